This is an optimization exercise on Yosys and OpenROAD, whose aim is small area, not a production implementation. Function was checked by simulation only, so behaviour that the tests miss may differ from the original. Order is by start time. A run may have started before the one above it ended, and the first run may already hold edits. Not every run is shown, and edits may drop behaviour that the tests do not exercise.

<file path="config.mk">
export PLATFORM = sky130hd
export DESIGN_NAME = BPC_TOP
export DESIGN_NICKNAME = BPC_TOP
export VERILOG_FILES = /design/flow/design.v
export SDC_FILE = /design/flow/constraint.sdc
export NUM_CORES = 4
export LEC_CHECK = 0
export CAP_MARGIN = 20
export CELL_PAD_IN_SITES_DETAIL_PLACEMENT = 1
export CELL_PAD_IN_SITES_GLOBAL_PLACEMENT = 2
export CORE_MARGIN = 2
export CORE_UTILIZATION = 22
export SLEW_MARGIN = 20
</file>
<file path="constraint.sdc">
create_clock -name core_clock -period 14.0 [get_ports {clk}]
set_input_delay 2.8000 -clock core_clock [delete_from_list [all_inputs] [get_ports {clk}]]
set_output_delay 2.8000 -clock core_clock [all_outputs]
set_load 0.01 [all_outputs]
</file>
<file path="design.v">
module BPC_DBX_ENC
(
    input wire	[62:0]		dbx_i,
    input wire			dbp_flag_i,
    output wire  		zeroflag_o,
    output wire [63:0]		codeword_o,
    output wire [6:0]		size_o
);
    reg				zeroflag_out;
    reg		[63:0]		codeword_out;
    reg		[6:0]		size_out;
    assign zeroflag_o = zeroflag_out;
    assign codeword_o = codeword_out;
    assign size_o = size_out;
    always @(*) begin
	    if ((| dbx_i) == 0) begin
		zeroflag_out = 1;
		codeword_out = 0;
		size_out = 0;
	    end else if ((& dbx_i) == 1) begin
		zeroflag_out = 0;
		codeword_out = {64'b0};
		size_out = 5;
	    end else if (dbp_flag_i) begin
		zeroflag_out = 0;
		codeword_out = {5'b00001, 59'b0};
		size_out = 5;
	    end else begin
		zeroflag_out = 0;
		size_out = 11;
		case (dbx_i)
		    {61'b0, 2'b11} : codeword_out = {5'b00010, 6'b000000, 53'b0};  
                    {60'b0, 2'b11, 1'b0} : codeword_out = {5'b00010, 6'b000001, 53'b0};
		    {59'b0, 2'b11, 2'b0} : codeword_out = {5'b00010, 6'b000010, 53'b0};
		    {58'b0, 2'b11, 3'b0} : codeword_out = {5'b00010, 6'b000011, 53'b0};
		    {57'b0, 2'b11, 4'b0} : codeword_out = {5'b00010, 6'b000100, 53'b0};
		    {56'b0, 2'b11, 5'b0} : codeword_out = {5'b00010, 6'b000101, 53'b0};
		    {55'b0, 2'b11, 6'b0} : codeword_out = {5'b00010, 6'b000110, 53'b0};
		    {54'b0, 2'b11, 7'b0} : codeword_out = {5'b00010, 6'b000111, 53'b0};
		    {53'b0, 2'b11, 8'b0} : codeword_out = {5'b00010, 6'b001000, 53'b0};
		    {52'b0, 2'b11, 9'b0} : codeword_out = {5'b00010, 6'b001001, 53'b0};
		    {51'b0, 2'b11, 10'b0} : codeword_out = {5'b00010, 6'b001010, 53'b0};
		    {50'b0, 2'b11, 11'b0} : codeword_out = {5'b00010, 6'b001011, 53'b0};
		    {49'b0, 2'b11, 12'b0} : codeword_out = {5'b00010, 6'b001100, 53'b0};
		    {48'b0, 2'b11, 13'b0} : codeword_out = {5'b00010, 6'b001101, 53'b0};
		    {47'b0, 2'b11, 14'b0} : codeword_out = {5'b00010, 6'b001110, 53'b0};
		    {46'b0, 2'b11, 15'b0} : codeword_out = {5'b00010, 6'b001111, 53'b0};
		    {45'b0, 2'b11, 16'b0} : codeword_out = {5'b00010, 6'b010000, 53'b0};
		    {44'b0, 2'b11, 17'b0} : codeword_out = {5'b00010, 6'b010001, 53'b0};
		    {43'b0, 2'b11, 18'b0} : codeword_out = {5'b00010, 6'b010010, 53'b0};
		    {42'b0, 2'b11, 19'b0} : codeword_out = {5'b00010, 6'b010011, 53'b0};
		    {41'b0, 2'b11, 20'b0} : codeword_out = {5'b00010, 6'b010100, 53'b0};
		    {40'b0, 2'b11, 21'b0} : codeword_out = {5'b00010, 6'b010101, 53'b0};
		    {39'b0, 2'b11, 22'b0} : codeword_out = {5'b00010, 6'b010110, 53'b0};
		    {38'b0, 2'b11, 23'b0} : codeword_out = {5'b00010, 6'b010111, 53'b0};
		    {37'b0, 2'b11, 24'b0} : codeword_out = {5'b00010, 6'b011000, 53'b0};
		    {36'b0, 2'b11, 25'b0} : codeword_out = {5'b00010, 6'b011001, 53'b0};
		    {35'b0, 2'b11, 26'b0} : codeword_out = {5'b00010, 6'b011010, 53'b0};
		    {34'b0, 2'b11, 27'b0} : codeword_out = {5'b00010, 6'b011011, 53'b0};
		    {33'b0, 2'b11, 28'b0} : codeword_out = {5'b00010, 6'b011100, 53'b0};
		    {32'b0, 2'b11, 29'b0} : codeword_out = {5'b00010, 6'b011101, 53'b0};
		    {31'b0, 2'b11, 30'b0} : codeword_out = {5'b00010, 6'b011110, 53'b0};
		    {30'b0, 2'b11, 31'b0} : codeword_out = {5'b00010, 6'b011111, 53'b0};
		    {29'b0, 2'b11, 32'b0} : codeword_out = {5'b00010, 6'b100000, 53'b0};
		    {28'b0, 2'b11, 33'b0} : codeword_out = {5'b00010, 6'b100001, 53'b0};
		    {27'b0, 2'b11, 34'b0} : codeword_out = {5'b00010, 6'b100010, 53'b0};
		    {26'b0, 2'b11, 35'b0} : codeword_out = {5'b00010, 6'b100011, 53'b0};
		    {25'b0, 2'b11, 36'b0} : codeword_out = {5'b00010, 6'b100100, 53'b0};
		    {24'b0, 2'b11, 37'b0} : codeword_out = {5'b00010, 6'b100101, 53'b0};
		    {23'b0, 2'b11, 38'b0} : codeword_out = {5'b00010, 6'b100110, 53'b0};
		    {22'b0, 2'b11, 39'b0} : codeword_out = {5'b00010, 6'b100111, 53'b0};
		    {21'b0, 2'b11, 40'b0} : codeword_out = {5'b00010, 6'b101000, 53'b0};
		    {20'b0, 2'b11, 41'b0} : codeword_out = {5'b00010, 6'b101001, 53'b0};
		    {19'b0, 2'b11, 42'b0} : codeword_out = {5'b00010, 6'b101010, 53'b0};
		    {18'b0, 2'b11, 43'b0} : codeword_out = {5'b00010, 6'b101011, 53'b0};
		    {17'b0, 2'b11, 44'b0} : codeword_out = {5'b00010, 6'b101100, 53'b0};
		    {16'b0, 2'b11, 45'b0} : codeword_out = {5'b00010, 6'b101101, 53'b0};
		    {15'b0, 2'b11, 46'b0} : codeword_out = {5'b00010, 6'b101110, 53'b0};
		    {14'b0, 2'b11, 47'b0} : codeword_out = {5'b00010, 6'b101111, 53'b0};
		    {13'b0, 2'b11, 48'b0} : codeword_out = {5'b00010, 6'b110000, 53'b0};
		    {12'b0, 2'b11, 49'b0} : codeword_out = {5'b00010, 6'b110001, 53'b0};
		    {11'b0, 2'b11, 50'b0} : codeword_out = {5'b00010, 6'b110010, 53'b0};
		    {10'b0, 2'b11, 51'b0} : codeword_out = {5'b00010, 6'b110011, 53'b0};
		    {9'b0, 2'b11, 52'b0} : codeword_out = {5'b00010, 6'b110100, 53'b0};
		    {8'b0, 2'b11, 53'b0} : codeword_out = {5'b00010, 6'b110101, 53'b0};
		    {7'b0, 2'b11, 54'b0} : codeword_out = {5'b00010, 6'b110110, 53'b0};
		    {6'b0, 2'b11, 55'b0} : codeword_out = {5'b00010, 6'b110111, 53'b0};
		    {5'b0, 2'b11, 56'b0} : codeword_out = {5'b00010, 6'b111000, 53'b0};
		    {4'b0, 2'b11, 57'b0} : codeword_out = {5'b00010, 6'b111001, 53'b0};
		    {3'b0, 2'b11, 58'b0} : codeword_out = {5'b00010, 6'b111010, 53'b0};
		    {2'b0, 2'b11, 59'b0} : codeword_out = {5'b00010, 6'b111011, 53'b0};
		    {1'b0, 2'b11, 60'b0} : codeword_out = {5'b00010, 6'b111100, 53'b0};
		    {2'b11, 61'b0} : codeword_out = {5'b00010, 6'b111101, 53'b0};  
		    {62'b0, 1'b1} : codeword_out = {5'b00011, 6'b000000, 53'b0};  
		    {61'b0, 1'b1, 1'b0} : codeword_out = {5'b00011, 6'b000001, 53'b0};
		    {60'b0, 1'b1, 2'b0} : codeword_out = {5'b00011, 6'b000010, 53'b0};
		    {59'b0, 1'b1, 3'b0} : codeword_out = {5'b00011, 6'b000011, 53'b0};
		    {58'b0, 1'b1, 4'b0} : codeword_out = {5'b00011, 6'b000100, 53'b0};
		    {57'b0, 1'b1, 5'b0} : codeword_out = {5'b00011, 6'b000101, 53'b0};
		    {56'b0, 1'b1, 6'b0} : codeword_out = {5'b00011, 6'b000110, 53'b0};
		    {55'b0, 1'b1, 7'b0} : codeword_out = {5'b00011, 6'b000111, 53'b0};
		    {54'b0, 1'b1, 8'b0} : codeword_out = {5'b00011, 6'b001000, 53'b0};
		    {53'b0, 1'b1, 9'b0} : codeword_out = {5'b00011, 6'b001001, 53'b0};
		    {52'b0, 1'b1, 10'b0} : codeword_out = {5'b00011, 6'b001010, 53'b0};
		    {51'b0, 1'b1, 11'b0} : codeword_out = {5'b00011, 6'b001011, 53'b0};
		    {50'b0, 1'b1, 12'b0} : codeword_out = {5'b00011, 6'b001100, 53'b0};
		    {49'b0, 1'b1, 13'b0} : codeword_out = {5'b00011, 6'b001101, 53'b0};
		    {48'b0, 1'b1, 14'b0} : codeword_out = {5'b00011, 6'b001110, 53'b0};
		    {47'b0, 1'b1, 15'b0} : codeword_out = {5'b00011, 6'b001111, 53'b0};
		    {46'b0, 1'b1, 16'b0} : codeword_out = {5'b00011, 6'b010000, 53'b0};
		    {45'b0, 1'b1, 17'b0} : codeword_out = {5'b00011, 6'b010001, 53'b0};
		    {44'b0, 1'b1, 18'b0} : codeword_out = {5'b00011, 6'b010010, 53'b0};
		    {43'b0, 1'b1, 19'b0} : codeword_out = {5'b00011, 6'b010011, 53'b0};
		    {42'b0, 1'b1, 20'b0} : codeword_out = {5'b00011, 6'b010100, 53'b0};
		    {41'b0, 1'b1, 21'b0} : codeword_out = {5'b00011, 6'b010101, 53'b0};
		    {40'b0, 1'b1, 22'b0} : codeword_out = {5'b00011, 6'b010110, 53'b0};
		    {39'b0, 1'b1, 23'b0} : codeword_out = {5'b00011, 6'b010111, 53'b0};
		    {38'b0, 1'b1, 24'b0} : codeword_out = {5'b00011, 6'b011000, 53'b0};
		    {37'b0, 1'b1, 25'b0} : codeword_out = {5'b00011, 6'b011001, 53'b0};
		    {36'b0, 1'b1, 26'b0} : codeword_out = {5'b00011, 6'b011010, 53'b0};
		    {35'b0, 1'b1, 27'b0} : codeword_out = {5'b00011, 6'b011011, 53'b0};
		    {34'b0, 1'b1, 28'b0} : codeword_out = {5'b00011, 6'b011100, 53'b0};
		    {33'b0, 1'b1, 29'b0} : codeword_out = {5'b00011, 6'b011101, 53'b0};
		    {32'b0, 1'b1, 30'b0} : codeword_out = {5'b00011, 6'b011110, 53'b0};
		    {31'b0, 1'b1, 31'b0} : codeword_out = {5'b00011, 6'b011111, 53'b0};
		    {30'b0, 1'b1, 32'b0} : codeword_out = {5'b00011, 6'b100000, 53'b0};
		    {29'b0, 1'b1, 33'b0} : codeword_out = {5'b00011, 6'b100001, 53'b0};
		    {28'b0, 1'b1, 34'b0} : codeword_out = {5'b00011, 6'b100010, 53'b0};
		    {27'b0, 1'b1, 35'b0} : codeword_out = {5'b00011, 6'b100011, 53'b0};
		    {26'b0, 1'b1, 36'b0} : codeword_out = {5'b00011, 6'b100100, 53'b0};
		    {25'b0, 1'b1, 37'b0} : codeword_out = {5'b00011, 6'b100101, 53'b0};
		    {24'b0, 1'b1, 38'b0} : codeword_out = {5'b00011, 6'b100110, 53'b0};
		    {23'b0, 1'b1, 39'b0} : codeword_out = {5'b00011, 6'b100111, 53'b0};
		    {22'b0, 1'b1, 40'b0} : codeword_out = {5'b00011, 6'b101000, 53'b0};
		    {21'b0, 1'b1, 41'b0} : codeword_out = {5'b00011, 6'b101001, 53'b0};
		    {20'b0, 1'b1, 42'b0} : codeword_out = {5'b00011, 6'b101010, 53'b0};
		    {19'b0, 1'b1, 43'b0} : codeword_out = {5'b00011, 6'b101011, 53'b0};
		    {18'b0, 1'b1, 44'b0} : codeword_out = {5'b00011, 6'b101100, 53'b0};
		    {17'b0, 1'b1, 45'b0} : codeword_out = {5'b00011, 6'b101101, 53'b0};
		    {16'b0, 1'b1, 46'b0} : codeword_out = {5'b00011, 6'b101110, 53'b0};
		    {15'b0, 1'b1, 47'b0} : codeword_out = {5'b00011, 6'b101111, 53'b0};
		    {14'b0, 1'b1, 48'b0} : codeword_out = {5'b00011, 6'b110000, 53'b0};
		    {13'b0, 1'b1, 49'b0} : codeword_out = {5'b00011, 6'b110001, 53'b0};
		    {12'b0, 1'b1, 50'b0} : codeword_out = {5'b00011, 6'b110010, 53'b0};
		    {11'b0, 1'b1, 51'b0} : codeword_out = {5'b00011, 6'b110011, 53'b0};
		    {10'b0, 1'b1, 52'b0} : codeword_out = {5'b00011, 6'b110100, 53'b0};
		    {9'b0, 1'b1, 53'b0} : codeword_out = {5'b00011, 6'b110101, 53'b0};
		    {8'b0, 1'b1, 54'b0} : codeword_out = {5'b00011, 6'b110110, 53'b0};
		    {7'b0, 1'b1, 55'b0} : codeword_out = {5'b00011, 6'b110111, 53'b0};
		    {6'b0, 1'b1, 56'b0} : codeword_out = {5'b00011, 6'b111000, 53'b0};
		    {5'b0, 1'b1, 57'b0} : codeword_out = {5'b00011, 6'b111001, 53'b0};
		    {4'b0, 1'b1, 58'b0} : codeword_out = {5'b00011, 6'b111010, 53'b0};
		    {3'b0, 1'b1, 59'b0} : codeword_out = {5'b00011, 6'b111011, 53'b0};
		    {2'b0, 1'b1, 60'b0} : codeword_out = {5'b00011, 6'b111100, 53'b0};
		    {1'b0, 1'b1, 61'b0} : codeword_out = {5'b00011, 6'b111101, 53'b0};
		    {1'b1, 62'b0} : codeword_out = {5'b00011, 6'b111110, 53'b0};  
		    default : begin
			codeword_out = {1'b1, dbx_i};
			size_out = 64;
		    end
	        endcase
	    end
    end
endmodule
module BPC_COMP
(
    input   wire  [63:0] 	data_i,
    input   wire              valid_i,
    input   wire  			sop_i,
    input   wire			eop_i,
    input   wire              rst_n,
    input   wire              clk,
    output  wire   [151:0] 	data_o,
    output  wire   [7:0]		size_o,
    output  wire			sop_o,
    output  wire 			eop_o,
    output  wire			valid_o
);
    reg		[15:0]		delta [0:62];
    reg		[15:0]		baseword_1;
    reg		[3:0]		bcnt_1, bcnt_1_n;
    reg 					valid_mid, valid_mid_n;
    reg 		[62:0]         mid_buf [0:15];
    reg        [62:0]         mid_buf_n [0:15];
    reg		[15:0]		baseword_buf, baseword_buf_n;
    reg					stage_2, stage_2_n;
    reg		[62:0]		dbp [0:15];
    reg		[62:0]		dbx [0:15];
    reg		[15:0]		baseword_2;
    reg		[3:0]		bcnt_2, bcnt_2_n;
    reg		[62:0]		de_input_1, de_input_2;
    reg					de_flag_1, de_flag_2;
    wire					de_zero_1, de_zero_2;
    wire		[63:0]		de_output_1, de_output_2;
    wire		[6:0]		de_size_1, de_size_2;
    reg		[4:0]		len_cnt, len_cnt_n;
    reg		[3:0]		send_cnt, send_cnt_n;
    reg		[151:0]		data_out, data_out_n;
    reg		[7:0]		size_out, size_out_n;
    reg					sop_out, sop_out_n;
    reg					eop_out, eop_out_n;
    reg					valid_out, valid_out_n;
    integer i;
    integer j;
    BPC_DBX_ENC DE0
    (
        .dbx_i		(de_input_1),
	.dbp_flag_i	(de_flag_1),
	.zeroflag_o	(de_zero_1),
	.codeword_o	(de_output_1),
	.size_o		(de_size_1)
    );
    BPC_DBX_ENC DE1
    (
	.dbx_i		(de_input_2),
	.dbp_flag_i	(de_flag_2),
	.zeroflag_o	(de_zero_2),
	.codeword_o	(de_output_2),
	.size_o		(de_size_2)
    );
    reg		[3:0]		idx_1;
    reg		[15:0]		base_1;
    reg		[15:0]		delta_cur [0:62];
    always @(*) begin
	idx_1 = sop_i ? 4'd0 : bcnt_1;
	base_1 = sop_i ? data_i[63:48] : baseword_1;
	for (i = 0; i < 63; i = i + 1) begin
	    delta_cur[i] = delta[i];
	end
	if (!sop_i && idx_1 != 0) begin
	    delta_cur[(idx_1*4)-1] = data_i[63:48] - base_1;
	end
	delta_cur[idx_1*4] = data_i[47:32] - base_1;
	delta_cur[(idx_1*4)+1] = data_i[31:16] - base_1;
	delta_cur[(idx_1*4)+2] = data_i[15:0] - base_1;
    end
    always @(*) begin
	bcnt_1_n = bcnt_1;
	valid_mid_n = 0;
	for (i = 0; i < 16; i = i + 1) begin
	    mid_buf_n[i] = mid_buf[i];
	end
	baseword_buf_n = baseword_buf;
	if (valid_i) begin
		bcnt_1_n = idx_1 + 1;
		if (eop_i) begin
			for (i = 0; i < 63; i = i + 1) begin
				for (j = 0; j < 16; j = j + 1) begin
					mid_buf_n[15-j][62-i] = delta_cur[i][j];
				end
			end
			baseword_buf_n = base_1;
			valid_mid_n = 1;
		end
	end
    end
    always @(posedge clk) begin
	if (valid_i) begin
	    for (i = 0; i < 63; i = i + 1) begin
		delta[i] <= delta_cur[i];
	    end
	    baseword_1 <= base_1;
	end
	if (valid_mid) begin
	    for (i = 0; i < 16; i = i + 1) begin
		dbp[i] <= mid_buf[i];
	    end
	    baseword_2 <= baseword_buf;
	end
    end
    always @(*) begin
	dbx[0] = dbp[0];
	for (i = 1; i < 16; i = i + 1) begin
	    dbx[i] = dbp[i-1] ^ dbp[i];
	end
    end
    always @(*) begin
	bcnt_2_n = bcnt_2;
	len_cnt_n = len_cnt;
	send_cnt_n = send_cnt;
	stage_2_n = stage_2;
	sop_out_n = 0;
	eop_out_n = 0;
	valid_out_n = 0;
	data_out_n = 'b0;
	size_out_n = 0;
	de_input_1 = dbx[bcnt_2*2];
	de_input_2 = dbx[(bcnt_2*2)+1];
	de_flag_1 = ~(| dbp[bcnt_2*2]);
	de_flag_2 = ~(| dbp[(bcnt_2*2)+1]);
	if (valid_mid) begin
	    len_cnt_n = 0;
	    bcnt_2_n = 0;
	    stage_2_n = 1;
        end
	if (stage_2) begin														 
	        size_out_n = de_size_1 + de_size_2;
            	case ({de_zero_1, de_zero_2})
		    2'b11 : begin
		        if (bcnt_2 == 7) begin
		            data_out_n = {2'b01, len_cnt_n[3:0], 146'b0};
			        size_out_n = 6;
			        valid_out_n = 1;
		        end 
                else begin
		 	        len_cnt_n = len_cnt_n + 2;
			        valid_out_n = 0;
	            end
	        end
		    2'b10 : begin
	                if (len_cnt_n == 0) begin
			    data_out_n = {3'b001, de_output_2, 85'b0};
			    size_out_n = size_out_n + 3;
		        end else begin
			    len_cnt_n = len_cnt_n - 1;
			    data_out_n = {2'b01, len_cnt_n[3:0], de_output_2, 82'b0};
			    size_out_n = size_out_n + 6;
		        end
		        len_cnt_n = 0;
		        valid_out_n = 1;
	            end
		    2'b01 : begin
		        if (len_cnt_n == 0) begin
			    data_out_n = {de_output_1, 88'b0};
		        end else if (len_cnt_n == 1) begin
			    data_out_n = {3'b001, de_output_1, 85'b0};
			    size_out_n = size_out_n + 3;
		        end else begin
			    len_cnt_n = len_cnt_n - 2;
			    data_out_n = {2'b01, len_cnt_n[3:0], de_output_1, 82'b0};
			    size_out_n = size_out_n + 6;
	                end
		        len_cnt_n = 1;
		        valid_out_n = 1;
		        if (bcnt_2 == 7) begin
			    data_out_n = data_out_n | ({3'b001} << (149 - size_out_n));
			    size_out_n = size_out_n + 3;
		        end
	            end
		    2'b00 : begin
		        if (len_cnt_n == 0) begin
			    data_out_n = {de_output_1, 88'b0};
			    data_out_n = data_out_n | (de_output_2 << (88 - de_size_1));
		        end else if (len_cnt_n == 1) begin
			    data_out_n = {3'b001, de_output_1, 85'b0};
			    data_out_n = data_out_n | (de_output_2 << (85 - de_size_1));
			    size_out_n = size_out_n + 3;
		        end else begin
			    len_cnt_n = len_cnt_n - 2;
			    data_out_n = {2'b01, len_cnt_n[3:0], de_output_1, 82'b0};
			    data_out_n = data_out_n | (de_output_2 << (82 - de_size_1));
		            size_out_n = size_out_n + 6;
		        end
		        len_cnt_n = 0;
		        valid_out_n = 1;
		    end
                endcase
	        if (valid_out_n) begin
		    send_cnt_n = send_cnt + 1;
		    if (send_cnt == 0) begin
	                sop_out_n = 1;
		        data_out_n = {2'b00, baseword_2, data_out_n[151:18]};
			size_out_n = size_out_n + 18;
	            end
		    if (bcnt_2 == 7) begin
	                eop_out_n = 1;
		        len_cnt_n = 0;
		        send_cnt_n = 0;
		        stage_2_n = 0;
	            end
	        end
	    bcnt_2_n = bcnt_2 + 1;
	    if (bcnt_2 == 7) begin
		bcnt_2_n = 0;
		send_cnt_n = 0;
	    end
	end
    end
    always @(posedge clk or negedge rst_n) begin
        if (!rst_n) begin
	    for (i = 0; i < 16; i = i + 1) begin
	        mid_buf[i] <= 'b0;
	    end
	    baseword_buf <= 'b0;
	    bcnt_1 <= 'b0;
	    valid_mid <= 'b0;
	    bcnt_2 <= 'b0;
	    len_cnt <= 'b0;
	    send_cnt <= 'b0;
	    data_out <= 'b0;
	    size_out <= 'b0;
	    sop_out <= 'b0;
	    eop_out <= 'b0;
	    valid_out <= 'b0;
	    stage_2 <= 'b0;
        end else begin
	    for (i = 0; i < 16; i = i + 1) begin
	        mid_buf[i] <= mid_buf_n[i];
	    end
	    baseword_buf <= baseword_buf_n;
	    bcnt_1 <= bcnt_1_n;
	    valid_mid <= valid_mid_n;
	    bcnt_2 <= bcnt_2_n;
	    len_cnt <= len_cnt_n;
	    send_cnt <= send_cnt_n;
	    data_out <= data_out_n;
	    size_out <= size_out_n;
	    sop_out <= sop_out_n;
	    eop_out <= eop_out_n;
	    valid_out <= valid_out_n;
	    stage_2 <= stage_2_n;
        end
    end
    assign data_o = data_out;
    assign size_o = size_out;
    assign sop_o = sop_out;
    assign eop_o = eop_out;
    assign valid_o = valid_out;
endmodule
module BPC_CODEBUF
(
    input wire [151:0]       data_i,             
    input wire [7:0]         size_i,             
    input wire             valid_i,
    input wire            sop_i,    
    input wire             eop_i,
    input wire               rst_n,
    input wire            clk,
    output wire [63:0]         data_o,             
    output wire [10:0]        size_o,             
    output wire             d_valid,
    output wire            s_valid
);
    reg [63:0]             data_out, data_out_n;         
    reg [10:0]             size_out, size_out_n;         
    reg [447:0]             code_buf, code_buf_n;         
    reg [8:0]             buf_size, buf_size_n;         
    reg [10:0]            total_size, total_size_n;
    reg                data_valid, data_valid_n;
    reg                 size_valid, size_valid_n;
    reg                flush, flush_n;
    reg [3:0]            output_cnt, output_cnt_n;
    reg [3:0]           send_cnt_n, send_cnt;
    always @(posedge clk or negedge rst_n) begin
        if (!rst_n) begin
            data_out <= 'b0;
            size_out <= 'b0;
            code_buf <= 'b0;
            buf_size <= 'b0;
            total_size <= 'b0;
            data_valid <= 'b0;
            size_valid <= 'b0;
            flush <= 'b0;
            send_cnt <= 'b0;
            output_cnt <= 'b0;
        end
        else begin
            data_out <= data_out_n;
            size_out <= size_out_n;
            code_buf <= code_buf_n;
            buf_size <= buf_size_n;
            total_size <= total_size_n;
            data_valid <= data_valid_n;
            size_valid <= size_valid_n;
            flush <= flush_n;
            send_cnt <= send_cnt_n;
            output_cnt <= output_cnt_n;
        end
    end
always @(*) begin
		buf_size_n = buf_size;
		total_size_n = total_size;
		code_buf_n = code_buf;
		flush_n = flush;
		send_cnt_n = send_cnt;
		data_valid_n = 1'b0;
		size_valid_n = 1'b0;
		data_out_n = 'b0;
		size_out_n = 'b0;
		if (valid_i) begin
			if (total_size < 512) begin
				code_buf_n = code_buf | (data_i << (296 - buf_size));
				buf_size_n = buf_size + size_i;
				total_size_n = total_size + size_i;
			end
			if (buf_size_n >= 64) begin
				data_valid_n = 1'b1;
				data_out_n = code_buf_n[447:384];
				code_buf_n = code_buf_n << 64;
				buf_size_n = buf_size_n - 64;
				send_cnt_n = send_cnt + 1;
			end
			if (eop_i) begin
				if (send_cnt_n == 8) begin
					flush_n = 0;
					size_valid_n = 1'b1;
					size_out_n = total_size_n;
					total_size_n = 0;
					code_buf_n = 'b0;
					buf_size_n = 0;
					send_cnt_n = 0;
				end else begin
					flush_n = 1;
					if (buf_size_n == 0) begin
						flush_n = 0;
						size_valid_n = 1'b1;
						size_out_n = total_size_n;
						total_size_n = 0;
						send_cnt_n = 0;
					end else if (buf_size_n <= 64) begin
						buf_size_n = 64;
					end else if (buf_size_n <= 128) begin
						buf_size_n = 128;
					end else if (buf_size_n <= 192) begin
						buf_size_n = 192;
					end else if (buf_size_n <= 256) begin
						buf_size_n = 256;
					end else if (buf_size_n <= 320) begin
						buf_size_n = 320;
					end else if (buf_size_n <= 384) begin
						buf_size_n = 384;
					end else begin
						buf_size_n = 448;
					end
				end
			end
		end
		if (flush) begin
			data_valid_n = 1'b1;
			data_out_n = code_buf_n[447:384];
			code_buf_n = code_buf_n << 64;
			buf_size_n = buf_size_n - 64;
			send_cnt_n = send_cnt + 1;
			if ((send_cnt_n == 8) | (buf_size_n == 0)) begin
				flush_n = 0;
				size_valid_n = 1'b1;
				size_out_n = total_size_n;
				total_size_n = 0;
				code_buf_n = 'b0;
				buf_size_n = 0;
				send_cnt_n = 0;
			end
		end
	end
    assign data_o = data_out;
    assign size_o = size_out;
    assign d_valid = data_valid;
    assign s_valid = size_valid;
endmodule
module BPC_TOP
(
    input   wire            clk,
    input   wire            rst_n,
    input   wire  [63:0]    data_i,
    input   wire            valid_i,
    input   wire            sop_i,
    input   wire            eop_i,
    output  wire  [63:0]    data_o,
    output  wire  [10:0]    size_o,
    output  wire            d_valid,
    output  wire            s_valid
);
    wire  [151:0] bpc_data_mid;
    wire  [7:0]   bpc_size_mid;
    wire          bpc_sop_mid;
    wire          bpc_eop_mid;
    wire          bpc_valid_mid;
    BPC_COMP BE0
    (
    .data_i           (data_i),
    .valid_i          (valid_i),
    .sop_i            (sop_i),
    .eop_i            (eop_i),
    .rst_n            (rst_n),
    .clk              (clk),
    .data_o           (bpc_data_mid),
    .size_o           (bpc_size_mid),
    .sop_o            (bpc_sop_mid),
    .eop_o            (bpc_eop_mid),
    .valid_o          (bpc_valid_mid)
    );
    BPC_CODEBUF BEBUF
    (
    .data_i           (bpc_data_mid),
    .size_i           (bpc_size_mid),
    .valid_i          (bpc_valid_mid),
    .sop_i            (bpc_sop_mid),
    .eop_i            (bpc_eop_mid),
    .rst_n            (rst_n),
    .clk              (clk),
    .data_o           (data_o),
    .size_o           (size_o),
    .d_valid          (d_valid),
    .s_valid          (s_valid)
    );
endmodule
</file>
<file path="run.sh">
#!/bin/bash
# synth_recipe.tcl (not shown) runs the flow's synth.tcl, then flattens the netlist and writes it again
# the make line also repeats each setting of config.mk as NAME=value (left out here)
make -C /OpenROAD-flow-scripts/flow DESIGN_CONFIG=/design/flow/config.mk WORK_HOME=/design/flow/orfs CLKGATE_MAP_FILE= SYNTH_SCRIPT=/design/flow/synth_recipe.tcl finish
</file>
==> impl_metrics.env, run 1 <==
export IMPL_clk_path_buf_depth=5
export IMPL_h_tree_depth=5
export IMPL_place_inst=37500
export IMPL_startpoint="BE0.bcnt_2[2]"
export IMPL_hold_path_class="flip-flop to flip-flop"
export IMPL_slowest_stage="dfrtp_4"
export IMPL_clkSlewWorstSetupHoldPaths_ns=0.07
export IMPL_ctsResizeCount=0
export IMPL_netlist_area_um2=222000
export IMPL_drive_above_1_share=0.127
export IMPL_clkLatencyLatePin_ns=1.20
export IMPL_worst_pin_slew_ns=1.38
export IMPL_vias_per_cell=5.74
export IMPL_yosysTopAreaCellShare=0.277
export IMPL_ys_warn_count=9
export IMPL_ys_ff_latch=3803
export IMPL_setup_tns_ns=0
export IMPL_finalCriticalPeriod_ns=13.58
export IMPL_gp_congestion=1.02
export IMPL_num_io_pins=146
export IMPL_instances_no_fill=38700
export IMPL_hold_viol=0
export IMPL_wl_per_cell_um=44.2
export IMPL_arrival_ns=14.48
export IMPL_setup_viol=0
export IMPL_synth_nets=24900
export IMPL_cts_setup_buffers=0
export IMPL_die_h_um=1010
export IMPL_skew_ns=0.239
export IMPL_syn_inst=24700
export IMPL_fmax_mhz=73.6
export IMPL_route_detailed_drc=0
export IMPL_finalMaxSlewViolations=0
export IMPL_yosysSeqAreaShare=0.475
export IMPL_async_flop_share=0.461
export IMPL_grt_usage=0.323
export IMPL_ant_nets=0
export IMPL_fp_dieW_um=1010
export IMPL_start_util=0.220
export IMPL_clockRootBuffer="clkbuf_16"
export IMPL_cts_buffers=464
export IMPL_dieArea_um2=1020000
export IMPL_synth_edf_count=2048
export IMPL_dp_hpwl_um=1280000
export IMPL_drv_cap=0
export IMPL_crit_path_end_kind="flip-flop"
export IMPL_period_share=0.970
export IMPL_crit_type="flip-flop to flip-flop"
export IMPL_synth_area_leader_cell="edfxtp_1"
export IMPL_worstPathRequired_ns=14.90
export IMPL_reg2reg_slack_ns=0.42
export IMPL_whs_ns=0.336
export IMPL_crit_top_cell="buf_4"
export IMPL_dr_pass1_iters=9
export IMPL_cp_max_fo=38
export IMPL_cts_tree="built"
export IMPL_row_count=369
export IMPL_rsz0062_at_grt="no"
export IMPL_max_stage_delay_ns=0.87
export IMPL_port_buffers=145
export IMPL_startpoint_type="flip-flop"
export IMPL_drt_iter0_drc=29500
export IMPL_final_nets=24800
export IMPL_yosys_most_used_dff="edfxtp_1"
export IMPL_grt_max_degree=190
export IMPL_grt_pass1_wl_um=2210000
export IMPL_first_global_vias=214000
export IMPL_regToRegStartpoint="BE0.bcnt_2[2]"
export IMPL_core_area_um2=1010000
export IMPL_synth_top_cells_by_area="edfxtp_1 (28%), dfrtp_1 (20%), nand2_1 (9.1%)"
export IMPL_hold_buffers=0
export IMPL_grt_ovfl_total=0
export IMPL_wl_um=1710000
export IMPL_syn_avg_cell_area_um2=9.00
export IMPL_antenna_found_initial=305
export IMPL_status="finished clean"
export IMPL_relSlewSlack=0.0761
export IMPL_cts_sinks=3803
export IMPL_vias=222000
export IMPL_area_growth_pct=18.0
export IMPL_synth_cell_types=135
export IMPL_worstHoldStart="BE0.mid_buf[9][28]"
[registers in the layout, summed over array words and instances (netlist names), 8 cells and up]
register and cells:
BE0.baseword_1 16, BE0.baseword_2 16, BE0.baseword_buf 16, BE0.data_out 152, BE0.dbp 1008, BE0.delta 1008, BE0.mid_buf 1008, BE0.size_out 8
BEBUF.buf_size 9, BEBUF.code_buf 448, BEBUF.data_out 64, BEBUF.size_out 11, BEBUF.total_size 11
[stage by stage]
| step | worst slack, ns | instance area (um2) | utilization |
|---|---|---|---|
| 6_report | 0.416 | 262000 | 0.260 |
| 5_1_grt | 0.215 | 261000 | 0.259 |
| 4_1_cts | 0.578 | 261000 | 0.259 |
| 3_5_place_dp | 0.694 | 245000 | 0.244 |
| 3_3_place_gp | 0.501 | 245000 | 0.243 |
| 2_1_floorplan | 2.30 | 222000 | - |
[layer usage]
metal	part of all wire	track usage	routed length, um
met5	0.00037	0	637
met4	0.058	0.161	98300
met3	0.078	0.0642	133000
met2	0.42	0.476	722000
met1	0.44	0.448	754000
[worst max-delay path: cells and delay by family (launching register included)]
family | cells | cell delay, ns
adders and majority gates | 4 | 1.71
AOI/OAI and AO/OA | 9 | 2.93
DFF | 1 | 0.87
and+or+nand+nor | 16 | 5.14
xor gates and xnor gates | 2 | 0.35
buffers and inverters | 8 | 2.30
[logic make-up (layout without fill, tap and decap cells)]
| family | Yosys count | in the layout | synth area share |
|---|---|---|---|
| xor gates and xnor gates | 1150 | 1150 | 0.0454 |
| other | 0 | 292 | 0 |
| muxes | 892 | 892 | 0.0469 |
| adders and majority gates | 130 | 130 | 0.00755 |
| DFF | 3803 | 3803 | 0.475 |
| and+or+nand+nor | 9357 | 9357 | 0.182 |
| AOI/OAI and AO/OA | 7196 | 7196 | 0.204 |
| buffers and inverters | 2141 | 2497 | 0.0397 |
[Yosys cell counts (62+ instances only)]
master    instances
a211oi_1        263
a21o_1          146
a21oi_1        1694
a221oi_1        117
a22o_1          115
a22oi_1         315
a31oi_1         170
and2_1           78
and3_1          165
buf_1           323
buf_2           170
clkbuf_1       1414
dfrtp_1        1755
edfxtp_1       2048
ha_1            122
inv_1           120
mux2_2          429
mux2i_1         385
mux4_2           72
nand2_1        5380
nand2b_1         62
nand3_1         628
nand4_1         160
nor2_1         1688
nor2b_1          86
nor3_1          385
nor4_1          286
o211ai_1        214
o21a_1           79
o21ai_0        2032
o221ai_1        104
o22ai_1         934
o31ai_1          65
or3_1            97
or4_1           110
xnor2_1         536
xor2_1          613
[layout make-up]
| class | count | area (um2) |
|---|---|---|
| sequential | 3803 | 105000 |
| multi-input combinational | 18700 | 110000 |
| inverter | 134 | 528 |
| timing repair buffer | 1516 | 12700 |
| antenna | 292 | 731 |
| tap | 13400 | 16700 |
| clock inverter | 195 | 2450 |
| clock buffer | 652 | 13100 |
| fill | 116000 | 746000 |
[path summary, 6_finish.rpt]
kind / depth (start not counted) / end
max in group asynchronous: 4 / BE0.mid_buf[4][26]
min reg2reg: 0 / BE0.dbp[9][28]
min in group asynchronous: 1 / BEBUF.data_out[18]
max reg2reg: 39 / BE0.data_out[123]
max: 39 / BE0.data_out[123]
min: 0 / BE0.dbp[9][28]
[layout by cell type, fill, tap and decap left out, types with 83 or more instances in the layout]
cell / instances
nor4_1: 273
or3_1: 96
mux2_2: 429
clkbuf_16: 466
nand3_1: 618
buf_4: 1287
a211oi_1: 250
a221oi_1: 114
o21ai_1: 86
nand4_1: 160
nor2_1: 1636
clkdlybuf4s50_1: 142
a21o_1: 145
clkinv_2: 83
xor2_1: 593
edfxtp_1: 2048
o21ai_0: 1988
a22oi_1: 313
mux2i_1: 362
xnor2_1: 488
inv_1: 117
dfrtp_1: 1748
nor3_1: 375
clkbuf_1: 112
o22ai_1: 926
or4_1: 110
nand2_1: 5342
diode_2: 292
a31oi_1: 163
nor2b_1: 83
o211ai_1: 214
a21oi_1: 1675
and3_1: 164
o221ai_1: 100
a22o_1: 115
ha_1: 110
Power of run 1 is not shown: the default activity estimate is doubtful for this run.
==> run 2, diff against run 1 <==
==> design.v (replaced) <==
module BPC_DBX_ENC
(
    input  wire [62:0]  dbx_i,
    input  wire         dbp_flag_i,
    output wire         zeroflag_o,
    output wire [63:0]  codeword_o,
    output wire [6:0]   size_o
);
    wire [62:0] adj = dbx_i & {1'b0, dbx_i[62:1]};    
    wire        zero = ~(|dbx_i);
    wire        ones = &dbx_i;
    function automatic onehot63(input [62:0] v);
        integer k;
        reg any, many;
        begin
            any = 1'b0; many = 1'b0;
            for (k = 0; k < 63; k = k + 1) begin
                many = many | (any & v[k]);
                any = any | v[k];
            end
            onehot63 = any & ~many;
        end
    endfunction
    function automatic [5:0] enc63(input [62:0] v);
        integer k;
        reg [5:0] r;
        begin
            r = 6'd0;
            for (k = 0; k < 63; k = k + 1)
                if (v[k]) r = r | k[5:0];
            enc63 = r;
        end
    endfunction
    wire single = onehot63(dbx_i);
    wire consec = onehot63(adj) & ~(|(dbx_i & ~(adj | {adj[61:0], 1'b0})));
    wire [5:0] pos = enc63(dbx_i & ~{dbx_i[61:0], 1'b0});    
    reg [63:0] cw;
    reg [6:0]  sz;
    always @(*) begin
        if (zero) begin
            cw = 64'd0;              sz = 7'd0;
        end else if (ones) begin
            cw = 64'd0;              sz = 7'd5;
        end else if (dbp_flag_i) begin
            cw = {5'b00001, 59'd0};  sz = 7'd5;
        end else if (single | consec) begin
            cw = {4'b0001, single, pos, 53'd0}; sz = 7'd11;
        end else begin
            cw = {1'b1, dbx_i};      sz = 7'd64;
        end
    end
    assign zeroflag_o = zero;
    assign codeword_o = cw;
    assign size_o = sz;
endmodule
module BPC_COMP
(
    input   wire            clk,
    input   wire            rst_n,
    input   wire  [63:0]    data_i,
    input   wire            valid_i,
    input   wire            sop_i,
    input   wire            eop_i,
    output  reg   [151:0]   data_o,
    output  reg   [7:0]     size_o,
    output  wire            valid_o,
    output  wire            eop_o
);
    integer i;
    reg  [3:0]  bcnt;
    reg  [15:0] base;
    wire [3:0]  idx    = sop_i ? 4'd0 : bcnt;
    wire [15:0] base_c = sop_i ? data_i[63:48] : base;
    wire [15:0] dw [0:3];
    assign dw[0] = data_i[63:48] - base;
    assign dw[1] = data_i[47:32] - base_c;
    assign dw[2] = data_i[31:16] - base_c;
    assign dw[3] = data_i[15:0]  - base_c;
    reg  [15:0] delta [0:38];
    always @(posedge clk) begin
        if (valid_i & sop_i)
            base <= data_i[63:48];
        for (i = 0; i < 39; i = i + 1)
            if (valid_i && idx == (i + 1) / 4)
                delta[i] <= dw[(i + 1) % 4];
    end
    always @(posedge clk or negedge rst_n) begin
        if (!rst_n)
            bcnt <= 4'd0;
        else if (valid_i)
            bcnt <= idx + 4'd1;
    end
    reg       vm1, vm2, act;
    reg [2:0] b;
    reg [4:0] len;
    reg       first;
    wire      last = (b == 3'd7);
    function automatic [15:0] ld(input [15:0] d);
        integer r;
        begin
            for (r = 0; r < 16; r = r + 1)
                ld[r] = d[(17 - r) % 16];
        end
    endfunction
    function automatic [15:0] rot(input [15:0] c);
        integer r;
        begin
            for (r = 0; r < 16; r = r + 1)
                rot[r] = c[(r + 2) % 16];
        end
    endfunction
    reg  [15:0] col [0:62];
    reg  [15:0] base2;
    wire        rot_en = vm2 | (act & ~last);
    always @(posedge clk) begin
        for (i = 0; i < 39; i = i + 1)
            col[i] <= vm1 ? ld(delta[i]) : rot(col[i]);
        for (i = 39; i < 63; i = i + 1) begin
            if (valid_i && idx == (i + 1) / 4)
                col[i] <= ld(dw[(i + 1) % 4]);
            else if (rot_en)
                col[i] <= rot(col[i]);
        end
        if (vm1)
            base2 <= base;
    end
    reg  [62:0] p0, p1, pp;
    always @(*) begin
        for (i = 0; i < 63; i = i + 1) begin
            p0[62 - i] = col[i][0];
            p1[62 - i] = col[i][1];
            pp[62 - i] = col[i][15];
        end
    end
    wire        z1, z2;
    wire [63:0] c1, c2;
    wire [6:0]  s1, s2;
    BPC_DBX_ENC DE0 (.dbx_i(p0 ^ (pp & {63{b != 3'd0}})), .dbp_flag_i(~(|p0)),
                     .zeroflag_o(z1), .codeword_o(c1), .size_o(s1));
    BPC_DBX_ENC DE1 (.dbx_i(p0 ^ p1), .dbp_flag_i(~(|p1)),
                     .zeroflag_o(z2), .codeword_o(c2), .size_o(s2));
    wire [4:0]  nrun = len + {4'd0, z1} + {4'd0, z1 & z2};
    wire        tail = ~z1 & z2 & last;            
    wire        cval = act & (~(z1 & z2) | last);
    wire [3:0]  nm2  = nrun[3:0] - 4'd2;
    wire [63:0]  c2t = c2 | {tail, 63'd0} >> 2;     
    reg  [127:0] x;
    reg  [133:0] y;
    reg  [7:0]   rs;
    always @(*) begin
        case (s1)
            7'd5:    x = {c1, 64'd0} | ({c2t, 64'd0} >> 5);
            7'd11:   x = {c1, 64'd0} | ({c2t, 64'd0} >> 11);
            7'd64:   x = {c1, c2t};
            default: x = {c2t, 64'd0};
        endcase
        if (nrun == 5'd0) begin
            y = {x, 6'd0};          rs = 8'd0;
        end else if (nrun == 5'd1) begin
            y = {3'b001, x, 3'd0};  rs = 8'd3;
        end else begin
            y = {2'b01, nm2, x};    rs = 8'd6;
        end
        if (first) begin
            data_o = {2'b00, base2, y};
            size_o = rs + s1 + s2 + (tail ? 8'd3 : 8'd0) + 8'd18;
        end else begin
            data_o = {y, 18'd0};
            size_o = rs + s1 + s2 + (tail ? 8'd3 : 8'd0);
        end
    end
    always @(posedge clk or negedge rst_n) begin
        if (!rst_n) begin
            vm1 <= 1'b0; vm2 <= 1'b0; act <= 1'b0;
            b <= 3'd0; len <= 5'd0; first <= 1'b0;
        end else begin
            vm1 <= valid_i & eop_i;
            vm2 <= vm1;
            if (vm2) begin
                act <= 1'b1; b <= 3'd0; len <= 5'd0; first <= 1'b1;
            end else if (act) begin
                b <= b + 3'd1;
                if (last) begin
                    act <= 1'b0; len <= 5'd0;
                end else if (cval) begin
                    first <= 1'b0;
                    len <= {4'd0, ~z1 & z2};
                end else begin
                    len <= len + 5'd2;
                end
            end
        end
    end
    assign valid_o = cval;
    assign eop_o = act & last;
endmodule
module BPC_CODEBUF
(
    input  wire [151:0] data_i,
    input  wire [7:0]   size_i,
    input  wire         valid_i,
    input  wire         eop_i,
    input  wire         rst_n,
    input  wire         clk,
    output wire [63:0]  data_o,
    output wire [10:0]  size_o,
    output wire         d_valid,
    output wire         s_valid
);
    reg [447:0] sbuf, sbuf_n;
    reg [8:0]   buf_size, buf_size_n;
    reg [10:0]  total_r, total_n;
    reg         dv, dv_n, sv, sv_n;
    reg         flush, flush_n;
    reg [3:0]   send_cnt, send_cnt_n;
    reg         clr;
    wire [447:0] cb    = dv ? {sbuf[383:0], 64'd0} : sbuf;
    wire [10:0]  total = sv ? 11'd0 : total_r;
    always @(*) begin
        sbuf_n     = cb;
        buf_size_n = buf_size;
        total_n    = total;
        flush_n    = flush;
        send_cnt_n = send_cnt;
        dv_n       = 1'b0;
        sv_n       = 1'b0;
        clr        = 1'b0;
        if (valid_i) begin
            if (total < 11'd512) begin
                sbuf_n     = cb | ({296'd0, data_i} << (9'd296 - buf_size));
                buf_size_n = buf_size + {1'b0, size_i};
                total_n    = total + {3'd0, size_i};
            end
            if (buf_size_n >= 9'd64) begin
                dv_n       = 1'b1;
                buf_size_n = buf_size_n - 9'd64;
                send_cnt_n = send_cnt + 4'd1;
            end
            if (eop_i) begin
                if (send_cnt_n == 4'd8) begin
                    flush_n = 1'b0;
                    sv_n    = 1'b1;
                    clr     = 1'b1;
                end else begin
                    flush_n = 1'b1;
                    if (buf_size_n == 9'd0) begin
                        flush_n = 1'b0;
                        sv_n    = 1'b1;
                    end else if (buf_size_n <= 9'd64)  buf_size_n = 9'd64;
                    else if (buf_size_n <= 9'd128) buf_size_n = 9'd128;
                    else if (buf_size_n <= 9'd192) buf_size_n = 9'd192;
                    else if (buf_size_n <= 9'd256) buf_size_n = 9'd256;
                    else if (buf_size_n <= 9'd320) buf_size_n = 9'd320;
                    else if (buf_size_n <= 9'd384) buf_size_n = 9'd384;
                    else                            buf_size_n = 9'd448;
                end
            end
        end else if (flush) begin
            dv_n       = 1'b1;
            buf_size_n = buf_size - 9'd64;
            send_cnt_n = send_cnt + 4'd1;
            if ((send_cnt_n == 4'd8) | (buf_size_n == 9'd0)) begin
                flush_n = 1'b0;
                sv_n    = 1'b1;
                clr     = 1'b1;
            end
        end
        if (sv_n) begin
            send_cnt_n = 4'd0;
            if (clr)
                buf_size_n = 9'd0;
        end
        if (clr)
            sbuf_n = {sbuf_n[447:384] & {64{dv_n}}, 384'd0};
    end
    always @(posedge clk or negedge rst_n) begin
        if (!rst_n) begin
            sbuf     <= 448'd0;
            buf_size <= 9'd0;
            total_r  <= 11'd0;
            dv       <= 1'b0;
            sv       <= 1'b0;
            flush    <= 1'b0;
            send_cnt <= 4'd0;
        end else begin
            sbuf     <= sbuf_n;
            buf_size <= buf_size_n;
            total_r  <= total_n;
            dv       <= dv_n;
            sv       <= sv_n;
            flush    <= flush_n;
            send_cnt <= send_cnt_n;
        end
    end
    assign data_o  = sbuf[447:384];
    assign size_o  = total_r;
    assign d_valid = dv;
    assign s_valid = sv;
endmodule
module BPC_TOP
(
    input   wire            clk,
    input   wire            rst_n,
    input   wire  [63:0]    data_i,
    input   wire            valid_i,
    input   wire            sop_i,
    input   wire            eop_i,
    output  wire  [63:0]    data_o,
    output  wire  [10:0]    size_o,
    output  wire            d_valid,
    output  wire            s_valid
);
    wire  [151:0] chunk;
    wire  [7:0]   chunk_size;
    wire          chunk_valid;
    wire          chunk_eop;
    BPC_COMP BE0
    (
    .clk              (clk),
    .rst_n            (rst_n),
    .data_i           (data_i),
    .valid_i          (valid_i),
    .sop_i            (sop_i),
    .eop_i            (eop_i),
    .data_o           (chunk),
    .size_o           (chunk_size),
    .valid_o          (chunk_valid),
    .eop_o            (chunk_eop)
    );
    BPC_CODEBUF BEBUF
    (
    .data_i           (chunk),
    .size_i           (chunk_size),
    .valid_i          (chunk_valid),
    .eop_i            (chunk_eop),
    .rst_n            (rst_n),
    .clk              (clk),
    .data_o           (data_o),
    .size_o           (size_o),
    .d_valid          (d_valid),
    .s_valid          (s_valid)
    );
endmodule
==> run 2 against run 1 <==
Net effect: sequential share of layout area decreased by 2.0 points; critical endpoint is now BEBUF.sbuf[314]; wire length decreased by 55%; synthesized cell count decreased by 49%; synthesized area decreased by 43%; largest cell class unchanged; clock skew decreased by 0.086 ns; final area decreased by 44%; hold slack improved by 0.050 ns.
==> impl_metrics.env, run 2 <==
export IMPL_clkSlewWorstSetupHoldPaths_ns=0.06
export IMPL_worstPathRequired_ns=14.84
export IMPL_cts_tree="built"
export IMPL_clockRootBuffer="clkbuf_16"
export IMPL_dp_hpwl_um=582000
export IMPL_drive_above_1_share=0.190
export IMPL_cp_max_fo=52
export IMPL_fp_dieW_um=759
export IMPL_ctsResizeCount=0
export IMPL_cts_setup_buffers=0
export IMPL_fin_util=0.258
export IMPL_crit_path_end_kind="flip-flop"
export IMPL_h_tree_depth=4
export IMPL_final_nets=12900
export IMPL_clkLatencyLatePin_ns=1.07
export IMPL_synth_edf_count=1040
export IMPL_yosysTopAreaCellShare=0.249
export IMPL_row_count=277
export IMPL_clk_path_buf_depth=4
export IMPL_area_growth_pct=16.7
export IMPL_crit_top_cell="a21oi_1"
export IMPL_max_stage_delay_ns=1.03
export IMPL_dr_pass1_iters=7
export IMPL_vias=117000
export IMPL_finalCriticalPeriod_ns=13.05
export IMPL_synth_nets=12900
export IMPL_route_detailed_drc=0
export IMPL_synth_most_common_cell="nand2_1"
export IMPL_ant_nets=0
export IMPL_wl_um=773000
export IMPL_wl_per_cell_um=37.8
export IMPL_ys_warn_count=5
export IMPL_drv_cap=0
export IMPL_setup_viol=0
export IMPL_regArea_um2=56000
export IMPL_yosysSeqAreaShare=0.446
export IMPL_reg2reg_slack_ns=0.95
export IMPL_synth_cell_types=127
export IMPL_period_share=0.932
export IMPL_drt_iter0_drc=14700
export IMPL_synth_area_leader_cell="edfxtp_1"
export IMPL_rsz0062_at_grt="no"
export IMPL_num_io_pins=146
export IMPL_hold_buffers=0
export IMPL_crit_type="flip-flop to flip-flop"
export IMPL_port_buffers=145
export IMPL_top_regs="BE0.col (1008), BE0.delta (624), BEBUF.sbuf (448)"
export IMPL_syn_inst=12700
export IMPL_grt_max_degree=138
export IMPL_slowest_stage="xnor2_2"
export IMPL_mostFrequentLayoutCell="nand2_1"
export IMPL_finalMaxSlewViolations=0
export IMPL_async_flop_share=0.228
export IMPL_worst_pin_slew_ns=1.39
export IMPL_hold_viol=0
export IMPL_netlist_area_um2=126000
export IMPL_hold_path_class="flip-flop to flip-flop"
export IMPL_grt_ovfl_total=0
export IMPL_multiInputGateArea_um2=65500
export IMPL_syn_avg_cell_area_um2=9.90
export IMPL_start_util=0.221
export IMPL_startpoint_type="flip-flop"
export IMPL_synth_common_cells="nand2_1 (1074), edfxtp_1 (1040), nor2_1 (1028), mux2_2 (960), o21ai_0 (808)"
export IMPL_regMostFlops="BE0.col"
export IMPL_core_area_um2=569000
export IMPL_skew_ns=0.153
export IMPL_yosys_most_used_dff="edfxtp_1"
export IMPL_final_cell_mix="nand2_1 (1056), edfxtp_1 (1040), nor2_1 (998), mux2_2 (960), o21ai_0 (791)"
export IMPL_nFillCells=64500
export IMPL_synth_top_cells_by_area="edfxtp_1 (25%), dfxtp_1 (9.9%), dfrtp_1 (9.8%)"
export IMPL_largest_register_ffs=1008
export IMPL_gp_congestion=1.03
export IMPL_first_global_vias=115000
export IMPL_antenna_found_initial=78
export IMPL_setup_tns_ns=0
export IMPL_cts_sinks=2155
export IMPL_relSlewSlack=0.0736
export IMPL_arrival_ns=13.89
export IMPL_ys_ff_latch=2155
export IMPL_cts_buffers=237
export IMPL_grt_usage=0.257
export IMPL_fmax_mhz=76.6
export IMPL_dieArea_um2=577000
export IMPL_status="finished clean"
export IMPL_die_h_um=759
export IMPL_grt_pass1_wl_um=1040000
export IMPL_vias_per_cell=5.75
-- run 2: cell types whose count changed in the layout (fill, tap and decap cells not counted), sizes merged, moves of 655 or more --
cell and change:
dfrtp -1264, nand2 -4309, nor2 -664, o22ai -750, a21oi -1063, edfxtp -1008
buf -655, o21ai -1223
-- run 2: worst max-delay path: cells and delay by family, from the launching register on --
kind	cells	cell delay (ns)
buffers and inverters	6	1.38
DFF	1	0.78
adders and majority gates	7	2.74
and+or+nand+nor	8	2.63
AOI/OAI and AO/OA	12	3.40
muxes	2	0.69
xor gates and xnor gates	2	1.19
-- run 2: layout make-up --
type | instances | area share
Multi-Input combinational cell | 9262 | 0.447
Sequential cell | 2155 | 0.382
Tap cell | 7533 | 0.0643
Timing Repair Buffer | 863 | 0.0492
Clock buffer | 344 | 0.0456
Clock inverter | 88 | 0.00688
Inverter | 170 | 0.00442
Antenna cell | 27 | 0.000461
-- run 2: path summary, 6_finish.rpt --
check / to / cells after the start / from
min in group asynchronous: BEBUF.sbuf[38] / 1 / rst_n
max in group asynchronous: BE0.first / 3 / rst_n
worst min-delay path: BE0.col[13][13] / 2 / BE0.delta[13][4]
worst min register to register: BE0.col[13][13] / 2 / BE0.delta[13][4]
worst max-delay path: BEBUF.sbuf[314] / 37 / BE0.col[58][0]
worst max register to register: BEBUF.sbuf[314] / 37 / BE0.col[58][0]
-- run 2: logic make-up after synthesis --
| kind of cell | after synthesis | share of synthesized area |
|---|---|---|
| buffers and inverters | 1272 | 0.0425 |
| AOI/OAI and AO/OA | 3733 | 0.206 |
| adders and majority gates | 122 | 0.0129 |
| and+or+nand+nor | 3601 | 0.137 |
| xor gates and xnor gates | 358 | 0.0254 |
| DFF | 2155 | 0.446 |
| muxes | 1448 | 0.130 |
-- run 2: metal layers --
metal,track usage,vias to the layer above,share of wire
met5,0,-,0.00014
met4,0.131,16,0.062
met3,0.0602,1550,0.087
met2,0.395,6075,0.43
met1,0.335,61600,0.42
li1,-,48200,-
-- run 2: per-stage QoR --
step	hold WS, ns	cell area, um2	worst slack, ns	cells
6_report	0.386	147000	0.952	20400
5_1_grt	0.390	146000	0.204	20400
4_1_cts	0.367	146000	1.06	20400
3_5_place_dp	0.438	139000	1.05	20000
3_3_place_gp	0.427	139000	1.02	20000
2_1_floorplan	0.418	126000	1.69	12700
Power of run 2 is not shown: the default activity estimate is doubtful for this run.
==> run 3, diff against run 2 <==
--- a/design.v
+++ b/design.v
@@ -61,7 +61,10 @@
     input   wire            valid_i,
     input   wire            sop_i,
     input   wire            eop_i,
-    output  reg   [151:0]   data_o,
+    output  reg   [133:0]   data_o,      
+    output  reg   [2:0]     rlen_o,      
+    output  wire  [15:0]    base_o,
+    output  wire            first_o,     
     output  reg   [7:0]     size_o,
     output  wire            valid_o,
     output  wire            eop_o
@@ -145,8 +148,6 @@
     wire [3:0]  nm2  = nrun[3:0] - 4'd2;
     wire [63:0]  c2t = c2 | {tail, 63'd0} >> 2;     
     reg  [127:0] x;
-    reg  [133:0] y;
-    reg  [7:0]   rs;
     always @(*) begin
         case (s1)
             7'd5:    x = {c1, 64'd0} | ({c2t, 64'd0} >> 5);
@@ -155,19 +156,13 @@
             default: x = {c2t, 64'd0};
         endcase
         if (nrun == 5'd0) begin
-            y = {x, 6'd0};          rs = 8'd0;
+            data_o = {6'd0, x};            rlen_o = 3'd0;
         end else if (nrun == 5'd1) begin
-            y = {3'b001, x, 3'd0};  rs = 8'd3;
+            data_o = {3'd0, 3'b001, x};    rlen_o = 3'd3;
         end else begin
-            y = {2'b01, nm2, x};    rs = 8'd6;
-        end
-        if (first) begin
-            data_o = {2'b00, base2, y};
-            size_o = rs + s1 + s2 + (tail ? 8'd3 : 8'd0) + 8'd18;
-        end else begin
-            data_o = {y, 18'd0};
-            size_o = rs + s1 + s2 + (tail ? 8'd3 : 8'd0);
+            data_o = {2'b01, nm2, x};      rlen_o = 3'd6;
         end
+        size_o = {5'd0, rlen_o} + {1'b0, s1} + {1'b0, s2} + (tail ? 8'd3 : 8'd0) + (first ? 8'd18 : 8'd0);
     end
     always @(posedge clk or negedge rst_n) begin
         if (!rst_n) begin
@@ -192,11 +187,16 @@
         end
     end
     assign valid_o = cval;
+    assign first_o = first;
+    assign base_o = base2;
     assign eop_o = act & last;
 endmodule
 module BPC_CODEBUF
 (
-    input  wire [151:0] data_i,
+    input  wire [133:0] data_i,         
+    input  wire [2:0]   rlen_i,
+    input  wire [15:0]  base_i,
+    input  wire         first_i,        
     input  wire [7:0]   size_i,
     input  wire         valid_i,
     input  wire         eop_i,
@@ -207,14 +207,16 @@
     output wire         d_valid,
     output wire         s_valid
 );
-    reg [447:0] sbuf, sbuf_n;
+    reg [447:40] sbuf, sbuf_n;
     reg [8:0]   buf_size, buf_size_n;
     reg [10:0]  total_r, total_n;
     reg         dv, dv_n, sv, sv_n;
     reg         flush, flush_n;
     reg [3:0]   send_cnt, send_cnt_n;
     reg         clr;
-    wire [447:0] cb    = dv ? {sbuf[383:0], 64'd0} : sbuf;
+    wire [447:40] cb   = dv ? {sbuf[383:40], 64'd0} : sbuf;
+    wire [8:0]   amt   = buf_size + (first_i ? 9'd18 : 9'd0) + {6'd0, rlen_i};
+    wire [453:0] field = {data_i, 320'd0} >> amt;
     wire [10:0]  total = sv ? 11'd0 : total_r;
     always @(*) begin
         sbuf_n     = cb;
@@ -227,7 +229,7 @@
         clr        = 1'b0;
         if (valid_i) begin
             if (total < 11'd512) begin
-                sbuf_n     = cb | ({296'd0, data_i} << (9'd296 - buf_size));
+                sbuf_n     = (first_i ? {2'b00, base_i, 390'd0} : cb) | field[447:40];
                 buf_size_n = buf_size + {1'b0, size_i};
                 total_n    = total + {3'd0, size_i};
             end
@@ -270,12 +272,11 @@
             if (clr)
                 buf_size_n = 9'd0;
         end
-        if (clr)
-            sbuf_n = {sbuf_n[447:384] & {64{dv_n}}, 384'd0};
     end
+    always @(posedge clk)
+        sbuf <= sbuf_n;
     always @(posedge clk or negedge rst_n) begin
         if (!rst_n) begin
-            sbuf     <= 448'd0;
             buf_size <= 9'd0;
             total_r  <= 11'd0;
             dv       <= 1'b0;
@@ -283,7 +284,6 @@
             flush    <= 1'b0;
             send_cnt <= 4'd0;
         end else begin
-            sbuf     <= sbuf_n;
             buf_size <= buf_size_n;
             total_r  <= total_n;
             dv       <= dv_n;
@@ -310,7 +310,10 @@
     output  wire            d_valid,
     output  wire            s_valid
 );
-    wire  [151:0] chunk;
+    wire  [133:0] chunk;
+    wire  [2:0]   chunk_rlen;
+    wire  [15:0]  chunk_base;
+    wire          chunk_first;
     wire  [7:0]   chunk_size;
     wire          chunk_valid;
     wire          chunk_eop;
@@ -323,6 +326,9 @@
     .sop_i            (sop_i),
     .eop_i            (eop_i),
     .data_o           (chunk),
+    .rlen_o           (chunk_rlen),
+    .base_o           (chunk_base),
+    .first_o          (chunk_first),
     .size_o           (chunk_size),
     .valid_o          (chunk_valid),
     .eop_o            (chunk_eop)
@@ -330,6 +336,9 @@
     BPC_CODEBUF BEBUF
     (
     .data_i           (chunk),
+    .rlen_i           (chunk_rlen),
+    .base_i           (chunk_base),
+    .first_i          (chunk_first),
     .size_i           (chunk_size),
     .valid_i          (chunk_valid),
     .eop_i            (chunk_eop),
--- a/config.mk
+++ b/config.mk
@@ -5,9 +5,10 @@
 export SDC_FILE = /design/flow/constraint.sdc
 export NUM_CORES = 4
 export LEC_CHECK = 0
+export ABC_AREA = 1
 export CAP_MARGIN = 20
 export CELL_PAD_IN_SITES_DETAIL_PLACEMENT = 1
 export CELL_PAD_IN_SITES_GLOBAL_PLACEMENT = 2
 export CORE_MARGIN = 2
-export CORE_UTILIZATION = 22
+export CORE_UTILIZATION = 50
 export SLEW_MARGIN = 20
==> run 3 against run 2 <==
Net effect: the flow now stops in 5_1_grt; synthesized cell count fell by 4.0%; synthesized area is 12% lower.
==> impl_metrics.env, run 3 <==
export IMPL_ys_ff_latch=2115
export IMPL_async_flop_share=0.0203
export IMPL_synthXorXnorAreaFrac=0.0168
export IMPL_clockRootBuffer="clkbuf_16"
export IMPL_synth_area_leader_cell="edfxtp_1"
export IMPL_cts_setup_buffers=0
export IMPL_ctsResizeCount=0
export IMPL_post_synth_mux_area_share=0.0682
export IMPL_clk_path_buf_depth=3
export IMPL_cts_buffers=211
export IMPL_status="stopped before the end"
export IMPL_start_util=0.504
export IMPL_synth_top_family_by_area="simple AND/OR/NAND/NOR gates"
export IMPL_synth_nets=12400
export IMPL_tool_error="[ERROR GRT-0228] Horizontal edge usage exceeds the maximum allowed. (7, 28) usage=65535 limit=3200"
export IMPL_synth_edf_count=1040
export IMPL_num_io_pins=146
export IMPL_synth_most_common_cell="nand2_1"
export IMPL_die_h_um=475
export IMPL_h_tree_depth=4
export IMPL_synth_common_cells="nand2_1 (2600), nand3_1 (1741), edfxtp_1 (1040), dfxtp_1 (1032), nor2_1 (788)"
export IMPL_yosys_most_used_dff="edfxtp_1"
export IMPL_gp_congestion=1.06
export IMPL_synthAdderAreaFrac=0.0154
export IMPL_synth_top_cells_by_area="edfxtp_1 (28%), dfxtp_1 (19%), nand2_1 (8.8%)"
export IMPL_yosysSeqAreaShare=0.478
export IMPL_hold_buffers=0
export IMPL_syn_inst=12200
export IMPL_synthSimpleGateAreaFrac=0.267
export IMPL_row_count=172
export IMPL_synth_compound_area_share=0.0738
export IMPL_fp_dieW_um=475
export IMPL_cts_sinks=2115
export IMPL_synth_cell_types=88
export IMPL_netlist_area_um2=111000
export IMPL_yosysTopAreaCellShare=0.282
export IMPL_ys_warn_count=5
export IMPL_lastStage="5_1_grt"
export IMPL_syn_avg_cell_area_um2=9.10
export IMPL_port_buffers=145
export IMPL_dp_hpwl_um=392000
export IMPL_grt_max_degree=187
==> run 3: cell count changes after synthesis, moves of 261 or more <==
cell	before	now
inv_1	163	653
nand2_1	1074	2600
dfrtp_1	491	43
mux2i_1	429	57
a21oi_1	645	148
mux2_2	960	620
clkbuf_1	800	317
nand3_2	3	264
nand3_1	256	1741
dfxtp_1	624	1032
==> run 3: through the flow <==
stage	util	setup WS (ns)	instance area, um2	hold slack, ns	std cells
after floorplan	-	3.83	111000	0.422	12200
after global placement	0.511	1.17	112000	0.433	14700
after detailed placement	0.512	1.21	113000	0.439	14700
after CTS	0.545	0.537	120000	0.411	15100
==> run 3: worst max-delay path by stage <==
stage	slack [ns]	cells after the start	from	to
after floorplan	3.83	86	BE0.b[0]	BEBUF.buf_size[6]
after global placement	1.17	57	BE0.b[0]	BEBUF.buf_size[8]
after detailed placement	1.21	82	BE0.b[0]	BEBUF.buf_size[8]
after CTS	0.54	82	BE0.b[0]	BEBUF.buf_size[8]
==> run 3: cell families after synthesis <==
group	Yosys count
xor gates and xnor gates	203
buffers and inverters	1521
and+or+nand+nor	6191
adders and majority gates	127
DFF	2115
muxes	677
AOI/OAI and AO/OA	1349
==> run 4, diff against run 3 <==
--- a/design.v
+++ b/design.v
@@ -31,9 +31,11 @@
             enc63 = r;
         end
     endfunction
-    wire single = onehot63(dbx_i);
-    wire consec = onehot63(adj) & ~(|(dbx_i & ~(adj | {adj[61:0], 1'b0})));
-    wire [5:0] pos = enc63(dbx_i & ~{dbx_i[61:0], 1'b0});    
+    wire [62:0] st = dbx_i & ~{dbx_i[61:0], 1'b0};    
+    wire one_run = onehot63(st);
+    wire single = one_run & ~(|adj);
+    wire consec = one_run & (|adj) & ~(|(adj & {1'b0, adj[62:1]}));
+    wire [5:0] pos = enc63(st);
     reg [63:0] cw;
     reg [6:0]  sz;
     always @(*) begin
@@ -79,11 +81,11 @@
     assign dw[1] = data_i[47:32] - base_c;
     assign dw[2] = data_i[31:16] - base_c;
     assign dw[3] = data_i[15:0]  - base_c;
-    reg  [15:0] delta [0:38];
+    reg  [15:0] delta [0:34];
     always @(posedge clk) begin
         if (valid_i & sop_i)
             base <= data_i[63:48];
-        for (i = 0; i < 39; i = i + 1)
+        for (i = 0; i < 35; i = i + 1)
             if (valid_i && idx == (i + 1) / 4)
                 delta[i] <= dw[(i + 1) % 4];
     end
@@ -116,9 +118,9 @@
     reg  [15:0] base2;
     wire        rot_en = vm2 | (act & ~last);
     always @(posedge clk) begin
-        for (i = 0; i < 39; i = i + 1)
+        for (i = 0; i < 35; i = i + 1)
             col[i] <= vm1 ? ld(delta[i]) : rot(col[i]);
-        for (i = 39; i < 63; i = i + 1) begin
+        for (i = 35; i < 63; i = i + 1) begin
             if (valid_i && idx == (i + 1) / 4)
                 col[i] <= ld(dw[(i + 1) % 4]);
             else if (rot_en)
@@ -214,9 +216,25 @@
     reg         flush, flush_n;
     reg [3:0]   send_cnt, send_cnt_n;
     reg         clr;
-    wire [447:40] cb   = dv ? {sbuf[383:40], 64'd0} : sbuf;
+    wire [447:40] cb   = (dv | (buf_size == 9'd0)) ? {sbuf[383:40], 64'd0} : sbuf;
     wire [8:0]   amt   = buf_size + (first_i ? 9'd18 : 9'd0) + {6'd0, rlen_i};
-    wire [453:0] field = {data_i, 320'd0} >> amt;
+    reg  [138:0] fa;
+    reg  [149:0] fb;
+    reg  [196:0] fr;
+    reg  [453:0] field;
+    integer k;
+    always @(*) begin
+        fa = 139'd0;
+        for (k = 0; k < 4; k = k + 1)
+            fa = fa | (({data_i, 5'd0} >> k) & {139{amt[1:0] == k}});
+        fb = 150'd0;
+        for (k = 0; k < 4; k = k + 1)
+            fb = fb | (({fa, 11'd0} >> (4 * k)) & {150{amt[3:2] == k}});
+        fr = {fb, 47'd0} >> {amt[5:4], 4'd0};
+        field = 454'd0;
+        for (k = 0; k < 5; k = k + 1)
+            field = field | (({fr, 257'd0} >> (64 * k)) & {454{amt[8:6] == k}});
+    end
     wire [10:0]  total = sv ? 11'd0 : total_r;
     always @(*) begin
         sbuf_n     = cb;
@@ -229,7 +247,7 @@
         clr        = 1'b0;
         if (valid_i) begin
             if (total < 11'd512) begin
-                sbuf_n     = (first_i ? {2'b00, base_i, 390'd0} : cb) | field[447:40];
+                sbuf_n     = cb | field[447:40] | {2'b00, base_i & {16{first_i}}, 390'd0};
                 buf_size_n = buf_size + {1'b0, size_i};
                 total_n    = total + {3'd0, size_i};
             end
--- a/config.mk
+++ b/config.mk
@@ -10,5 +10,5 @@
 export CELL_PAD_IN_SITES_DETAIL_PLACEMENT = 1
 export CELL_PAD_IN_SITES_GLOBAL_PLACEMENT = 2
 export CORE_MARGIN = 2
-export CORE_UTILIZATION = 50
+export CORE_UTILIZATION = 40
 export SLEW_MARGIN = 20
==> run 4 against run 3 <==
Net effect: the run now finishes clean; synthesized area shrank 8.6%; synthesized cell count decreased by 3.4%.
==> impl_metrics.env, run 4 <==
export IMPL_worst_slack_ns=2.80
export IMPL_worstPathRequired_ns=14.78
export IMPL_netlist_area_um2=101000
export IMPL_synth_nets=12000
export IMPL_clk_path_buf_depth=3
export IMPL_yosysSeqAreaShare=0.510
export IMPL_synth_cell_types=77
export IMPL_ys_warn_count=5
export IMPL_rsz0062_at_grt="no"
export IMPL_hold_path_class="flip-flop to flip-flop"
export IMPL_grt_usage=0.341
export IMPL_status="finished clean"
export IMPL_mostFrequentLayoutCell="nand2_1"
export IMPL_cts_setup_buffers=0
export IMPL_dr_pass1_iters=5
export IMPL_drive_above_1_share=0.114
export IMPL_regMostFlops="BE0.col"
export IMPL_largest_register_ffs=1008
export IMPL_clkSlewWorstSetupHoldPaths_ns=0.08
export IMPL_yosys_most_used_dff="edfxtp_1"
export IMPL_crit_type="flip-flop to flip-flop"
export IMPL_vias_per_cell=5.66
export IMPL_fmax_mhz=89.3
export IMPL_hold_viol=0
export IMPL_dp_hpwl_um=331000
export IMPL_dieArea_um2=257000
export IMPL_synth_area_leader_cell="edfxtp_1"
export IMPL_holdPathStages=1
export IMPL_ant_nets=0
export IMPL_instances_no_fill=15200
export IMPL_final_nets=11800
export IMPL_synth_edf_count=1040
export IMPL_finalCriticalPeriod_ns=11.20
export IMPL_busiest_layer="met2"
export IMPL_reg2reg_slack_ns=2.80
export IMPL_async_flop_share=0.0210
export IMPL_fp_dieW_um=507
export IMPL_drv_cap=0
export IMPL_grt_max_degree=166
export IMPL_port_buffers=145
export IMPL_clockRootBuffer="clkbuf_16"
export IMPL_hold_buffers=0
export IMPL_area_growth_pct=11.7
export IMPL_syn_avg_cell_area_um2=8.60
export IMPL_grt_met1_usage=0.428
export IMPL_skew_ns=0.119
export IMPL_grt_ovfl_total=0
export IMPL_met3_usage=0.0335
export IMPL_rr_endpoint="BEBUF.send_cnt[1]"
export IMPL_antenna_found_initial=16
export IMPL_max_stage_delay_ns=0.55
export IMPL_setup_viol=0
export IMPL_startpoint="BE0.b[0]"
export IMPL_cp_max_fo=56
export IMPL_worst_pin_slew_ns=1.21
export IMPL_route_detailed_drc=0
export IMPL_gp_congestion=0.974
export IMPL_clkLatencyLatePin_ns=0.94
export IMPL_wl_per_cell_um=29.3
export IMPL_regToRegStartpoint="BE0.b[0]"
export IMPL_startpoint_type="flip-flop"
export IMPL_h_tree_depth=4
export IMPL_vias=85900
export IMPL_synth_common_cells="nand2_1 (3001), nand3_1 (1105), nor2_1 (1083), edfxtp_1 (1040), dfxtp_1 (968)"
export IMPL_worstHoldStart="BE0.col[7][7]"
export IMPL_finalMaxSlewViolations=0
export IMPL_syn_inst=11800
export IMPL_place_inst=14800
export IMPL_first_global_vias=87400
export IMPL_holdPathEnd="BE0.col[7][5]"
export IMPL_core_area_um2=252000
export IMPL_yosysTopAreaCellShare=0.308
export IMPL_cts_tree="built"
export IMPL_period_share=0.800
export IMPL_ys_ff_latch=2051
export IMPL_reg2reg_depth=48
export IMPL_die_h_um=507
export IMPL_num_io_pins=146
export IMPL_ctsResizeCount=0
export IMPL_cts_buffers=215
export IMPL_top_regs="BE0.col (1008), BE0.delta (560), BEBUF.sbuf (408)"
export IMPL_drt_iter0_drc=7102
export IMPL_dp_slack_ns=2.57
export IMPL_whs_ns=0.399
export IMPL_start_util=0.402
export IMPL_cts_sinks=2051
export IMPL_relSlewSlack=0.188
export IMPL_grt_pass1_wl_um=638000
export IMPL_synth_most_common_cell="nand2_1"
export IMPL_arrival_ns=11.99
export IMPL_final_cell_mix="nand2_1 (2993), nand3_1 (1105), nor2_1 (1063), edfxtp_1 (1040), dfxtp_1 (968)"
export IMPL_synth_top_cells_by_area="edfxtp_1 (31%), dfxtp_1 (19%), nand2_1 (11%)"
export IMPL_slowest_stage="buf_4"
export IMPL_crit_path_end_kind="flip-flop"
export IMPL_row_count=184
export IMPL_wl_um=446000
export IMPL_setup_tns_ns=0
export IMPL_met2_usage=0.571
-- run 4: critical path, delay by kind of cell (launching register included) --
| kind | cells | cell delay [ns] |
|---|---|---|
| AND/OR/NAND/NOR | 23 | 4.94 |
| buffers and inverters | 10 | 1.62 |
| flip-flops | 1 | 0.38 |
| XOR/XNOR | 4 | 1.01 |
| AO/OA/AOI/OAI | 4 | 0.78 |
| adder cells (fa/ha/maj) | 7 | 2.23 |
-- run 4: per-stage QoR --
| step | cell area, um2 | util |
|---|---|---|
| 2_1_floorplan | 101000 | - |
| 3_3_place_gp | 106000 | 0.420 |
| 3_5_place_dp | 106000 | 0.421 |
| 4_1_cts | 113000 | 0.449 |
| 5_1_grt | 113000 | 0.450 |
| 6_report | 113000 | 0.450 |
-- run 4: worst max path at each step --
| stage | slack (ns) | cells past startpoint | end |
|---|---|---|---|
| global route | 1.85 | 48 | BEBUF.send_cnt[1] |
| finish | 2.80 | 48 | BEBUF.send_cnt[1] |
| CTS | 2.48 | 48 | BEBUF.send_cnt[1] |
| detailed placement | 2.57 | 48 | BEBUF.send_cnt[1] |
| global placement | 2.84 | 48 | BEBUF.send_cnt[1] |
| floorplan | 5.65 | 54 | BEBUF.buf_size[0] |
-- run 4: kinds of logic after synthesis --
group	after synthesis	synth area share
AOI/OAI and AO/OA	1610	0.0880
xor gates and xnor gates	192	0.0183
adders and majority gates	128	0.0169
buffers and inverters	1486	0.0602
DFF	2051	0.510
muxes	578	0.0641
and+or+nand+nor	5728	0.242
-- run 4: per-layer routing --
metal	wire, um	vias to the layer above
li1	-	39500
met1	185000	43400
met2	213000	2294
met3	17700	679
met4	30400	2
met5	11	-
-- run 4: cell type report --
cell class	instances	area, um2
Antenna cell	3	7.51
Clock buffer	296	6020
Clock inverter	111	1250
Fill cell	29100	139000
Inverter	815	3100
Multi-Input combinational cell	8236	43900
Sequential cell	2051	51700
Tap cell	3348	4190
Timing Repair Buffer	332	2960
Power of run 4 is not shown: the default activity estimate is doubtful for this run.
==> run 5, diff against run 4 <==
--- a/config.mk
+++ b/config.mk
@@ -11,4 +11,6 @@
 export CELL_PAD_IN_SITES_GLOBAL_PLACEMENT = 2
 export CORE_MARGIN = 2
 export CORE_UTILIZATION = 40
+export CTS_CLUSTER_DIAMETER = 60
+export CTS_CLUSTER_SIZE = 20
 export SLEW_MARGIN = 20
==> run 5 against run 4 <==
Net effect: highest routed layer unchanged; maximum frequency is 0.66% higher; final cell count is 0.68% lower; first-iteration DRC count is 0.72% higher; setup slack better by 0.074 ns.
==> impl_metrics.env, run 5 <==
export IMPL_clkSlewWorstSetupHoldPaths_ns=0.09
export IMPL_synth_common_cells="nand2_1 (3001), nand3_1 (1105), nor2_1 (1083), edfxtp_1 (1040), dfxtp_1 (968)"
export IMPL_max_stage_delay_ns=0.55
export IMPL_grt_ovfl_total=0
export IMPL_wl_per_cell_um=29.2
export IMPL_cts_tree="built"
export IMPL_clk_path_buf_depth=3
export IMPL_placed_cell_area_um2=106000
export IMPL_grt_met1_usage=0.425
export IMPL_setup_viol=0
export IMPL_ant_nets=0
export IMPL_fmax_mhz=89.8
export IMPL_row_count=184
export IMPL_async_flop_share=0.0210
export IMPL_drv_cap=0
export IMPL_rsz0062_at_grt="no"
export IMPL_drive_above_1_share=0.108
export IMPL_regArea_um2=51700
export IMPL_crit_top_cell="inv_1"
export IMPL_clockRootBuffer="clkbuf_16"
export IMPL_final_cell_mix="nand2_1 (2993), nand3_1 (1105), nor2_1 (1063), edfxtp_1 (1040), dfxtp_1 (968)"
export IMPL_met3_usage=0.0310
export IMPL_drt_iter0_drc=7153
export IMPL_synth_cell_types=77
export IMPL_worst_pin_slew_ns=1.27
export IMPL_core_area_um2=252000
export IMPL_grt_usage=0.337
export IMPL_arrival_ns=11.87
export IMPL_syn_avg_cell_area_um2=8.60
export IMPL_antenna_found_initial=15
export IMPL_crit_path_end_kind="flip-flop"
export IMPL_synth_nets=12000
export IMPL_yosysSeqAreaShare=0.510
export IMPL_busiest_layer="met2"
export IMPL_yosysTopAreaCellShare=0.308
export IMPL_dr_pass1_iters=5
export IMPL_period_share=0.795
export IMPL_ctsResizeCount=0
export IMPL_wl_um=441000
export IMPL_met2_usage=0.565
export IMPL_nFillCells=29100
export IMPL_syn_inst=11800
export IMPL_clkLatencyLatePin_ns=0.95
export IMPL_cts_buffers=162
export IMPL_worst_slack_ns=2.87
export IMPL_hold_viol=0
export IMPL_setup_tns_ns=0
export IMPL_crit_type="flip-flop to flip-flop"
export IMPL_skew_ns=0.131
export IMPL_hold_buffers=0
export IMPL_first_global_vias=86600
export IMPL_fp_dieW_um=507
export IMPL_start_util=0.402
export IMPL_num_io_pins=146
export IMPL_multiInputGateArea_um2=43900
export IMPL_h_tree_depth=4
export IMPL_relSlewSlack=0.151
export IMPL_ys_ff_latch=2051
export IMPL_netlist_area_um2=101000
export IMPL_slowest_stage="buf_4"
export IMPL_regMostFlops="BE0.col"
export IMPL_grt_pass1_wl_um=631000
export IMPL_yosys_most_used_dff="edfxtp_1"
export IMPL_hold_path_class="flip-flop to flip-flop"
export IMPL_finalCriticalPeriod_ns=11.13
export IMPL_die_h_um=507
export IMPL_vias_per_cell=5.68
export IMPL_worstPathRequired_ns=14.74
export IMPL_fin_area_um2=111000
export IMPL_largest_register_ffs=1008
export IMPL_synth_top_cells_by_area="edfxtp_1 (31%), dfxtp_1 (19%), nand2_1 (11%)"
export IMPL_port_buffers=145
export IMPL_status="finished clean"
export IMPL_route_detailed_drc=0
export IMPL_grt_max_degree=166
export IMPL_ys_warn_count=5
export IMPL_mostFrequentLayoutCell="nand2_1"
export IMPL_vias=85700
export IMPL_final_nets=11800
export IMPL_cp_max_fo=56
export IMPL_instances_no_fill=15100
export IMPL_dp_hpwl_um=331000
export IMPL_top_regs="BE0.col (1008), BE0.delta (560), BEBUF.sbuf (408)"
export IMPL_synth_edf_count=1040
export IMPL_finalMaxSlewViolations=0
export IMPL_cts_sinks=2051
export IMPL_dieArea_um2=257000
export IMPL_synth_most_common_cell="nand2_1"
export IMPL_area_growth_pct=10.1
export IMPL_synth_area_leader_cell="edfxtp_1"
export IMPL_cts_setup_buffers=0
export IMPL_place_inst=14800
export IMPL_dp_slack_ns=2.57
export IMPL_gp_congestion=0.974
export IMPL_startpoint_type="flip-flop"
## run 5: cell counts after synthesis
No cell type changed its count.
## run 5: cell families after synthesis
group	after synthesis	share of synthesized area
adder cells (fa/ha/maj)	128	0.0169
buffers and inverters	1486	0.0602
AO/OA/AOI/OAI	1610	0.0880
flip-flops	2051	0.510
multiplexers	578	0.0641
AND/OR/NAND/NOR	5728	0.242
XOR/XNOR	192	0.0183
## run 5: through the flow
step / hold slack (ns) / utilization
final: 0.410 / 0.443
after detailed placement: 0.439 / 0.421
after floorplan: 0.426 / -
after CTS: 0.412 / 0.443
after global routing: 0.432 / 0.443
after global placement: 0.434 / 0.420
## run 5: cell type report
cell class / instances / area share
clock buffers: 226 / 0.0403
repair buffers: 332 / 0.0266
well taps: 3348 / 0.0376
clock inverters: 78 / 0.0100
inverters: 815 / 0.0278
flip-flops and latches: 2051 / 0.464
multi-input cells: 8236 / 0.394
diodes: 3 / 0.0000673
## run 5: final timing paths
check,endpoint,depth (start not counted),slack [ns],startpoint
max in group asynchronous,BE0.vm1,2,11.38,rst_n
min in group asynchronous,BEBUF.total_r[8],2,2.01,rst_n
worst max-delay path,BEBUF.buf_size[6],49,2.87,BE0.b[0]
worst min-delay path,BE0.col[12][2],1,0.41,BE0.col[12][4]
worst max register to register,BEBUF.buf_size[6],49,2.87,BE0.b[0]
worst min register to register,BE0.col[12][2],1,0.41,BE0.col[12][4]
## run 5: layer usage
layer,vias to the layer above,part of all wire
li1,39400,-
met1,43200,0.41
met2,2374,0.48
met3,660,0.040
met4,2,0.068
met5,-,0.000029
## run 5: worst max-delay path: cells and delay by family (launching register included)
kind / cells / cell delay, ns
and+or+nand+nor: 23 / 4.92
AOI/OAI and AO/OA: 5 / 0.78
DFF: 1 / 0.37
buffers and inverters: 10 / 1.58
xor gates and xnor gates: 4 / 1.02
adders and majority gates: 7 / 2.22
Power of run 5 is not shown: the default activity estimate is doubtful for this run.
==> run 6, diff against run 5 <==
--- a/config.mk
+++ b/config.mk
@@ -11,6 +11,6 @@
 export CELL_PAD_IN_SITES_GLOBAL_PLACEMENT = 2
 export CORE_MARGIN = 2
 export CORE_UTILIZATION = 40
-export CTS_CLUSTER_DIAMETER = 60
+export CTS_CLUSTER_DIAMETER = 120
 export CTS_CLUSTER_SIZE = 20
 export SLEW_MARGIN = 20
==> run 6 against run 5 <==
Net effect: hold slack better by 0.011 ns; global-route usage is 0.26 points lower; final area decreased by 1.9%; utilization decreased by 0.86 points; critical path depth shrank 1; sequential share of layout area is 0.92 points higher; register-to-register slack improved by 0.13 ns; setup slack improved by 0.13 ns; first-iteration DRC count shrank 3.0%.
==> impl_metrics.env, run 6 <==
export IMPL_gp_congestion=0.974
export IMPL_async_flop_share=0.0210
export IMPL_slowest_stage="buf_4"
export IMPL_vias=84800
export IMPL_hold_path_class="flip-flop to flip-flop"
export IMPL_core_area_um2=252000
export IMPL_die_h_um=507
export IMPL_holdPathStages=1
export IMPL_clk_path_buf_depth=3
export IMPL_largest_register_ffs=1008
export IMPL_ys_ff_latch=2051
export IMPL_port_buffers=145
export IMPL_synth_common_cells="nand2_1 (3001), nand3_1 (1105), nor2_1 (1083), edfxtp_1 (1040), dfxtp_1 (968)"
export IMPL_worstPathRequired_ns=14.76
export IMPL_vias_per_cell=5.66
export IMPL_dr_pass1_iters=5
export IMPL_cts_tree="built"
export IMPL_skew_ns=0.153
export IMPL_period_share=0.786
export IMPL_clkLatencyLatePin_ns=0.88
export IMPL_cp_max_fo=56
export IMPL_ys_warn_count=5
export IMPL_first_global_vias=85700
export IMPL_grt_ovfl_total=0
export IMPL_worst_pin_slew_ns=1.27
export IMPL_dieArea_um2=257000
export IMPL_ant_nets=0
export IMPL_antenna_found_initial=11
export IMPL_dp_hpwl_um=331000
export IMPL_finalCriticalPeriod_ns=11.00
export IMPL_reg2reg_depth=48
export IMPL_crit_path_end_kind="flip-flop"
export IMPL_setup_tns_ns=0
export IMPL_synth_most_common_cell="nand2_1"
export IMPL_num_io_pins=146
export IMPL_max_stage_delay_ns=0.55
export IMPL_cts_buffers=115
export IMPL_regToRegStartpoint="BE0.b[0]"
export IMPL_startpoint_type="flip-flop"
export IMPL_row_count=184
export IMPL_relSlewSlack=0.151
export IMPL_rr_endpoint="BEBUF.send_cnt[1]"
export IMPL_top_regs="BE0.col (1008), BE0.delta (560), BEBUF.sbuf (408)"
export IMPL_route_detailed_drc=0
export IMPL_syn_avg_cell_area_um2=8.60
export IMPL_h_tree_depth=3
export IMPL_fmax_mhz=90.9
export IMPL_start_util=0.402
export IMPL_grt_usage=0.335
export IMPL_wl_um=439000
export IMPL_regMostFlops="BE0.col"
export IMPL_netlist_area_um2=101000
export IMPL_cts_setup_buffers=0
export IMPL_nFillCells=29200
export IMPL_synth_cell_types=77
export IMPL_synth_edf_count=1040
export IMPL_final_cell_mix="nand2_1 (2993), nand3_1 (1105), nor2_1 (1063), edfxtp_1 (1040), dfxtp_1 (968)"
export IMPL_grt_pass1_wl_um=627000
export IMPL_drv_cap=0
export IMPL_clockRootBuffer="clkbuf_16"
export IMPL_hold_viol=0
export IMPL_drt_iter0_drc=6938
export IMPL_final_nets=11700
export IMPL_crit_end="BEBUF.send_cnt[1]"
export IMPL_wl_per_cell_um=29.3
export IMPL_status="finished clean"
export IMPL_synth_top_cells_by_area="edfxtp_1 (31%), dfxtp_1 (19%), nand2_1 (11%)"
export IMPL_grt_max_degree=166
export IMPL_clkSlewWorstSetupHoldPaths_ns=0.10
export IMPL_hold_buffers=0
export IMPL_area_growth_pct=7.95
export IMPL_setup_viol=0
export IMPL_mostFrequentLayoutCell="nand2_1"
export IMPL_yosysTopAreaCellShare=0.308
export IMPL_ctsResizeCount=0
export IMPL_startpoint="BE0.b[0]"
export IMPL_drive_above_1_share=0.0986
export IMPL_finalMaxSlewViolations=0
export IMPL_yosysSeqAreaShare=0.510
export IMPL_arrival_ns=11.76
export IMPL_syn_inst=11800
export IMPL_synth_area_leader_cell="edfxtp_1"
export IMPL_rsz0062_at_grt="no"
export IMPL_fp_dieW_um=507
export IMPL_cts_sinks=2051
export IMPL_yosys_most_used_dff="edfxtp_1"
export IMPL_crit_type="flip-flop to flip-flop"
export IMPL_synth_nets=12000
export IMPL_reg2reg_slack_ns=3.00
-- run 6: changes by cell type in the layout (fill, tap and decap cells not counted), moves of 5 or more --
cell	delta
clkbuf_16	-53
clkbuf_1	+17
clkinv_2	-12
clkinvlp_4	-9
clkinv_16	-8
clkinv_4	-8
clkbuf_8	-7
inv_6	-6
bufinv_16	-5
-- run 6: worst min-delay path by stage --
stage / startpoint / to / slack [ns]
finish: BE0.col[12][4] / BE0.col[12][2] / 0.42
global route: BE0.col[20][4] / BE0.col[20][2] / 0.43
CTS: BE0.col[7][9] / BE0.col[7][7] / 0.41
detailed placement: BE0.base[11] / BE0.base2[11] / 0.44
global placement: BE0.base[9] / BE0.base2[9] / 0.43
floorplan: BEBUF.sbuf[50] / BEBUF.sbuf[50] / 0.43
-- run 6: per-stage QoR --
stage | util | cells | hold slack [ns] | area (um2) | setup slack (ns)
6_report | 0.434 | 15000 | 0.422 | 109000 | 3.00
5_1_grt | 0.434 | 15000 | 0.433 | 109000 | 1.99
4_1_cts | 0.434 | 15000 | 0.413 | 109000 | 2.66
3_5_place_dp | 0.421 | 14800 | 0.439 | 106000 | 2.57
3_3_place_gp | 0.420 | 14800 | 0.434 | 106000 | 2.84
2_1_floorplan | - | 11800 | 0.426 | 101000 | 5.65
-- run 6: routing by layer --
| layer | up-vias | track usage | wire length (um) |
|---|---|---|---|
| met5 | - | 0 | 0 |
| met2 | 2081 | 0.562 | 209000 |
| li1 | 39200 | - | - |
| met4 | 0 | 0.189 | 29400 |
| met3 | 600 | 0.0279 | 15800 |
| met1 | 42900 | 0.425 | 184000 |
-- run 6: kinds of logic after synthesis --
| kind of cell | share of synthesized area |
|---|---|
| simple gates | 0.242 |
| xor+xnor | 0.0183 |
| buf+inv | 0.0602 |
| compound gates | 0.0880 |
| flops | 0.510 |
| fa+ha+maj | 0.0169 |
| mux | 0.0641 |
-- run 6: final cells by class --
class | count | area (um2) | area share
Clock inverter | 14 | 290 | 0.00266
Clock buffer | 182 | 3130 | 0.0286
Antenna cell | 3 | 7.51 | 0.0000687
Timing Repair Buffer | 333 | 2990 | 0.0274
Multi-Input combinational cell | 8236 | 43900 | 0.402
Tap cell | 3348 | 4190 | 0.0383
Inverter | 815 | 3100 | 0.0283
Sequential cell | 2051 | 51700 | 0.473
-- run 6: worst max-delay path: cells and delay by family (launching register included) --
family	cells	cell delay [ns]
simple gates	23	4.96
fa+ha+maj	7	2.21
buf+inv	10	1.59
xor+xnor	4	0.98
compound gates	4	0.78
flops	1	0.36
Power of run 6 is not shown: the default activity estimate is doubtful for this run.
==> run 7, diff against run 6 <==
==> flow/run.sh (new file) <==
#!/bin/bash
# The standard layout, with clock tree synthesis clustering up to 24 sinks within
# 90 um per leaf buffer and without dummy loads (the tree is not padded to balance
# load; hold and setup are still repaired by the standard flow).
set -euo pipefail
export CTS_ARGS="-sink_clustering_enable -repair_clock_nets -sink_clustering_size 24 -sink_clustering_max_diameter 90 -dont_use_dummy_load"
bash standard.sh > standard.log 2>&1
==> standard.sh (new file) <==
#!/bin/bash
# synth_recipe.tcl (not shown) runs the flow's synth.tcl, then flattens the netlist and writes it again
# the make line also repeats each setting of config.mk as NAME=value (left out here)
make -C /OpenROAD-flow-scripts/flow DESIGN_CONFIG=/design/flow/config.mk WORK_HOME=/design/flow/orfs CLKGATE_MAP_FILE= SYNTH_SCRIPT=/design/flow/synth_recipe.tcl "${@:-finish}"
--- a/config.mk
+++ b/config.mk
@@ -11,6 +11,4 @@
 export CELL_PAD_IN_SITES_GLOBAL_PLACEMENT = 2
 export CORE_MARGIN = 2
 export CORE_UTILIZATION = 40
-export CTS_CLUSTER_DIAMETER = 120
-export CTS_CLUSTER_SIZE = 20
 export SLEW_MARGIN = 20
removed: run.sh
==> run 7 against run 6 <==
Net effect: still clean on timing, DRC and antenna; maximum frequency fell by 1.1%; synthesized area did not move; critical path depth rose by 3; first-iteration DRC count rose by 3.9%; utilization fell by 0.26 points; register-to-register slack got worse by 0.12 ns; largest cell class unchanged.
==> impl_metrics.env, run 7 <==
export IMPL_yosys_most_used_dff="edfxtp_1"
export IMPL_ys_warn_count=5
export IMPL_dp_hpwl_um=331000
export IMPL_drt_iter0_drc=7211
export IMPL_place_inst=14800
export IMPL_reg2reg_depth=51
export IMPL_arrival_ns=11.74
export IMPL_cp_max_fo=56
export IMPL_crit_type="flip-flop to flip-flop"
export IMPL_dp_slack_ns=2.57
export IMPL_synth_cell_types=77
export IMPL_grt_max_degree=166
export IMPL_syn_inst=11800
export IMPL_worstPathRequired_ns=14.62
export IMPL_final_nets=11700
export IMPL_max_stage_delay_ns=0.55
export IMPL_whs_ns=0.364
export IMPL_clkLatencyLatePin_ns=0.88
export IMPL_row_count=184
export IMPL_vias=84800
export IMPL_holdPathStages=1
export IMPL_met3_usage=0.0302
export IMPL_worst_pin_slew_ns=1.22
export IMPL_mostFrequentLayoutCell="nand2_1"
export IMPL_wl_um=438000
export IMPL_fp_dieW_um=507
export IMPL_holdPathEnd="BE0.col[16][0]"
export IMPL_regToRegStartpoint="BE0.b[0]"
export IMPL_worstHoldStart="BE0.col[16][2]"
export IMPL_drv_cap=0
export IMPL_grt_met1_usage=0.423
export IMPL_worst_slack_ns=2.88
export IMPL_hold_buffers=0
export IMPL_regMostFlops="BE0.col"
export IMPL_drive_above_1_share=0.0977
export IMPL_port_buffers=145
export IMPL_cts_setup_buffers=0
export IMPL_skew_ns=0.154
export IMPL_synth_top_cells_by_area="edfxtp_1 (31%), dfxtp_1 (19%), nand2_1 (11%)"
export IMPL_start_util=0.402
export IMPL_finalCriticalPeriod_ns=11.12
export IMPL_synth_most_common_cell="nand2_1"
export IMPL_synth_area_leader_cell="edfxtp_1"
export IMPL_ctsResizeCount=0
export IMPL_async_flop_share=0.0210
export IMPL_relSlewSlack=0.179
export IMPL_first_global_vias=85500
export IMPL_hold_viol=0
export IMPL_synth_edf_count=1040
export IMPL_yosysTopAreaCellShare=0.308
export IMPL_h_tree_depth=3
export IMPL_rr_endpoint="BEBUF.buf_size[6]"
export IMPL_clockRootBuffer="clkbuf_16"
export IMPL_startpoint_type="flip-flop"
export IMPL_ys_ff_latch=2051
export IMPL_status="finished clean"
export IMPL_setup_viol=0
export IMPL_setup_tns_ns=0
export IMPL_ant_nets=0
export IMPL_fmax_mhz=90.0
export IMPL_netlist_area_um2=101000
export IMPL_area_growth_pct=7.30
export IMPL_reg2reg_slack_ns=2.88
export IMPL_busiest_layer="met2"
export IMPL_dr_pass1_iters=5
export IMPL_yosysSeqAreaShare=0.510
export IMPL_clk_path_buf_depth=3
export IMPL_met2_usage=0.558
export IMPL_clkSlewWorstSetupHoldPaths_ns=0.09
export IMPL_instances_no_fill=14900
export IMPL_final_cell_mix="nand2_1 (2993), nand3_1 (1105), nor2_1 (1063), edfxtp_1 (1040), dfxtp_1 (968)"
export IMPL_period_share=0.794
export IMPL_cts_tree="built"
export IMPL_largest_register_ffs=1008
export IMPL_grt_pass1_wl_um=626000
export IMPL_synth_common_cells="nand2_1 (3001), nand3_1 (1105), nor2_1 (1083), edfxtp_1 (1040), dfxtp_1 (968)"
export IMPL_gp_congestion=0.974
export IMPL_hold_path_class="flip-flop to flip-flop"
export IMPL_vias_per_cell=5.69
export IMPL_dieArea_um2=257000
export IMPL_core_area_um2=252000
export IMPL_grt_ovfl_total=0
export IMPL_route_detailed_drc=0
export IMPL_finalMaxSlewViolations=0
export IMPL_grt_usage=0.334
export IMPL_crit_path_end_kind="flip-flop"
export IMPL_num_io_pins=146
export IMPL_cts_buffers=111
export IMPL_cts_sinks=2051
export IMPL_wl_per_cell_um=29.4
export IMPL_syn_avg_cell_area_um2=8.60
export IMPL_slowest_stage="buf_4"
export IMPL_top_regs="BE0.col (1008), BE0.delta (560), BEBUF.sbuf (408)"
export IMPL_synth_nets=12000
export IMPL_die_h_um=507
export IMPL_antenna_found_initial=13
export IMPL_rsz0062_at_grt="no"
-- run 7: cell counts after synthesis --
No cell type changed its count.
-- run 7: worst max path at each step --
stage	endpoint	slack (ns)	start	depth (start not counted)
finish	BEBUF.buf_size[6]	2.88	BE0.b[0]	51
CTS	BEBUF.send_cnt[1]	2.56	BE0.b[0]	48
global placement	BEBUF.send_cnt[1]	2.84	BE0.b[0]	48
global route	BEBUF.send_cnt[1]	1.90	BE0.b[0]	48
floorplan	BEBUF.buf_size[0]	5.65	BE0.b[0]	54
detailed placement	BEBUF.send_cnt[1]	2.57	BE0.b[0]	48
-- run 7: area by class of cell --
| type | count | area [um2] |
|---|---|---|
| fill | 29200 | 143000 |
| sequential | 2051 | 51700 |
| tap | 3348 | 4190 |
| multi-input combinational | 8236 | 43900 |
| clock buffer | 111 | 2780 |
| antenna | 7 | 17.5 |
| timing repair buffer | 332 | 2960 |
| inverter | 815 | 3100 |
-- run 7: cell families after synthesis --
logic type / Yosys count / synth area share
AND/OR/NAND/NOR: 5728 / 0.242
flip-flops: 2051 / 0.510
AO/OA/AOI/OAI: 1610 / 0.0880
buffers and inverters: 1486 / 0.0602
multiplexers: 578 / 0.0641
XOR/XNOR: 192 / 0.0183
adder cells (fa/ha/maj): 128 / 0.0169
-- run 7: metal layers --
layer	share of wire	vias up	wire length (um)
met1	0.42	42900	182000
met4	0.072	2	31500
met3	0.038	639	16600
met5	0.000030	-	13
met2	0.47	2099	207000
li1	-	39200	-
-- run 7: critical path, delay by kind of cell, from the launching register on --
kind                     cells  cell delay, ns
AO/OA/AOI/OAI                5            0.78
XOR/XNOR                     3            0.61
adder cells (fa/ha/maj)      7            2.22
buffers and inverters       10            1.60
flip-flops                   1            0.37
AND/OR/NAND/NOR             26            5.22
-- run 7: metrics by stage --
step	util	instance area [um2]
after floorplan	-	101000
after detailed placement	0.421	106000
final	0.432	109000
after global routing	0.432	109000
after CTS	0.432	109000
after global placement	0.420	106000
Power of run 7 is not shown: the default activity estimate is doubtful for this run.
==> run 8, diff against run 7 <==
--- a/design.v
+++ b/design.v
@@ -4,21 +4,29 @@
     input  wire         dbp_flag_i,
     output wire         zeroflag_o,
     output wire [63:0]  codeword_o,
-    output wire [6:0]   size_o
+    output wire         len5_o,      
+    output wire         len11_o,     
+    output wire         len64_o      
 );
     wire [62:0] adj = dbx_i & {1'b0, dbx_i[62:1]};    
     wire        zero = ~(|dbx_i);
     wire        ones = &dbx_i;
     function automatic onehot63(input [62:0] v);
-        integer k;
-        reg any, many;
+        integer k, l, w;
+        reg [63:0] a, m;
         begin
-            any = 1'b0; many = 1'b0;
-            for (k = 0; k < 63; k = k + 1) begin
-                many = many | (any & v[k]);
-                any = any | v[k];
+            a = {1'b0, v};
+            m = 64'd0;
+            w = 64;
+            for (l = 0; l < 6; l = l + 1) begin
+                w = w / 2;
+                for (k = 0; k < 32; k = k + 1)
+                    if (k < w) begin
+                        m[k] = m[2*k] | m[2*k+1] | (a[2*k] & a[2*k+1]);
+                        a[k] = a[2*k] | a[2*k+1];
+                    end
             end
-            onehot63 = any & ~many;
+            onehot63 = a[0] & ~m[0];
         end
     endfunction
     function automatic [5:0] enc63(input [62:0] v);
@@ -36,24 +44,13 @@
     wire single = one_run & ~(|adj);
     wire consec = one_run & (|adj) & ~(|(adj & {1'b0, adj[62:1]}));
     wire [5:0] pos = enc63(st);
-    reg [63:0] cw;
-    reg [6:0]  sz;
-    always @(*) begin
-        if (zero) begin
-            cw = 64'd0;              sz = 7'd0;
-        end else if (ones) begin
-            cw = 64'd0;              sz = 7'd5;
-        end else if (dbp_flag_i) begin
-            cw = {5'b00001, 59'd0};  sz = 7'd5;
-        end else if (single | consec) begin
-            cw = {4'b0001, single, pos, 53'd0}; sz = 7'd11;
-        end else begin
-            cw = {1'b1, dbx_i};      sz = 7'd64;
-        end
-    end
+    wire raw = ~zero & ~ones & ~dbp_flag_i & ~single & ~consec;
     assign zeroflag_o = zero;
-    assign codeword_o = cw;
-    assign size_o = sz;
+    assign len5_o  = ~zero & (ones | dbp_flag_i);
+    assign len11_o = ~zero & ~ones & ~dbp_flag_i & (single | consec);
+    assign len64_o = raw;
+    assign codeword_o = raw ? {1'b1, dbx_i}
+                      : {3'b000, len11_o, len11_o & single | len5_o & ~ones, len11_o ? pos : 6'd0, 53'd0};
 endmodule
 module BPC_COMP
 (
@@ -114,36 +111,58 @@
                 rot[r] = c[(r + 2) % 16];
         end
     endfunction
-    reg  [15:0] col [0:62];
+    reg  [15:0] col [0:34];
+    reg  [15:0] dcol [35:62];
+    reg  [62:35] dprev;
     reg  [15:0] base2;
-    wire        rot_en = vm2 | (act & ~last);
     always @(posedge clk) begin
         for (i = 0; i < 35; i = i + 1)
             col[i] <= vm1 ? ld(delta[i]) : rot(col[i]);
-        for (i = 35; i < 63; i = i + 1) begin
+        for (i = 35; i < 63; i = i + 1)
             if (valid_i && idx == (i + 1) / 4)
-                col[i] <= ld(dw[(i + 1) % 4]);
-            else if (rot_en)
-                col[i] <= rot(col[i]);
-        end
+                dcol[i] <= dw[(i + 1) % 4];
         if (vm1)
             base2 <= base;
     end
+    wire [7:0]  bsel = 8'd1 << b;
+    reg  [62:35] dp0, dp1;
+    integer j;
+    always @(*) begin
+        for (i = 35; i < 63; i = i + 1) begin
+            dp0[i] = 1'b0;
+            dp1[i] = 1'b0;
+            for (j = 0; j < 8; j = j + 1) begin
+                dp0[i] = dp0[i] | (bsel[j] & dcol[i][15 - 2 * j]);
+                dp1[i] = dp1[i] | (bsel[j] & dcol[i][14 - 2 * j]);
+            end
+        end
+    end
+    always @(posedge clk)
+        dprev <= dp1;
     reg  [62:0] p0, p1, pp;
     always @(*) begin
-        for (i = 0; i < 63; i = i + 1) begin
+        for (i = 0; i < 35; i = i + 1) begin
             p0[62 - i] = col[i][0];
             p1[62 - i] = col[i][1];
             pp[62 - i] = col[i][15];
         end
+        for (i = 35; i < 63; i = i + 1) begin
+            p0[62 - i] = dp0[i];
+            p1[62 - i] = dp1[i];
+            pp[62 - i] = dprev[i];
+        end
     end
     wire        z1, z2;
     wire [63:0] c1, c2;
-    wire [6:0]  s1, s2;
+    wire        k5a, k11a, k64a, k5b, k11b, k64b;
     BPC_DBX_ENC DE0 (.dbx_i(p0 ^ (pp & {63{b != 3'd0}})), .dbp_flag_i(~(|p0)),
-                     .zeroflag_o(z1), .codeword_o(c1), .size_o(s1));
+                     .zeroflag_o(z1), .codeword_o(c1),
+                     .len5_o(k5a), .len11_o(k11a), .len64_o(k64a));
     BPC_DBX_ENC DE1 (.dbx_i(p0 ^ p1), .dbp_flag_i(~(|p1)),
-                     .zeroflag_o(z2), .codeword_o(c2), .size_o(s2));
+                     .zeroflag_o(z2), .codeword_o(c2),
+                     .len5_o(k5b), .len11_o(k11b), .len64_o(k64b));
+    wire [6:0]  s1 = {k64a, 2'b00, k11a, k5a, k11a, k5a | k11a};
+    wire [6:0]  s2 = {k64b, 2'b00, k11b, k5b, k11b, k5b | k11b};
     wire [4:0]  nrun = len + {4'd0, z1} + {4'd0, z1 & z2};
     wire        tail = ~z1 & z2 & last;            
     wire        cval = act & (~(z1 & z2) | last);
@@ -151,12 +170,14 @@
     wire [63:0]  c2t = c2 | {tail, 63'd0} >> 2;     
     reg  [127:0] x;
     always @(*) begin
-        case (s1)
-            7'd5:    x = {c1, 64'd0} | ({c2t, 64'd0} >> 5);
-            7'd11:   x = {c1, 64'd0} | ({c2t, 64'd0} >> 11);
-            7'd64:   x = {c1, c2t};
-            default: x = {c2t, 64'd0};
-        endcase
+        if (k64a)
+            x = {c1, c2t};
+        else if (k11a)
+            x = {c1, 64'd0} | ({c2t, 64'd0} >> 11);
+        else if (k5a)
+            x = {c1, 64'd0} | ({c2t, 64'd0} >> 5);
+        else
+            x = {c2t, 64'd0};
         if (nrun == 5'd0) begin
             data_o = {6'd0, x};            rlen_o = 3'd0;
         end else if (nrun == 5'd1) begin
@@ -218,19 +239,10 @@
     reg         clr;
     wire [447:40] cb   = (dv | (buf_size == 9'd0)) ? {sbuf[383:40], 64'd0} : sbuf;
     wire [8:0]   amt   = buf_size + (first_i ? 9'd18 : 9'd0) + {6'd0, rlen_i};
-    reg  [138:0] fa;
-    reg  [149:0] fb;
-    reg  [196:0] fr;
+    wire [196:0] fr = {data_i, 63'd0} >> amt[5:0];
     reg  [453:0] field;
     integer k;
     always @(*) begin
-        fa = 139'd0;
-        for (k = 0; k < 4; k = k + 1)
-            fa = fa | (({data_i, 5'd0} >> k) & {139{amt[1:0] == k}});
-        fb = 150'd0;
-        for (k = 0; k < 4; k = k + 1)
-            fb = fb | (({fa, 11'd0} >> (4 * k)) & {150{amt[3:2] == k}});
-        fr = {fb, 47'd0} >> {amt[5:4], 4'd0};
         field = 454'd0;
         for (k = 0; k < 5; k = k + 1)
             field = field | (({fr, 257'd0} >> (64 * k)) & {454{amt[8:6] == k}});
--- a/config.mk
+++ b/config.mk
@@ -12,3 +12,4 @@
 export CORE_MARGIN = 2
 export CORE_UTILIZATION = 40
 export SLEW_MARGIN = 20
+export SYNTH_HIERARCHICAL = 1
==> run 8 against run 7 <==
Net effect: critical path type unchanged; critical endpoint is now BEBUF.buf_size[0]; highest routed layer unchanged; still clean; wire length fell by 2.8%; global-route usage down 0.11 points; synthesized cell count fell by 7.5%; maximum frequency is 6.5% lower.
==> impl_metrics.env, run 8 <==
export IMPL_drt_iter0_drc=6362
export IMPL_slowest_stage="dfrtp_2"
export IMPL_synth_nets=11100
export IMPL_grt_pass1_wl_um=599000
export IMPL_synth_top_cells_by_area="edfxtp_1 (32%), dfxtp_1 (20%), nand2_1 (11%)"
export IMPL_syn_avg_cell_area_um2=9.04
export IMPL_drv_cap=0
export IMPL_startpoint_type="flip-flop"
export IMPL_crit_top_cell="nand2_1"
export IMPL_hold_path_class="flip-flop to flip-flop"
export IMPL_wl_per_cell_um=30.3
export IMPL_netlist_area_um2=98400
export IMPL_cts_sinks=2079
export IMPL_worst_pin_slew_ns=1.29
export IMPL_dieArea_um2=250000
export IMPL_die_h_um=500
export IMPL_vias_per_cell=5.62
export IMPL_relSlewSlack=0.131
export IMPL_dr_pass1_iters=6
export IMPL_top_regs="BE0.col (560), BE0.delta (560), BE0.dcol (448)"
export IMPL_cts_tree="built"
export IMPL_synth_top_family_by_area="simple AND/OR/NAND/NOR gates"
export IMPL_yosys_most_used_dff="edfxtp_1"
export IMPL_crit_path_end_kind="flip-flop"
export IMPL_skew_ns=0.200
export IMPL_async_flop_share=0.0207
export IMPL_synth_common_cells="nand2_1 (2810), edfxtp_1 (1040), nor2_1 (1005), dfxtp_1 (996), inv_1 (844)"
export IMPL_setup_tns_ns=0
export IMPL_critPathTopFamily="simple AND/OR/NAND/NOR gates"
export IMPL_syn_inst=10900
export IMPL_ys_warn_count=12
export IMPL_area_growth_pct=8.21
export IMPL_finalMaxSlewViolations=0
export IMPL_clkSlewWorstSetupHoldPaths_ns=0.09
export IMPL_arrival_ns=12.52
export IMPL_nFillCells=28000
export IMPL_yosysTopAreaCellShare=0.317
export IMPL_vias=78700
export IMPL_port_buffers=145
export IMPL_h_tree_depth=3
export IMPL_grt_usage=0.333
export IMPL_hold_buffers=0
export IMPL_num_io_pins=146
export IMPL_status="finished clean"
export IMPL_fp_dieW_um=500
export IMPL_crit_type="flip-flop to flip-flop"
export IMPL_final_nets=11000
export IMPL_synthAdderAreaFrac=0.0178
export IMPL_worst_slack_ns=2.11
export IMPL_clockRootBuffer="clkbuf_16"
export IMPL_max_stage_delay_ns=0.95
export IMPL_core_area_um2=245000
export IMPL_grt_ovfl_total=0
export IMPL_ctsResizeCount=0
export IMPL_route_detailed_drc=0
export IMPL_drive_above_1_share=0.109
export IMPL_synth_most_common_cell="nand2_1"
export IMPL_synth_area_leader_cell="edfxtp_1"
export IMPL_critPathBufInv=9
export IMPL_gp_congestion=0.958
export IMPL_ys_ff_latch=2079
export IMPL_fin_util=0.434
export IMPL_cts_setup_buffers=0
export IMPL_synth_cell_types=61
export IMPL_row_count=182
export IMPL_wl_um=425000
export IMPL_regArea_um2=52300
export IMPL_ant_nets=0
export IMPL_clkLatencyLatePin_ns=0.88
export IMPL_first_global_vias=80000
export IMPL_finalCriticalPeriod_ns=11.89
export IMPL_worstPathRequired_ns=14.63
export IMPL_synth_edf_count=1040
export IMPL_final_cell_mix="nand2_1 (2804), edfxtp_1 (1040), dfxtp_1 (996), nor2_1 (986), inv_1 (841)"
export IMPL_rsz0062_at_grt="no"
export IMPL_clk_path_buf_depth=3
export IMPL_post_synth_mux_area_share=0.0713
export IMPL_hold_viol=0
export IMPL_synth_compound_area_share=0.108
export IMPL_fmax_mhz=84.1
export IMPL_period_share=0.849
export IMPL_synthSimpleGateAreaFrac=0.190
export IMPL_cp_max_fo=47
export IMPL_synthXorXnorAreaFrac=0.0180
export IMPL_dp_hpwl_um=318000
export IMPL_setup_viol=0
export IMPL_multiInputGateArea_um2=40600
export IMPL_dp_slack_ns=2.20
export IMPL_cts_buffers=112
export IMPL_yosysSeqAreaShare=0.531
export IMPL_antenna_found_initial=21
export IMPL_mostFrequentLayoutCell="nand2_1"
export IMPL_start_util=0.401
export IMPL_grt_max_degree=173
==> run 8: cell types whose count changed after synthesis, moves of 51 or more <==
cell	delta
buf_2	+138
clkbuf_1	-175
inv_1	+111
mux2_2	-51
mux2i_1	+111
nand2_1	-191
nand3_1	-611
nand4_1	-168
nor2_1	-78
nor4_1	-63
o21ai_0	-214
o221ai_1	+210
o22ai_1	+66
or2_2	+60
==> run 8: area by class of cell <==
cell class,instances,area share
diodes,10,0.000235
clock buffers,112,0.0263
inverters,887,0.0315
multi-input cells,7298,0.381
flip-flops and latches,2079,0.490
well taps,3220,0.0378
repair buffers,403,0.0329
==> run 8: per-layer routing <==
layer	share of wire	track usage
met1	0.41	0.407
met2	0.49	0.574
met3	0.041	0.0328
met4	0.068	0.188
met5	0.00020	0
==> run 8: per-module statistics from Yosys, one instance, submodules excluded, excerpt <==
module | cell area (um2) | cells | copies in the design
BPC_DBX_ENC | 2810 | 615 | 2
BPC_CODEBUF | 30900 | 4909 | 1
BPC_COMP | 61900 | 4750 | 1
==> run 8: worst paths after layout <==
check                           startpoint                 to  slack (ns)  cells after the start
min in group asynchronous            rst_n        BE0.bcnt[1]        2.16                      2
max in group asynchronous            rst_n           BE0.b[2]       11.26                      2
max reg2reg                       BE0.b[2]  BEBUF.buf_size[0]        2.11                     54
max                               BE0.b[2]  BEBUF.buf_size[0]        2.11                     54
min                        BE0.col[11][11]     BE0.col[11][9]        0.41                      1
min reg2reg                BE0.col[11][11]     BE0.col[11][9]        0.41                      1
==> run 8: cell families after synthesis <==
group	after synthesis
XOR/XNOR	201
other	1
adder cells (fa/ha/maj)	131
AND/OR/NAND/NOR	4587
buffers and inverters	1512
flip-flops	2079
AO/OA/AOI/OAI	1740
multiplexers	638
==> run 8: metrics by stage <==
stage	std cells	hold slack, ns	instance area, um2
6_report	14000	0.412	107000
5_1_grt	14000	0.430	107000
4_1_cts	14000	0.410	106000
3_5_place_dp	13900	0.436	104000
3_3_place_gp	13900	0.425	104000
2_1_floorplan	10900	0.418	98400
Power of run 8 is not shown: default switching activity piles up to over one toggle a cycle in this logic, so the estimate is an artifact.
==> run 9, diff against run 8 <==
==> run.sh (new file) <==
#!/bin/bash
# synth_recipe.tcl (not shown) runs the flow's synth.tcl, then flattens the netlist and writes it again
# the make line also repeats each setting of config.mk as NAME=value (left out here)
make -C /OpenROAD-flow-scripts/flow DESIGN_CONFIG=/design/flow/config.mk WORK_HOME=/design/flow/orfs CLKGATE_MAP_FILE= SYNTH_SCRIPT=/design/flow/synth_recipe.tcl finish
--- a/config.mk
+++ b/config.mk
@@ -11,5 +11,7 @@
 export CELL_PAD_IN_SITES_GLOBAL_PLACEMENT = 2
 export CORE_MARGIN = 2
 export CORE_UTILIZATION = 40
+export CTS_CLUSTER_DIAMETER = 120
+export CTS_CLUSTER_SIZE = 20
 export SLEW_MARGIN = 20
 export SYNTH_HIERARCHICAL = 1
removed: flow/run.sh
removed: standard.sh
==> run 9 against run 8 <==
Net effect: critical endpoint is now BEBUF.buf_size[1]; clock-buffer cell count is 80 higher; global-route usage hardly changed; maximum frequency is 0.74% higher; via count is 0.62% higher; synthesized cell count stayed put; hold slack better by 0.0035 ns; setup slack better by 0.088 ns.
==> impl_metrics.env, run 9 <==
export IMPL_grt_ovfl_total=0
export IMPL_cp_max_fo=47
export IMPL_cts_setup_buffers=0
export IMPL_yosysSeqAreaShare=0.531
export IMPL_clkLatencyLatePin_ns=0.84
export IMPL_port_buffers=145
export IMPL_drive_above_1_share=0.109
export IMPL_ctsResizeCount=0
export IMPL_drt_iter0_drc=6428
export IMPL_hold_buffers=0
export IMPL_clockRootBuffer="clkbuf_16"
export IMPL_netlist_area_um2=98400
export IMPL_h_tree_depth=3
export IMPL_synth_area_leader_cell="edfxtp_1"
export IMPL_mostFrequentLayoutCell="nand2_1"
export IMPL_top_regs="BE0.col (560), BE0.delta (560), BE0.dcol (448)"
export IMPL_start_util=0.401
export IMPL_wl_per_cell_um=30.2
export IMPL_worst_pin_slew_ns=1.23
export IMPL_die_h_um=500
export IMPL_route_detailed_drc=0
export IMPL_ys_warn_count=12
export IMPL_dr_pass1_iters=6
export IMPL_ant_nets=0
export IMPL_cts_sinks=2079
export IMPL_core_area_um2=245000
export IMPL_crit_path_end_kind="flip-flop"
export IMPL_syn_inst=10900
export IMPL_synth_edf_count=1040
export IMPL_relSlewSlack=0.169
export IMPL_slowest_stage="dfrtp_2"
export IMPL_yosysTopAreaCellShare=0.317
export IMPL_first_global_vias=80100
export IMPL_worstHoldStart="BE0.col[22][2]"
export IMPL_arrival_ns=12.52
export IMPL_synth_most_common_cell="nand2_1"
export IMPL_yosys_most_used_dff="edfxtp_1"
export IMPL_setup_tns_ns=0
export IMPL_status="finished clean"
export IMPL_async_flop_share=0.0207
export IMPL_row_count=182
export IMPL_cts_buffers=116
export IMPL_grt_met1_usage=0.410
export IMPL_fmax_mhz=84.7
export IMPL_fp_dieW_um=500
export IMPL_synth_top_cells_by_area="edfxtp_1 (32%), dfxtp_1 (20%), nand2_1 (11%)"
export IMPL_grt_pass1_wl_um=600000
export IMPL_regToRegStartpoint="BE0.b[2]"
export IMPL_clk_path_buf_depth=3
export IMPL_wl_um=426000
export IMPL_grt_max_degree=173
export IMPL_dieArea_um2=250000
export IMPL_num_io_pins=146
export IMPL_final_nets=11000
export IMPL_finalMaxSlewViolations=0
export IMPL_worstPathRequired_ns=14.72
export IMPL_final_cell_mix="nand2_1 (2804), edfxtp_1 (1040), dfxtp_1 (996), nor2_1 (986), inv_1 (841)"
export IMPL_vias=79200
export IMPL_hold_viol=0
export IMPL_met3_usage=0.0324
export IMPL_finalCriticalPeriod_ns=11.80
export IMPL_setup_viol=0
export IMPL_dp_hpwl_um=318000
export IMPL_synth_nets=11100
export IMPL_syn_avg_cell_area_um2=9.04
export IMPL_synth_cell_types=61
export IMPL_max_stage_delay_ns=0.96
export IMPL_nFillCells=28000
export IMPL_grt_usage=0.333
export IMPL_met2_usage=0.571
export IMPL_clkSlewWorstSetupHoldPaths_ns=0.10
export IMPL_synth_common_cells="nand2_1 (2810), edfxtp_1 (1040), nor2_1 (1005), dfxtp_1 (996), inv_1 (844)"
export IMPL_crit_type="flip-flop to flip-flop"
export IMPL_ys_ff_latch=2079
export IMPL_busiest_layer="met2"
export IMPL_skew_ns=0.0808
export IMPL_vias_per_cell=5.61
export IMPL_hold_path_class="flip-flop to flip-flop"
export IMPL_antenna_found_initial=16
export IMPL_cts_tree="built"
export IMPL_drv_cap=0
export IMPL_period_share=0.843
export IMPL_gp_congestion=0.958
export IMPL_startpoint_type="flip-flop"
export IMPL_startpoint="BE0.b[2]"
export IMPL_rsz0062_at_grt="no"
export IMPL_area_growth_pct=8.86
export IMPL_crit_top_cell="nand2_1"
## run 9: per-module statistics from Yosys (local to each module, per instance), excerpt
module	cells inside	area, um2
BPC_CODEBUF	4909	30900
BPC_COMP	4750	61900
BPC_DBX_ENC	615	2810
## run 9: layout make-up
cell class / count / area [um2] / area share
Sequential cell: 2079 / 52300 / 0.488
Multi-Input combinational cell: 7298 / 40600 / 0.378
Tap cell: 3220 / 4030 / 0.0376
Timing Repair Buffer: 403 / 3500 / 0.0327
Inverter: 887 / 3360 / 0.0313
Clock buffer: 192 / 3200 / 0.0298
Clock inverter: 11 / 254 / 0.00237
Antenna cell: 7 / 17.5 / 0.000163
## run 9: routing by layer
metal	vias up	wire length [um]	part of all wire
li1	36400	-	-
met1	40200	173000	0.41
met2	1953	206000	0.48
met3	626	17700	0.041
met4	8	28600	0.067
met5	-	50	0.00012
## run 9: worst max-delay path, delay by kind of cell, from the launching register on
kind                       cells  cell delay, ns
AOI/OAI and AO/OA              4            0.81
xor gates and xnor gates       3            1.08
adders and majority gates      8            2.99
buffers and inverters          9            1.62
DFF                            1            0.96
and+or+nand+nor               31            4.17
## run 9: worst paths after layout
path,endpoint,slack (ns),cells after the start
max,BEBUF.buf_size[1],2.20,55
min,BE0.col[22][0],0.42,1
max reg2reg,BEBUF.buf_size[1],2.20,55
min reg2reg,BE0.col[22][0],0.42,1
max in group asynchronous,BE0.vm1,11.25,2
min in group asynchronous,BEBUF.total_r[10],2.11,2
## run 9: cell families (layout without fill, tap and decap cells)
logic type	after synthesis	count (layout)	synth area share
xor gates and xnor gates	201	201	0.0180
AOI/OAI and AO/OA	1740	1740	0.108
and+or+nand+nor	4587	4587	0.190
adders and majority gates	131	131	0.0178
buffers and inverters	1512	1493	0.0644
muxes	638	638	0.0713
DFF	2079	2079	0.531
other	1	8	0.0000381
## run 9: per-stage QoR
stage / worst slack, ns / util / instances / hold WS [ns] / area, um2
floorplan: 5.13 / - / 10900 / 0.418 / 98400
global placement: 2.03 / 0.423 / 13900 / 0.425 / 104000
detailed placement: 2.20 / 0.423 / 13900 / 0.436 / 104000
CTS: 2.15 / 0.437 / 14100 / 0.404 / 107000
global route: 1.12 / 0.437 / 14100 / 0.441 / 107000
finish: 2.20 / 0.437 / 14100 / 0.415 / 107000
Power of run 9 is left out for the same reason.
==> run 10, diff against run 9 <==
--- a/design.v
+++ b/design.v
@@ -10,7 +10,6 @@
 );
     wire [62:0] adj = dbx_i & {1'b0, dbx_i[62:1]};    
     wire        zero = ~(|dbx_i);
-    wire        ones = &dbx_i;
     function automatic onehot63(input [62:0] v);
         integer k, l, w;
         reg [63:0] a, m;
@@ -41,8 +40,10 @@
     endfunction
     wire [62:0] st = dbx_i & ~{dbx_i[61:0], 1'b0};    
     wire one_run = onehot63(st);
-    wire single = one_run & ~(|adj);
-    wire consec = one_run & (|adj) & ~(|(adj & {1'b0, adj[62:1]}));
+    wire ones   = one_run & st[0] & dbx_i[62];
+    wire no_adj = ~(|adj);
+    wire single = one_run & no_adj;
+    wire consec = one_run & ~no_adj & ~(|(adj & {1'b0, adj[62:1]}));
     wire [5:0] pos = enc63(st);
     wire raw = ~zero & ~ones & ~dbp_flag_i & ~single & ~consec;
     assign zeroflag_o = zero;
==> flow/run.sh (new file) <==
#!/bin/bash
# The standard layout, with clock tree synthesis clustering up to 24 sinks within
# 90 um per leaf buffer and without dummy loads (the tree is not padded to balance
# load; hold and setup are still repaired by the standard flow).
set -euo pipefail
export CTS_ARGS="-sink_clustering_enable -repair_clock_nets -sink_clustering_size 24 -sink_clustering_max_diameter 90 -dont_use_dummy_load"
bash standard.sh > standard.log 2>&1
==> standard.sh (new file) <==
#!/bin/bash
# synth_recipe.tcl (not shown) runs the flow's synth.tcl, then flattens the netlist and writes it again
# the make line also repeats each setting of config.mk as NAME=value (left out here)
make -C /OpenROAD-flow-scripts/flow DESIGN_CONFIG=/design/flow/config.mk WORK_HOME=/design/flow/orfs CLKGATE_MAP_FILE= SYNTH_SCRIPT=/design/flow/synth_recipe.tcl "${@:-finish}"
--- a/config.mk
+++ b/config.mk
@@ -11,7 +11,5 @@
 export CELL_PAD_IN_SITES_GLOBAL_PLACEMENT = 2
 export CORE_MARGIN = 2
 export CORE_UTILIZATION = 40
-export CTS_CLUSTER_DIAMETER = 120
-export CTS_CLUSTER_SIZE = 20
 export SLEW_MARGIN = 20
 export SYNTH_HIERARCHICAL = 1
removed: run.sh
==> run 10 against run 9 <==
Net effect: non-clock buffer count is 39 lower; synthesized cell count is 1.4% lower; first-iteration DRC count is 4.1% higher; register-to-register slack worse by 0.35 ns; maximum frequency is 2.9% lower; utilization is 0.22 points lower; hold slack worse by 0.020 ns; sequential share of layout area is 0.56 points higher; setup slack worse by 0.35 ns.
==> impl_metrics.env, run 10 <==
export IMPL_finalMaxSlewViolations=0
export IMPL_mostFrequentLayoutCell="nand2_1"
export IMPL_dieArea_um2=249000
export IMPL_synth_nets=10900
export IMPL_arrival_ns=12.78
export IMPL_area_growth_pct=7.93
export IMPL_core_area_um2=244000
export IMPL_ctsResizeCount=0
export IMPL_fin_area_um2=106000
export IMPL_antenna_found_initial=19
export IMPL_drive_above_1_share=0.118
export IMPL_hold_buffers=0
export IMPL_finalCriticalPeriod_ns=12.15
export IMPL_worst_pin_slew_ns=1.27
export IMPL_port_buffers=145
export IMPL_first_global_vias=79100
export IMPL_fin_util=0.435
export IMPL_clkSlewWorstSetupHoldPaths_ns=0.09
export IMPL_crit_path_end_kind="flip-flop"
export IMPL_start_util=0.403
export IMPL_holdPathStages=1
export IMPL_setup_tns_ns=0
export IMPL_ys_ff_latch=2079
export IMPL_dp_slack_ns=2.01
export IMPL_wl_per_cell_um=30.3
export IMPL_clkLatencyLatePin_ns=0.89
export IMPL_hold_path_class="flip-flop to flip-flop"
export IMPL_syn_avg_cell_area_um2=9.15
export IMPL_grt_ovfl_total=0
export IMPL_route_detailed_drc=0
export IMPL_rsz0062_at_grt="no"
export IMPL_synth_cell_types=62
export IMPL_synth_edf_count=1040
export IMPL_worst_slack_ns=1.85
export IMPL_die_h_um=499
export IMPL_vias=78000
export IMPL_fp_dieW_um=499
export IMPL_skew_ns=0.181
export IMPL_relSlewSlack=0.149
export IMPL_final_nets=10800
export IMPL_hold_viol=0
export IMPL_synth_most_common_cell="nand2_1"
export IMPL_top_regs="BE0.col (560), BE0.delta (560), BE0.dcol (448)"
export IMPL_yosysSeqAreaShare=0.532
export IMPL_multiInputGateArea_um2=40400
export IMPL_max_stage_delay_ns=0.88
export IMPL_grt_max_degree=204
export IMPL_synth_area_leader_cell="edfxtp_1"
export IMPL_ys_warn_count=12
export IMPL_yosys_most_used_dff="edfxtp_1"
export IMPL_fmax_mhz=82.3
export IMPL_setup_viol=0
export IMPL_grt_usage=0.328
export IMPL_crit_top_cell="nand2_1"
export IMPL_row_count=181
export IMPL_period_share=0.868
export IMPL_num_io_pins=146
export IMPL_dr_pass1_iters=5
export IMPL_placed_cell_area_um2=103000
export IMPL_status="finished clean"
export IMPL_drv_cap=0
export IMPL_grt_pass1_wl_um=590000
export IMPL_ant_nets=0
export IMPL_slowest_stage="o21ai_0"
export IMPL_drt_iter0_drc=6693
export IMPL_gp_congestion=0.938
export IMPL_wl_um=418000
export IMPL_h_tree_depth=3
export IMPL_synth_common_cells="nand2_1 (2820), edfxtp_1 (1040), dfxtp_1 (996), nor2_1 (801), o21ai_0 (770)"
export IMPL_synth_top_cells_by_area="edfxtp_1 (32%), dfxtp_1 (20%), nand2_1 (11%)"
export IMPL_nFillCells=27800
export IMPL_crit_type="flip-flop to flip-flop"
export IMPL_cts_setup_buffers=0
export IMPL_regArea_um2=52300
export IMPL_netlist_area_um2=98200
export IMPL_cts_buffers=112
export IMPL_cts_tree="built"
export IMPL_clockRootBuffer="clkbuf_16"
export IMPL_cp_max_fo=65
export IMPL_reg2reg_depth=39
export IMPL_vias_per_cell=5.65
export IMPL_dp_hpwl_um=313000
export IMPL_clk_path_buf_depth=3
export IMPL_yosysTopAreaCellShare=0.318
export IMPL_worstPathRequired_ns=14.63
export IMPL_async_flop_share=0.0207
export IMPL_cts_sinks=2079
export IMPL_syn_inst=10700
export IMPL_final_cell_mix="nand2_1 (2813), edfxtp_1 (1040), dfxtp_1 (996), nor2_1 (782), o21ai_0 (754)"
export IMPL_startpoint_type="flip-flop"
==> run 10: per-stage QoR <==
step	hold WS [ns]	instances
CTS	0.387	13800
global placement	0.426	13700
floorplan	0.418	10700
global route	0.419	13800
detailed placement	0.438	13700
finish	0.395	13800
==> run 10: per-module statistics from Yosys, one instance, submodules excluded, a selection <==
module,cells inside,times used
BPC_CODEBUF,4909,1
BPC_DBX_ENC,537,2
BPC_COMP,4750,1
==> run 10: cell type report <==
type | count | share of cell area
repair buffers | 364 | 0.0308
inverters | 835 | 0.0301
multi-input cells | 7200 | 0.381
flip-flops and latches | 2079 | 0.493
clock buffers | 112 | 0.0265
diodes | 8 | 0.000189
well taps | 3202 | 0.0378
==> run 10: path summary, 6_finish.rpt <==
path                       slack (ns)                 to            from
min                              0.40     BE0.col[15][3]  BE0.col[15][5]
min reg2reg                      0.40     BE0.col[15][3]  BE0.col[15][5]
max reg2reg                      1.85    BEBUF.sbuf[153]        BE0.b[1]
max                              1.85    BEBUF.sbuf[153]        BE0.b[1]
max in group asynchronous       11.16            BE0.vm1           rst_n
min in group asynchronous        2.17  BEBUF.total_r[10]           rst_n
==> run 10: layer usage <==
layer | global-route usage | vias to the layer above | part of all wire
li1 | - | 35900 | -
met2 | 0.557 | 1951 | 0.48
met1 | 0.405 | 39500 | 0.41
met4 | 0.196 | 8 | 0.071
met5 | 0 | - | 0.00013
met3 | 0.0309 | 632 | 0.039
==> run 10: worst max-delay path, delay by kind of cell (launching register included) <==
family | cells | cell delay [ns]
AND/OR/NAND/NOR | 17 | 3.24
adder cells (fa/ha/maj) | 6 | 2.93
buffers and inverters | 9 | 2.55
AO/OA/AOI/OAI | 4 | 1.91
XOR/XNOR | 2 | 0.61
flip-flops | 1 | 0.41
multiplexers | 1 | 0.16
==> run 10: cell families after synthesis <==
logic type,after synthesis,synth area share
mux,638,0.0715
buf+inv,1454,0.0624
flops,2079,0.532
simple gates,4483,0.190
compound gates,1746,0.108
fa+ha+maj,131,0.0178
xor+xnor,201,0.0181
other cells,1,0.0000382
Power of run 10 is left out for the same reason.
==> run 11, diff against run 10 <==
--- a/config.mk
+++ b/config.mk
@@ -10,6 +10,7 @@
 export CELL_PAD_IN_SITES_DETAIL_PLACEMENT = 1
 export CELL_PAD_IN_SITES_GLOBAL_PLACEMENT = 2
 export CORE_MARGIN = 2
-export CORE_UTILIZATION = 40
+export CORE_UTILIZATION = 55
+export PLACE_DENSITY = 0.7
 export SLEW_MARGIN = 20
 export SYNTH_HIERARCHICAL = 1
==> run 11 against run 10 <==
Net effect: first-iteration DRC count increased by 52%; via count up 6.1%; critical endpoint is now BEBUF.buf_size[1]; global-route usage rose by 12 points; critical path depth up 16; synthesized cell count did not move; clock-buffer cell count shrank 9; utilization up 15 points; hold slack better by 0.038 ns; maximum frequency decreased by 2.4%; die area down 27%.
==> impl_metrics.env, run 11 <==
export IMPL_clk_path_buf_depth=3
export IMPL_cts_sinks=2079
export IMPL_cts_setup_buffers=0
export IMPL_critPathBufInv=11
export IMPL_ys_warn_count=12
export IMPL_start_util=0.552
export IMPL_setup_tns_ns=0
export IMPL_dp_slack_ns=2.26
export IMPL_vias=82800
export IMPL_rsz0062_at_grt="no"
export IMPL_arrival_ns=13.13
export IMPL_synth_area_leader_cell="edfxtp_1"
export IMPL_drt_iter0_drc=10200
export IMPL_skew_ns=0.131
export IMPL_grt_usage=0.450
export IMPL_cts_tree="built"
export IMPL_worst_slack_ns=1.55
export IMPL_synth_nets=10900
export IMPL_fmax_mhz=80.3
export IMPL_synth_edf_count=1040
export IMPL_dieArea_um2=182000
export IMPL_synth_common_cells="nand2_1 (2820), edfxtp_1 (1040), dfxtp_1 (996), nor2_1 (801), o21ai_0 (770)"
export IMPL_crit_top_cell="nand2_1"
export IMPL_status="finished clean"
export IMPL_netlist_area_um2=98200
export IMPL_ys_ff_latch=2079
export IMPL_grt_ovfl_total=0
export IMPL_synth_most_common_cell="nand2_1"
export IMPL_dr_pass1_iters=6
export IMPL_startpoint_type="flip-flop"
export IMPL_wl_per_cell_um=32.3
export IMPL_grt_max_degree=220
export IMPL_antenna_found_initial=22
export IMPL_drive_above_1_share=0.111
export IMPL_clkSlewWorstSetupHoldPaths_ns=0.10
export IMPL_hold_buffers=0
export IMPL_num_io_pins=146
export IMPL_final_nets=10700
export IMPL_synth_cell_types=62
export IMPL_max_stage_delay_ns=0.82
export IMPL_area_growth_pct=6.01
export IMPL_crit_path_end_kind="flip-flop"
export IMPL_top_regs="BE0.col (560), BE0.delta (560), BE0.dcol (448)"
export IMPL_ant_nets=0
export IMPL_hold_viol=0
export IMPL_worstPathRequired_ns=14.68
export IMPL_relSlewSlack=0.164
export IMPL_crit_type="flip-flop to flip-flop"
export IMPL_hold_path_class="flip-flop to flip-flop"
export IMPL_h_tree_depth=3
export IMPL_dp_hpwl_um=290000
export IMPL_port_buffers=145
export IMPL_drv_cap=0
export IMPL_vias_per_cell=6.42
export IMPL_core_area_um2=178000
export IMPL_period_share=0.889
export IMPL_clockRootBuffer="clkbuf_16"
export IMPL_ctsResizeCount=0
export IMPL_critPathTopFamily="simple AND/OR/NAND/NOR gates"
export IMPL_cts_buffers=103
export IMPL_worst_pin_slew_ns=1.24
export IMPL_yosysSeqAreaShare=0.532
export IMPL_row_count=155
export IMPL_final_cell_mix="nand2_1 (2812), edfxtp_1 (1040), dfxtp_1 (996), nor2_1 (782), o21ai_0 (761)"
export IMPL_yosysTopAreaCellShare=0.318
export IMPL_syn_inst=10700
export IMPL_die_h_um=426
export IMPL_nFillCells=19900
export IMPL_mostFrequentLayoutCell="nand2_1"
export IMPL_route_detailed_drc=0
export IMPL_async_flop_share=0.0207
export IMPL_cp_max_fo=72
export IMPL_finalMaxSlewViolations=0
export IMPL_finalCriticalPeriod_ns=12.45
export IMPL_yosys_most_used_dff="edfxtp_1"
export IMPL_setup_viol=0
export IMPL_wl_um=416000
export IMPL_syn_avg_cell_area_um2=9.15
export IMPL_gp_congestion=1.09
export IMPL_grt_pass1_wl_um=590000
export IMPL_first_global_vias=84000
export IMPL_fp_dieW_um=426
export IMPL_clkLatencyLatePin_ns=0.85
export IMPL_synth_top_cells_by_area="edfxtp_1 (32%), dfxtp_1 (20%), nand2_1 (11%)"
export IMPL_slowest_stage="buf_4"
run 11: cell count changes in the layout (fill, tap and decap cells not counted), sizes merged:
cell,change
clkbuf,-9
diode,+5
buf,-57
run 11: final cells by class:
cell class	count	area, um2	share of cell area
inverters	835	3190	0.0307
clock buffers	103	2580	0.0248
well taps	2355	2950	0.0283
flip-flops and latches	2079	52300	0.502
repair buffers	307	2760	0.0265
multi-input cells	7200	40300	0.387
diodes	13	32.5	0.000313
run 11: worst reg2reg max path, delay by kind of cell, from the launching register on:
family	cells	cell delay [ns]
AOI/OAI and AO/OA	3	0.78
xor gates and xnor gates	3	1.03
adders and majority gates	7	2.64
buffers and inverters	11	2.56
DFF	1	0.41
and+or+nand+nor	31	4.92
run 11: metrics by stage:
step	utilization	cell area, um2	std cells	hold slack, ns
floorplan	-	98200	10700	0.418
global placement	0.570	101000	12800	0.426
detailed placement	0.570	101000	12800	0.439
CTS	0.584	104000	12900	0.436
global route	0.585	104000	12900	0.443
finish	0.585	104000	12900	0.433
run 11: routing by layer:
layer / GRT usage / share of wire
met2: 0.704 / 0.45
met3: 0.0916 / 0.087
met5: 0 / 0.00017
met1: 0.522 / 0.35
met4: 0.408 / 0.11
run 11: logic make-up (layout without fill, tap and decap cells):
family | after synthesis | count (layout) | synth area share
and+or+nand+nor | 4483 | 4483 | 0.190
buffers and inverters | 1454 | 1245 | 0.0624
other | 1 | 14 | 0.0000382
adders and majority gates | 131 | 131 | 0.0178
AOI/OAI and AO/OA | 1746 | 1746 | 0.108
DFF | 2079 | 2079 | 0.532
muxes | 638 | 638 | 0.0715
xor gates and xnor gates | 201 | 201 | 0.0181
run 11: final timing paths:
| path | endpoint | startpoint | slack, ns | cells past startpoint |
|---|---|---|---|---|
| setup / recovery | BEBUF.buf_size[1] | BE0.b[2] | 1.55 | 55 |
| hold / removal | BE0.col[20][2] | BE0.col[20][4] | 0.43 | 1 |
| setup reg to reg | BEBUF.buf_size[1] | BE0.b[2] | 1.55 | 55 |
| hold reg to reg | BE0.col[20][2] | BE0.col[20][4] | 0.43 | 1 |
| max in group asynchronous | BE0.vm1 | rst_n | 11.25 | 2 |
| min in group asynchronous | BEBUF.total_r[10] | rst_n | 2.15 | 2 |
run 11: per-module statistics from Yosys (local to each module, per instance), a selection:
module / cells inside / flip-flops and latches / times used / cell area [um2]
BPC_COMP: 4750 / 1644 / 1 / 61900
BPC_CODEBUF: 4909 / 435 / 1 / 30900
BPC_DBX_ENC: 537 / 0 / 2 / 2660
Power of run 11 is not shown: the default activity estimate is doubtful for this run.
==> run 12, diff against run 11 <==
==> flow/run.sh (replaced) <==
#!/bin/bash
# The standard layout, with clock tree synthesis clustering up to 24 sinks within
# 120 um per leaf buffer and without dummy loads (the tree is not padded to balance
# load; hold and setup are still repaired by the standard flow).
set -euo pipefail
export CTS_ARGS="-sink_clustering_enable -repair_clock_nets -sink_clustering_size 24 -sink_clustering_max_diameter 120 -dont_use_dummy_load"
bash standard.sh > standard.log 2>&1
==> run 12 against run 11 <==
Net effect: final cell count about the same; critical path depth increased by 1; synthesized cell count unchanged; global-route usage decreased by 0.53 points; final area decreased by 0.11%; synthesized area unchanged; utilization decreased by 0.065 points; clock-buffer cell count decreased by 4; sequential share of layout area increased by 0.057 points; non-clock buffer count unchanged; critical path type unchanged; largest cell class unchanged.
==> impl_metrics.env, run 12 <==
export IMPL_skew_ns=0.127
export IMPL_drive_above_1_share=0.111
export IMPL_num_io_pins=146
export IMPL_hold_path_class="flip-flop to flip-flop"
export IMPL_cts_buffers=99
export IMPL_synthXorXnorAreaFrac=0.0181
export IMPL_period_share=0.871
export IMPL_ant_nets=0
export IMPL_post_synth_mux_area_share=0.0715
export IMPL_die_h_um=426
export IMPL_vias=82200
export IMPL_core_area_um2=178000
export IMPL_setup_tns_ns=0
export IMPL_synth_nets=10900
export IMPL_route_detailed_drc=0
export IMPL_finalCriticalPeriod_ns=12.20
export IMPL_finalMaxSlewViolations=0
export IMPL_whs_ns=0.441
export IMPL_drt_iter0_drc=9614
export IMPL_regArea_um2=52300
export IMPL_crit_type="flip-flop to flip-flop"
export IMPL_synth_common_cells="nand2_1 (2820), edfxtp_1 (1040), dfxtp_1 (996), nor2_1 (801), o21ai_0 (770)"
export IMPL_synth_compound_area_share=0.108
export IMPL_final_cell_mix="nand2_1 (2812), edfxtp_1 (1040), dfxtp_1 (996), nor2_1 (782), o21ai_0 (756)"
export IMPL_synth_edf_count=1040
export IMPL_port_buffers=145
export IMPL_cp_max_fo=31
export IMPL_fmax_mhz=82.0
export IMPL_syn_inst=10700
export IMPL_wl_um=411000
export IMPL_grt_usage=0.445
export IMPL_final_nets=10700
export IMPL_nFillCells=19900
export IMPL_start_util=0.552
export IMPL_mostFrequentLayoutCell="nand2_1"
export IMPL_crit_top_cell="nand2_1"
export IMPL_startpoint_type="flip-flop"
export IMPL_yosysTopAreaCellShare=0.318
export IMPL_netlist_area_um2=98200
export IMPL_place_inst=12800
export IMPL_max_stage_delay_ns=0.85
export IMPL_syn_avg_cell_area_um2=9.15
export IMPL_async_flop_share=0.0207
export IMPL_row_count=155
export IMPL_synth_cell_types=62
export IMPL_dp_hpwl_um=290000
export IMPL_cts_setup_buffers=0
export IMPL_instances_no_fill=12900
export IMPL_crit_path_end_kind="flip-flop"
export IMPL_synth_most_common_cell="nand2_1"
export IMPL_status="finished clean"
export IMPL_clk_path_buf_depth=3
export IMPL_grt_max_degree=220
export IMPL_yosysSeqAreaShare=0.532
export IMPL_clockRootBuffer="clkbuf_16"
export IMPL_hold_buffers=0
export IMPL_area_growth_pct=5.89
export IMPL_rsz0062_at_grt="no"
export IMPL_fp_dieW_um=426
export IMPL_synth_top_family_by_area="simple AND/OR/NAND/NOR gates"
export IMPL_synthSimpleGateAreaFrac=0.190
export IMPL_grt_pass1_wl_um=584000
export IMPL_synth_area_leader_cell="edfxtp_1"
export IMPL_slowest_stage="clkinv_1"
export IMPL_dieArea_um2=182000
export IMPL_h_tree_depth=3
export IMPL_ys_ff_latch=2079
export IMPL_synth_top_cells_by_area="edfxtp_1 (32%), dfxtp_1 (20%), nand2_1 (11%)"
export IMPL_multiInputGateArea_um2=40300
export IMPL_grt_ovfl_total=0
export IMPL_top_regs="BE0.col (560), BE0.delta (560), BE0.dcol (448)"
export IMPL_arrival_ns=12.88
export IMPL_yosys_most_used_dff="edfxtp_1"
export IMPL_relSlewSlack=0.126
export IMPL_first_global_vias=83500
export IMPL_worstPathRequired_ns=14.68
export IMPL_clkLatencyLatePin_ns=0.85
export IMPL_ctsResizeCount=0
export IMPL_cts_tree="built"
export IMPL_fin_util=0.584
export IMPL_synthAdderAreaFrac=0.0178
export IMPL_ys_warn_count=12
export IMPL_dr_pass1_iters=6
export IMPL_vias_per_cell=6.38
export IMPL_cts_sinks=2079
export IMPL_hold_viol=0
export IMPL_antenna_found_initial=20
export IMPL_clkSlewWorstSetupHoldPaths_ns=0.10
export IMPL_wl_per_cell_um=31.9
export IMPL_drv_cap=0
export IMPL_gp_congestion=1.09
export IMPL_setup_viol=0
export IMPL_worst_pin_slew_ns=1.30
==> run 12: final timing paths <==
path	start	end	slack, ns	depth (start not counted)
max	BE0.b[2]	BEBUF.buf_size[6]	1.80	56
min	BE0.col[6][11]	BE0.col[6][9]	0.44	1
max reg2reg	BE0.b[2]	BEBUF.buf_size[6]	1.80	56
min reg2reg	BE0.col[6][11]	BE0.col[6][9]	0.44	1
max in group asynchronous	rst_n	BE0.vm1	11.27	2
min in group asynchronous	rst_n	BEBUF.dv	2.15	2
==> run 12: routing by layer <==
metal | part of all wire | global-route usage
met3 | 0.086 | 0.0875
met4 | 0.11 | 0.401
met1 | 0.35 | 0.519
met2 | 0.45 | 0.695
met5 | 0.00014 | 0
==> run 12: logic make-up after synthesis <==
kind of cell | Yosys count
other cells | 1
simple gates | 4483
flops | 2079
fa+ha+maj | 131
mux | 638
xor+xnor | 201
buf+inv | 1454
compound gates | 1746
==> run 12: stage by stage <==
| stage | instance area [um2] | worst slack [ns] |
|---|---|---|
| 3_5_place_dp | 101000 | 2.26 |
| 5_1_grt | 104000 | 0.946 |
| 6_report | 104000 | 1.80 |
| 4_1_cts | 104000 | 2.15 |
| 3_3_place_gp | 101000 | 2.62 |
| 2_1_floorplan | 98200 | 5.11 |
==> run 12: per-module statistics from Yosys, one instance, submodules excluded, a selection <==
| module | area, um2 | flip-flops and latches | cells inside |
|---|---|---|---|
| BPC_COMP | 61900 | 1644 | 4750 |
| BPC_DBX_ENC | 2660 | 0 | 537 |
| BPC_CODEBUF | 30900 | 435 | 4909 |
==> run 12: layout make-up <==
cell class	instances	share of cell area
Timing Repair Buffer	307	0.0264
Inverter	835	0.0307
Multi-Input combinational cell	7200	0.388
Tap cell	2355	0.0283
Antenna cell	14	0.000337
Sequential cell	2079	0.503
Clock buffer	99	0.0238
==> run 12: critical path, delay by kind of cell (launching register included) <==
kind / cells / cell delay [ns]
compound gates: 5 / 0.92
simple gates: 31 / 4.75
fa+ha+maj: 7 / 2.55
buf+inv: 10 / 2.53
flops: 1 / 0.44
xor+xnor: 3 / 0.86
Power of run 12 is not shown: the default activity estimate is doubtful for this run.

==> afterwards: timing with drivers on the ports <==
The results above use ideal ports. As a check the final layouts listed here were re-extracted and re-timed, cells and wires unchanged.
Step 1 assumes that a clkbuf_16 drives the clock port and a buf_2 every other input.
Step 2 adds t to the input delays and takes it off the output delays; t is the mean of the earliest and latest rising clock arrival at the registers after step 1. Input paths then give back, and output paths get back, about the clock's delay inside the block.
a / b / c = ideal ports / drivers / drivers and shift; a / b = the first two.
| run | t, ns | setup WS [ns] | slew at the worst register clock pin (ns) |
|---|---|---|---|
| run 1 | 1.238 | 0.416 / 0.416 / 0.416 | 0.08 / 0.08 |
| run 2 | 1.128 | 0.952 / 0.952 / 0.952 | 0.11 / 0.11 |
| run 4 | 0.980 | 2.796 / 2.796 / 2.796 | 0.08 / 0.08 |
| run 5 | 0.985 | 2.870 / 2.870 / 2.870 | 0.09 / 0.09 |
| run 6 | 0.905 | 3.000 / 3.000 / 3.000 | 0.10 / 0.10 |
| run 7 | 0.900 | 2.883 / 2.883 / 2.883 | 0.11 / 0.11 |
| run 8 | 0.880 | 2.111 / 2.111 / 2.111 | 0.11 / 0.11 |
| run 9 | 0.909 | 2.199 / 2.199 / 2.199 | 0.11 / 0.11 |
| run 10 | 0.903 | 1.846 / 1.846 / 1.846 | 0.11 / 0.11 |
| run 11 | 0.886 | 1.549 / 1.549 / 1.549 | 0.11 / 0.11 |
| run 12 | 0.897 | 1.800 / 1.800 / 1.800 | 0.12 / 0.12 |
After both steps every run listed still meets setup and hold.
